What follows belongs to an exercise in optimizing a design on an open flow for small area, a short achievable clock period and few clock cycles; a production flow would make more cautious choices. At most, simulation tests tie the RTL to the original design; equivalence was not proved. Runs are listed by start time; runs that overlapped did not see each other's results, and the first one shown may already differ from the original design. Some runs may be left out. An edit can pass the tests and still lose a function that they never use. Function not checked in runs 3 to 6: the RTL went through the layout flow alone.

===== design/flow/design.v =====
module mips_cpu_bus(
    input logic clk,
    input logic reset,
    output logic active,
    output logic[31:0] register_v0,
    output logic[31:0] address,
    output logic write,
    output logic read,
    input logic waitrequest,
    output logic[31:0] writedata,
    output logic[3:0] byteenable,
    input logic[31:0] readdata
);
    reg[31:0] instr;
    logic [31:0] addresstemp;
    logic [1:0] addressend;
    logic [3:0] bytetranslate;
    wire [5:0]  instr_opcode    = instr[31:26];  
    wire [4:0]  R_instr_rd          = instr[15:11];
    wire [5:0]  R_instr_func        = instr[5:0];
    wire [4:0]  I_instr_rt          = instr[20:16];
    wire [15:0] I_instr_immediate   = instr[15:0];
    reg [31:0] exImmediate, zeroImmediate;
	reg [4:0] shiftamount;
    wire [25:0]  J_instr_addr        = instr[25:0];
    typedef enum logic[5:0] {
        OPCODE_ADDIU = 6'b001001,
        OPCODE_ANDI  = 6'b001100,
        OPCODE_ORI    = 6'b001101,
        OPCODE_XORI   = 6'b001110,
        OPCODE_REGIMM = 6'b000001,
        OPCODE_BEQ    = 6'b000100,
        OPCODE_BLEZ   = 6'b000110,
        OPCODE_BGTZ   = 6'b000111,
        OPCODE_BNE    = 6'b000101,
        OPCODE_SLTI   = 6'b001010,
        OPCODE_SLTIU = 6'b001011,
        OPCODE_LB     = 6'b100000,
        OPCODE_LBU    = 6'b100100,
        OPCODE_LHU    = 6'b100101,
        OPCODE_LH     = 6'b100001,
        OPCODE_LUI    = 6'b001111,
        OPCODE_LW     = 6'b100011,
        OPCODE_LWL    = 6'b100010,
        OPCODE_LWR    = 6'b100110,
        OPCODE_SB     = 6'b101000,
        OPCODE_SH     = 6'b101001,
        OPCODE_SW     = 6'b101011,
        OPCODE_J      = 6'b000010,
        OPCODE_JAL    = 6'b000011,
        OPCODE_R    = 6'b000000
    } opcode_t;
    typedef enum logic[5:0] {
        FUNC_JR = 6'b001000,
        FUNC_JALR = 6'b001001,
        FUNC_ADDU = 6'b100001,
        FUNC_SUBU = 6'b100011,
        FUNC_XOR  = 6'b100110,
        FUNC_AND  = 6'b100100,
        FUNC_OR   = 6'b100101,
        FUNC_DIV  = 6'b011010,
        FUNC_DIVU = 6'b011011,
        FUNC_MULT = 6'b011000,
        FUNC_MULTU= 6'b011001,
        FUNC_MFHI = 6'b010000,
        FUNC_MFLO = 6'b010010,
        FUNC_MTHI = 6'b010001,
        FUNC_MTLO = 6'b010011,
        FUNC_SLT  = 6'b101010,
        FUNC_SLTU = 6'b101011,
        FUNC_SLL  = 6'b000000,
        FUNC_SLLV = 6'b000100,
        FUNC_SRA  = 6'b000011,
        FUNC_SRAV = 6'b000111,
        FUNC_SRL  = 6'b000010,
        FUNC_SRLV = 6'b000110
    } func_t;
    typedef enum logic[2:0] {
        INSTR_FETCH = 3'b000,
        INSTR_DECODE = 3'b001,
        EXEC         = 3'b010,
        MEM          = 3'b011,
        WRITE_BACK   = 3'b100,
        HALTED       = 3'b111
    } state_t;
    typedef enum logic[3:0]{
        ALU_AND = 4'd0,
        ALU_OR =  4'd1,
        ALU_ADD = 4'd2,
        ALU_SUB = 4'd3,
        ALU_SLT = 4'd4,
        ALU_XOR = 4'd5,
        ALU_SLL = 4'd6,
        ALU_SRL = 4'd7,
        ALU_SRA = 4'd8,
        ALU_SLLV = 4'd9,
        ALU_SRLV = 4'd10,
        ALU_SRAV = 4'd11,
        ALU_LUI  = 4'd12,
        ALU_SLTU = 4'd13,
        ALU_A    = 4'd14
    }aluop_t;
    typedef enum logic[4:0]{
        BGEZ  = 5'b00001,
        BGEZAL =5'b10001,  
        BLTZ   =5'b00000,
        BLTZAL =5'b10000  
    }branchop_t;
    logic [2:0] state;
    logic [31:0] PC, PC_increment, PC_temp;
    assign PC_increment = PC+4;
    reg [31:0] HI, LO;
    logic moduleReset;
    assign moduleReset = (reset) ? 1'b1:1'b0;
    logic regWriteEn;
    logic [4:0]  regDest, regRdA,     regRdB;
    reg [31:0] regDestData, regRdDataA, regRdDataB;
    logic[31:0] regBLSB,regBLSH;
    assign regBLSB = {4{regRdDataB[7:0]}};
    assign regBLSH = {2{regRdDataB[15:0]}};
    wire [4:0] regRdATemp, regRdBTemp;
    assign regRdATemp = (state == INSTR_DECODE) ? readdata[25:21] : regRdA;
    assign regRdBTemp = (state == INSTR_DECODE) ? readdata[20:16] : regRdB;
    logic regWriteEnable;
    assign regWriteEnable = !(instr_opcode == OPCODE_R && (R_instr_func == FUNC_MTLO ||R_instr_func == FUNC_MTHI
                                                        ||R_instr_func == FUNC_JR ||R_instr_func == FUNC_MULT
                                                        ||R_instr_func == FUNC_MULTU ||R_instr_func == FUNC_DIV
                                                        ||R_instr_func == FUNC_DIVU )
                            ||(instr_opcode == OPCODE_REGIMM && (I_instr_rt == BGEZ || I_instr_rt == BLTZ)) || instr_opcode == OPCODE_J
                            || instr_opcode == OPCODE_BEQ || instr_opcode == OPCODE_BNE|| instr_opcode == OPCODE_BLEZ ||  instr_opcode == OPCODE_BGTZ
                            || instr_opcode == OPCODE_SB || instr_opcode == OPCODE_SH|| instr_opcode == OPCODE_SW
                            || ((instr_opcode == OPCODE_LH||instr_opcode == OPCODE_LHU) &&  ALUOut[0] != 0)
                            || (instr_opcode == OPCODE_LW && !(ALUOut[0] == 0 && ALUOut[1] == 0)));
    logic [3:0] ALUop;
    logic [31:0] ALUInA, ALUInB;
    reg [31:0] ALUOut;
    reg ALUZero;
    assign ALUInB = (instr_opcode == OPCODE_ORI ||  instr_opcode == OPCODE_XORI || instr_opcode == OPCODE_ANDI) ? zeroImmediate
                    :(instr_opcode == OPCODE_R || instr_opcode == OPCODE_J || instr_opcode == OPCODE_JAL || instr_opcode == OPCODE_BEQ || instr_opcode == OPCODE_BNE || instr_opcode == OPCODE_REGIMM)? regRdDataB
                    : exImmediate;
    assign ALUInA = regRdDataA;
    reg [63:0] MultOut;
    logic MultSign;
    assign MultSign = (instr_opcode == OPCODE_R && R_instr_func == FUNC_MULT) ? 1'b1:1'b0;
    logic [31:0] DivQuotient, DivRemainder;
    logic DivStart, DivDone, DivDbz, DivSign;
    assign DivStart = (state == EXEC && instr_opcode == OPCODE_R && (R_instr_func == FUNC_DIV || R_instr_func == FUNC_DIVU)) ? 1:0;
    assign DivSign = (instr_opcode == OPCODE_R && R_instr_func == FUNC_DIV) ? 1'b1 :1'b0;
    assign bytetranslate = (addresstemp[1:0] == 2'b00) ? 4'b0001 : (addresstemp[1:0] == 2'b01) ? 4'b0010 : (addresstemp[1:0] == 2'b10) ? 4'b0100 : (addresstemp[1:0] == 2'b11) ? 4'b1000 : 4'b0000 ;
    assign addresstemp = (state == INSTR_FETCH) ? PC : ALUOut;
    assign address = {addresstemp[31:2],2'd0};
    assign read =   (state==INSTR_FETCH || (state == MEM &&
                                        (((instr_opcode == OPCODE_LH||instr_opcode == OPCODE_LHU) &&  ALUOut[0] == 0)
                                        ||(instr_opcode == OPCODE_LW && ALUOut[0] == 0 && ALUOut[1] == 0)
                                        ||instr_opcode == OPCODE_LWL||instr_opcode == OPCODE_LWR
                                        ||instr_opcode == OPCODE_LB||instr_opcode == OPCODE_LBU))
                    ) ? 1'b1 : 1'b0;
    assign byteenable = (state==INSTR_FETCH || (state == MEM && (instr_opcode == OPCODE_LW ||instr_opcode == OPCODE_SW) && addresstemp[1:0] == 2'b00)) ? 4'b1111
                        : (state == MEM & instr_opcode == OPCODE_LWL & addresstemp[1:0] == 2'b00) ? 4'b0001
                        : (state == MEM & instr_opcode == OPCODE_LWL & addresstemp[1:0] == 2'b01) ? 4'b0011
                        : (state == MEM & instr_opcode == OPCODE_LWL & addresstemp[1:0] == 2'b10) ? 4'b0111
                        : (state == MEM & instr_opcode == OPCODE_LWL & addresstemp[1:0] == 2'b11) ? 4'b1111
                        : (state == MEM & instr_opcode == OPCODE_LWR & addresstemp[1:0] == 2'b00) ? 4'b1111
                        : (state == MEM & instr_opcode == OPCODE_LWR & addresstemp[1:0] == 2'b01) ? 4'b1110
                        : (state == MEM & instr_opcode == OPCODE_LWR & addresstemp[1:0] == 2'b10) ? 4'b1100
                        : (state == MEM & instr_opcode == OPCODE_LWR & addresstemp[1:0] == 2'b11) ? 4'b1000
                        : (state == MEM && (instr_opcode == OPCODE_LB || instr_opcode == OPCODE_LBU || instr_opcode == OPCODE_SB)) ? bytetranslate
                        : (state == MEM && (instr_opcode == OPCODE_LH || instr_opcode == OPCODE_LHU || instr_opcode == OPCODE_SH) & addresstemp[1:0] == 2'b00) ? 4'b0011 
                        : (state == MEM && (instr_opcode == OPCODE_LH || instr_opcode == OPCODE_LHU || instr_opcode == OPCODE_SH) & addresstemp[1:0] == 2'b10) ? 4'b1100
                        : 4'b0000;
    assign write =  (state == MEM &&    (instr_opcode == OPCODE_SW || instr_opcode == OPCODE_SB
                                        ||instr_opcode == OPCODE_SH)
                    ) ? 1'b1 :1'b0;
    assign writedata =  (instr_opcode == OPCODE_SW  && addresstemp[1:0] == 2'b00) ? regRdDataB 
                        :(instr_opcode == OPCODE_SH && addresstemp[1:0] == 2'b00) ? 32'h0000FFFF & regBLSH
                        :(instr_opcode == OPCODE_SH && addresstemp[1:0] == 2'b10) ? 32'hFFFF0000 & regBLSH
                        :(instr_opcode == OPCODE_SB && addresstemp[1:0] == 2'b00) ? 32'h000000FF & regBLSB
                        :(instr_opcode == OPCODE_SB && addresstemp[1:0] == 2'b01) ? 32'h0000FF00 & regBLSB
                        :(instr_opcode == OPCODE_SB && addresstemp[1:0] == 2'b10) ? 32'h00FF0000 & regBLSB
                        :(instr_opcode == OPCODE_SB && addresstemp[1:0] == 2'b11) ? 32'hFF000000 & regBLSB
                        :32'b0;
    reg [2:0] branch;
    always @(posedge clk) begin
        if (reset) begin
            state <= INSTR_FETCH;
            PC <= 32'hBFC00000;
            PC_temp <= 32'd0;
            active<=1;
            branch <=0;
            HI <= 0;
            LO <= 0;
            regDestData <=0;
            regWriteEn <= 0;
        end
        else begin
        if (state==INSTR_FETCH) begin
            if(address == 32'h00000000) begin
                active <= 0; state<=HALTED;
            end else if(waitrequest) begin
            end else begin state<=INSTR_DECODE; end
            regWriteEn<=0;
        end
        if (state==INSTR_DECODE) begin
            state <= EXEC;
            instr <= readdata;
            regRdA <= readdata[25:21];
            regRdB <= readdata[20:16];
            exImmediate <= {{16{readdata[15]}}, readdata[15:0]};
            zeroImmediate<={16'b0, readdata[15:0]};
            shiftamount <= readdata[10:6];
            ALUop <=  (readdata[31:26] == OPCODE_ANDI    || (readdata[31:26] == OPCODE_R && readdata[5:0] == FUNC_AND)) ? ALU_AND
                    : (readdata[31:26] == OPCODE_ORI   || (readdata[31:26] == OPCODE_R && readdata[5:0] == FUNC_OR)) ? ALU_OR
                    : (readdata[31:26] == OPCODE_XORI  || (readdata[31:26] == OPCODE_R && readdata[5:0] == FUNC_XOR)) ? ALU_XOR
                    : (readdata[31:26] == OPCODE_SLTI  || (readdata[31:26] == OPCODE_R && readdata[5:0] == FUNC_SLT)) ? ALU_SLT
                    : (readdata[31:26] == OPCODE_SLTIU || (readdata[31:26] == OPCODE_R && readdata[5:0] == FUNC_SLTU)) ? ALU_SLTU
                    : (readdata[31:26] == OPCODE_BLEZ  || readdata[31:26] == OPCODE_BGTZ || (readdata[31:26] == OPCODE_REGIMM && (readdata[20:16] == BGEZ || readdata[20:16] == BGEZAL || readdata[20:16] == BLTZ || readdata[20:16] == BLTZAL))) ? ALU_A
                    : (readdata[31:26] == OPCODE_BEQ   || (readdata[31:26] == OPCODE_R && readdata[5:0] == FUNC_SUBU) || readdata[31:26] == OPCODE_BNE ) ? ALU_SUB
                    : (readdata[31:26] == OPCODE_LUI) ? ALU_LUI
                    : (readdata[31:26] == OPCODE_R && readdata[5:0] == FUNC_SRAV) ? ALU_SRAV
                    : (readdata[31:26] == OPCODE_R && readdata[5:0] == FUNC_SRLV) ? ALU_SRLV
                    : (readdata[31:26] == OPCODE_R && readdata[5:0] == FUNC_SLLV) ? ALU_SLLV
                    : (readdata[31:26] == OPCODE_R && readdata[5:0] == FUNC_SRA) ? ALU_SRA
                    : (readdata[31:26] == OPCODE_R && readdata[5:0] == FUNC_SLL) ? ALU_SLL
                    : (readdata[31:26] == OPCODE_R && readdata[5:0] == FUNC_SRL) ? ALU_SRL
                    : (
                        readdata[31:26] == OPCODE_ADDIU || readdata[31:26] == OPCODE_LW  || readdata[31:26] == OPCODE_LB  || readdata[31:26] == OPCODE_LBU 
                        || readdata[31:26] == OPCODE_LH || readdata[31:26] == OPCODE_LHU || readdata[31:26] == OPCODE_LWL || readdata[31:26] == OPCODE_LWR
                        || readdata[31:26] == OPCODE_SW || readdata[31:26] == OPCODE_SH  || readdata[31:26] == OPCODE_SB  || 
                        (
                            readdata[31:26] == OPCODE_R && (readdata[5:0] == FUNC_ADDU || readdata[5:0] == FUNC_MTHI || readdata[5:0] == FUNC_MTLO)
                        )
                    ) ? ALU_ADD 
                    : 4'b1111;
        end
        if (state==EXEC) begin
            state <= MEM;
            if (instr_opcode == OPCODE_J)begin
                    branch <= 1;
                    PC_temp <= {PC_increment[31:28],J_instr_addr, 2'd0};
            end else if(instr_opcode == OPCODE_JAL) begin
                    branch <=1;
                    PC_temp <= {PC_increment[31:28],J_instr_addr, 2'd0};
            end else if(instr_opcode == OPCODE_R)begin
                    if(R_instr_func == FUNC_JR)begin
                            branch <= 1;
                            PC_temp<=regRdDataA;
                    end else if(R_instr_func ==  FUNC_JALR) begin
                            branch <=1;
                            PC_temp<=regRdDataA;
                    end else begin end
            end else begin end
        end
        if (state==MEM) begin
            if (waitrequest || (!DivDone && instr_opcode == OPCODE_R && (R_instr_func == FUNC_DIVU||R_instr_func == FUNC_DIV)) ) begin 
            end
            else begin state <= WRITE_BACK; end
            if(instr_opcode == OPCODE_BEQ && ALUZero) begin
                branch <= 1;
                PC_temp <= PC_increment + {{14{I_instr_immediate[15]}},I_instr_immediate, 2'd0};
            end else if(instr_opcode == OPCODE_BNE && !ALUZero) begin
                branch <= 1;
                PC_temp <= PC_increment + {{14{I_instr_immediate[15]}},I_instr_immediate, 2'd0};
            end else if(instr_opcode == OPCODE_BGTZ && ALUOut[31] == 0 && !ALUZero) begin
                branch <= 1;
                PC_temp <= PC_increment + {{14{I_instr_immediate[15]}},I_instr_immediate, 2'd0};
            end else if(instr_opcode == OPCODE_BLEZ && (ALUOut[31] == 1 || ALUZero)) begin
                branch <= 1;
                PC_temp <= PC_increment + {{14{I_instr_immediate[15]}},I_instr_immediate, 2'd0};
            end else if(instr_opcode == OPCODE_REGIMM) begin
                if((I_instr_rt == BGEZ || I_instr_rt == BGEZAL) && ALUOut[31] == 0)begin
                    branch <= 1;
                    PC_temp <= PC_increment + {{14{I_instr_immediate[15]}},I_instr_immediate, 2'd0};
                end else if((I_instr_rt == BLTZ || I_instr_rt == BLTZAL) && ALUOut[31] == 1)begin
                    branch <= 1;
                    PC_temp <= PC_increment + {{14{I_instr_immediate[15]}},I_instr_immediate, 2'd0};
                end
            end
        end
        if (state==WRITE_BACK) begin
            state <= INSTR_FETCH;
            regDest <= (instr_opcode == OPCODE_JAL ||(instr_opcode == OPCODE_REGIMM && (I_instr_rt == BLTZAL || I_instr_rt == BGEZAL) )) ? 5'd31
                        :(instr_opcode == OPCODE_R) ? R_instr_rd
                        :I_instr_rt;
             regDestData <=  (instr_opcode == OPCODE_LB & addresstemp[1:0] == 2'b00) ? {{24{readdata[7]}},readdata[7:0]} : (instr_opcode == OPCODE_LB & addresstemp[1:0] == 2'b01) ? {{24{readdata[15]}},readdata[15:8]} : (instr_opcode == OPCODE_LB & addresstemp[1:0] == 2'b10) ? {{24{readdata[23]}},readdata[23:16]} : (instr_opcode == OPCODE_LB & addresstemp[1:0] == 2'b11) ? {{24{readdata[31]}},readdata[31:24]}
                            :(instr_opcode == OPCODE_LBU & addresstemp[1:0] == 2'b00) ? {24'b0,readdata[7:0]} : (instr_opcode == OPCODE_LBU & addresstemp[1:0] == 2'b01) ? {24'b0,readdata[15:8]} : (instr_opcode == OPCODE_LBU & addresstemp[1:0] == 2'b10) ? {24'b0,readdata[23:16]} : (instr_opcode == OPCODE_LBU & addresstemp[1:0] == 2'b11) ? {24'b0,readdata[31:24]}
                            :(instr_opcode == OPCODE_LH & addresstemp[1:0] == 2'b00)  ? {{16{readdata[15]}},readdata[15:0]} : (instr_opcode == OPCODE_LH & addresstemp[1:0] == 2'b10) ? {{16{readdata[31]}},readdata[31:16]}
                            :(instr_opcode == OPCODE_LHU & addresstemp[1:0] == 2'b00)  ? {16'b0,readdata[15:0]} : (instr_opcode == OPCODE_LHU & addresstemp[1:0] == 2'b10) ? {16'b0,readdata[31:16]}
                            :(instr_opcode == OPCODE_LW)  ? readdata
                            :(instr_opcode == OPCODE_LWL & addresstemp[1:0] == 0) ? {readdata[7:0],regRdDataB[23:0]}
                            :(instr_opcode == OPCODE_LWL & addresstemp[1:0] == 1) ? {readdata[15:0],regRdDataB[15:0]}
                            :(instr_opcode == OPCODE_LWL & addresstemp[1:0] == 2) ? {readdata[23:0],regRdDataB[7:0]}
                            :(instr_opcode == OPCODE_LWL & addresstemp[1:0] == 3) ? readdata
                            :(instr_opcode == OPCODE_LWR & addresstemp[1:0] == 0) ? readdata
                            :(instr_opcode == OPCODE_LWR & addresstemp[1:0] == 1) ? {regRdDataB[31:24],readdata[31:8]}
                            :(instr_opcode == OPCODE_LWR & addresstemp[1:0] == 2) ? {regRdDataB[31:16],readdata[31:16]}
                            :(instr_opcode == OPCODE_LWR & addresstemp[1:0] == 3) ? {regRdDataB[31:8],readdata[31:24]}
                            :(instr_opcode == OPCODE_JAL||(instr_opcode == OPCODE_R && R_instr_func == FUNC_JALR ||(instr_opcode == OPCODE_REGIMM && (I_instr_rt == BLTZAL || I_instr_rt == BGEZAL)))) ? PC+8
                            :(instr_opcode == OPCODE_R && R_instr_func == FUNC_MFHI) ? HI
                            :(instr_opcode == OPCODE_R && R_instr_func == FUNC_MFLO) ? LO
                            :ALUOut;
            regWriteEn<= (regWriteEnable) ? 1'b1 : 1'b0;
            if(instr_opcode == OPCODE_R && (R_instr_func == FUNC_MULT || R_instr_func == FUNC_MULTU)) begin
                HI <= MultOut[63:32];
                LO <= MultOut[31:0];
            end else if(instr_opcode == OPCODE_R && R_instr_func == FUNC_MTHI)  begin
                HI <= ALUOut;
            end else if(instr_opcode == OPCODE_R && R_instr_func == FUNC_MTLO)  begin
                LO <= ALUOut;
            end else if(instr_opcode == OPCODE_R && (R_instr_func == FUNC_DIV || R_instr_func == FUNC_DIVU)) begin
                HI <= DivRemainder;
                LO <= DivQuotient;
            end
            if (branch == 1) begin
                branch <=2;
                PC <= PC_increment;
            end else if (branch == 2)begin
                branch <= 0;
                PC<= PC_temp;
            end else begin
                branch <= 0;
                PC <= PC_increment;
            end
        end
        end
    end
    mips_cpu_registers registerInst(
        .clk(clk), .write(regWriteEn), .reset(moduleReset),
        .wrAddr(regDest), .wrData(regDestData),
        .rdAddrA(regRdATemp), .rdDataA(regRdDataA),
        .rdAddrB(regRdBTemp), .rdDataB(regRdDataB),
        .register_v0(register_v0)
    );
    mips_cpu_ALU ALUInst(
        .op(ALUop), .a(ALUInA), .b(ALUInB),
        .result(ALUOut), .zero(ALUZero), .sa(shiftamount), .clk(clk), .reset(moduleReset)
    );
    mips_cpu_multiplier MultInst(
        .a(regRdDataA), .b(regRdDataB), .out(MultOut), .sign(MultSign), .clk(clk), .reset(moduleReset)
    );
    mips_cpu_divider DivInst(
        .clk(clk), .start(DivStart), .sign(DivSign),
        .Dividend(regRdDataA), .Divisor(regRdDataB), 
        .Quotient(DivQuotient), .Remainder(DivRemainder), 
        .done(DivDone), .dbz(DivDbz), .reset(moduleReset)
    );
endmodule
module mips_cpu_registers
    (
        input logic clk,
        input logic write,
        input logic reset,
        input logic [4:0] wrAddr,
        input logic [31:0] wrData,
        input logic [4:0] rdAddrA,
        output logic [31:0] rdDataA,
        input logic [4:0] rdAddrB,
        output logic [31:0] rdDataB,
        output logic [31:0] register_v0
    );
    reg [31:0] Register[0:31];  
    assign register_v0 = (write && wrAddr == 2) ? wrData: Register[2];   
    integer i;
    always@(posedge clk) begin
        if(reset) begin
            for( i = 0; i<32; i= i+1)begin
                Register[i] <= 0;  
            end
        end else if (write && wrAddr == 0) begin  
        end else if(write) begin
            Register[wrAddr] <= wrData;  
        end
        rdDataA <= (reset == 1) ? 0 : Register[rdAddrA];
        rdDataB <= (reset == 1) ? 0 : Register[rdAddrB];
    end
endmodule
module mips_cpu_ALU (
  input logic [3:0] op,
  input logic [31:0] a,
  input logic [31:0] b,
  input logic [4:0] sa,
  output logic [31:0] result,
  output logic zero,
  input logic clk,
  input logic reset
);
  logic [4:0] sav;
  logic [15:0] lower;
  assign zero = (result == 0);
  assign sav = (op==9 || op==10 || op==11) ? a[4:0] : 5'b0;
  assign lower = b[15:0];
  always_ff @(posedge clk) begin
    if(reset) begin
      result <= 0;
    end else begin
    case (op)
      0: begin result <= a & b; end  
      1: begin result <= a | b; end  
      2: begin result <= a + b; end  
      3: begin result <= a - b; end  
      4: begin result <= $signed(a) < $signed(b) ? 1 : 0; end  
      5: begin result <= a ^ b; end  
      6: begin result <= b << sa; end 
      7: begin result <= b >> sa; end  
      8: begin result <= $signed(b) >>> sa; end  
      9: begin result <= b << sav; end  
      10: begin result <= b >> sav; end  
      11: begin result <= $signed(b) >>> sav; end  
      12: begin result <= {lower,16'd0}; end
      13: begin result <= $unsigned(a) < $unsigned(b) ? 1'b1 : 1'b0; end 
      14: begin result <= a; end 
      default: begin end
    endcase
  end
  end
endmodule
module mips_cpu_multiplier
    (
    input logic [31:0] a, 
    input logic [31:0] b,
    input logic  clk, sign, reset,
    output logic [63:0] out
    );
	  always_ff @(posedge clk) begin
        if (reset) begin
            out <=0;
        end else begin
            if(sign)begin 
                out <= $signed(a)*$signed(b); 
            end
            else begin 
                out =$unsigned(a)*$unsigned(b); 
            end
        end
    end
endmodule
module mips_cpu_divider 
    (
    input  logic clk,
    input  logic start,           
    input  logic [31:0] Dividend,   
    input  logic [31:0] Divisor,   
    input  logic reset,
    input  logic sign,
    output     logic [31:0] Quotient,   
    output     logic [31:0] Remainder,   
    output     logic done,            
    output     logic dbz              
    );
    wire [31:0] Dividend_in,Divisor_in,Quotient_out, Remainder_out;
    assign Dividend_in = (sign) ? (Dividend[31]) ? -Dividend :Dividend :Dividend;
    assign Divisor_in = (sign) ? (Divisor[31]) ? -Divisor :Divisor :Divisor;
    assign Quotient = (sign) ? (Divisor[31]==Dividend[31]) ? Quotient_out : -Quotient_out : Quotient_out;
    assign Remainder = (sign) ? (Dividend[31]) ? -Remainder_out : Remainder_out : Remainder_out;
    mips_cpu_divideru inst(
        .clk(clk), .start(start), .Dividend(Dividend_in), .Divisor(Divisor_in), .reset(reset), .done(done), .dbz(dbz),
        .Quotient(Quotient_out), .Remainder(Remainder_out)
    );
endmodule
module mips_cpu_divideru
    (
    input  logic clk,
    input  logic start,           
    input  logic [31:0] Dividend,   
    input  logic [31:0] Divisor,   
    input  logic reset,
    output     logic [31:0] Quotient,   
    output     logic [31:0] Remainder,   
    output     logic done,            
    output     logic dbz              
    );
    logic [31:0] y1;             
    logic [31:0] q1, q1_next;    
    logic [31:0] ac, ac_next;    
    logic [5:0] i;    
    always@(*) begin
        if (ac >= y1) begin
            ac_next = ac - y1;
            {ac_next, q1_next} = {ac_next[30:0], q1, 1'b1};
        end else begin
            {ac_next, q1_next} = {ac, q1} << 1;
        end
    end
    always_ff @(posedge clk) begin
        if (reset) begin
            Quotient <= 0;
            Remainder <= 0;
            done <= 0;
            dbz <= 0;
        end else if (start) begin
            if (Divisor == 0) begin   
                dbz <= 1;
                done <= 1;
                Quotient <= 0;
                Remainder <= 0;
            end else if(Dividend == 0) begin
                done <= 1;
                Quotient <= 0;
                Remainder <= 0;
            end else if (Divisor > Dividend) begin
                done <= 1;
                Quotient <= 0;
                Remainder <= Dividend;
            end else begin   
                dbz <= 0;
                done <= 0;
                i <= 0;
                y1 <= Divisor;
                {ac, q1} <= {{31{1'b0}}, Dividend, 1'b0};
            end
        end else if (!done) begin
            if (i == 31) begin   
                done <= 1;
                Quotient <= q1_next;
                Remainder <= ac_next >> 1;   
            end else begin   
                i <= i + 6'd1;
                ac <= ac_next;
                q1 <= q1_next;
            end
        end
    end
endmodule

===== design/flow/config.mk =====
export PLATFORM = sky130hd
export DESIGN_NAME = mips_cpu_bus
export DESIGN_NICKNAME = mips_cpu_bus
export VERILOG_FILES = /design/flow/design.v
export SDC_FILE = /design/flow/constraint.sdc
export NUM_CORES = 8
export LEC_CHECK = 0
export CAP_MARGIN = 20
export CORE_MARGIN = 2
export CORE_UTILIZATION = 40
export SLEW_MARGIN = 20

===== design/flow/constraint.sdc =====
create_clock -name core_clock -period 12.5 [get_ports {clk}]
set_input_delay 2.5000 -clock core_clock [delete_from_list [all_inputs] [get_ports {clk}]]
set_output_delay 2.5000 -clock core_clock [all_outputs]
set_load 0.01 [all_outputs]

===== design/flow/run.sh =====
#!/bin/bash
# synth_recipe.tcl (not shown) runs the flow's synth.tcl, then flattens the netlist and writes it again
# the make line also repeats each setting of config.mk as NAME=value (left out here)
make -C /OpenROAD-flow-scripts/flow DESIGN_CONFIG=/design/flow/config.mk WORK_HOME=/design/flow/orfs CLKGATE_MAP_FILE= SYNTH_SCRIPT=/design/flow/synth_recipe.tcl finish

==> impl_metrics.tcl, run 1 <==
set metrics [dict create \
    worst_ep_required_time_ps 13260 \
    postCtsHoldBufs 0 \
    core_area_um2 383000 \
    tightest_slew_ps 1380 \
    cts_setup_buffers 0 \
    synth_top_family_by_area "adder cells" \
    numClockSinks 1570 \
    drc 0 \
    die_width_um 624 \
    first_pass_iters 11 \
    gp_congestion 1.13 \
    maxCapViolCount 0 \
    netlist_area_um2 154000 \
    clockBufferDepth 4 \
    overflow 0 \
    max_slew_margin_pct 8.05 \
    synth_edf_count 1177 \
    port_buffers 135 \
    crit_path_max_fanout 20 \
    cp_common_cell "fa_1" \
    reg.largest.list "registerInst.Register x1024, MultInst.out x64" \
    clock-root-buffer "clkbuf_16" \
    fmax_mhz 93.3 \
    synth-warning-count 5 \
    status "timing/DRC/antenna clean" \
    setup_violations 0 \
    cp_slowest_cell "fa_1" \
    final_nets 19600 \
    rsz0062_at_grt "false" \
    drive_gt1_share_pct 6.47 \
    startpoint_type "register" \
    synth_area_leaders "edfxtp_1 23%, fa_1 19%, nand2_1 8.1%" \
    synth_common_cells "3,330 x nand2_1, 1,748 x inv_1, 1,476 x fa_1" \
    synth_mux_area_share_pct 2.23 \
    grt_start_max_net_pins 128 \
    async_flop_share_pct 0 \
    grt_pass1_wl_mm 990 \
    ys_seq_elements 1570 \
    die_area_um2 389000 \
    synth-compound-area-share_pct 12.3 \
    crit_chain "clkinv_1, nor2_1, fa_1, fa_1, fa_1, fa_1, inv_1, fa_1, inv_1, fa_1, fa_1, fa_1, ha_1, a21oi_1, o21ai_0, a31oi_1, nand4_1, and3_1, a31oi_1, xnor2_1, a2111oi_0" \
    ios 138 \
    timing.hold.ws_ps 462 \
    grt_antenna_before_repair 71 \
    hold_class "reg -> reg" \
    finClkSkew_ps 127 \
    synth_cell_type_count 97 \
    syn_inst 18100 \
    critPathKind "reg -> reg" \
    cts_resized 0 \
    timing.final.ws_setup_ps 1790 \
    n_fill_cell 37300 \
    grt_use_total_pct 35.0 \
    wl_per_cell_um 30.7 \
    synth_simple_gate_area_share_pct 23.5 \
    synth.largest_area_cell "edfxtp_1" \
    syn_avg_cell_area_um2 8.51 \
    clock_latency_ps 970 \
    synth_fa_ha_area_share_pct 24.0 \
    min_period_over_period_pct 85.7 \
    die_h_um 624 \
    start_util_pct 40.2 \
    finalCriticalPeriod_ps 10710 \
    via_per_inst 6.16 \
    first_iter_violations 20800 \
    largest_reg_flops 1024 \
    synth.top_cell.area_share_pct 23.0 \
    regMostFlops "registerInst.Register" \
    synth.most_common_cell "nand2_1" \
    worstPathArrival_ps 11470 \
    dp_slack_ps 2100 \
    cts_tree "built" \
    setup-tns-final_ps 0 \
    end_kind "register" \
    vias 140000 \
    finalHoldViolCount 0 \
    synth-xor-area-share_pct 2.04 \
    hpwl_mm 485 \
    regToRegSetupSlack_ps 1790 \
    clk_pin_slew_ps 70 \
    htree_levels 4 \
    finalMaxSlewViolations 0 \
    cpPeakStageDelay_ps 1020 \
    grt_pass1_vias 135000 \
    seq_area_frac_synth_pct 28.1 \
    postLayoutCoreUtil_pct 43.8 \
    wl_mm 698 \
    synthToLayoutAreaGrowth_pct 8.88 \
    synth_ff_type "edfxtp_1" \
    rows 227 \
    cts-buffers-inserted 189 \
    postRouteAntennaNets 0 \
]
cell type report:
class                      count  area, um2  area share [%]
sequential                  1570      43300            25.9
antenna                       52        130          0.0777
clock buffer                 258       5210            3.11
clock inverter                85        732           0.437
tap                         5038       6300            3.77
inverter                    1767       6670            3.99
multi-input combinational  13400      99800            59.6
timing repair buffer         629       5280            3.15
worst max-delay path: cells and delay by family (launching register included):
| family | cells | cell delay [ps] |
|---|---|---|
| fa+ha+maj | 9 | 5280 |
| compound gates | 5 | 1720 |
| simple gates | 3 | 1470 |
| buf+inv | 3 | 1230 |
| flops | 1 | 720 |
| xor+xnor | 1 | 110 |
stage by stage:
step / instances / instance area [um2]
3_3_place_gp: 22400 / 161000
5_1_grt: 22700 / 167000
6_report: 22800 / 167000
4_1_cts: 22700 / 167000
2_1_floorplan: 18100 / 154000
3_5_place_dp: 22400 / 161000
logic make-up (layout without fill, tap and decap cells):
logic type / count (synthesis) / count (layout)
AO/OA/AOI/OAI: 2839 / 2839
XOR/XNOR: 359 / 359
adder cells (fa/ha/maj): 2062 / 2062
buffers and inverters: 3166 / 2739
flip-flops: 1570 / 1570
multiplexers: 328 / 328
other: 1 / 86
AND/OR/NAND/NOR: 7748 / 7748
layout by cell type, fill, tap and decap left out, types with 192 or more instances in the layout:
cell type / count
nand2_1: 3327
inv_1: 1745
fa_1: 1476
and2_1: 1372
edfxtp_1: 1177
nand3_1: 1171
nor2_1: 979
a21oi_1: 736
ha_1: 586
buf_4: 475
o21ai_0: 426
a311oi_1: 352
dfxtp_1: 331
a211oi_1: 225
xnor2_1: 219
mux2i_1: 209
and3_1: 200
nor3_1: 197
clkbuf_16: 192
path summary, 6_finish.rpt:
path / startpoint / to / depth (start not counted)
worst max-delay path: registerInst.rdDataA[31] / MultInst.out[63] / 21
worst max register to register: registerInst.rdDataA[31] / MultInst.out[63] / 21
worst min register to register: LO[23] / LO[23] / 2
worst min-delay path: LO[23] / LO[23] / 2
routing by layer:
layer	global-route usage (%)	routed length, um	vias to the layer above
met5	0	263	-
met4	25.7	63200	40
met3	9.19	81000	2448
met2	52.5	299000	9606
met1	43.5	255000	68800
li1	-	-	59500
Testbench counts, summed over its fixed seeds: cycles 399,225.
Power of run 1 is not shown: the default activity estimate is doubtful for this run.
==> inputs of run 2 (changes only) <==
==> design/flow/design.v (replaced) <==
module mips_cpu_bus(
    input logic clk,
    input logic reset,
    output logic active,
    output logic[31:0] register_v0,
    output logic[31:0] address,
    output logic write,
    output logic read,
    input logic waitrequest,
    output logic[31:0] writedata,
    output logic[3:0] byteenable,
    input logic[31:0] readdata
);
    logic [29:0] fpc;           
    logic        inflight;      
    logic        f0;            
    logic        dbuf;          
    logic [31:0] ird;
    logic        ev;
    logic [31:0] ea, eb;
    logic [25:0] ei;            
    logic [29:0] epc4;          
    logic [4:0]  edst;          
    logic [3:0]  ealu;
    logic        eload, estore;
    logic [2:0]  emt;           
    logic        ebr, ejmp, ejr, elink;
    logic [2:0]  ebt;           
    logic        emfhi, emflo, emthi, emtlo, emul, ediv, emsign;
    logic        wv;
    logic [4:0]  wdst;
    logic [31:0] wd;
    logic        wload;
    logic [2:0]  wmt;
    logic [1:0]  woff;
    logic        dv;
    logic [31:0] di;
    assign dv = dbuf | inflight;
    assign di = dbuf ? ird : readdata;
    wire [5:0] d_op = di[31:26];
    wire [4:0] d_rs = di[25:21];
    wire [4:0] d_rt = di[20:16];
    wire [4:0] d_rd = di[15:11];
    wire [5:0] d_fn = di[5:0];
    wire d_r      = d_op == 6'b000000;
    wire d_regimm = d_op == 6'b000001;
    wire d_j      = d_op == 6'b000010;
    wire d_jal    = d_op == 6'b000011;
    wire d_br4    = d_op[5:2] == 4'b0001;            
    wire d_immalu = d_op[5:3] == 3'b001;              
    wire d_load   = d_op[5:3] == 3'b100;
    wire d_store  = d_op[5:3] == 3'b101;
    wire d_jr     = d_r & (d_fn == 6'b001000);
    wire d_jalr   = d_r & (d_fn == 6'b001001);
    wire d_mfhi   = d_r & (d_fn == 6'b010000);
    wire d_mflo   = d_r & (d_fn == 6'b010010);
    wire d_mthi   = d_r & (d_fn == 6'b010001);
    wire d_mtlo   = d_r & (d_fn == 6'b010011);
    wire d_mul    = d_r & (d_fn[5:1] == 5'b01100);
    wire d_div    = d_r & (d_fn[5:1] == 5'b01101);
    wire d_ralu   = d_r & (d_fn[5] | (d_fn[5:3] == 3'b000));
    wire d_rlink  = d_regimm & d_rt[4];
    localparam ALU_ADD = 4'd0, ALU_SUB = 4'd1, ALU_AND = 4'd2, ALU_OR = 4'd3,
               ALU_XOR = 4'd4, ALU_SLT = 4'd5, ALU_SLTU = 4'd6,
               ALU_SLL = 4'd8, ALU_SRL = 4'd10, ALU_SRA = 4'd11,
               ALU_SLLV = 4'd12, ALU_SRLV = 4'd14, ALU_SRAV = 4'd15;
    logic [3:0] d_alu;
    always_comb begin
        d_alu = ALU_ADD;
        if (d_r) begin
            case (d_fn)
                6'b100011: d_alu = ALU_SUB;
                6'b100100: d_alu = ALU_AND;
                6'b100101: d_alu = ALU_OR;
                6'b100110: d_alu = ALU_XOR;
                6'b101010: d_alu = ALU_SLT;
                6'b101011: d_alu = ALU_SLTU;
                6'b000000: d_alu = ALU_SLL;
                6'b000010: d_alu = ALU_SRL;
                6'b000011: d_alu = ALU_SRA;
                6'b000100: d_alu = ALU_SLLV;
                6'b000110: d_alu = ALU_SRLV;
                6'b000111: d_alu = ALU_SRAV;
                default:   d_alu = ALU_ADD;
            endcase
        end else begin
            case (d_op[2:0])
                3'b010: d_alu = ALU_SLT;
                3'b011: d_alu = ALU_SLTU;
                3'b100: d_alu = ALU_AND;
                3'b101: d_alu = ALU_OR;
                3'b110: d_alu = ALU_XOR;
                default: d_alu = ALU_ADD;    
            endcase
        end
    end
    logic [4:0] d_dst;
    always_comb begin
        if (d_jal | d_rlink)                 d_dst = 5'd31;
        else if (d_ralu | d_mfhi | d_mflo | d_jalr) d_dst = d_rd;
        else if (d_immalu | d_load)          d_dst = d_rt;
        else                                 d_dst = 5'd0;
    end
    logic [31:0] d_imm;
    always_comb begin
        if (d_op[2:0] == 3'b111)      d_imm = {di[15:0], 16'd0};               
        else if (d_op[2])             d_imm = {16'd0, di[15:0]};               
        else                          d_imm = {{16{di[15]}}, di[15:0]};        
    end
    logic        rf_we;
    logic [4:0]  rf_wa;
    logic [31:0] rf_wd;
    logic [31:0] rf_a, rf_b;
    mips_cpu_registers regs(
        .clk(clk), .reset(reset),
        .we(rf_we), .wa(rf_wa), .wd(rf_wd),
        .ra(d_rs), .rda(rf_a),
        .rb(d_rt), .rdb(rf_b),
        .v0(register_v0)
    );
    logic [31:0] alu_y;
    logic [4:0]  alu_sa;
    assign alu_sa = ealu[2] ? ea[4:0] : ei[10:6];
    mips_cpu_ALU alu(.op(ealu), .a(ea), .b(eb), .sa(alu_sa), .y(alu_y));
    logic        md_busy;
    logic [31:0] md_hi, md_lo;
    logic        md_start;
    wire [31:0] agu = ea + {{16{ei[15]}}, ei[15:0]};
    wire [29:0] link = epc4 + 30'd1;
    logic [31:0] eres;
    always_comb begin
        if (elink)      eres = {link, 2'b00};
        else if (emfhi) eres = md_hi;
        else if (emflo) eres = md_lo;
        else if (eload) eres = eb;
        else            eres = alu_y;
    end
    wire a_zero = (ea == 32'd0);
    wire a_neg  = ea[31];
    logic br_cond;
    always_comb begin
        case (ebt)
            3'b100:  br_cond = (ea == eb);           
            3'b101:  br_cond = (ea != eb);           
            3'b110:  br_cond = a_neg | a_zero;       
            3'b111:  br_cond = !a_neg & !a_zero;     
            3'b000:  br_cond = a_neg;                
            default: br_cond = !a_neg;               
        endcase
    end
    wire e_taken = ev & (ejmp | ejr | (ebr & br_cond));
    wire [29:0] bta = epc4 + {{14{ei[15]}}, ei[15:0]};
    wire [29:0] target = ejr ? ea[31:2] : ejmp ? {epc4[29:26], ei[25:0]} : bta;
    wire e_bus   = ev & (eload | estore);
    wire e_mdop  = emfhi | emflo | emthi | emtlo | emul | ediv;
    wire e_md_stall = ev & e_mdop & md_busy;
    wire e_br_wait  = e_taken & !dv;            
    logic halted;
    wire fetch_req = !halted && !e_bus && !(dv && f0) &&
                     (!dv || !ev || !(e_md_stall || e_br_wait));
    wire [29:0] faddr = (e_taken & dv) ? target : fpc;
    wire accepted = !waitrequest;
    wire e_done = ev & !e_md_stall & !e_br_wait &
                  !((e_bus | (e_taken & dv)) & waitrequest);
    wire e_free = !ev | e_done;
    wire d_hazard = ev & eload & (edst != 5'd0) & ((edst == d_rs) | (edst == d_rt));
    wire d_adv = dv & !f0 & e_free & !d_hazard;
    assign md_start = e_done & (emul | ediv);
    wire [1:0] boff = agu[1:0];
    logic [3:0] be_mem;
    always_comb begin
        case (emt[1:0])
            2'b00: be_mem = 4'b0001 << boff;                                    
            2'b01: be_mem = boff[0] ? 4'b0000 : (boff[1] ? 4'b1100 : 4'b0011);  
            2'b11: be_mem = (boff == 2'b00) ? 4'b1111 : 4'b0000;                
            default: be_mem = eload ? ((emt[2] ? (4'b1111 << boff)               
                                               : (4'b1111 >> (2'd3 - boff))))    
                                    : 4'b0000;
        endcase
    end
    assign address    = e_bus ? {agu[31:2], 2'b00} : {faddr, 2'b00};
    assign read       = (ev & eload) | (!e_bus & fetch_req);
    assign write      = ev & estore;
    assign byteenable = e_bus ? be_mem : 4'b1111;
    assign writedata  = (emt[1:0] == 2'b00) ? {4{eb[7:0]}} :
                        (emt[1:0] == 2'b01) ? {2{eb[15:0]}} : eb;
    logic [31:0] ld;
    always_comb begin
        case (wmt)
            3'b000: case (woff)                                    
                2'd0: ld = {{24{readdata[7]}},  readdata[7:0]};
                2'd1: ld = {{24{readdata[15]}}, readdata[15:8]};
                2'd2: ld = {{24{readdata[23]}}, readdata[23:16]};
                default: ld = {{24{readdata[31]}}, readdata[31:24]};
            endcase
            3'b100: case (woff)                                    
                2'd0: ld = {24'd0, readdata[7:0]};
                2'd1: ld = {24'd0, readdata[15:8]};
                2'd2: ld = {24'd0, readdata[23:16]};
                default: ld = {24'd0, readdata[31:24]};
            endcase
            3'b001: ld = woff[1] ? {{16{readdata[31]}}, readdata[31:16]}
                                 : {{16{readdata[15]}}, readdata[15:0]};    
            3'b101: ld = woff[1] ? {16'd0, readdata[31:16]}
                                 : {16'd0, readdata[15:0]};                 
            3'b010: case (woff)                                    
                2'd0: ld = {readdata[7:0],  wd[23:0]};
                2'd1: ld = {readdata[15:0], wd[15:0]};
                2'd2: ld = {readdata[23:0], wd[7:0]};
                default: ld = readdata;
            endcase
            3'b110: case (woff)                                    
                2'd0: ld = readdata;
                2'd1: ld = {wd[31:24], readdata[31:8]};
                2'd2: ld = {wd[31:16], readdata[31:16]};
                default: ld = {wd[31:8], readdata[31:24]};
            endcase
            default: ld = readdata;                                
        endcase
    end
    wire w_misal = wload & ((wmt[1:0] == 2'b11 & woff != 2'b00) |
                            (wmt[1:0] == 2'b01 & woff[0]));
    wire [31:0] wval = wload ? ld : wd;
    assign rf_we = wv & (wdst != 5'd0) & !w_misal;
    assign rf_wa = wdst;
    assign rf_wd = wval;
    wire e_fwd = e_done & !eload & (edst != 5'd0);
    wire [31:0] d_a = (e_fwd && edst == d_rs) ? eres :
                      (rf_we && wdst == d_rs) ? wval : rf_a;
    wire [31:0] d_b0 = (e_fwd && edst == d_rt) ? eres :
                       (rf_we && wdst == d_rt) ? wval : rf_b;
    wire [31:0] d_b = d_immalu ? d_imm : d_b0;
    always_ff @(posedge clk) begin
        if (reset) begin
            fpc      <= 30'h2FF00000;      
            inflight <= 1'b0;
            f0       <= 1'b0;
            dbuf     <= 1'b0;
            ev       <= 1'b0;
            wv       <= 1'b0;
            halted   <= 1'b0;
            active   <= 1'b1;
        end else begin
            inflight <= fetch_req & accepted;
            if (fetch_req & accepted) begin
                fpc <= faddr + 30'd1;
                f0  <= (faddr == 30'd0);
            end
            if (inflight & !d_adv) begin
                ird  <= readdata;
                dbuf <= 1'b1;
            end else if (d_adv) begin
                dbuf <= 1'b0;
            end
            if (e_free) ev <= d_adv;
            wv <= e_done & (edst != 5'd0);
            if (dv & f0 & !ev & !wv) begin
                halted <= 1'b1;
                active <= 1'b0;
            end
        end
        if (d_adv & e_free) begin
            ea    <= d_a;
            eb    <= d_b;
            ei    <= di[25:0];
            epc4  <= fpc;
            edst  <= d_dst;
            ealu  <= d_alu;
            eload <= d_load;
            estore<= d_store;
            emt   <= d_op[2:0];
            ebr   <= d_br4 | d_regimm;
            ebt   <= d_regimm ? {2'b00, d_rt[0]} : d_op[2:0];
            ejmp  <= d_j | d_jal;
            ejr   <= d_jr | d_jalr;
            elink <= d_jal | d_jalr | d_rlink;
            emfhi <= d_mfhi;
            emflo <= d_mflo;
            emthi <= d_mthi;
            emtlo <= d_mtlo;
            emul  <= d_mul;
            ediv  <= d_div;
            emsign<= !d_fn[0];
        end
        if (e_done) begin
            wdst  <= edst;
            wd    <= eres;
            wload <= eload;
            wmt   <= emt;
            woff  <= agu[1:0];
        end
    end
    mips_cpu_multiplier md(
        .clk(clk), .reset(reset),
        .start(md_start), .is_div(ediv), .sign(emsign),
        .a(ea), .b(eb),
        .wr_hi(e_done & emthi), .wr_lo(e_done & emtlo),
        .busy(md_busy), .hi(md_hi), .lo(md_lo)
    );
endmodule
module mips_cpu_registers(
    input  logic        clk,
    input  logic        reset,
    input  logic        we,
    input  logic [4:0]  wa,
    input  logic [31:0] wd,
    input  logic [4:0]  ra,
    output logic [31:0] rda,
    input  logic [4:0]  rb,
    output logic [31:0] rdb,
    output logic [31:0] v0
);
    logic [31:0] r [1:31];
    wire  [31:0] wdm = reset ? 32'd0 : wd;
    genvar i;
    generate
        for (i = 1; i < 32; i = i + 1) begin : g_reg
            always_ff @(posedge clk)
                if (reset | (we & (wa == i))) r[i] <= wdm;
        end
    endgenerate
    always_comb begin
        rda = 32'd0;
        rdb = 32'd0;
        for (int k = 1; k < 32; k++) begin
            if (ra == k) rda = r[k];
            if (rb == k) rdb = r[k];
        end
    end
    assign v0 = r[2];
endmodule
module mips_cpu_ALU(
    input  logic [3:0]  op,
    input  logic [31:0] a,
    input  logic [31:0] b,
    input  logic [4:0]  sa,
    output logic [31:0] y
);
    wire sub = (op == 4'd1) | (op == 4'd5) | (op == 4'd6);
    wire [32:0] s = {1'b0, a} + {1'b0, b ^ {32{sub}}} + {32'd0, sub};
    wire slt  = (a[31] ^ b[31]) ? a[31] : s[31];
    wire sltu = ~s[32];
    wire left  = op[3] & ~op[1];           
    wire arith = op[3] & op[1] & op[0];    
    logic [31:0] x, r, sh;
    always_comb begin
        for (int k = 0; k < 32; k++) x[k] = left ? b[31-k] : b[k];
        r = $signed({arith & b[31], x}) >>> sa;
        for (int k = 0; k < 32; k++) sh[k] = left ? r[31-k] : r[k];
    end
    always_comb begin
        case (op)
            4'd0, 4'd1: y = s[31:0];
            4'd2:       y = a & b;
            4'd3:       y = a | b;
            4'd4:       y = a ^ b;
            4'd5:       y = {31'd0, slt};
            4'd6:       y = {31'd0, sltu};
            default:    y = sh;
        endcase
    end
endmodule
module mips_cpu_multiplier(
    input  logic        clk,
    input  logic        reset,
    input  logic        start,
    input  logic        is_div,
    input  logic        sign,
    input  logic [31:0] a,
    input  logic [31:0] b,
    input  logic        wr_hi,
    input  logic        wr_lo,
    output logic        busy,
    output logic [31:0] hi,
    output logic [31:0] lo
);
    localparam S_IDLE = 3'd0, S_ABS1 = 3'd1, S_ABS2 = 3'd2, S_MUL = 3'd3,
               S_NORM = 3'd4, S_DIV = 3'd5, S_NEGH = 3'd6, S_NEGL = 3'd7;
    logic [2:0]  st;
    logic        div, negq, negr, nega, negb;
    logic [31:0] m, c;
    logic        cin;
    logic [5:0]  cnt;
    assign busy = (st != S_IDLE);
    logic [31:0] ax, ay;
    logic        aci;
    logic [32:0] asum;
    always_comb begin
        ax = 32'd0; ay = ~m; aci = 1'b1;
        case (st)
            S_ABS1: begin ax = 32'd0; ay = div ? ~hi : ~lo; aci = 1'b1; end
            S_ABS2: begin ax = 32'd0; ay = ~m;              aci = 1'b1; end
            S_MUL:  begin ax = hi;    ay = c;               aci = cin;  end
            S_NORM: begin ax = hi;    ay = ~{m[30:0], 1'b0}; aci = 1'b1; end
            S_DIV:  begin ax = hi;    ay = ~m;              aci = 1'b1; end
            S_NEGH: begin ax = 32'd0; ay = ~hi; aci = div ? 1'b1 : (lo == 32'd0); end
            S_NEGL: begin ax = 32'd0; ay = ~lo;             aci = 1'b1; end
            default: ;
        endcase
    end
    assign asum = {1'b0, ax} + {1'b0, ay} + {32'd0, aci};
    logic [35:0] p0, p1, p2, p3, s1, c1, s2, c2, s3, c3, s4, c4;
    logic [4:0]  low;
    always_comb begin
        p0 = lo[0] ? {4'd0, m}        : 36'd0;
        p1 = lo[1] ? {3'd0, m, 1'b0}  : 36'd0;
        p2 = lo[2] ? {2'd0, m, 2'b0}  : 36'd0;
        p3 = lo[3] ? {1'd0, m, 3'b0}  : 36'd0;
        s1 = {4'd0, hi} ^ {4'd0, c} ^ p0;
        c1 = (({4'd0, hi} & {4'd0, c}) | ({4'd0, hi} & p0) | ({4'd0, c} & p0)) << 1;
        s2 = p1 ^ p2 ^ p3;
        c2 = ((p1 & p2) | (p1 & p3) | (p2 & p3)) << 1;
        s3 = s1 ^ c1 ^ s2;
        c3 = ((s1 & c1) | (s1 & s2) | (c1 & s2)) << 1;
        s4 = s3 ^ c3 ^ c2;
        c4 = ((s3 & c3) | (s3 & c2) | (c3 & c2)) << 1;
        low = {1'b0, s4[3:0]} + {1'b0, c4[3:0]} + {4'd0, cin};
    end
    always_ff @(posedge clk) begin
        if (reset) begin
            st <= S_IDLE;
            hi <= 32'd0;
            lo <= 32'd0;
        end else begin
            case (st)
                S_IDLE: begin
                    if (wr_hi) hi <= a;
                    if (wr_lo) lo <= a;
                    if (start) begin
                        div  <= is_div;
                        nega <= sign & a[31];
                        negb <= sign & b[31];
                        negq <= sign & (a[31] ^ b[31]);
                        negr <= sign & a[31];
                        m    <= b;
                        c    <= 32'd0;
                        cin  <= 1'b0;
                        cnt  <= 6'd0;
                        if (is_div) begin hi <= a;     lo <= 32'd0; end
                        else        begin hi <= 32'd0; lo <= a;     end
                        st <= (sign & a[31]) ? S_ABS1 :
                              (sign & b[31]) ? S_ABS2 :
                              is_div ? S_NORM : S_MUL;
                    end
                end
                S_ABS1: begin
                    if (div) hi <= asum[31:0]; else lo <= asum[31:0];
                    st <= negb ? S_ABS2 : (div ? S_NORM : S_MUL);
                end
                S_ABS2: begin
                    m  <= asum[31:0];
                    st <= div ? S_NORM : S_MUL;
                end
                S_MUL: begin
                    if (cnt[3]) begin
                        hi <= asum[31:0];
                        st <= negq ? S_NEGH : S_IDLE;
                    end else begin
                        hi  <= s4[35:4];
                        c   <= c4[35:4];
                        cin <= low[4];
                        lo  <= {low[3:0], lo[31:4]};
                        cnt <= cnt + 6'd1;
                    end
                end
                S_NORM: begin
                    if (m == 32'd0) begin
                        hi <= 32'd0;
                        lo <= 32'd0;
                        st <= S_IDLE;
                    end else if (!m[31] && asum[32]) begin
                        m   <= {m[30:0], 1'b0};
                        cnt <= cnt + 6'd1;
                    end else begin
                        st <= S_DIV;
                    end
                end
                S_DIV: begin
                    if (asum[32]) hi <= asum[31:0];
                    lo  <= {lo[30:0], asum[32]};
                    m   <= {1'b0, m[31:1]};
                    cnt <= cnt - 6'd1;
                    if (cnt == 6'd0)
                        st <= negq ? S_NEGL : (negr ? S_NEGH : S_IDLE);
                end
                S_NEGL: begin
                    lo <= asum[31:0];
                    st <= (div & negr) ? S_NEGH : S_IDLE;
                end
                S_NEGH: begin
                    hi <= asum[31:0];
                    st <= div ? S_IDLE : S_NEGL;
                end
                default: st <= S_IDLE;
            endcase
        end
    end
endmodule
==> impl_metrics.tcl, run 2 <==
set metrics [dict create \
    status "timing/DRC/antenna clean" \
    cpPeakStageDelay_ps 940 \
    gp_congestion 1.02 \
    finalMaxSlewViolations 0 \
    syn_avg_cell_area_um2 10.4 \
    synth_area_leaders "edfxtp_1 46%, a21oi_1 3.4%, nand2_1 3.1%" \
    netlist_area_um2 84400 \
    crit_chain "buf_4, inv_1, ha_1, nor4_1, nand4_1, nor4_2, a2111o_2, o211a_1, o21ai_0, a31oi_1, nor2_1, a31oi_1, clkdlybuf4s50_1" \
    via_per_inst 7.02 \
    postCtsHoldBufs 0 \
    final_common_cell "edfxtp_1" \
    drc 0 \
    ios 138 \
    setup_violations 0 \
    rows 168 \
    grt_pass1_vias 72700 \
    postLayoutCoreUtil_pct 45.6 \
    first_iter_violations 13900 \
    first_pass_iters 10 \
    regMostFlops "regs.r" \
    ys_seq_elements 1394 \
    min_period_over_period_pct 71.4 \
    grt_start_max_net_pins 94 \
    synth.top_cell.area_share_pct 45.9 \
    postRouteAntennaNets 0 \
    core_area_um2 210000 \
    synth.largest_area_cell "edfxtp_1" \
    multi_input_area_um2 41200 \
    synth_cell_type_count 122 \
    vias 77800 \
    tightest_slew_ps 1400 \
    rsz0062_at_grt "false" \
    numClockSinks 1394 \
    die_area_um2 215000 \
    overflow 0 \
    clock-root-buffer "clkbuf_16" \
    synth_common_cells "1,290 x edfxtp_1, 698 x nand2_1, 583 x nor2_1" \
    final_nets 8491 \
    cts_tree "built" \
    wl_per_cell_um 36.9 \
    cts-buffers-inserted 159 \
    critPathKind "reg -> out" \
    finalCriticalPeriod_ps 8930 \
    grt_use_total_pct 36.7 \
    crit_path_max_fanout 26 \
    drive_gt1_share_pct 10.9 \
    die_h_um 463 \
    synth.most_common_cell "edfxtp_1" \
    clock_latency_ps 870 \
    htree_levels 4 \
    hold_class "reg -> reg" \
    clockBufferDepth 3 \
    hpwl_mm 281 \
    synth-warning-count 5 \
    synth_edf_count 1290 \
    cts_resized 0 \
    syn_inst 8096 \
    cp_common_cell "a31oi_1" \
    end_kind "primary output" \
    start_util_pct 40.2 \
    async_flop_share_pct 0 \
    finClkSkew_ps 73.7 \
    fmax_mhz 112 \
    setup-tns-final_ps 0 \
    max_slew_margin_pct 6.03 \
    worst_ep_required_time_ps 10000 \
    wl_mm 409 \
    register_area_um2 40800 \
    grt_pass1_wl_mm 567 \
    largest_reg_flops 992 \
    synth_ff_type "edfxtp_1" \
    grt_antenna_before_repair 25 \
    finalHoldViolCount 0 \
    seq_area_frac_synth_pct 48.3 \
    worstPathArrival_ps 6430 \
    n_fill_cell 19400 \
    synthToLayoutAreaGrowth_pct 13.3 \
    die_width_um 463 \
    port_buffers 135 \
    cp_slowest_cell "nor4_1" \
    final_cell_mix "1,290 x edfxtp_1, 683 x nand2_1, 559 x a21oi_1, 543 x nor2_1, 470 x o21ai_0" \
    clk_pin_slew_ps 60 \
    startpoint_type "register" \
    cts_setup_buffers 0 \
    maxCapViolCount 0 \
]
## run 2: cell types whose count changed in the layout (fill, tap and decap cells not counted), moves of 236 or more
cell      before  now
a311oi_1     352    6
nand3_1     1171  143
and2_1      1372  200
nand2_1     3327  683
nor2_1       979  543
inv_1       1745  192
fa_1        1476  129
ha_1         586  201
a22oi_1       28  264
## run 2: logic make-up (layout without fill, tap and decap cells)
group	Yosys count	after routing	share of synthesized area (%)
compound gates	2841	2841	23.1
xor+xnor	186	186	1.93
fa+ha+maj	330	330	6.04
buf+inv	814	979	3.86
flops	1394	1394	48.3
mux	283	283	4.11
other cells	1	21	0.00444
simple gates	2247	2247	12.6
## run 2: final cells by class
class	instances	area share, %
antenna	19	0.0497
clock buffer	201	4.40
clock inverter	96	1.14
inverter	205	0.814
multi-input combinational	5889	43.1
sequential	1394	42.7
tap	2805	3.67
timing repair buffer	477	4.15
## run 2: per-stage QoR
step	cell area [um2]	worst slack, ps	cells	hold WS, ps
after floorplan	84400	4980	8097	408
after global placement	90100	3770	10800	413
after detailed placement	90200	3960	10800	413
after CTS	95500	3630	11100	431
after global routing	95600	3330	11100	441
final	95600	3570	11100	437
## run 2: metal layers
| layer | track usage, % | wire length (um) |
|---|---|---|
| met3 | 9.24 | 48600 |
| met5 | 0.423 | 121 |
| met4 | 27.5 | 36800 |
| met1 | 45.7 | 147000 |
| met2 | 54.8 | 177000 |
## run 2: worst max-delay path, delay by kind of cell (launching register included)
kind,cells,cell delay [ps]
AO/OA/AOI/OAI,5,1930
adder cells (fa/ha/maj),1,360
buffers and inverters,3,1130
flip-flops,1,320
AND/OR/NAND/NOR,4,1840
## run 2: worst paths after layout
check	from	endpoint	slack, ps	cells after the start
setup reg to reg	md.st[1]	md.m[9]	5310	19
hold / removal	fpc[23]	epc4[23]	440	0
setup / recovery	eb[6]	address[30]	3570	13
hold reg to reg	fpc[23]	epc4[23]	440	0
Testbench counts for the RTL of run 2, summed over its fixed seeds: cycles 118,745.
Power of run 2 is not shown: the default activity estimate is doubtful for this run.
==> inputs of run 3 (changes only) <==
--- a/design/flow/design.v
+++ b/design/flow/design.v
@@ -26,7 +26,7 @@
     logic [2:0]  emt;           
     logic        ebr, ejmp, ejr, elink;
     logic [2:0]  ebt;           
-    logic        emfhi, emflo, emthi, emtlo, emul, ediv, emsign;
+    logic        emthi, emtlo, emul, ediv, emsign, emf, emfhi;
     logic        wv;
     logic [4:0]  wdst;
     logic [31:0] wd;
@@ -124,14 +124,13 @@
     mips_cpu_ALU alu(.op(ealu), .a(ea), .b(eb), .sa(alu_sa), .y(alu_y));
     logic        md_busy;
     logic [31:0] md_hi, md_lo;
+    logic        md_nhi, md_nlo, md_chi;
     logic        md_start;
     wire [31:0] agu = ea + {{16{ei[15]}}, ei[15:0]};
     wire [29:0] link = epc4 + 30'd1;
     logic [31:0] eres;
     always_comb begin
         if (elink)      eres = {link, 2'b00};
-        else if (emfhi) eres = md_hi;
-        else if (emflo) eres = md_lo;
         else if (eload) eres = eb;
         else            eres = alu_y;
     end
@@ -152,8 +151,8 @@
     wire [29:0] bta = epc4 + {{14{ei[15]}}, ei[15:0]};
     wire [29:0] target = ejr ? ea[31:2] : ejmp ? {epc4[29:26], ei[25:0]} : bta;
     wire e_bus   = ev & (eload | estore);
-    wire e_mdop  = emfhi | emflo | emthi | emtlo | emul | ediv;
-    wire e_md_stall = ev & e_mdop & md_busy;
+    wire e_mdop  = emthi | emtlo | emul | ediv;
+    wire e_md_stall = ev & (e_mdop | emf) & md_busy;
     wire e_br_wait  = e_taken & !dv;            
     logic halted;
     wire fetch_req = !halted && !e_bus && !(dv && f0) &&
@@ -163,7 +162,10 @@
     wire e_done = ev & !e_md_stall & !e_br_wait &
                   !((e_bus | (e_taken & dv)) & waitrequest);
     wire e_free = !ev | e_done;
-    wire d_hazard = ev & eload & (edst != 5'd0) & ((edst == d_rs) | (edst == d_rt));
+    wire d_uses_rs = !(d_j | d_jal);
+    wire d_uses_rt = d_r | d_store | (d_op[5:1] == 5'b00010) | (d_op[5:3] == 3'b100 & d_op[1:0] == 2'b10);
+    wire d_hazard = ev & eload & (edst != 5'd0) &
+                    (((edst == d_rs) & d_uses_rs) | ((edst == d_rt) & d_uses_rt));
     wire d_adv = dv & !f0 & e_free & !d_hazard;
     assign md_start = e_done & (emul | ediv);
     wire [1:0] boff = agu[1:0];
@@ -229,7 +231,12 @@
                       (rf_we && wdst == d_rs) ? wval : rf_a;
     wire [31:0] d_b0 = (e_fwd && edst == d_rt) ? eres :
                        (rf_we && wdst == d_rt) ? wval : rf_b;
-    wire [31:0] d_b = d_immalu ? d_imm : d_b0;
+    wire d_mf    = d_mfhi | d_mflo;
+    wire d_mfneg = d_fn[1] ? md_nlo : md_nhi;
+    wire d_mfc   = d_fn[1] | md_chi;
+    wire e_mfneg = emfhi ? md_nhi : md_nlo;
+    wire e_mfc   = !emfhi | md_chi;
+    wire [31:0] d_b = d_immalu ? d_imm : d_mf ? (d_fn[1] ? md_lo : md_hi) : d_b0;
     always_ff @(posedge clk) begin
         if (reset) begin
             fpc      <= 30'h2FF00000;      
@@ -260,12 +267,12 @@
             end
         end
         if (d_adv & e_free) begin
-            ea    <= d_a;
+            ea    <= d_a | {32{d_mf & d_mfneg & !d_mfc}};
             eb    <= d_b;
             ei    <= di[25:0];
             epc4  <= fpc;
             edst  <= d_dst;
-            ealu  <= d_alu;
+            ealu  <= (d_mf & d_mfneg) ? ALU_SUB : d_alu;
             eload <= d_load;
             estore<= d_store;
             emt   <= d_op[2:0];
@@ -274,14 +281,19 @@
             ejmp  <= d_j | d_jal;
             ejr   <= d_jr | d_jalr;
             elink <= d_jal | d_jalr | d_rlink;
-            emfhi <= d_mfhi;
-            emflo <= d_mflo;
             emthi <= d_mthi;
+            emf   <= d_mf;
+            emfhi <= d_mfhi;
             emtlo <= d_mtlo;
             emul  <= d_mul;
             ediv  <= d_div;
             emsign<= !d_fn[0];
         end
+        if (ev & emf & !e_done) begin
+            ea   <= {32{e_mfneg & !e_mfc}};
+            eb   <= emfhi ? md_hi : md_lo;
+            ealu <= e_mfneg ? ALU_SUB : ALU_ADD;
+        end
         if (e_done) begin
             wdst  <= edst;
             wd    <= eres;
@@ -295,7 +307,8 @@
         .start(md_start), .is_div(ediv), .sign(emsign),
         .a(ea), .b(eb),
         .wr_hi(e_done & emthi), .wr_lo(e_done & emtlo),
-        .busy(md_busy), .hi(md_hi), .lo(md_lo)
+        .busy(md_busy), .hi_n(md_hi), .lo_n(md_lo),
+        .nhi_n(md_nhi), .nlo_n(md_nlo), .chi_n(md_chi)
     );
 endmodule
 module mips_cpu_registers(
@@ -371,128 +384,172 @@
     input  logic        wr_hi,
     input  logic        wr_lo,
     output logic        busy,
-    output logic [31:0] hi,
-    output logic [31:0] lo
+    output logic [31:0] hi_n,       
+    output logic [31:0] lo_n,
+    output logic        nhi_n,
+    output logic        nlo_n,
+    output logic        chi_n       
 );
-    localparam S_IDLE = 3'd0, S_ABS1 = 3'd1, S_ABS2 = 3'd2, S_MUL = 3'd3,
-               S_NORM = 3'd4, S_DIV = 3'd5, S_NEGH = 3'd6, S_NEGL = 3'd7;
+    logic [31:0] hi, lo;
+    logic        neg_hi, neg_lo, c_hi;
+    localparam S_IDLE = 3'd0, S_ABSB = 3'd1, S_MUL = 3'd2, S_DCHK = 3'd3,
+               S_NORM = 3'd4, S_DIV = 3'd5;
     logic [2:0]  st;
-    logic        div, negq, negr, nega, negb;
-    logic [31:0] m, c;
+    logic        hix;               
+    logic [32:0] c;
     logic        cin;
     logic [5:0]  cnt;
+    logic [31:0] m;
     assign busy = (st != S_IDLE);
-    logic [31:0] ax, ay;
+    logic [32:0] ax, ay;
     logic        aci;
-    logic [32:0] asum;
+    logic [33:0] asum;
     always_comb begin
-        ax = 32'd0; ay = ~m; aci = 1'b1;
+        ax = {1'b0, hi}; ay = {1'b1, ~m}; aci = 1'b1;
         case (st)
-            S_ABS1: begin ax = 32'd0; ay = div ? ~hi : ~lo; aci = 1'b1; end
-            S_ABS2: begin ax = 32'd0; ay = ~m;              aci = 1'b1; end
-            S_MUL:  begin ax = hi;    ay = c;               aci = cin;  end
-            S_NORM: begin ax = hi;    ay = ~{m[30:0], 1'b0}; aci = 1'b1; end
-            S_DIV:  begin ax = hi;    ay = ~m;              aci = 1'b1; end
-            S_NEGH: begin ax = 32'd0; ay = ~hi; aci = div ? 1'b1 : (lo == 32'd0); end
-            S_NEGL: begin ax = 32'd0; ay = ~lo;             aci = 1'b1; end
-            default: ;
+            S_IDLE: begin ax = 33'd0; ay = {1'b1, ~a}; aci = 1'b1; end
+            S_ABSB: begin ax = 33'd0; ay = {1'b1, ~m}; aci = 1'b1; end
+            S_MUL:  begin ax = {hix, hi}; ay = c;       aci = cin;  end
+            S_NORM: begin ax = {1'b0, hi}; ay = ~{1'b0, m[30:0], 1'b0}; aci = 1'b1; end
+            default: ;    
         endcase
     end
-    assign asum = {1'b0, ax} + {1'b0, ay} + {32'd0, aci};
-    logic [35:0] p0, p1, p2, p3, s1, c1, s2, c2, s3, c3, s4, c4;
+    assign asum = {1'b0, ax} + {1'b0, ay} + {33'd0, aci};
+    wire ge = asum[33] | (st == S_MUL);    
+    logic [36:0] p0, p1, p2, p3, sv, cv, s1, c1, s2, c2, s3, c3, s4, c4;
     logic [4:0]  low;
     always_comb begin
-        p0 = lo[0] ? {4'd0, m}        : 36'd0;
-        p1 = lo[1] ? {3'd0, m, 1'b0}  : 36'd0;
-        p2 = lo[2] ? {2'd0, m, 2'b0}  : 36'd0;
-        p3 = lo[3] ? {1'd0, m, 3'b0}  : 36'd0;
-        s1 = {4'd0, hi} ^ {4'd0, c} ^ p0;
-        c1 = (({4'd0, hi} & {4'd0, c}) | ({4'd0, hi} & p0) | ({4'd0, c} & p0)) << 1;
+        sv = {4'd0, hix, hi};
+        cv = {4'd0, c};
+        p0 = lo[0] ? {5'd0, m}        : 37'd0;
+        p1 = lo[1] ? {4'd0, m, 1'b0}  : 37'd0;
+        p2 = lo[2] ? {3'd0, m, 2'b0}  : 37'd0;
+        p3 = lo[3] ? {2'd0, m, 3'b0}  : 37'd0;
+        s1 = sv ^ cv ^ p0;
+        c1 = {((sv & cv) | (sv & p0) | (cv & p0)), cin};    
         s2 = p1 ^ p2 ^ p3;
         c2 = ((p1 & p2) | (p1 & p3) | (p2 & p3)) << 1;
-        s3 = s1 ^ c1 ^ s2;
-        c3 = ((s1 & c1) | (s1 & s2) | (c1 & s2)) << 1;
+        s3 = s1 ^ c1[36:0] ^ s2;
+        c3 = ((s1 & c1[36:0]) | (s1 & s2) | (c1[36:0] & s2)) << 1;
         s4 = s3 ^ c3 ^ c2;
         c4 = ((s3 & c3) | (s3 & c2) | (c3 & c2)) << 1;
-        low = {1'b0, s4[3:0]} + {1'b0, c4[3:0]} + {4'd0, cin};
+        low = {1'b0, s4[3:0]} + {1'b0, c4[3:0]};
     end
-    always_ff @(posedge clk) begin
-        if (reset) begin
-            st <= S_IDLE;
-            hi <= 32'd0;
-            lo <= 32'd0;
-        end else begin
-            case (st)
-                S_IDLE: begin
-                    if (wr_hi) hi <= a;
-                    if (wr_lo) lo <= a;
-                    if (start) begin
-                        div  <= is_div;
-                        nega <= sign & a[31];
-                        negb <= sign & b[31];
-                        negq <= sign & (a[31] ^ b[31]);
-                        negr <= sign & a[31];
-                        m    <= b;
-                        c    <= 32'd0;
-                        cin  <= 1'b0;
-                        cnt  <= 6'd0;
-                        if (is_div) begin hi <= a;     lo <= 32'd0; end
-                        else        begin hi <= 32'd0; lo <= a;     end
-                        st <= (sign & a[31]) ? S_ABS1 :
-                              (sign & b[31]) ? S_ABS2 :
-                              is_div ? S_NORM : S_MUL;
-                    end
-                end
-                S_ABS1: begin
-                    if (div) hi <= asum[31:0]; else lo <= asum[31:0];
-                    st <= negb ? S_ABS2 : (div ? S_NORM : S_MUL);
-                end
-                S_ABS2: begin
-                    m  <= asum[31:0];
-                    st <= div ? S_NORM : S_MUL;
-                end
-                S_MUL: begin
-                    if (cnt[3]) begin
-                        hi <= asum[31:0];
-                        st <= negq ? S_NEGH : S_IDLE;
-                    end else begin
-                        hi  <= s4[35:4];
-                        c   <= c4[35:4];
-                        cin <= low[4];
-                        lo  <= {low[3:0], lo[31:4]};
-                        cnt <= cnt + 6'd1;
-                    end
-                end
-                S_NORM: begin
-                    if (m == 32'd0) begin
-                        hi <= 32'd0;
-                        lo <= 32'd0;
-                        st <= S_IDLE;
-                    end else if (!m[31] && asum[32]) begin
-                        m   <= {m[30:0], 1'b0};
-                        cnt <= cnt + 6'd1;
+    function automatic [4:0] clz32(input [31:0] x);
+        clz32 = 5'd0;
+        for (int k = 0; k < 32; k++) if (x[k]) clz32 = 5'd31 - k[4:0];
+    endfunction
+    wire [4:0] nsh = clz32(m) - clz32(hi);
+    wire [31:0] r1 = ge ? asum[31:0] : hi;
+    wire [32:0] sum2 = {1'b0, r1} + {1'b0, ~{1'b0, m[31:1]}} + 33'd1;
+    wire ge2 = sum2[32];
+    wire na = sign & a[31];
+    wire nb = sign & b[31];
+    wire [31:0] am = a ^ {32{na}};
+    wire [31:0] bm = b ^ {32{nb}};
+    logic [2:0]  st_n;
+    logic        hix_n, cin_n;
+    logic [32:0] c_n;
+    logic [5:0]  cnt_n;
+    logic [31:0] m_n;
+    always_comb begin
+        st_n = st; hix_n = hix; cin_n = cin; c_n = c; cnt_n = cnt; m_n = m;
+        hi_n = hi; lo_n = lo; nhi_n = neg_hi; nlo_n = neg_lo; chi_n = c_hi;
+        case (st)
+            S_IDLE: begin
+                if (wr_hi) begin hi_n = a; nhi_n = 1'b0; chi_n = 1'b1; end
+                if (wr_lo) begin lo_n = a; nlo_n = 1'b0; end
+                if (start) begin
+                    cnt_n = 6'd0;
+                    if (is_div) begin
+                        hi_n  = na ? asum[31:0] : a;
+                        m_n   = b;
+                        lo_n  = 32'd0;
+                        nlo_n = na ^ nb;
+                        nhi_n = na;
+                        chi_n = 1'b1;
+                        st_n  = nb ? S_ABSB : S_DCHK;
                     end else begin
-                        st <= S_DIV;
+                        m_n   = am;
+                        lo_n  = bm;
+                        hi_n  = na ? bm : 32'd0;
+                        hix_n = 1'b0;
+                        c_n   = nb ? {1'b0, am} : 33'd0;
+                        cin_n = na & nb;
+                        nlo_n = na ^ nb;
+                        nhi_n = na ^ nb;
+                        st_n  = S_MUL;
                     end
                 end
-                S_DIV: begin
-                    if (asum[32]) hi <= asum[31:0];
-                    lo  <= {lo[30:0], asum[32]};
-                    m   <= {1'b0, m[31:1]};
-                    cnt <= cnt - 6'd1;
-                    if (cnt == 6'd0)
-                        st <= negq ? S_NEGL : (negr ? S_NEGH : S_IDLE);
+            end
+            S_ABSB: begin
+                m_n  = asum[31:0];
+                st_n = S_DCHK;
+            end
+            S_MUL: begin
+                if (cnt[3]) begin
+                    hi_n  = asum[31:0];
+                    chi_n = (lo == 32'd0);
+                    st_n  = S_IDLE;
+                end else begin
+                    {hix_n, hi_n} = s4[36:4];
+                    c_n   = c4[36:4];
+                    cin_n = low[4];
+                    lo_n  = {low[3:0], lo[31:4]};
+                    cnt_n = cnt + 6'd1;
                 end
-                S_NEGL: begin
-                    lo <= asum[31:0];
-                    st <= (div & negr) ? S_NEGH : S_IDLE;
+            end
+            S_DCHK: begin
+                if (m == 32'd0) begin
+                    hi_n = 32'd0;
+                    st_n = S_IDLE;
+                end else if (!ge) begin
+                    st_n = S_IDLE;
+                end else begin
+                    st_n = S_NORM;
                 end
-                S_NEGH: begin
-                    hi <= asum[31:0];
-                    st <= div ? S_IDLE : S_NEGL;
+            end
+            S_NORM: begin
+                m_n   = m << nsh;
+                cnt_n = {1'b0, nsh};
+                st_n  = S_DIV;
+            end
+            S_DIV: begin
+                if (cnt == 6'd0) begin
+                    if (ge) hi_n = asum[31:0];
+                    lo_n = {lo[30:0], ge};
+                    st_n = S_IDLE;
+                end else begin
+                    hi_n = ge2 ? sum2[31:0] : r1;
+                    lo_n = {lo[29:0], ge, ge2};
+                    m_n  = {2'b0, m[31:2]};
+                    cnt_n = cnt - 6'd2;
+                    if (cnt == 6'd1) st_n = S_IDLE;
                 end
-                default: st <= S_IDLE;
-            endcase
+            end
+            default: st_n = S_IDLE;
+        endcase
+    end
+    always_ff @(posedge clk) begin
+        if (reset) begin
+            st     <= S_IDLE;
+            hi     <= 32'd0;
+            lo     <= 32'd0;
+            neg_hi <= 1'b0;
+            neg_lo <= 1'b0;
+            c_hi   <= 1'b1;
+        end else begin
+            st     <= st_n;
+            hi     <= hi_n;
+            lo     <= lo_n;
+            neg_hi <= nhi_n;
+            neg_lo <= nlo_n;
+            c_hi   <= chi_n;
         end
+        hix <= hix_n;
+        cin <= cin_n;
+        c   <= c_n;
+        cnt <= cnt_n;
+        m   <= m_n;
     end
 endmodule
--- a/design/flow/config.mk
+++ b/design/flow/config.mk
@@ -8,4 +8,5 @@
 export CAP_MARGIN = 20
 export CORE_MARGIN = 2
 export CORE_UTILIZATION = 40
+export SETUP_SLACK_MARGIN = 5
 export SLEW_MARGIN = 20
==> impl_metrics.tcl, run 3 <==
set metrics [dict create \
    grt_pass1_wl_mm 693 \
    syn_avg_cell_area_um2 9.83 \
    worstPathArrival_ps 8290 \
    finalNonFillerCells 12800 \
    finalHoldViolCount 0 \
    synth.top_cell.area_share_pct 41.4 \
    final_cell_mix "1,286 x edfxtp_1, 769 x nand2_1, 694 x nor2_1, 650 x a21oi_1, 614 x o21ai_0" \
    status "timing/DRC/antenna clean" \
    startpoint_type "input port" \
    holdCritStartpoint "active" \
    synth_ff_type "edfxtp_1" \
    worst_ep_required_time_ps 13030 \
    end_kind "register" \
    setup-tns-final_ps 0 \
    crit_path_max_fanout 21 \
    rsz0062_at_grt "true" \
    fmax_mhz 129 \
    grt_use_total_pct 41.1 \
    drc 0 \
    finalCriticalPeriod_ps 7750 \
    clockBufferDepth 3 \
    first_pass_iters 13 \
    min_period_over_period_pct 62.0 \
    clock_latency_ps 870 \
    final_common_cell "edfxtp_1" \
    die_width_um 487 \
    drive_gt1_share_pct 13.9 \
    syn_inst 9482 \
    synth_cell_type_count 119 \
    htree_levels 4 \
    register_area_um2 40800 \
    die_area_um2 237000 \
    core_area_um2 232000 \
    holdPathEnd "active" \
    cts_tree "built" \
    synth-warning-count 5 \
    ios 138 \
    reg2reg_to "eb[11]" \
    async_flop_share_pct 0 \
    via_per_inst 7.27 \
    start_util_pct 40.2 \
    finalMaxSlewViolations 0 \
    wl_mm 505 \
    port_buffers 135 \
    rows 177 \
    n_fill_cell 21900 \
    dpl.cell_count 12400 \
    largest_reg_flops 992 \
    cts-buffers-inserted 159 \
    clock-root-buffer "clkbuf_16" \
    max_slew_margin_pct 6.41 \
    regToRegSetupSlack_ps 5170 \
    postRouteAntennaNets 0 \
    regMostFlops "regs.r" \
    maxCapViolCount 0 \
    numClockSinks 1393 \
    ff2ff_path_depth 33 \
    synthToLayoutAreaGrowth_pct 14.8 \
    overflow 0 \
    final_nets 9989 \
    synth_area_leaders "edfxtp_1 41%, a21oi_1 3.6%, o21ai_0 3.5%" \
    holdPathStages 1 \
    grt_antenna_before_repair 34 \
    vias 92900 \
    multi_input_area_um2 50200 \
    netlist_area_um2 93200 \
    clk_pin_slew_ps 60 \
    gp_congestion 1.07 \
    die_h_um 487 \
    postCtsHoldBufs 0 \
    synth_edf_count 1286 \
    hpwl_mm 353 \
    setup_violations 0 \
    grt_pass1_vias 86500 \
    finClkSkew_ps 84.9 \
    ys_seq_elements 1393 \
    first_iter_violations 18100 \
    synth.most_common_cell "edfxtp_1" \
    wl_per_cell_um 39.5 \
    grt_start_max_net_pins 69 \
    synth.largest_area_cell "edfxtp_1" \
    r2r-start "ea[0]" \
    hold_class "reg -> reg" \
    synth_common_cells "1,286 x edfxtp_1, 788 x nand2_1, 748 x nor2_1" \
    tightest_slew_ps 1400 \
    seq_area_frac_synth_pct 43.7 \
    critPathKind "in -> reg" \
]
[run 3: cell type report]
type | instances | share of cell area (%)
Clock buffer | 185 | 3.87
Timing Repair Buffer | 681 | 5.36
Multi-Input combinational cell | 7122 | 46.9
Antenna cell | 25 | 0.0584
Inverter | 227 | 0.839
Clock inverter | 111 | 1.33
Tap cell | 3043 | 3.56
Sequential cell | 1393 | 38.1
[run 3: per-stage QoR]
stage | hold slack, ps | area (um2) | setup WS [ps] | util [%]
4_1_cts | 461 | 106000 | 4870 | 45.8
2_1_floorplan | 422 | 93300 | 5060 | -
6_report | 458 | 107000 | 4750 | 46.1
3_5_place_dp | 441 | 99500 | 3190 | 42.9
5_1_grt | 474 | 107000 | 4880 | 46.1
3_3_place_gp | 443 | 99500 | 3310 | 42.9
[run 3: cell families after synthesis]
| family | count (synthesis) | share of synthesized area [%] |
|---|---|---|
| other | 1 | 0.00402 |
| adders and majority gates | 370 | 6.03 |
| muxes | 413 | 5.53 |
| AOI/OAI and AO/OA | 3359 | 24.3 |
| and+or+nand+nor | 2707 | 13.7 |
| buffers and inverters | 968 | 4.15 |
| DFF | 1393 | 43.7 |
| xor gates and xnor gates | 271 | 2.55 |
[run 3: routing by layer]
metal / wire length, um / share of wire, % / global-route usage (%) / vias up
li1: - / - / - / 37100
met5: 278 / 0.055 / 0 / -
met1: 178000 / 35 / 50.8 / 45400
met3: 68200 / 13 / 13.0 / 2057
met4: 48800 / 9.7 / 31.1 / 30
met2: 210000 / 42 / 59.9 / 8315
[run 3: what timing repair did]
action,CTS,global route
endpoints found under the setup margin,95,81
resized for setup,177,118
pin swaps,20,34
setup buffers,50,34
cloned,3,1
[run 3: how the worst max path moves through the flow]
stage,start,endpoint,slack (ps),depth (start not counted)
3_5_place_dp,md.st[1],eb[1],3190,25
6_report,readdata[20],eb[18],4750,17
5_1_grt,ei[0],address[22],4880,13
4_1_cts,ea[2],address[31],4870,16
2_1_floorplan,md.st[2],eb[29],5060,29
3_3_place_gp,md.st[1],eb[11],3310,29
[run 3: critical path, cell delays in order]
cell,delay [ps]
clkdlybuf4s50_1,400
buf_4,230
mux2i_1,160
buf_4,240
inv_1,350
o21ai_0,450
nor2_2,340
buf_4,370
a22oi_1,180
nand3_1,100
a221oi_1,470
a21oi_1,190
o21ai_0,660
a31oi_1,210
a22o_1,260
a2111oi_0,990
a21oi_1,130
Power of run 3 is not shown: the default activity estimate is doubtful for this run.
==> inputs of run 4 (changes only) <==
==> design/flow/design.v (replaced) <==
module mips_cpu_bus(
    input logic clk,
    input logic reset,
    output logic active,
    output logic[31:0] register_v0,
    output logic[31:0] address,
    output logic write,
    output logic read,
    input logic waitrequest,
    output logic[31:0] writedata,
    output logic[3:0] byteenable,
    input logic[31:0] readdata
);
    localparam [29:0] RESET_PC = 30'h2FF00000;    
    logic        qv, qd, qw;
    logic [29:0] qa;
    logic [3:0]  qbe;
    logic [31:0] qwd;
    assign address    = {qa, 2'b00};
    assign read       = qv & !qw;
    assign write      = qv & qw;
    assign byteenable = qbe;
    assign writedata  = qwd;
    wire acc = qv & !waitrequest;
    logic [29:0] fpc;           
    logic        arr;           
    logic [1:0]  nq;            
    logic [31:0] iq0, iq1;
    logic [29:0] dpc;           
    logic        dsk;           
    logic        halting;
    logic        ev;
    logic [31:0] ea, eb;
    logic [25:0] ei;
    logic [29:0] epc1;          
    logic [4:0]  edst;
    logic [3:0]  ealu;
    logic        eload, estore, elink;
    logic [2:0]  emt;
    logic        ebr, ejmp, ejr;
    logic [2:0]  ebt;
    logic        emfhi, emflo, emthi, emtlo, emul, ediv, emsign;
    logic        mv, mmem, mload;
    logic [4:0]  mdst;
    logic [31:0] mres;
    logic [2:0]  mmt;
    logic [1:0]  moff;
    logic        wv, wload;
    logic [4:0]  wdst;
    logic [31:0] wres;
    logic [2:0]  wmt;
    logic [1:0]  woff;
    wire        dv = (nq != 2'd0) | arr;
    wire [31:0] di = (nq != 2'd0) ? iq0 : readdata;
    wire [5:0] d_op = di[31:26];
    wire [4:0] d_rs = di[25:21];
    wire [4:0] d_rt = di[20:16];
    wire [4:0] d_rd = di[15:11];
    wire [5:0] d_fn = di[5:0];
    wire d_r      = d_op == 6'b000000;
    wire d_regimm = d_op == 6'b000001;
    wire d_j      = d_op == 6'b000010;
    wire d_jal    = d_op == 6'b000011;
    wire d_br4    = d_op[5:2] == 4'b0001;            
    wire d_immalu = d_op[5:3] == 3'b001;              
    wire d_load   = d_op[5:3] == 3'b100;
    wire d_store  = d_op[5:3] == 3'b101;
    wire d_jr     = d_r & (d_fn == 6'b001000);
    wire d_jalr   = d_r & (d_fn == 6'b001001);
    wire d_mfhi   = d_r & (d_fn == 6'b010000);
    wire d_mflo   = d_r & (d_fn == 6'b010010);
    wire d_mthi   = d_r & (d_fn == 6'b010001);
    wire d_mtlo   = d_r & (d_fn == 6'b010011);
    wire d_mul    = d_r & (d_fn[5:1] == 5'b01100);
    wire d_div    = d_r & (d_fn[5:1] == 5'b01101);
    wire d_ralu   = d_r & (d_fn[5] | (d_fn[5:3] == 3'b000));
    wire d_rlink  = d_regimm & d_rt[4];
    wire d_link   = d_jal | d_jalr | d_rlink;
    localparam ALU_ADD = 4'd0, ALU_SUB = 4'd1, ALU_AND = 4'd2, ALU_OR = 4'd3,
               ALU_XOR = 4'd4, ALU_SLT = 4'd5, ALU_SLTU = 4'd6,
               ALU_SLL = 4'd8, ALU_SRL = 4'd10, ALU_SRA = 4'd11,
               ALU_SLLV = 4'd12, ALU_SRLV = 4'd14, ALU_SRAV = 4'd15;
    logic [3:0] d_alu;
    always_comb begin
        d_alu = ALU_ADD;
        if (d_r) begin
            case (d_fn)
                6'b100011: d_alu = ALU_SUB;
                6'b100100: d_alu = ALU_AND;
                6'b100101: d_alu = ALU_OR;
                6'b100110: d_alu = ALU_XOR;
                6'b101010: d_alu = ALU_SLT;
                6'b101011: d_alu = ALU_SLTU;
                6'b000000: d_alu = ALU_SLL;
                6'b000010: d_alu = ALU_SRL;
                6'b000011: d_alu = ALU_SRA;
                6'b000100: d_alu = ALU_SLLV;
                6'b000110: d_alu = ALU_SRLV;
                6'b000111: d_alu = ALU_SRAV;
                default:   d_alu = ALU_ADD;
            endcase
        end else begin
            case (d_op[2:0])
                3'b010: d_alu = ALU_SLT;
                3'b011: d_alu = ALU_SLTU;
                3'b100: d_alu = ALU_AND;
                3'b101: d_alu = ALU_OR;
                3'b110: d_alu = ALU_XOR;
                default: d_alu = ALU_ADD;    
            endcase
        end
    end
    logic [4:0] d_dst;
    always_comb begin
        if (d_jal | d_rlink)                        d_dst = 5'd31;
        else if (d_ralu | d_mfhi | d_mflo | d_jalr) d_dst = d_rd;
        else if (d_immalu | d_load)                 d_dst = d_rt;
        else                                        d_dst = 5'd0;
    end
    logic [31:0] d_imm;
    always_comb begin
        if (d_op[2:0] == 3'b111) d_imm = {di[15:0], 16'd0};               
        else if (d_op[2])        d_imm = {16'd0, di[15:0]};               
        else                     d_imm = {{16{di[15]}}, di[15:0]};        
    end
    wire [29:0] dpc1 = dpc + 30'd1;
    wire [29:0] dpc2 = dpc1 + 30'd1;
    logic        rf_we;
    logic [4:0]  rf_wa;
    logic [31:0] rf_wd;
    logic [31:0] rf_a, rf_b;
    mips_cpu_registers regs(
        .clk(clk), .reset(reset),
        .we(rf_we), .wa(rf_wa), .wd(rf_wd),
        .ra(d_rs), .rda(rf_a),
        .rb(d_rt), .rdb(rf_b),
        .v0(register_v0)
    );
    logic [31:0] alu_y;
    wire  [4:0]  alu_sa = ealu[2] ? ea[4:0] : ei[10:6];
    mips_cpu_ALU alu(.op(ealu), .a(ea), .b(eb), .sa(alu_sa), .y(alu_y));
    logic        md_busy;
    logic [31:0] md_hi, md_lo;
    logic [31:0] eres;
    always_comb begin
        if (eload | elink) eres = eb;
        else if (emfhi)    eres = md_hi;
        else if (emflo)    eres = md_lo;
        else               eres = alu_y;
    end
    wire [31:0] agu = ea + {{16{ei[15]}}, ei[15:0]};
    wire a_zero = (ea == 32'd0);
    wire a_neg  = ea[31];
    logic br_cond;
    always_comb begin
        case (ebt)
            3'b100:  br_cond = (ea == eb);           
            3'b101:  br_cond = (ea != eb);           
            3'b110:  br_cond = a_neg | a_zero;       
            3'b111:  br_cond = !a_neg & !a_zero;     
            3'b000:  br_cond = a_neg;                
            default: br_cond = !a_neg;               
        endcase
    end
    wire        e_taken = ev & (ejmp | ejr | (ebr & br_cond));
    wire [29:0] bta     = epc1 + {{14{ei[15]}}, ei[15:0]};
    wire [29:0] target  = ejr ? ea[31:2] : ejmp ? {epc1[29:26], ei[25:0]} : bta;
    wire q_free   = !qv | acc | !qd;
    wire m_done   = mv & (!mmem | (acc & qd));
    wire m_free   = !mv | m_done;
    wire e_mdop     = emthi | emtlo | emul | ediv | emfhi | emflo;
    wire e_md_stall = e_mdop & md_busy;
    wire e_mem      = eload | estore;
    wire e_br_wait  = e_taken & !dv;              
    wire e_done = ev & m_free & !e_md_stall & !e_br_wait &
                  !((e_mem | e_taken) & !q_free);
    wire e_free = !ev | e_done;
    wire d_uses_rs = !(d_j | d_jal);
    wire d_uses_rt = d_r | d_store | (d_op[5:1] == 5'b00010) |
                     (d_op[5:3] == 3'b100 & d_op[1:0] == 2'b10);
    wire d_dep_e = (edst != 5'd0) & (((edst == d_rs) & d_uses_rs) | ((edst == d_rt) & d_uses_rt));
    wire d_dep_m = (mdst != 5'd0) & (((mdst == d_rs) & d_uses_rs) | ((mdst == d_rt) & d_uses_rt));
    wire d_hazard = (ev & eload & d_dep_e) | (mv & mload & d_dep_m);
    wire d_adv = dv & e_free & !d_hazard;
    wire redirect = e_done & e_taken;
    wire [1:0] nq_next_raw = nq + {1'b0, arr} - {1'b0, d_adv};
    wire s0 = (nq == 2'd0) & !arr;                  
    wire s1 = ((nq == 2'd0) & arr) | ((nq == 2'd1) & !arr);
    wire af = acc & !qd;                            
    wire fetch_ok = !halting && !redirect &&
                    (d_adv ? !(!s0 & !s1 & af) : (s0 | (s1 & !af)));
    wire [29:0] nfa = (acc & !qd) ? qa + 30'd1 : fpc;
    wire [1:0] boff = agu[1:0];
    logic [3:0] be_mem;
    always_comb begin
        case (emt[1:0])
            2'b00: be_mem = 4'b0001 << boff;                                    
            2'b01: be_mem = boff[0] ? 4'b0000 : (boff[1] ? 4'b1100 : 4'b0011);  
            2'b11: be_mem = (boff == 2'b00) ? 4'b1111 : 4'b0000;                
            default: be_mem = eload ? (emt[2] ? (4'b1111 << boff)               
                                              : (4'b1111 >> (2'd3 - boff)))     
                                    : 4'b0000;
        endcase
    end
    wire [31:0] st_data = (emt[1:0] == 2'b00) ? {4{eb[7:0]}} :
                          (emt[1:0] == 2'b01) ? {2{eb[15:0]}} : eb;
    logic [31:0] ld;
    always_comb begin
        case (wmt)
            3'b000: case (woff)                                    
                2'd0: ld = {{24{readdata[7]}},  readdata[7:0]};
                2'd1: ld = {{24{readdata[15]}}, readdata[15:8]};
                2'd2: ld = {{24{readdata[23]}}, readdata[23:16]};
                default: ld = {{24{readdata[31]}}, readdata[31:24]};
            endcase
            3'b100: case (woff)                                    
                2'd0: ld = {24'd0, readdata[7:0]};
                2'd1: ld = {24'd0, readdata[15:8]};
                2'd2: ld = {24'd0, readdata[23:16]};
                default: ld = {24'd0, readdata[31:24]};
            endcase
            3'b001: ld = woff[1] ? {{16{readdata[31]}}, readdata[31:16]}
                                 : {{16{readdata[15]}}, readdata[15:0]};    
            3'b101: ld = woff[1] ? {16'd0, readdata[31:16]}
                                 : {16'd0, readdata[15:0]};                 
            3'b010: case (woff)                                    
                2'd0: ld = {readdata[7:0],  wres[23:0]};
                2'd1: ld = {readdata[15:0], wres[15:0]};
                2'd2: ld = {readdata[23:0], wres[7:0]};
                default: ld = readdata;
            endcase
            3'b110: case (woff)                                    
                2'd0: ld = readdata;
                2'd1: ld = {wres[31:24], readdata[31:8]};
                2'd2: ld = {wres[31:16], readdata[31:16]};
                default: ld = {wres[31:8], readdata[31:24]};
            endcase
            default: ld = readdata;                                
        endcase
    end
    wire w_misal = wload & ((wmt[1:0] == 2'b11 & woff != 2'b00) |
                            (wmt[1:0] == 2'b01 & woff[0]));
    wire [31:0] wval = wload ? ld : wres;
    assign rf_we = wv & (wdst != 5'd0) & !w_misal;
    assign rf_wa = wdst;
    assign rf_wd = wval;
    wire fe = ev & !eload & (edst != 5'd0);
    wire fm = mv & !mload & (mdst != 5'd0);
    wire [31:0] d_a  = (fe && edst == d_rs) ? eres :
                       (fm && mdst == d_rs) ? mres :
                       (rf_we && wdst == d_rs) ? wval : rf_a;
    wire [31:0] d_b0 = (fe && edst == d_rt) ? eres :
                       (fm && mdst == d_rt) ? mres :
                       (rf_we && wdst == d_rt) ? wval : rf_b;
    wire [31:0] d_b  = d_immalu ? d_imm : d_link ? {dpc2, 2'b00} : d_b0;
    always_ff @(posedge clk) begin
        if (reset) begin
            qv      <= 1'b1;
            qd      <= 1'b0;
            qw      <= 1'b0;
            qa      <= RESET_PC;
            qbe     <= 4'b1111;
            fpc     <= RESET_PC;
            arr     <= 1'b0;
            nq      <= 2'd0;
            dpc     <= RESET_PC;
            dsk     <= 1'b0;
            halting <= 1'b0;
            ev      <= 1'b0;
            mv      <= 1'b0;
            wv      <= 1'b0;
            active  <= 1'b1;
        end else begin
            if (e_done & e_mem) begin
                qv  <= 1'b1;
                qd  <= 1'b1;
                qw  <= estore;
                qa  <= agu[31:2];
                qbe <= be_mem;
                qwd <= st_data;
            end else if (redirect) begin
                qv  <= (target != 30'd0);
                qd  <= 1'b0;
                qw  <= 1'b0;
                qa  <= target;
                qbe <= 4'b1111;
            end else if (q_free) begin
                qv  <= fetch_ok;
                qd  <= 1'b0;
                qw  <= 1'b0;
                qa  <= nfa;
                qbe <= 4'b1111;
            end
            if (acc & !qd) fpc <= qa + 30'd1;
            if (redirect)  fpc <= target;
            if (redirect & (target == 30'd0)) halting <= 1'b1;
            arr <= acc & !qd & !redirect;
            if (redirect) begin
                if (d_adv) nq <= 2'd0;
                else begin
                    nq  <= 2'd1;
                    iq0 <= di;
                end
            end else begin
                nq <= nq_next_raw;
                case (nq)
                    2'd0: if (arr & !d_adv) iq0 <= readdata;
                    2'd1: if (d_adv) begin if (arr) iq0 <= readdata; end
                          else if (arr) iq1 <= readdata;
                    default: if (d_adv) begin iq0 <= iq1; if (arr) iq1 <= readdata; end
                endcase
            end
            if (redirect) begin
                dpc <= target;
                dsk <= !d_adv;
            end else if (d_adv) begin
                if (dsk) dsk <= 1'b0;
                else     dpc <= dpc1;
            end
            if (e_free) ev <= d_adv;
            if (m_free) mv <= e_done;
            wv <= m_done;
            if (halting & !dv & !ev & !mv & !wv) active <= 1'b0;
        end
        if (d_adv) begin
            ea    <= d_a;
            eb    <= d_b;
            ei    <= di[25:0];
            epc1  <= dpc1;
            edst  <= d_dst;
            ealu  <= d_alu;
            eload <= d_load;
            estore<= d_store;
            elink <= d_link;
            emt   <= d_op[2:0];
            ebr   <= d_br4 | d_regimm;
            ebt   <= d_regimm ? {2'b00, d_rt[0]} : d_op[2:0];
            ejmp  <= d_j | d_jal;
            ejr   <= d_jr | d_jalr;
            emfhi <= d_mfhi;
            emflo <= d_mflo;
            emthi <= d_mthi;
            emtlo <= d_mtlo;
            emul  <= d_mul;
            ediv  <= d_div;
            emsign<= !d_fn[0];
        end
        if (e_done) begin
            mmem  <= e_mem;
            mload <= eload;
            mdst  <= edst;
            mres  <= eres;
            mmt   <= emt;
            moff  <= agu[1:0];
        end
        if (m_done) begin
            wload <= mload;
            wdst  <= mdst;
            wres  <= mres;
            wmt   <= mmt;
            woff  <= moff;
        end
    end
    mips_cpu_multiplier md(
        .clk(clk), .reset(reset),
        .start(e_done & (emul | ediv)), .is_div(ediv), .sign(emsign),
        .a(ea), .b(eb),
        .wr_hi(e_done & emthi), .wr_lo(e_done & emtlo),
        .busy(md_busy), .hi(md_hi), .lo(md_lo)
    );
endmodule
module mips_cpu_registers(
    input  logic        clk,
    input  logic        reset,
    input  logic        we,
    input  logic [4:0]  wa,
    input  logic [31:0] wd,
    input  logic [4:0]  ra,
    output logic [31:0] rda,
    input  logic [4:0]  rb,
    output logic [31:0] rdb,
    output logic [31:0] v0
);
    logic [31:0] r [1:31];
    wire  [31:0] wdm = reset ? 32'd0 : wd;
    genvar i;
    generate
        for (i = 1; i < 32; i = i + 1) begin : g_reg
            always_ff @(posedge clk)
                if (reset | (we & (wa == i))) r[i] <= wdm;
        end
    endgenerate
    always_comb begin
        rda = 32'd0;
        rdb = 32'd0;
        for (int k = 1; k < 32; k++) begin
            if (ra == k) rda = r[k];
            if (rb == k) rdb = r[k];
        end
    end
    assign v0 = r[2];
endmodule
module mips_cpu_ALU(
    input  logic [3:0]  op,
    input  logic [31:0] a,
    input  logic [31:0] b,
    input  logic [4:0]  sa,
    output logic [31:0] y
);
    wire sub = (op == 4'd1) | (op == 4'd5) | (op == 4'd6);
    wire [32:0] s = {1'b0, a} + {1'b0, b ^ {32{sub}}} + {32'd0, sub};
    wire slt  = (a[31] ^ b[31]) ? a[31] : s[31];
    wire sltu = ~s[32];
    wire left  = op[3] & ~op[1];           
    wire arith = op[3] & op[1] & op[0];    
    logic [31:0] x, r, sh;
    always_comb begin
        for (int k = 0; k < 32; k++) x[k] = left ? b[31-k] : b[k];
        r = $signed({arith & b[31], x}) >>> sa;
        for (int k = 0; k < 32; k++) sh[k] = left ? r[31-k] : r[k];
    end
    always_comb begin
        case (op)
            4'd0, 4'd1: y = s[31:0];
            4'd2:       y = a & b;
            4'd3:       y = a | b;
            4'd4:       y = a ^ b;
            4'd5:       y = {31'd0, slt};
            4'd6:       y = {31'd0, sltu};
            default:    y = sh;
        endcase
    end
endmodule
module mips_cpu_multiplier(
    input  logic        clk,
    input  logic        reset,
    input  logic        start,
    input  logic        is_div,
    input  logic        sign,
    input  logic [31:0] a,
    input  logic [31:0] b,
    input  logic        wr_hi,
    input  logic        wr_lo,
    output logic        busy,
    output logic [31:0] hi,
    output logic [31:0] lo
);
    localparam S_IDLE = 4'd0, S_ABS1 = 4'd1, S_ABS2 = 4'd2, S_MUL = 4'd3,
               S_NORM = 4'd4, S_DIV = 4'd5, S_NEGH = 4'd6, S_NEGL = 4'd7,
               S_NRM4 = 4'd8;
    logic [3:0]  st;
    logic        div, negq, negr, nega, negb;
    logic [31:0] m, c;
    logic        cin;
    logic [5:0]  cnt;
    assign busy = (st != S_IDLE);
    logic [31:0] ax, ay;
    logic        aci;
    logic [32:0] asum;
    always_comb begin
        ax = 32'd0; ay = ~m; aci = 1'b1;
        case (st)
            S_ABS1: begin ax = 32'd0; ay = div ? ~hi : ~lo; aci = 1'b1; end
            S_ABS2: begin ax = 32'd0; ay = ~m;              aci = 1'b1; end
            S_MUL:  begin ax = hi;    ay = c;               aci = cin;  end
            S_NORM: begin ax = hi;    ay = ~{m[30:0], 1'b0}; aci = 1'b1; end
            S_NRM4: begin ax = hi;    ay = ~{m[27:0], 4'b0}; aci = 1'b1; end
            S_DIV:  begin ax = hi;    ay = ~m;              aci = 1'b1; end
            S_NEGH: begin ax = 32'd0; ay = ~hi; aci = div ? 1'b1 : (lo == 32'd0); end
            S_NEGL: begin ax = 32'd0; ay = ~lo;             aci = 1'b1; end
            default: ;
        endcase
    end
    assign asum = {1'b0, ax} + {1'b0, ay} + {32'd0, aci};
    logic [35:0] p0, p1, p2, p3, s1, c1, s2, c2, s3, c3, s4, c4;
    logic [4:0]  low;
    always_comb begin
        p0 = lo[0] ? {4'd0, m}        : 36'd0;
        p1 = lo[1] ? {3'd0, m, 1'b0}  : 36'd0;
        p2 = lo[2] ? {2'd0, m, 2'b0}  : 36'd0;
        p3 = lo[3] ? {1'd0, m, 3'b0}  : 36'd0;
        s1 = {4'd0, hi} ^ {4'd0, c} ^ p0;
        c1 = (({4'd0, hi} & {4'd0, c}) | ({4'd0, hi} & p0) | ({4'd0, c} & p0)) << 1;
        s2 = p1 ^ p2 ^ p3;
        c2 = ((p1 & p2) | (p1 & p3) | (p2 & p3)) << 1;
        s3 = s1 ^ c1 ^ s2;
        c3 = ((s1 & c1) | (s1 & s2) | (c1 & s2)) << 1;
        s4 = s3 ^ c3 ^ c2;
        c4 = ((s3 & c3) | (s3 & c2) | (c3 & c2)) << 1;
        low = {1'b0, s4[3:0]} + {1'b0, c4[3:0]} + {4'd0, cin};
    end
    always_ff @(posedge clk) begin
        if (reset) begin
            st <= S_IDLE;
            hi <= 32'd0;
            lo <= 32'd0;
        end else begin
            case (st)
                S_IDLE: begin
                    if (wr_hi) hi <= a;
                    if (wr_lo) lo <= a;
                    if (start) begin
                        div  <= is_div;
                        nega <= sign & a[31];
                        negb <= sign & b[31];
                        negq <= sign & (a[31] ^ b[31]);
                        negr <= sign & a[31];
                        m    <= b;
                        c    <= 32'd0;
                        cin  <= 1'b0;
                        cnt  <= 6'd0;
                        if (is_div) begin hi <= a;     lo <= 32'd0; end
                        else        begin hi <= 32'd0; lo <= a;     end
                        st <= (sign & a[31]) ? S_ABS1 :
                              (sign & b[31]) ? S_ABS2 :
                              is_div ? S_NRM4 : S_MUL;
                    end
                end
                S_ABS1: begin
                    if (div) hi <= asum[31:0]; else lo <= asum[31:0];
                    st <= negb ? S_ABS2 : (div ? S_NRM4 : S_MUL);
                end
                S_ABS2: begin
                    m  <= asum[31:0];
                    st <= div ? S_NRM4 : S_MUL;
                end
                S_MUL: begin
                    if (cnt[3]) begin
                        hi <= asum[31:0];
                        st <= negq ? S_NEGH : S_IDLE;
                    end else begin
                        hi  <= s4[35:4];
                        c   <= c4[35:4];
                        cin <= low[4];
                        lo  <= {low[3:0], lo[31:4]};
                        cnt <= cnt + 6'd1;
                    end
                end
                S_NRM4: begin
                    if (m == 32'd0) begin
                        hi <= 32'd0;
                        lo <= 32'd0;
                        st <= S_IDLE;
                    end else if (m[31:28] == 4'd0 && asum[32]) begin
                        m   <= {m[27:0], 4'b0};
                        cnt <= cnt + 6'd4;
                    end else begin
                        st <= S_NORM;
                    end
                end
                S_NORM: begin
                    if (m == 32'd0) begin
                        hi <= 32'd0;
                        lo <= 32'd0;
                        st <= S_IDLE;
                    end else if (!m[31] && asum[32]) begin
                        m   <= {m[30:0], 1'b0};
                        cnt <= cnt + 6'd1;
                    end else begin
                        st <= S_DIV;
                    end
                end
                S_DIV: begin
                    if (asum[32]) hi <= asum[31:0];
                    lo  <= {lo[30:0], asum[32]};
                    m   <= {1'b0, m[31:1]};
                    cnt <= cnt - 6'd1;
                    if (cnt == 6'd0)
                        st <= negq ? S_NEGL : (negr ? S_NEGH : S_IDLE);
                end
                S_NEGL: begin
                    lo <= asum[31:0];
                    st <= (div & negr) ? S_NEGH : S_IDLE;
                end
                S_NEGH: begin
                    hi <= asum[31:0];
                    st <= div ? S_IDLE : S_NEGL;
                end
                default: st <= S_IDLE;
            endcase
        end
    end
endmodule
==> impl_metrics.tcl, run 4 <==
set metrics [dict create \
    syn_avg_cell_area_um2 10.4 \
    grt_use_total_pct 38.6 \
    via_per_inst 7.18 \
    clk_pin_slew_ps 60 \
    synth.largest_area_cell "edfxtp_1" \
    clockBufferDepth 3 \
    synth_common_cells "1,398 x edfxtp_1, 708 x nor2_1, 634 x nand2_1" \
    synth.most_common_cell "edfxtp_1" \
    rows 176 \
    crit_path_max_fanout 29 \
    grt_start_max_net_pins 160 \
    maxCapViolCount 0 \
    cts_resized 0 \
    hold_class "reg -> reg" \
    synth_cell_type_count 115 \
    core_area_um2 230000 \
    synth_ff_type "edfxtp_1" \
    first_iter_violations 16600 \
    drive_gt1_share_pct 10.5 \
    holdPathStages 0 \
    r2r-start "md.st[3]" \
    first_pass_iters 13 \
    max_slew_margin_pct 7.02 \
    startpoint_type "input port" \
    setup-tns-final_ps 0 \
    ff2ff_path_depth 21 \
    final_nets 9278 \
    cpPeakStageDelay_ps 670 \
    ys_seq_elements 1572 \
    worstPathArrival_ps 8380 \
    synth_simple_gate_area_share_pct 12.9 \
    cts_setup_buffers 0 \
    gp_congestion 1.06 \
    cp_common_cell "o21ai_0" \
    synth-compound-area-share_pct 22.5 \
    die_area_um2 236000 \
    synth_top_family_by_area "compound AO/OA/AOI/OAI gates" \
    final_common_cell "edfxtp_1" \
    syn_inst 8881 \
    postRouteAntennaNets 0 \
    postCtsHoldBufs 0 \
    reg2reg_to "md.m[13]" \
    netlist_area_um2 92700 \
    clock_latency_ps 900 \
    synth_area_leaders "edfxtp_1 45%, dfxtp_1 3.8%, a21oi_1 3.2%" \
    seq_area_frac_synth_pct 49.0 \
    wl_per_cell_um 39.0 \
    async_flop_share_pct 0 \
    cp_slowest_cell "a31oi_1" \
    htree_levels 4 \
    worst_ep_required_time_ps 13170 \
    grt_pass1_vias 80600 \
    tightest_slew_ps 1380 \
    final_cell_mix "1,398 x edfxtp_1, 671 x nor2_1, 629 x nand2_1, 590 x a21oi_1, 532 x o21ai_0" \
    crit_start "readdata[20]" \
    clock-root-buffer "clkbuf_16" \
    wl_mm 473 \
    synth_mux_area_share_pct 3.68 \
    rsz0062_at_grt "false" \
    finalHoldViolCount 0 \
    cts_tree "built" \
    ios 138 \
    overflow 0 \
    start_util_pct 40.3 \
    synth-warning-count 5 \
    synthToLayoutAreaGrowth_pct 13.2 \
    synth_edf_count 1398 \
    endpoint "eb[7]" \
    die_h_um 486 \
    status "timing/DRC/antenna clean" \
    fmax_mhz 130 \
    numClockSinks 1572 \
    crit_chain "clkdlybuf4s50_1, nor3b_1, nor2_4, buf_4, nor3_2, buf_4, nor2_1, o21ai_0, nor3_1, o21ai_0, a21o_1, a31oi_1, o21ai_0, o211ai_1" \
    min_period_over_period_pct 61.7 \
    hpwl_mm 322 \
    finalMaxSlewViolations 0 \
    end_kind "register" \
    port_buffers 135 \
    synth-xor-area-share_pct 2.41 \
    grt_pass1_wl_mm 647 \
    largest_reg_flops 992 \
    regToRegSetupSlack_ps 5490 \
    critPathKind "in -> reg" \
    postLayoutCoreUtil_pct 45.6 \
    drc 0 \
    setup_violations 0 \
    die_width_um 486 \
    synth.top_cell.area_share_pct 45.3 \
    finalCriticalPeriod_ps 7710 \
    synth_fa_ha_area_share_pct 5.55 \
    vias 86900 \
    regMostFlops "regs.r" \
    finClkSkew_ps 79.4 \
    cts-buffers-inserted 178 \
    grt_antenna_before_repair 26 \
]
[run 4: changes by cell type in the layout (fill, tap and decap cells not counted), sizes merged, moves of 67 or more]
cell / before / now
a21oi: 676 / 595
buf: 544 / 381
dfxtp: 107 / 174
edfxtp: 1286 / 1398
mux2i: 261 / 192
nand2: 790 / 635
o21ai: 687 / 583
[run 4: cells by family after synthesis]
family | Yosys count
AO/OA/AOI/OAI | 3073
XOR/XNOR | 255
adder cells (fa/ha/maj) | 334
multiplexers | 280
other | 1
AND/OR/NAND/NOR | 2480
buffers and inverters | 886
flip-flops | 1572
[run 4: layout make-up]
| class | count | area [um2] |
|---|---|---|
| antenna | 24 | 60.1 |
| clock buffer | 217 | 4650 |
| clock inverter | 110 | 1390 |
| fill | 21400 | 125000 |
| inverter | 217 | 817 |
| multi-input combinational | 6424 | 44500 |
| sequential | 1572 | 45500 |
| tap | 3026 | 3790 |
| timing repair buffer | 516 | 4250 |
[run 4: critical path, delay by kind of cell]
kind	cells	cell delay [ps]
simple gates	5	2190
compound gates	6	2140
buf+inv	3	1450
[run 4: worst min-delay path by stage]
stage	startpoint	end	slack, ps
6_report	mmt[0]	wmt[0]	440
5_1_grt	mmt[1]	wmt[1]	440
4_1_cts	mmt[0]	wmt[0]	420
3_5_place_dp	mmt[0]	wmt[0]	410
3_3_place_gp	mmt[0]	wmt[0]	410
2_1_floorplan	mmt[0]	wmt[0]	400
[run 4: per-layer routing]
| layer | track usage, % | wire length, um | part of all wire [%] |
|---|---|---|---|
| met5 | 0.408 | 173 | 0.037 |
| met4 | 29.0 | 44700 | 9.5 |
| met3 | 12.9 | 65400 | 14 |
| met2 | 56.6 | 198000 | 42 |
| met1 | 46.9 | 165000 | 35 |
[run 4: per-stage QoR]
| step | cells | area, um2 | setup WS, ps | hold slack [ps] |
|---|---|---|---|---|
| floorplan | 8882 | 92800 | 5010 | 400 |
| global placement | 11800 | 98700 | 4350 | 412 |
| detailed placement | 11800 | 98800 | 4440 | 406 |
| CTS | 12100 | 105000 | 5270 | 425 |
| global route | 12100 | 105000 | 5040 | 439 |
| finish | 12100 | 105000 | 4790 | 437 |
Power of run 4 is not shown: the default activity estimate is doubtful for this run.
==> inputs of run 5 (changes only) <==
--- a/design/flow/design.v
+++ b/design/flow/design.v
@@ -15,12 +15,11 @@
     logic        qv, qd, qw;
     logic [29:0] qa;
     logic [3:0]  qbe;
-    logic [31:0] qwd;
     assign address    = {qa, 2'b00};
     assign read       = qv & !qw;
     assign write      = qv & qw;
     assign byteenable = qbe;
-    assign writedata  = qwd;
+    assign writedata  = mres;        
     wire acc = qv & !waitrequest;
     logic [29:0] fpc;           
     logic        arr;           
@@ -32,7 +31,6 @@
     logic        ev;
     logic [31:0] ea, eb;
     logic [25:0] ei;
-    logic [29:0] epc1;          
     logic [4:0]  edst;
     logic [3:0]  ealu;
     logic        eload, estore, elink;
@@ -124,7 +122,6 @@
         else                     d_imm = {{16{di[15]}}, di[15:0]};        
     end
     wire [29:0] dpc1 = dpc + 30'd1;
-    wire [29:0] dpc2 = dpc1 + 30'd1;
     logic        rf_we;
     logic [4:0]  rf_wa;
     logic [31:0] rf_wd;
@@ -143,7 +140,8 @@
     logic [31:0] md_hi, md_lo;
     logic [31:0] eres;
     always_comb begin
-        if (eload | elink) eres = eb;
+        if (eload)         eres = eb;
+        else if (elink)    eres = {dpc1, 2'b00};    
         else if (emfhi)    eres = md_hi;
         else if (emflo)    eres = md_lo;
         else               eres = alu_y;
@@ -163,15 +161,15 @@
         endcase
     end
     wire        e_taken = ev & (ejmp | ejr | (ebr & br_cond));
-    wire [29:0] bta     = epc1 + {{14{ei[15]}}, ei[15:0]};
-    wire [29:0] target  = ejr ? ea[31:2] : ejmp ? {epc1[29:26], ei[25:0]} : bta;
+    wire [29:0] bta     = dpc + {{14{ei[15]}}, ei[15:0]};
+    wire [29:0] target  = ejr ? ea[31:2] : ejmp ? {dpc[29:26], ei[25:0]} : bta;
     wire q_free   = !qv | acc | !qd;
     wire m_done   = mv & (!mmem | (acc & qd));
     wire m_free   = !mv | m_done;
     wire e_mdop     = emthi | emtlo | emul | ediv | emfhi | emflo;
     wire e_md_stall = e_mdop & md_busy;
     wire e_mem      = eload | estore;
-    wire e_br_wait  = e_taken & !dv;              
+    wire e_br_wait  = (e_taken | elink) & !dv;    
     wire e_done = ev & m_free & !e_md_stall & !e_br_wait &
                   !((e_mem | e_taken) & !q_free);
     wire e_free = !ev | e_done;
@@ -252,7 +250,7 @@
     wire [31:0] d_b0 = (fe && edst == d_rt) ? eres :
                        (fm && mdst == d_rt) ? mres :
                        (rf_we && wdst == d_rt) ? wval : rf_b;
-    wire [31:0] d_b  = d_immalu ? d_imm : d_link ? {dpc2, 2'b00} : d_b0;
+    wire [31:0] d_b  = d_immalu ? d_imm : d_b0;
     always_ff @(posedge clk) begin
         if (reset) begin
             qv      <= 1'b1;
@@ -277,7 +275,6 @@
                 qw  <= estore;
                 qa  <= agu[31:2];
                 qbe <= be_mem;
-                qwd <= st_data;
             end else if (redirect) begin
                 qv  <= (target != 30'd0);
                 qd  <= 1'b0;
@@ -326,7 +323,6 @@
             ea    <= d_a;
             eb    <= d_b;
             ei    <= di[25:0];
-            epc1  <= dpc1;
             edst  <= d_dst;
             ealu  <= d_alu;
             eload <= d_load;
@@ -349,7 +345,7 @@
             mmem  <= e_mem;
             mload <= eload;
             mdst  <= edst;
-            mres  <= eres;
+            mres  <= estore ? st_data : eres;
             mmt   <= emt;
             moff  <= agu[1:0];
         end
==> design/flow/flow/run.sh (new file) <==
#!/bin/bash
# Layout flow: the standard ORFS flow (standard synthesis unchanged), with
# repair_timing aiming below the design's clock period, and real buffers
# (not delay cells) on the ports. Each tool's output goes to flow.log.
set -euo pipefail
MARGIN=$(cat flow/margin.txt 2>/dev/null || echo 7)
sed -e "s#\"\${@:-finish}\"#SETUP_SLACK_MARGIN=${MARGIN} BUFFER_PORTS_ARGS=\"-buffer_cell sky130_fd_sc_hd__buf_4\" \"\${@:-finish}\"#" \
    standard.sh > my_standard.sh
cat my_standard.sh > my_standard_sh.log
bash my_standard.sh > flow.log 2>&1
==> design/flow/flow/margin.txt (new file) <==
7
==> design/flow/standard.sh (new file) <==
#!/bin/bash
# synth_recipe.tcl (not shown) runs the flow's synth.tcl, then flattens the netlist and writes it again
# the make line also repeats each setting of config.mk as NAME=value (left out here)
make -C /OpenROAD-flow-scripts/flow DESIGN_CONFIG=/design/flow/config.mk WORK_HOME=/design/flow/orfs CLKGATE_MAP_FILE= SYNTH_SCRIPT=/design/flow/synth_recipe.tcl "${@:-finish}"
--- a/design/flow/config.mk
+++ b/design/flow/config.mk
@@ -8,5 +8,4 @@
 export CAP_MARGIN = 20
 export CORE_MARGIN = 2
 export CORE_UTILIZATION = 40
-export SETUP_SLACK_MARGIN = 5
 export SLEW_MARGIN = 20
removed: design/flow/run.sh
==> impl_metrics.tcl, run 5 <==
set metrics [dict create \
    status "timing/DRC/antenna clean" \
    synthToLayoutAreaGrowth_pct 16.2 \
    drc 0 \
    crit_family "compound AO/OA/AOI/OAI gates" \
    start_util_pct 40.2 \
    synth_fa_ha_area_share_pct 5.62 \
    hpwl_mm 343 \
    maxCapViolCount 0 \
    synth_mux_area_share_pct 4.02 \
    rows 175 \
    clock-root-buffer "clkbuf_16" \
    port_buffers 135 \
    setup_violations 0 \
    cp_slowest_cell "a211oi_4" \
    clock_latency_ps 900 \
    finalCriticalPeriod_ps 5740 \
    final_common_cell "edfxtp_1" \
    clk_pin_slew_ps 60 \
    vias 88000 \
    hold_class "reg -> reg" \
    first_pass_iters 10 \
    worstPathArrival_ps 6390 \
    setup-tns-final_ps 0 \
    grt_pass1_wl_mm 676 \
    max_slew_margin_pct 15.6 \
    final_nets 9366 \
    numClockSinks 1510 \
    critPathKind "in -> reg" \
    syn_inst 8877 \
    wl_mm 499 \
    wl_per_cell_um 40.9 \
    gp_congestion 1.07 \
    crit_path_max_fanout 26 \
    cpPeakStageDelay_ps 600 \
    seq_area_frac_synth_pct 47.7 \
    tightest_slew_ps 1240 \
    async_flop_share_pct 0 \
    end_kind "register" \
    die_area_um2 232000 \
    core_area_um2 227000 \
    synth_common_cells "1,336 x edfxtp_1, 755 x nor2_1, 624 x a21oi_1" \
    ys_seq_elements 1510 \
    postRouteAntennaNets 0 \
    die_width_um 482 \
    grt_start_max_net_pins 100 \
    synth_cell_type_count 115 \
    synth_edf_count 1336 \
    worst_ep_required_time_ps 13160 \
    netlist_area_um2 91400 \
    synth-warning-count 5 \
    crit_chain "buf_4, or4_1, o31ai_1, buf_4, nand2_1, buf_4, a2bb2oi_1, o22ai_1, o221ai_1, a211oi_4, o21ai_0, a211oi_2, o22ai_1, a21oi_1" \
    synth-compound-area-share_pct 23.3 \
    startpoint_type "input port" \
    syn_avg_cell_area_um2 10.3 \
    clockBufferDepth 3 \
    synth_top_family_by_area "compound AO/OA/AOI/OAI gates" \
    cts_tree "built" \
    synth.top_cell.area_share_pct 43.9 \
    cts-buffers-inserted 172 \
    final_cell_mix "1,336 x edfxtp_1, 710 x nor2_1, 600 x nand2_1, 588 x a21oi_1, 541 x buf_4" \
    fmax_mhz 174 \
    largest_reg_flops 992 \
    synth.most_common_cell "edfxtp_1" \
    via_per_inst 7.22 \
    postCtsHoldBufs 0 \
    cp_common_cell "buf_4" \
    finClkSkew_ps 105 \
    finalHoldViolCount 0 \
    grt_pass1_vias 80400 \
    ios 138 \
    crit_buf_inv 3 \
    n_fill_cell 20900 \
    postLayoutCoreUtil_pct 46.7 \
    die_h_um 482 \
    synth_ff_type "edfxtp_1" \
    min_period_over_period_pct 45.9 \
    synth_area_leaders "edfxtp_1 44%, dfxtp_1 3.8%, a21oi_1 3.4%" \
    overflow 0 \
    regMostFlops "regs.r" \
    synth.largest_area_cell "edfxtp_1" \
    synth-xor-area-share_pct 2.10 \
    drive_gt1_share_pct 15.8 \
    synth_simple_gate_area_share_pct 13.5 \
    grt_use_total_pct 41.6 \
    htree_levels 4 \
    grt_antenna_before_repair 34 \
    finalMaxSlewViolations 0 \
    first_iter_violations 16000 \
    rsz0062_at_grt "true" \
]
## run 5: routing by layer
| layer | track usage (%) | up-vias | routed length, um |
|---|---|---|---|
| li1 | - | 35000 | - |
| met1 | 50.9 | 43200 | 174000 |
| met2 | 59.7 | 7739 | 207000 |
| met3 | 12.2 | 2046 | 62900 |
| met4 | 36.3 | 10 | 54900 |
| met5 | 0 | - | 94 |
## run 5: per-stage QoR
| stage | worst slack [ps] | std cells | hold WS [ps] | cell area, um2 |
|---|---|---|---|---|
| after detailed placement | 4760 | 11800 | 407 | 97300 |
| after CTS | 6810 | 12100 | 418 | 105000 |
| after global routing | 6860 | 12200 | 419 | 106000 |
| final | 6760 | 12200 | 426 | 106000 |
| after global placement | 4790 | 11800 | 408 | 97300 |
| after floorplan | 5310 | 8878 | 400 | 91500 |
## run 5: what timing repair did
action                                 CTS  global route
setup buffers                           37            23
gates cloned                             6             6
pin swaps                               23            42
endpoints found under the hold margin    0             0
gates resized for setup                296           204
setup endpoints to repair              428           360
## run 5: path summary, 6_finish.rpt
| path | from | endpoint | slack (ps) | cells past startpoint |
|---|---|---|---|---|
| max | readdata[19] | eb[21] | 6760 | 14 |
| max reg2reg | ea[20] | qv | 6940 | 15 |
| min reg2reg | mmt[2] | wmt[2] | 430 | 0 |
| min | mmt[2] | wmt[2] | 430 | 0 |
## run 5: cell families after synthesis
family          after synthesis
xor+xnor                    219
simple gates               2548
buf+inv                     853
other cells                   1
compound gates             3116
fa+ha+maj                   333
flops                      1510
mux                         297
## run 5: layout make-up
type / instances / area (um2) / share of cell area [%]
multi-input combinational: 6517 / 46900 / 44.1
clock buffer: 217 / 4560 / 4.30
tap: 3009 / 3760 / 3.55
inverter: 184 / 762 / 0.718
sequential: 1510 / 43600 / 41.1
clock inverter: 100 / 1170 / 1.10
antenna: 36 / 90.1 / 0.0849
timing repair buffer: 613 / 5320 / 5.01
## run 5: worst register-to-register path, delay by kind of cell, from the launching register on
family / cells / cell delay (ps)
compound gates: 3 / 1160
fa+ha+maj: 1 / 420
buf+inv: 3 / 990
flops: 1 / 310
simple gates: 8 / 2480
Power of run 5 is not shown: the default activity estimate is doubtful for this run.
==> inputs of run 6 (changes only) <==
==> design/flow/flow/margin.txt (replaced) <==
8
==> impl_metrics.tcl, run 6 <==
set metrics [dict create \
    rows 175 \
    critPathKind "in -> reg" \
    wl_per_cell_um 42.8 \
    first_iter_violations 18100 \
    cts_tree "built" \
    end_kind "register" \
    hold_class "reg -> reg" \
    synth_common_cells "1,336 x edfxtp_1, 755 x nor2_1, 624 x a21oi_1" \
    ios 138 \
    seq_area_frac_synth_pct 47.7 \
    port_buffers 135 \
    async_flop_share_pct 0 \
    htree_levels 4 \
    finalCriticalPeriod_ps 5610 \
    syn_inst 8877 \
    setup_violations 0 \
    ys_seq_elements 1510 \
    numClockSinks 1510 \
    met3_usage_pct 16.9 \
    synth_simple_gate_area_share_pct 13.5 \
    core_area_um2 227000 \
    netlist_area_um2 91400 \
    clock-root-buffer "clkbuf_16" \
    failed_checks "capacitance limit, slew limit" \
    crit_chain "buf_12, or4_4, o31a_1, buf_12, nor3_4, buf_6, buf_12, buf_12, a2bb2oi_2, o22ai_2, o221ai_2, a211oi_4, o21ai_2, a211oi_4, o22ai_1, a21oi_1" \
    first_pass_iters 9 \
    synth_cell_type_count 115 \
    clockBufferDepth 3 \
    synth_mux_area_share_pct 4.02 \
    clock_latency_ps 880 \
    hpwl_mm 347 \
    synth.top_cell.area_share_pct 43.9 \
    finClkSkew_ps 78.7 \
    final_common_cell "edfxtp_1" \
    synth_area_leaders "edfxtp_1 44%, dfxtp_1 3.8%, a21oi_1 3.4%" \
    synth-warning-count 5 \
    final_nets 10100 \
    via_per_inst 7.38 \
    finalHoldViolCount 0 \
    synth.most_common_cell "edfxtp_1" \
    vias 95200 \
    use_met1_pct 53.7 \
    grt_pass1_wl_mm 733 \
    die_area_um2 232000 \
    finalMaxSlewViolations 2 \
    largest_reg_flops 992 \
    grt_use_total_pct 45.4 \
    worst_ep_required_time_ps 13190 \
    postRouteAntennaNets 0 \
    synth_ff_type "edfxtp_1" \
    die_width_um 482 \
    synth_edf_count 1336 \
    regMostFlops "regs.r" \
    maxCapViolCount 2 \
    crit_family "compound AO/OA/AOI/OAI gates" \
    crit_buf_inv 5 \
    tightest_slew_ps 1500 \
    synth-xor-area-share_pct 2.10 \
    postCtsHoldBufs 0 \
    startpoint_type "input port" \
    cpPeakStageDelay_ps 850 \
    cp_common_cell "buf_12" \
    start_util_pct 40.2 \
    n_fill_cell 19500 \
    grt_antenna_before_repair 47 \
    overflow 0 \
    min_period_over_period_pct 44.9 \
    synth_top_family_by_area "compound AO/OA/AOI/OAI gates" \
    crit_path_max_fanout 6 \
    drc 0 \
    gp_congestion 1.04 \
    worstPathArrival_ps 6290 \
    drive_gt1_share_pct 29.0 \
    cp_slowest_cell "a211oi_4" \
    synthToLayoutAreaGrowth_pct 32.9 \
    grt_pass1_vias 86600 \
    cts-buffers-inserted 172 \
    wl_mm 552 \
    grt_start_max_net_pins 72 \
    synth-compound-area-share_pct 23.3 \
    final_cell_mix "1,336 x edfxtp_1, 838 x buf_4, 632 x nor2_1, 557 x nand2_1, 525 x a21oi_1" \
    gr-usage-met2_pct 63.6 \
    status "failed layout checks" \
    clk_pin_slew_ps 60 \
    max_slew_margin_pct -0.379 \
    synth.largest_area_cell "edfxtp_1" \
    setup-tns-final_ps 0 \
    synth_fa_ha_area_share_pct 5.62 \
    syn_avg_cell_area_um2 10.3 \
    rsz0062_at_grt "true" \
    grt.busiest_layer "met2" \
    fmax_mhz 178 \
    die_h_um 482 \
]
[run 6: what timing repair did]
item	in CTS	in global routing
pin swaps	440	404
setup endpoints to repair	1202	818
buffers inserted	474	219
gates resized for setup	1419	444
gates cloned	86	30
[run 6: metal layers]
| metal | wire (um) | vias up |
|---|---|---|
| li1 | - | 36600 |
| met1 | 183000 | 46300 |
| met2 | 220000 | 9411 |
| met3 | 80300 | 2867 |
| met4 | 68100 | 42 |
| met5 | 593 | - |
[run 6: cells by family (layout without fill, tap and decap cells)]
kind of cell / Yosys count / after routing
AO/OA/AOI/OAI: 3116 / 3116
XOR/XNOR: 219 / 219
adder cells (fa/ha/maj): 333 / 333
buffers and inverters: 853 / 1798
flip-flops: 1510 / 1510
multiplexers: 297 / 297
other: 1 / 37
AND/OR/NAND/NOR: 2548 / 2569
[run 6: final timing paths]
check                from     end  slack (ps)  depth (start not counted)
max reg2reg         nq[0]  eb[12]        7240                         16
max          readdata[19]  eb[21]        6890                         16
min                mmt[0]  wmt[0]         440                          0
min reg2reg        mmt[0]  wmt[0]         440                          0
[run 6: cell type report]
| type | count | area, um2 | share of cell area, % |
|---|---|---|---|
| inverter | 184 | 779 | 0.642 |
| clock buffer | 204 | 4540 | 3.74 |
| sequential | 1510 | 43600 | 35.9 |
| tap | 3009 | 3760 | 3.10 |
| multi-input combinational | 6536 | 52700 | 43.4 |
| timing repair inverter | 6 | 66.3 | 0.0546 |
| timing repair buffer | 1297 | 14600 | 12.0 |
| antenna | 35 | 87.6 | 0.0721 |
| clock inverter | 107 | 1290 | 1.07 |
[run 6: metrics by stage]
step / worst slack (ps) / utilization [%] / hold WS [ps] / std cells / instance area (um2)
after floorplan: 5320 / - / 400 / 8878 / 93300
after global placement: 4430 / 43.1 / 417 / 11700 / 98000
after detailed placement: 4830 / 43.1 / 429 / 11700 / 98100
after CTS: 7330 / 51.3 / 434 / 12600 / 117000
after global routing: 7020 / 53.4 / 447 / 12900 / 121000
final: 6890 / 53.4 / 439 / 12900 / 121000
Power of run 6 is not shown: the default activity estimate is doubtful for this run.
==> inputs of run 7 (changes only) <==
--- a/design/flow/design.v
+++ b/design/flow/design.v
@@ -32,6 +32,10 @@
     logic [31:0] ea, eb;
     logic [25:0] ei;
     logic [4:0]  edst;
+    logic [1:0]  sela, selb;    
+    logic        lda, ldb;      
+    logic        eimm;          
+    logic [2:0]  eimmt;
     logic [3:0]  ealu;
     logic        eload, estore, elink;
     logic [2:0]  emt;
@@ -48,6 +52,8 @@
     logic [31:0] wres;
     logic [2:0]  wmt;
     logic [1:0]  woff;
+    logic [4:0]  w2dst;
+    logic [31:0] w2val;
     wire        dv = (nq != 2'd0) | arr;
     wire [31:0] di = (nq != 2'd0) ? iq0 : readdata;
     wire [5:0] d_op = di[31:26];
@@ -115,12 +121,6 @@
         else if (d_immalu | d_load)                 d_dst = d_rt;
         else                                        d_dst = 5'd0;
     end
-    logic [31:0] d_imm;
-    always_comb begin
-        if (d_op[2:0] == 3'b111) d_imm = {di[15:0], 16'd0};               
-        else if (d_op[2])        d_imm = {16'd0, di[15:0]};               
-        else                     d_imm = {{16{di[15]}}, di[15:0]};        
-    end
     wire [29:0] dpc1 = dpc + 30'd1;
     logic        rf_we;
     logic [4:0]  rf_wa;
@@ -134,26 +134,49 @@
         .v0(register_v0)
     );
     logic [31:0] alu_y;
-    wire  [4:0]  alu_sa = ealu[2] ? ea[4:0] : ei[10:6];
-    mips_cpu_ALU alu(.op(ealu), .a(ea), .b(eb), .sa(alu_sa), .y(alu_y));
+    logic [31:0] opa, opb, opb_r, immx;
+    always_comb begin
+        if (eimmt == 3'b111) immx = {ei[15:0], 16'd0};               
+        else if (eimmt[2])   immx = {16'd0, ei[15:0]};               
+        else                 immx = {{16{ei[15]}}, ei[15:0]};        
+    end
+    always_comb begin
+        case (sela)
+            2'd3:    opa = mres;
+            2'd2:    opa = wres;
+            2'd1:    opa = w2val;
+            default: opa = ea;
+        endcase
+        case (selb)
+            2'd3:    opb_r = mres;
+            2'd2:    opb_r = wres;
+            2'd1:    opb_r = w2val;
+            default: opb_r = eb;
+        endcase
+        opb = eimm ? immx : opb_r;
+    end
+    wire haza = lda & sela[1];
+    wire hazb = ldb & selb[1];
+    wire  [4:0]  alu_sa = ealu[2] ? opa[4:0] : ei[10:6];
+    mips_cpu_ALU alu(.op(ealu), .a(opa), .b(opb), .sa(alu_sa), .y(alu_y));
     logic        md_busy;
     logic [31:0] md_hi, md_lo;
     logic [31:0] eres;
     always_comb begin
-        if (eload)         eres = eb;
+        if (eload)         eres = opb;
         else if (elink)    eres = {dpc1, 2'b00};    
         else if (emfhi)    eres = md_hi;
         else if (emflo)    eres = md_lo;
         else               eres = alu_y;
     end
-    wire [31:0] agu = ea + {{16{ei[15]}}, ei[15:0]};
-    wire a_zero = (ea == 32'd0);
-    wire a_neg  = ea[31];
+    wire [31:0] agu = opa + {{16{ei[15]}}, ei[15:0]};
+    wire a_zero = (opa == 32'd0);
+    wire a_neg  = opa[31];
     logic br_cond;
     always_comb begin
         case (ebt)
-            3'b100:  br_cond = (ea == eb);           
-            3'b101:  br_cond = (ea != eb);           
+            3'b100:  br_cond = (opa == opb);         
+            3'b101:  br_cond = (opa != opb);         
             3'b110:  br_cond = a_neg | a_zero;       
             3'b111:  br_cond = !a_neg & !a_zero;     
             3'b000:  br_cond = a_neg;                
@@ -162,24 +185,35 @@
     end
     wire        e_taken = ev & (ejmp | ejr | (ebr & br_cond));
     wire [29:0] bta     = dpc + {{14{ei[15]}}, ei[15:0]};
-    wire [29:0] target  = ejr ? ea[31:2] : ejmp ? {dpc[29:26], ei[25:0]} : bta;
+    wire [29:0] target  = ejr ? opa[31:2] : ejmp ? {dpc[29:26], ei[25:0]} : bta;
     wire q_free   = !qv | acc | !qd;
     wire m_done   = mv & (!mmem | (acc & qd));
     wire m_free   = !mv | m_done;
-    wire e_mdop     = emthi | emtlo | emul | ediv | emfhi | emflo;
-    wire e_md_stall = e_mdop & md_busy;
+    wire e_md_stall = (emthi | emtlo | emfhi | emflo) & md_busy;
     wire e_mem      = eload | estore;
-    wire e_br_wait  = (e_taken | elink) & !dv;    
-    wire e_done = ev & m_free & !e_md_stall & !e_br_wait &
-                  !((e_mem | e_taken) & !q_free);
+    wire e_cti      = ebr | ejmp | ejr;
+    wire e_br_wait  = e_cti & !dv;
+    wire e_haz      = haza | hazb;
+    wire e_done = ev & m_free & !e_md_stall & !e_br_wait & !e_haz &
+                  !((e_mem | e_cti) & !q_free);
     wire e_free = !ev | e_done;
     wire d_uses_rs = !(d_j | d_jal);
-    wire d_uses_rt = d_r | d_store | (d_op[5:1] == 5'b00010) |
-                     (d_op[5:3] == 3'b100 & d_op[1:0] == 2'b10);
-    wire d_dep_e = (edst != 5'd0) & (((edst == d_rs) & d_uses_rs) | ((edst == d_rt) & d_uses_rt));
-    wire d_dep_m = (mdst != 5'd0) & (((mdst == d_rs) & d_uses_rs) | ((mdst == d_rt) & d_uses_rt));
-    wire d_hazard = (ev & eload & d_dep_e) | (mv & mload & d_dep_m);
-    wire d_adv = dv & e_free & !d_hazard;
+    wire d_uses_rt = d_r | d_store | d_load | (d_op[5:1] == 5'b00010);
+    wire d_adv = dv & e_free;
+    wire fa_e = ev & (edst != 5'd0) & (edst == d_rs) & d_uses_rs;
+    wire fa_m = mv & (mdst != 5'd0) & (mdst == d_rs) & d_uses_rs;
+    wire fa_w = wv & (wdst != 5'd0) & (wdst == d_rs) & d_uses_rs;
+    wire d_usb = d_uses_rt & !d_immalu;
+    wire fb_e = ev & (edst != 5'd0) & (edst == d_rt) & d_usb;
+    wire fb_m = mv & (mdst != 5'd0) & (mdst == d_rt) & d_usb;
+    wire fb_w = wv & (wdst != 5'd0) & (wdst == d_rt) & d_usb;
+    wire [1:0] m_next = m_done ? 2'd2 : 2'd3;    
+    wire [1:0] sela_d = fa_e ? 2'd3 : fa_m ? m_next : fa_w ? 2'd1 : 2'd0;
+    wire [1:0] selb_d = fb_e ? 2'd3 : fb_m ? m_next : fb_w ? 2'd1 : 2'd0;
+    wire lda_d = fa_e ? eload : mload;
+    wire ldb_d = fb_e ? eload : mload;
+    wire [1:0] sela_s = (sela == 2'd3) ? m_next : {1'b0, sela[1]};
+    wire [1:0] selb_s = (selb == 2'd3) ? m_next : {1'b0, selb[1]};
     wire redirect = e_done & e_taken;
     wire [1:0] nq_next_raw = nq + {1'b0, arr} - {1'b0, d_adv};
     wire s0 = (nq == 2'd0) & !arr;                  
@@ -200,8 +234,8 @@
                                     : 4'b0000;
         endcase
     end
-    wire [31:0] st_data = (emt[1:0] == 2'b00) ? {4{eb[7:0]}} :
-                          (emt[1:0] == 2'b01) ? {2{eb[15:0]}} : eb;
+    wire [31:0] st_data = (emt[1:0] == 2'b00) ? {4{opb[7:0]}} :
+                          (emt[1:0] == 2'b01) ? {2{opb[15:0]}} : opb;
     logic [31:0] ld;
     always_comb begin
         case (wmt)
@@ -238,19 +272,10 @@
     end
     wire w_misal = wload & ((wmt[1:0] == 2'b11 & woff != 2'b00) |
                             (wmt[1:0] == 2'b01 & woff[0]));
-    wire [31:0] wval = wload ? ld : wres;
-    assign rf_we = wv & (wdst != 5'd0) & !w_misal;
+    wire [31:0] wval = (wload & !w_misal) ? ld : wres;
+    assign rf_we = wv & (wdst != 5'd0);
     assign rf_wa = wdst;
     assign rf_wd = wval;
-    wire fe = ev & !eload & (edst != 5'd0);
-    wire fm = mv & !mload & (mdst != 5'd0);
-    wire [31:0] d_a  = (fe && edst == d_rs) ? eres :
-                       (fm && mdst == d_rs) ? mres :
-                       (rf_we && wdst == d_rs) ? wval : rf_a;
-    wire [31:0] d_b0 = (fe && edst == d_rt) ? eres :
-                       (fm && mdst == d_rt) ? mres :
-                       (rf_we && wdst == d_rt) ? wval : rf_b;
-    wire [31:0] d_b  = d_immalu ? d_imm : d_b0;
     always_ff @(posedge clk) begin
         if (reset) begin
             qv      <= 1'b1;
@@ -320,8 +345,10 @@
             if (halting & !dv & !ev & !mv & !wv) active <= 1'b0;
         end
         if (d_adv) begin
-            ea    <= d_a;
-            eb    <= d_b;
+            eimm  <= d_immalu;
+            eimmt <= d_op[2:0];
+            lda   <= lda_d;
+            ldb   <= ldb_d;
             ei    <= di[25:0];
             edst  <= d_dst;
             ealu  <= d_alu;
@@ -341,6 +368,12 @@
             ediv  <= d_div;
             emsign<= !d_fn[0];
         end
+        ea <= d_adv ? rf_a : opa;
+        eb <= d_adv ? rf_b : opb_r;
+        sela <= d_adv ? sela_d : sela_s;
+        selb <= d_adv ? selb_d : selb_s;
+        w2dst <= rf_we ? rf_wa : 5'd0;
+        w2val <= rf_wd;
         if (e_done) begin
             mmem  <= e_mem;
             mload <= eload;
@@ -360,7 +393,7 @@
     mips_cpu_multiplier md(
         .clk(clk), .reset(reset),
         .start(e_done & (emul | ediv)), .is_div(ediv), .sign(emsign),
-        .a(ea), .b(eb),
+        .a(opa), .b(opb),
         .wr_hi(e_done & emthi), .wr_lo(e_done & emtlo),
         .busy(md_busy), .hi(md_hi), .lo(md_lo)
     );
@@ -443,12 +476,12 @@
 );
     localparam S_IDLE = 4'd0, S_ABS1 = 4'd1, S_ABS2 = 4'd2, S_MUL = 4'd3,
                S_NORM = 4'd4, S_DIV = 4'd5, S_NEGH = 4'd6, S_NEGL = 4'd7,
-               S_NRM4 = 4'd8;
+               S_NRM4 = 4'd8, S_DCHK = 4'd9;
     logic [3:0]  st;
     logic        div, negq, negr, nega, negb;
-    logic [31:0] m, c;
-    logic        cin;
+    logic [31:0] m;
     logic [5:0]  cnt;
+    logic        lcy;
     assign busy = (st != S_IDLE);
     logic [31:0] ax, ay;
     logic        aci;
@@ -458,86 +491,66 @@
         case (st)
             S_ABS1: begin ax = 32'd0; ay = div ? ~hi : ~lo; aci = 1'b1; end
             S_ABS2: begin ax = 32'd0; ay = ~m;              aci = 1'b1; end
-            S_MUL:  begin ax = hi;    ay = c;               aci = cin;  end
+            S_MUL:  begin ax = hi;    ay = lo[0] ? m : 32'd0; aci = 1'b0; end
             S_NORM: begin ax = hi;    ay = ~{m[30:0], 1'b0}; aci = 1'b1; end
             S_NRM4: begin ax = hi;    ay = ~{m[27:0], 4'b0}; aci = 1'b1; end
-            S_DIV:  begin ax = hi;    ay = ~m;              aci = 1'b1; end
-            S_NEGH: begin ax = 32'd0; ay = ~hi; aci = div ? 1'b1 : (lo == 32'd0); end
+            S_DIV,
+            S_DCHK: begin ax = hi;    ay = ~m;              aci = 1'b1; end
+            S_NEGH: begin ax = 32'd0; ay = ~hi; aci = div | lcy; end
             S_NEGL: begin ax = 32'd0; ay = ~lo;             aci = 1'b1; end
             default: ;
         endcase
     end
     assign asum = {1'b0, ax} + {1'b0, ay} + {32'd0, aci};
-    logic [35:0] p0, p1, p2, p3, s1, c1, s2, c2, s3, c3, s4, c4;
-    logic [4:0]  low;
-    always_comb begin
-        p0 = lo[0] ? {4'd0, m}        : 36'd0;
-        p1 = lo[1] ? {3'd0, m, 1'b0}  : 36'd0;
-        p2 = lo[2] ? {2'd0, m, 2'b0}  : 36'd0;
-        p3 = lo[3] ? {1'd0, m, 3'b0}  : 36'd0;
-        s1 = {4'd0, hi} ^ {4'd0, c} ^ p0;
-        c1 = (({4'd0, hi} & {4'd0, c}) | ({4'd0, hi} & p0) | ({4'd0, c} & p0)) << 1;
-        s2 = p1 ^ p2 ^ p3;
-        c2 = ((p1 & p2) | (p1 & p3) | (p2 & p3)) << 1;
-        s3 = s1 ^ c1 ^ s2;
-        c3 = ((s1 & c1) | (s1 & s2) | (c1 & s2)) << 1;
-        s4 = s3 ^ c3 ^ c2;
-        c4 = ((s3 & c3) | (s3 & c2) | (c3 & c2)) << 1;
-        low = {1'b0, s4[3:0]} + {1'b0, c4[3:0]} + {4'd0, cin};
-    end
     always_ff @(posedge clk) begin
         if (reset) begin
             st <= S_IDLE;
             hi <= 32'd0;
             lo <= 32'd0;
+        end else if (start) begin
+            if ((a == 32'd0) | (b == 32'd0)) begin
+                hi <= 32'd0;
+                lo <= 32'd0;
+                st <= S_IDLE;
+            end else begin
+                div  <= is_div;
+                nega <= sign & a[31];
+                negb <= sign & b[31];
+                negq <= sign & (a[31] ^ b[31]);
+                negr <= sign & a[31];
+                m    <= b;
+                cnt  <= 6'd0;
+                if (is_div) begin hi <= a;     lo <= 32'd0; end
+                else        begin hi <= 32'd0; lo <= a;     end
+                st <= (sign & a[31]) ? S_ABS1 :
+                      (sign & b[31]) ? S_ABS2 :
+                      is_div ? S_DCHK : S_MUL;
+            end
         end else begin
             case (st)
                 S_IDLE: begin
                     if (wr_hi) hi <= a;
                     if (wr_lo) lo <= a;
-                    if (start) begin
-                        div  <= is_div;
-                        nega <= sign & a[31];
-                        negb <= sign & b[31];
-                        negq <= sign & (a[31] ^ b[31]);
-                        negr <= sign & a[31];
-                        m    <= b;
-                        c    <= 32'd0;
-                        cin  <= 1'b0;
-                        cnt  <= 6'd0;
-                        if (is_div) begin hi <= a;     lo <= 32'd0; end
-                        else        begin hi <= 32'd0; lo <= a;     end
-                        st <= (sign & a[31]) ? S_ABS1 :
-                              (sign & b[31]) ? S_ABS2 :
-                              is_div ? S_NRM4 : S_MUL;
-                    end
                 end
                 S_ABS1: begin
                     if (div) hi <= asum[31:0]; else lo <= asum[31:0];
-                    st <= negb ? S_ABS2 : (div ? S_NRM4 : S_MUL);
+                    st <= negb ? S_ABS2 : (div ? S_DCHK : S_MUL);
                 end
                 S_ABS2: begin
                     m  <= asum[31:0];
-                    st <= div ? S_NRM4 : S_MUL;
+                    st <= div ? S_DCHK : S_MUL;
                 end
                 S_MUL: begin
-                    if (cnt[3]) begin
-                        hi <= asum[31:0];
-                        st <= negq ? S_NEGH : S_IDLE;
-                    end else begin
-                        hi  <= s4[35:4];
-                        c   <= c4[35:4];
-                        cin <= low[4];
-                        lo  <= {low[3:0], lo[31:4]};
-                        cnt <= cnt + 6'd1;
-                    end
+                    {hi, lo} <= {asum[32:0], lo[31:1]};
+                    cnt <= cnt + 6'd1;
+                    if (cnt == 6'd31) st <= negq ? S_NEGL : S_IDLE;
+                end
+                S_DCHK: begin
+                    if (!asum[32]) st <= negr ? S_NEGH : S_IDLE;
+                    else           st <= S_NRM4;
                 end
                 S_NRM4: begin
-                    if (m == 32'd0) begin
-                        hi <= 32'd0;
-                        lo <= 32'd0;
-                        st <= S_IDLE;
-                    end else if (m[31:28] == 4'd0 && asum[32]) begin
+                    if (m[31:28] == 4'd0 && asum[32]) begin
                         m   <= {m[27:0], 4'b0};
                         cnt <= cnt + 6'd4;
                     end else begin
@@ -545,11 +558,7 @@
                     end
                 end
                 S_NORM: begin
-                    if (m == 32'd0) begin
-                        hi <= 32'd0;
-                        lo <= 32'd0;
-                        st <= S_IDLE;
-                    end else if (!m[31] && asum[32]) begin
+                    if (!m[31] && asum[32]) begin
                         m   <= {m[30:0], 1'b0};
                         cnt <= cnt + 6'd1;
                     end else begin
@@ -565,12 +574,13 @@
                         st <= negq ? S_NEGL : (negr ? S_NEGH : S_IDLE);
                 end
                 S_NEGL: begin
-                    lo <= asum[31:0];
-                    st <= (div & negr) ? S_NEGH : S_IDLE;
+                    lo  <= asum[31:0];
+                    lcy <= asum[32];
+                    st  <= (!div | negr) ? S_NEGH : S_IDLE;
                 end
                 S_NEGH: begin
                     hi <= asum[31:0];
-                    st <= div ? S_IDLE : S_NEGL;
+                    st <= S_IDLE;
                 end
                 default: st <= S_IDLE;
             endcase
==> design/flow/flow/margin.txt (replaced) <==
7.5
==> impl_metrics.tcl, run 7 <==
set metrics [dict create \
    status "timing/DRC/antenna clean" \
    startpoint_type "input port" \
    hpwl_mm 334 \
    place_area_um2 93400 \
    r2r-start "wres[4]" \
    htree_levels 4 \
    crit_buf_inv 5 \
    finClkSkew_ps 67.5 \
    finalCriticalPeriod_ps 5480 \
    clockBufferDepth 3 \
    final_common_cell "edfxtp_1" \
    hold_class "reg -> reg" \
    final_nets 9410 \
    synth_ff_type "edfxtp_1" \
    synth.largest_area_cell "edfxtp_1" \
    syn_inst 8693 \
    drc 0 \
    via_per_inst 7.44 \
    finalHoldViolCount 0 \
    crit_cells 14 \
    async_flop_share_pct 0 \
    die_h_um 472 \
    seq_area_frac_synth_pct 48.9 \
    holdPathStages 0 \
    ys_seq_elements 1517 \
    syn_avg_cell_area_um2 10.1 \
    worstPathArrival_ps 6210 \
    gp_congestion 1.07 \
    largest_reg_flops 992 \
    first_iter_violations 19300 \
    first_pass_iters 13 \
    numClockSinks 1517 \
    ios 138 \
    core_area_um2 217000 \
    synth.top_cell.area_share_pct 42.6 \
    fmax_mhz 182 \
    clock_latency_ps 910 \
    synth_cell_type_count 103 \
    synth_common_cells "1,243 x edfxtp_1, 856 x nor2_1, 705 x a21oi_1" \
    crit_chain "buf_8, or4b_4, o21ai_4, buf_12, buf_6, buf_16, a222oi_1, inv_1, a222oi_1, a31oi_2, a2111oi_4, nor3_2, nor3_4, o221ai_2" \
    grt_pass1_vias 80800 \
    wl_mm 519 \
    ff2ff_path_depth 19 \
    setup-tns-final_ps 0 \
    cp_slowest_cell "a222oi_1" \
    overflow 0 \
    worst_ep_required_time_ps 13230 \
    rows 171 \
    die_area_um2 223000 \
    finalMaxSlewViolations 0 \
    grt_antenna_before_repair 47 \
    finalNonFillerCells 12200 \
    final_cell_mix "1,243 x edfxtp_1, 778 x nor2_1, 660 x buf_4, 615 x a21oi_1, 608 x nand2_1" \
    regMostFlops "regs.r" \
    clk_pin_slew_ps 60 \
    max_slew_margin_pct 12.2 \
    finalInstanceArea_um2 110000 \
    cts-buffers-inserted 168 \
    cts_tree "built" \
    crit_path_max_fanout 11 \
    synth_area_leaders "edfxtp_1 43%, dfxtp_1 6.3%, a21oi_1 4.0%" \
    setup_violations 0 \
    rsz0062_at_grt "true" \
    cp_common_cell "a222oi_1" \
    wl_per_cell_um 42.6 \
    crit_start "readdata[21]" \
    start_util_pct 40.3 \
    end_kind "register" \
    synth_edf_count 1243 \
    tightest_slew_ps 1310 \
    synth.most_common_cell "edfxtp_1" \
    min_period_over_period_pct 43.9 \
    postRouteAntennaNets 0 \
    vias 90700 \
    grt_pass1_wl_mm 688 \
    synth-warning-count 5 \
    die_width_um 472 \
    endpoint "ea[28]" \
    synthToLayoutAreaGrowth_pct 25.9 \
    grt_use_total_pct 44.2 \
    netlist_area_um2 87600 \
    grt_start_max_net_pins 101 \
    maxCapViolCount 0 \
    crit_family "compound AO/OA/AOI/OAI gates" \
    port_buffers 135 \
    cpPeakStageDelay_ps 1000 \
    dpl.cell_count 11400 \
    drive_gt1_share_pct 23.7 \
    reg2reg_to "mres[16]" \
    clock-root-buffer "clkbuf_16" \
    critPathKind "in -> reg" \
    regToRegSetupSlack_ps 7160 \
]
run 7: cell types whose count changed after synthesis, sizes merged, moves of 57 or more:
cell,before,now
edfxtp,1336,1243
and2,188,44
fa,129,6
a211oi,198,141
nor2,757,857
a21oi,625,710
dfxtp,174,274
run 7: worst min-delay path by stage:
stage / start / endpoint / slack, ps
detailed placement: moff[1] / woff[1] / 410
floorplan: mmt[0] / wmt[0] / 400
global placement: moff[0] / woff[0] / 410
global route: moff[1] / woff[1] / 440
finish: moff[0] / woff[0] / 420
CTS: moff[0] / woff[0] / 420
run 7: per-stage QoR:
step / hold slack (ps) / util (%) / worst slack, ps
finish: 423 / 50.8 / 7020
global route: 436 / 50.7 / 7110
CTS: 424 / 48.7 / 7310
detailed placement: 411 / 43.0 / 4450
global placement: 408 / 43.0 / 4520
floorplan: 400 / - / 7150
run 7: timing repair:
action / 4_1_cts / 5_1_grt
endpoints found under the setup margin: 747 / 718
gates resized for setup: 796 / 552
hold buffers: 0 / 0
hold endpoints to repair: 0 / 0
pin swaps: 155 / 238
gates cloned: 55 / 16
setup buffers: 222 / 174
run 7: cell type report:
cell class | count | area, um2
fill | 19300 | 107000
antenna | 22 | 55.1
clock buffer | 214 | 4500
timing repair inverter | 5 | 46.3
inverter | 175 | 806
tap | 2854 | 3570
clock inverter | 98 | 1110
timing repair buffer | 943 | 10200
multi-input combinational | 6363 | 47200
sequential | 1517 | 42800
run 7: worst reg2reg max path: stages, from the launching register on:
cell and delay, ps:
edfxtp_1 550, mux4_2 570, a21boi_4 210, buf_6 160, clkinvlp_4 210, xnor2_2 200
ha_1 340, a21o_1 220, a21oi_4 310, buf_4 210, nand3_1 110, nand2b_1 210
nand2_1 100, nand2b_1 80, nand2_1 70, xor2_1 290, a221oi_1 160, a31oi_1 320
a211oi_2 140, a221oi_4 600
run 7: layer usage:
| layer | part of all wire (%) | global-route usage (%) | up-vias |
|---|---|---|---|
| met1 | 34 | 53.6 | 44100 |
| li1 | - | - | 35100 |
| met3 | 16 | 19.2 | 2233 |
| met5 | 0.045 | 0 | - |
| met4 | 10 | 32.5 | 34 |
| met2 | 40 | 61.8 | 9251 |
run 7: cells by family after synthesis:
kind of cell / count (synthesis) / synth area share [%]
fa+ha+maj: 202 / 2.94
flops: 1517 / 48.9
buf+inv: 829 / 3.73
simple gates: 2414 / 12.5
xor+xnor: 256 / 2.56
other cells: 1 / 0.00428
mux: 347 / 5.22
compound gates: 3127 / 24.1
Testbench counts for the RTL of run 7, summed over its fixed seeds: cycles 118,396.
Power of run 7 is not shown: the default activity estimate is doubtful for this run.
==> inputs of run 8 (changes only) <==
--- a/design/flow/design.v
+++ b/design/flow/design.v
@@ -161,14 +161,18 @@
     mips_cpu_ALU alu(.op(ealu), .a(opa), .b(opb), .sa(alu_sa), .y(alu_y));
     logic        md_busy;
     logic [31:0] md_hi, md_lo;
-    logic [31:0] eres;
+    wire [31:0] st_data = (emt[1:0] == 2'b00) ? {4{opb[7:0]}} :
+                          (emt[1:0] == 2'b01) ? {2{opb[15:0]}} : opb;
+    logic [31:0] eoth;
     always_comb begin
-        if (eload)         eres = opb;
-        else if (elink)    eres = {dpc1, 2'b00};    
-        else if (emfhi)    eres = md_hi;
-        else if (emflo)    eres = md_lo;
-        else               eres = alu_y;
+        if (estore)        eoth = st_data;
+        else if (eload)    eoth = opb;
+        else if (elink)    eoth = {dpc1, 2'b00};    
+        else if (emfhi)    eoth = md_hi;
+        else               eoth = md_lo;
     end
+    wire ealu_res = !(estore | eload | elink | emfhi | emflo);
+    wire [31:0] eres = ealu_res ? alu_y : eoth;
     wire [31:0] agu = opa + {{16{ei[15]}}, ei[15:0]};
     wire a_zero = (opa == 32'd0);
     wire a_neg  = opa[31];
@@ -219,7 +223,8 @@
     wire s0 = (nq == 2'd0) & !arr;                  
     wire s1 = ((nq == 2'd0) & arr) | ((nq == 2'd1) & !arr);
     wire af = acc & !qd;                            
-    wire fetch_ok = !halting && !redirect &&
+    wire q0 = qv & !qd & (qa == 30'd0);
+    wire fetch_ok = !halting && !q0 && !redirect &&
                     (d_adv ? !(!s0 & !s1 & af) : (s0 | (s1 & !af)));
     wire [29:0] nfa = (acc & !qd) ? qa + 30'd1 : fpc;
     wire [1:0] boff = agu[1:0];
@@ -234,8 +239,6 @@
                                     : 4'b0000;
         endcase
     end
-    wire [31:0] st_data = (emt[1:0] == 2'b00) ? {4{opb[7:0]}} :
-                          (emt[1:0] == 2'b01) ? {2{opb[15:0]}} : opb;
     logic [31:0] ld;
     always_comb begin
         case (wmt)
@@ -301,7 +304,7 @@
                 qa  <= agu[31:2];
                 qbe <= be_mem;
             end else if (redirect) begin
-                qv  <= (target != 30'd0);
+                qv  <= 1'b1;
                 qd  <= 1'b0;
                 qw  <= 1'b0;
                 qa  <= target;
@@ -315,8 +318,8 @@
             end
             if (acc & !qd) fpc <= qa + 30'd1;
             if (redirect)  fpc <= target;
-            if (redirect & (target == 30'd0)) halting <= 1'b1;
-            arr <= acc & !qd & !redirect;
+            if (q0) halting <= 1'b1;
+            arr <= acc & !qd & !redirect & !q0;
             if (redirect) begin
                 if (d_adv) nq <= 2'd0;
                 else begin
@@ -378,17 +381,15 @@
             mmem  <= e_mem;
             mload <= eload;
             mdst  <= edst;
-            mres  <= estore ? st_data : eres;
+            mres  <= eres;
             mmt   <= emt;
             moff  <= agu[1:0];
         end
-        if (m_done) begin
-            wload <= mload;
-            wdst  <= mdst;
-            wres  <= mres;
-            wmt   <= mmt;
-            woff  <= moff;
-        end
+        wload <= mload;
+        wdst  <= mdst;
+        wres  <= mres;
+        wmt   <= mmt;
+        woff  <= moff;
     end
     mips_cpu_multiplier md(
         .clk(clk), .reset(reset),
==> design/flow/flow/margin.txt (replaced) <==
7
--- a/design/flow/config.mk
+++ b/design/flow/config.mk
@@ -7,5 +7,7 @@
 export LEC_CHECK = 0
 export CAP_MARGIN = 20
 export CORE_MARGIN = 2
-export CORE_UTILIZATION = 40
+export CORE_UTILIZATION = 50
+export CTS_CLUSTER_DIAMETER = 120
+export CTS_CLUSTER_SIZE = 20
 export SLEW_MARGIN = 20
==> impl_metrics.tcl, run 8 <==
set metrics [dict create \
    status "timing/DRC/antenna clean" \
    regToRegSetupSlack_ps 6700 \
    clockBufferDepth 3 \
    clk_pin_slew_ps 100 \
    wl_mm 439 \
    cpPeakStageDelay_ps 1170 \
    setup-tns-final_ps 0 \
    top_layer_used "met5" \
    final_nets 8721 \
    holdCritStartpoint "mmt[2]" \
    synth_cell_type_count 106 \
    holdPathStages 0 \
    ios 138 \
    synthToLayoutAreaGrowth_pct 9.86 \
    m1WireLength_mm 148 \
    reg2reg_to "mres[23]" \
    syn_inst 8587 \
    finalCriticalPeriod_ps 5800 \
    cts-buffers-inserted 88 \
    drc 0 \
    regMostFlops "regs.r" \
    start_util_pct 50.2 \
    setup_violations 0 \
    drive_gt1_share_pct 12.2 \
    vias 83000 \
    min_period_over_period_pct 46.4 \
    worst_ep_required_time_ps 13000 \
    tightest_slew_ps 1300 \
    finalInstanceArea_um2 95700 \
    synth.most_common_cell "edfxtp_1" \
    r2r-start "selb[1]" \
    grt_start_max_net_pins 120 \
    rows 153 \
    synth-warning-count 5 \
    fmax_mhz 173 \
    ys_seq_elements 1517 \
    end_kind "register" \
    timing.final.ws_setup_ps 6700 \
    rsz0062_at_grt "true" \
    synth_edf_count 1200 \
    critPathKind "reg -> reg" \
    grt_use_total_pct 47.4 \
    cp_slowest_cell "a2111oi_1" \
    grt_pass1_wl_mm 601 \
    async_flop_share_pct 0 \
    clock-root-buffer "clkbuf_16" \
    core_area_um2 173000 \
    holdPathEnd "wmt[2]" \
    final_cell_mix "1,200 x edfxtp_1, 635 x nor2_1, 628 x a21oi_1, 609 x nand2_1, 457 x buf_4" \
    die_width_um 421 \
    hpwl_mm 295 \
    clock_latency_ps 830 \
    wl_per_cell_um 40.3 \
    gp_congestion 1.09 \
    crit_family "compound AO/OA/AOI/OAI gates" \
    numClockSinks 1517 \
    first_iter_violations 15400 \
    final_common_cell "edfxtp_1" \
    place_area_um2 91300 \
    seq_area_frac_synth_pct 48.6 \
    synth.largest_area_cell "edfxtp_1" \
    finClkSkew_ps 61.2 \
    cts_tree "built" \
    die_area_um2 178000 \
    max_slew_margin_pct 13.2 \
    syn_avg_cell_area_um2 10.1 \
    netlist_area_um2 87100 \
    crit_cells 12 \
    finalNonFillerCells 10900 \
    grt_antenna_before_repair 37 \
    worstPathArrival_ps 6290 \
    crit_start "selb[1]" \
    port_buffers 135 \
    crit_path_max_fanout 15 \
    first_pass_iters 10 \
    synth_area_leaders "edfxtp_1 41%, dfxtp_1 7.3%, a21oi_1 3.7%" \
    dp_slack_ps 5400 \
    crit_buf_inv 2 \
    hold_class "reg -> reg" \
    wl_met2_mm 187 \
    crit_chain "bufbuf_16, mux4_2, nor2_1, a31o_2, inv_1, mux4_2, nor2_1, a211o_1, or2_2, a31oi_1, a2111oi_1, a31oi_1" \
    finalMaxSlewViolations 0 \
    htree_levels 3 \
    postRouteAntennaNets 0 \
    synth.top_cell.area_share_pct 41.4 \
    maxCapViolCount 0 \
    ff2ff_path_depth 12 \
    dpl.cell_count 10600 \
    met3_length_mm 56.4 \
    largest_reg_flops 992 \
    postCtsHoldBufs 0 \
    startpoint_type "register" \
    synth_ff_type "edfxtp_1" \
    synth_common_cells "1,200 x edfxtp_1, 668 x nor2_1, 640 x a21oi_1" \
    overflow 0 \
    via_per_inst 7.61 \
    die_h_um 421 \
    grt_pass1_vias 75100 \
    finalHoldViolCount 0 \
]
run 8: worst max-delay path by stage:
stage	end	slack, ps
finish	mres[23]	6700
global route	mres[0]	6810
CTS	eb[20]	7000
detailed placement	ea[18]	5400
global placement	ea[23]	5040
floorplan	md.m[0]	7030
run 8: per-stage QoR:
stage                     hold slack (ps)  utilization (%)
after floorplan                       323                -
after global placement                326             52.6
after detailed placement              330             52.6
after CTS                             312             54.7
after global routing                  356             55.2
final                                 343             55.2
run 8: cells by family after synthesis:
logic type,Yosys count,synth area share [%]
adders and majority gates,203,2.97
and+or+nand+nor,2239,12.0
xor gates and xnor gates,238,2.39
buffers and inverters,938,4.27
DFF,1517,48.6
AOI/OAI and AO/OA,3139,24.7
muxes,312,5.00
other,1,0.00430
run 8: layout make-up:
class	count	area, um2
fillers	15300	77700
flip-flops and latches	1517	42400
multi-input cells	6136	42400
inverters	231	908
repair buffers	509	4310
clock inverters	15	246
clock buffers	149	2470
diodes	24	60.1
well taps	2325	2910
run 8: per-layer routing:
metal,global-route usage [%],vias up
li1,-,33500
met1,56.6,40500
met2,71.3,7081
met3,14.1,1858
met4,38.0,32
met5,1.18,-
run 8: what timing repair did:
action | in CTS | in global routing
resized for setup | 128 | 89
buffers inserted | 21 | 45
cloned | 8 | 3
pin swaps | 11 | 9
setup endpoints to repair | 492 | 307
Testbench counts for the RTL of run 8, summed over its fixed seeds: cycles 118,396.
Power of run 8 is not shown: the default activity estimate is doubtful for this run.
==> inputs of run 9 (changes only) <==
--- a/design/flow/design.v
+++ b/design/flow/design.v
@@ -81,7 +81,7 @@
     wire d_rlink  = d_regimm & d_rt[4];
     wire d_link   = d_jal | d_jalr | d_rlink;
     localparam ALU_ADD = 4'd0, ALU_SUB = 4'd1, ALU_AND = 4'd2, ALU_OR = 4'd3,
-               ALU_XOR = 4'd4, ALU_SLT = 4'd5, ALU_SLTU = 4'd6,
+               ALU_XOR = 4'd4, ALU_SLT = 4'd5, ALU_SLTU = 4'd6, ALU_PASSB = 4'd7,
                ALU_SLL = 4'd8, ALU_SRL = 4'd10, ALU_SRA = 4'd11,
                ALU_SLLV = 4'd12, ALU_SRLV = 4'd14, ALU_SRAV = 4'd15;
     logic [3:0] d_alu;
@@ -153,34 +153,32 @@
             2'd1:    opb_r = w2val;
             default: opb_r = eb;
         endcase
-        opb = eimm ? immx : opb_r;
+    end
+    always_comb begin
+        if (eimm)          opb = immx;
+        else if (estore)   opb = st_data;
+        else if (elink)    opb = {dpc1, 2'b00};    
+        else if (emfhi)    opb = md_hi;
+        else if (emflo)    opb = md_lo;
+        else               opb = opb_r;            
     end
     wire haza = lda & sela[1];
     wire hazb = ldb & selb[1];
-    wire  [4:0]  alu_sa = ealu[2] ? opa[4:0] : ei[10:6];
-    mips_cpu_ALU alu(.op(ealu), .a(opa), .b(opb), .sa(alu_sa), .y(alu_y));
     logic        md_busy;
     logic [31:0] md_hi, md_lo;
-    wire [31:0] st_data = (emt[1:0] == 2'b00) ? {4{opb[7:0]}} :
-                          (emt[1:0] == 2'b01) ? {2{opb[15:0]}} : opb;
-    logic [31:0] eoth;
-    always_comb begin
-        if (estore)        eoth = st_data;
-        else if (eload)    eoth = opb;
-        else if (elink)    eoth = {dpc1, 2'b00};    
-        else if (emfhi)    eoth = md_hi;
-        else               eoth = md_lo;
-    end
-    wire ealu_res = !(estore | eload | elink | emfhi | emflo);
-    wire [31:0] eres = ealu_res ? alu_y : eoth;
+    wire [31:0] st_data = (emt[1:0] == 2'b00) ? {4{opb_r[7:0]}} :
+                          (emt[1:0] == 2'b01) ? {2{opb_r[15:0]}} : opb_r;
+    wire  [4:0]  alu_sa = ealu[2] ? opa[4:0] : ei[10:6];
+    mips_cpu_ALU alu(.op(ealu), .a(opa), .b(opb), .sa(alu_sa), .y(alu_y));
+    wire [31:0] eres = alu_y;
     wire [31:0] agu = opa + {{16{ei[15]}}, ei[15:0]};
     wire a_zero = (opa == 32'd0);
     wire a_neg  = opa[31];
     logic br_cond;
     always_comb begin
         case (ebt)
-            3'b100:  br_cond = (opa == opb);         
-            3'b101:  br_cond = (opa != opb);         
+            3'b100:  br_cond = (opa == opb_r);       
+            3'b101:  br_cond = (opa != opb_r);       
             3'b110:  br_cond = a_neg | a_zero;       
             3'b111:  br_cond = !a_neg & !a_zero;     
             3'b000:  br_cond = a_neg;                
@@ -354,7 +352,7 @@
             ldb   <= ldb_d;
             ei    <= di[25:0];
             edst  <= d_dst;
-            ealu  <= d_alu;
+            ealu  <= (d_load | d_store | d_link | d_mfhi | d_mflo) ? ALU_PASSB : d_alu;
             eload <= d_load;
             estore<= d_store;
             elink <= d_link;
@@ -394,7 +392,7 @@
     mips_cpu_multiplier md(
         .clk(clk), .reset(reset),
         .start(e_done & (emul | ediv)), .is_div(ediv), .sign(emsign),
-        .a(opa), .b(opb),
+        .a(opa), .b(opb_r),
         .wr_hi(e_done & emthi), .wr_lo(e_done & emtlo),
         .busy(md_busy), .hi(md_hi), .lo(md_lo)
     );
@@ -457,6 +455,7 @@
             4'd4:       y = a ^ b;
             4'd5:       y = {31'd0, slt};
             4'd6:       y = {31'd0, sltu};
+            4'd7:       y = b;
             default:    y = sh;
         endcase
     end
--- a/design/flow/config.mk
+++ b/design/flow/config.mk
@@ -7,7 +7,7 @@
 export LEC_CHECK = 0
 export CAP_MARGIN = 20
 export CORE_MARGIN = 2
-export CORE_UTILIZATION = 50
+export CORE_UTILIZATION = 56
 export CTS_CLUSTER_DIAMETER = 120
 export CTS_CLUSTER_SIZE = 20
 export SLEW_MARGIN = 20
==> impl_metrics.tcl, run 9 <==
set metrics [dict create \
    status "timing/DRC/antenna clean" \
    cts_tree "built" \
    synth_cell_type_count 103 \
    synth.top_cell.area_share_pct 40.8 \
    worst_ep_required_time_ps 13210 \
    multi_input_area_um2 44600 \
    setup-tns-final_ps 0 \
    die_width_um 401 \
    grt_pass1_wl_mm 605 \
    final_common_cell "edfxtp_1" \
    postRouteAntennaNets 0 \
    via_per_inst 7.96 \
    rsz0062_at_grt "true" \
    hold_class "reg -> reg" \
    drc 0 \
    finalCriticalPeriod_ps 5770 \
    m1WireLength_mm 140 \
    first_pass_iters 17 \
    max_slew_margin_pct 11.7 \
    overflow 0 \
    crit_path_max_fanout 51 \
    cpPeakStageDelay_ps 750 \
    die_area_um2 161000 \
    rows 145 \
    clock_latency_ps 830 \
    grt_antenna_before_repair 47 \
    synth_common_cells "1,200 x edfxtp_1, 864 x nor2_1, 725 x a21oi_1" \
    maxCapViolCount 0 \
    drive_gt1_share_pct 13.8 \
    crit_family "compound AO/OA/AOI/OAI gates" \
    synth_edf_count 1200 \
    port_buffers 135 \
    end_kind "register" \
    syn_inst 8941 \
    clockBufferDepth 3 \
    wl_per_cell_um 39.8 \
    worstPathArrival_ps 6480 \
    crit_chain "buf_4, or4b_2, o21ai_1, nand2_1, nor2_4, buf_12, a21oi_1, a21oi_1, o21ai_4, a31oi_1, o21ai_1, o211ai_1" \
    register_area_um2 42400 \
    finClkSkew_ps 91.9 \
    largest_reg_flops 992 \
    finalHoldViolCount 0 \
    clk_pin_slew_ps 100 \
    startpoint_type "input port" \
    core_area_um2 156000 \
    r2r-start "eb[2]" \
    synth-warning-count 5 \
    ios 138 \
    start_util_pct 56.4 \
    final_cell_mix "1,200 x edfxtp_1, 820 x nor2_1, 702 x a21oi_1, 640 x nand2_1, 532 x buf_4" \
    netlist_area_um2 88200 \
    final_nets 9162 \
    cts-buffers-inserted 87 \
    met3_length_mm 68.5 \
    synthToLayoutAreaGrowth_pct 11.0 \
    synth.most_common_cell "edfxtp_1" \
    gp_congestion 1.13 \
    clock-root-buffer "clkbuf_16" \
    die_h_um 401 \
    numClockSinks 1517 \
    ys_seq_elements 1517 \
    n_fill_cell 12800 \
    wl_met2_mm 179 \
    postCtsHoldBufs 0 \
    synth_area_leaders "edfxtp_1 41%, dfxtp_1 7.2%, a21oi_1 4.1%" \
    regMostFlops "regs.r" \
    tightest_slew_ps 1320 \
    seq_area_frac_synth_pct 48.0 \
    top_layer_used "met5" \
    first_iter_violations 20000 \
    critPathKind "in -> reg" \
    synth.largest_area_cell "edfxtp_1" \
    holdCritStartpoint "mmt[2]" \
    syn_avg_cell_area_um2 9.87 \
    wl_mm 440 \
    finalMaxSlewViolations 0 \
    crit_start "readdata[19]" \
    grt_start_max_net_pins 107 \
    async_flop_share_pct 0 \
    grt_pass1_vias 78800 \
    hpwl_mm 294 \
    vias 88100 \
    cp_slowest_cell "a21oi_1" \
    setup_violations 0 \
    synth_ff_type "edfxtp_1" \
    min_period_over_period_pct 46.2 \
    fmax_mhz 173 \
    htree_levels 3 \
    crit_buf_inv 2 \
    grt_use_total_pct 52.5 \
]
run 9: area by class of cell:
cell class | count | share of cell area, %
multi-input combinational | 6551 | 45.6
clock buffer | 132 | 2.40
tap | 2058 | 2.63
inverter | 176 | 0.718
timing repair inverter | 2 | 0.0102
clock inverter | 12 | 0.234
sequential | 1517 | 43.3
timing repair buffer | 589 | 5.08
antenna | 20 | 0.0511
run 9: repair_timing:
item	CTS	global route
buffers inserted	72	58
setup endpoints to repair	491	368
gates cloned	7	9
pin swaps	16	30
gates resized for setup	183	210
run 9: worst register-to-register path, stage by stage (launching register included):
cell,delay [ps]
dfxtp_1,750
mux4_2,600
buf_4,220
buf_4,200
o22ai_1,110
a211oi_1,900
o311ai_1,440
a21oi_1,310
a211oi_1,110
a31oi_1,300
mux2_2,290
mux2i_1,170
o221a_1,390
o221ai_1,600
run 9: cells by family after synthesis:
group                    count (synthesis)  share of synthesized area (%)
multiplexers                           269                           4.19
other                                    1                        0.00425
XOR/XNOR                               243                           2.41
AND/OR/NAND/NOR                       2526                           13.2
AO/OA/AOI/OAI                         3301                           25.4
flip-flops                            1517                           48.0
buffers and inverters                  881                           3.86
adder cells (fa/ha/maj)                203                           2.93
run 9: worst paths after layout:
check | slack (ps) | to | cells past startpoint
min reg2reg | 330 | wmt[2] | 0
min | 330 | wmt[2] | 0
max reg2reg | 6840 | mres[1] | 13
max | 6730 | eb[27] | 12
run 9: metrics by stage:
step / hold slack [ps] / cells / worst slack (ps) / instance area [um2] / utilization (%)
after global placement: 329 / 10700 / 4710 / 92300 / 59.0
after CTS: 347 / 11000 / 6950 / 96300 / 61.6
after detailed placement: 329 / 10700 / 4460 / 92300 / 59.0
after global routing: 361 / 11000 / 6740 / 97900 / 62.6
final: 335 / 11100 / 6730 / 97900 / 62.6
after floorplan: 323 / 8942 / 6930 / 88300 / -
run 9: routing by layer:
metal  track usage [%]  vias up
met1              61.6    41700
met3              20.7     2499
met5              1.04        -
met2              74.7     8908
met4              45.7       58
li1                  -    34900
Testbench counts for the RTL of run 9, summed over its fixed seeds: cycles 118,396.
Power of run 9 is not shown: the default activity estimate is doubtful for this run.
==> inputs of run 10 (changes only) <==
--- a/design/flow/config.mk
+++ b/design/flow/config.mk
@@ -7,7 +7,7 @@
 export LEC_CHECK = 0
 export CAP_MARGIN = 20
 export CORE_MARGIN = 2
-export CORE_UTILIZATION = 56
+export CORE_UTILIZATION = 50
 export CTS_CLUSTER_DIAMETER = 120
 export CTS_CLUSTER_SIZE = 20
 export SLEW_MARGIN = 20
==> impl_metrics.tcl, run 10 <==
set metrics [dict create \
    synth_mux_area_share_pct 4.19 \
    finalInstanceArea_um2 98000 \
    synth-xor-area-share_pct 2.41 \
    finalCriticalPeriod_ps 5650 \
    grt_antenna_before_repair 41 \
    gr-usage-met2_pct 70.8 \
    die_area_um2 180000 \
    grt_use_total_pct 48.9 \
    grt_pass1_vias 77800 \
    overflow 0 \
    synthToLayoutAreaGrowth_pct 11.1 \
    gp_congestion 1.09 \
    synth_fa_ha_area_share_pct 2.93 \
    setup-tns-final_ps 0 \
    clk_pin_slew_ps 90 \
    synth_cell_type_count 103 \
    grt_start_max_net_pins 87 \
    finClkSkew_ps 84.8 \
    postRouteAntennaNets 0 \
    clockBufferDepth 3 \
    seq_area_frac_synth_pct 48.0 \
    syn_avg_cell_area_um2 9.87 \
    die_width_um 424 \
    hold_class "reg -> reg" \
    rsz0062_at_grt "true" \
    htree_levels 3 \
    tightest_slew_ps 1330 \
    crit_chain "buf_4, or4b_2, o21a_2, nor2_1, buf_4, a21oi_1, o2bb2ai_1, o21ai_0, a21oi_1, o21ai_2, a21oi_1, o21ai_0, a31oi_1" \
    finalHoldViolCount 0 \
    max_slew_margin_pct 10.9 \
    end_kind "register" \
    crit_cells 13 \
    crit_family "compound AO/OA/AOI/OAI gates" \
    synth.top_cell.area_share_pct 40.8 \
    drive_gt1_share_pct 13.5 \
    netlist_area_um2 88200 \
    regMostFlops "regs.r" \
    ys_seq_elements 1517 \
    holdPathStages 0 \
    crit_buf_inv 2 \
    cts-buffers-inserted 86 \
    largest_reg_flops 992 \
    status "timing/DRC/antenna clean" \
    port_buffers 135 \
    synth_simple_gate_area_share_pct 13.2 \
    synth_ff_type "edfxtp_1" \
    cp_common_cell "a21oi_1" \
    final_common_cell "edfxtp_1" \
    async_flop_share_pct 0 \
    met3_usage_pct 15.7 \
    fmax_mhz 177 \
    final_nets 9145 \
    multi_input_area_um2 44500 \
    wl_per_cell_um 40.2 \
    synth-compound-area-share_pct 25.4 \
    maxCapViolCount 0 \
    place_area_um2 92900 \
    finalMaxSlewViolations 0 \
    synth.largest_area_cell "edfxtp_1" \
    hpwl_mm 316 \
    final_cell_mix "1,200 x edfxtp_1, 822 x nor2_1, 698 x a21oi_1, 643 x nand2_1, 523 x buf_4" \
    first_pass_iters 13 \
    synth_area_leaders "edfxtp_1 41%, dfxtp_1 7.2%, a21oi_1 4.1%" \
    numClockSinks 1517 \
    cp_slowest_cell "or4b_2" \
    use_met1_pct 58.6 \
    synth_top_family_by_area "compound AO/OA/AOI/OAI gates" \
    grt_pass1_wl_mm 623 \
    vias 86300 \
    ff2ff_path_depth 13 \
    synth_edf_count 1200 \
    synth-warning-count 5 \
    wl_mm 456 \
    synth_common_cells "1,200 x edfxtp_1, 864 x nor2_1, 725 x a21oi_1" \
    first_iter_violations 16000 \
    critPathKind "in -> reg" \
    clock_latency_ps 830 \
    grt.busiest_layer "met2" \
    ios 138 \
    worst_ep_required_time_ps 13160 \
    n_fill_cell 15400 \
    crit_path_max_fanout 12 \
    syn_inst 8941 \
    die_h_um 424 \
    synth.most_common_cell "edfxtp_1" \
    core_area_um2 176000 \
    cpPeakStageDelay_ps 680 \
    cts_tree "built" \
    via_per_inst 7.61 \
    worstPathArrival_ps 6310 \
    register_area_um2 42400 \
    rows 154 \
    setup_violations 0 \
    clock-root-buffer "clkbuf_16" \
    start_util_pct 50.2 \
    min_period_over_period_pct 45.2 \
    drc 0 \
    startpoint_type "input port" \
]
-- run 10: cell counts after synthesis --
Identical to the previous run, type by type.
-- run 10: through the flow --
| step | setup slack [ps] | instances | hold WS, ps | utilization [%] |
|---|---|---|---|---|
| after global routing | 6950 | 11300 | 357 | 55.7 |
| after global placement | 4710 | 11000 | 327 | 52.8 |
| after CTS | 6850 | 11300 | 351 | 55.0 |
| after floorplan | 6930 | 8942 | 323 | - |
| after detailed placement | 4510 | 11100 | 329 | 52.9 |
| final | 6850 | 11300 | 350 | 55.8 |
-- run 10: cell families after synthesis --
kind of cell	count (synthesis)
compound gates	3301
simple gates	2526
flops	1517
buf+inv	881
mux	269
xor+xnor	243
fa+ha+maj	203
other cells	1
-- run 10: layer usage --
layer  routed length [um]  share of wire, %
met3                61800                14
met2               189000                41
met5                  345             0.076
met1               152000                33
met4                52300                11
-- run 10: worst paths after layout --
path	start	endpoint	slack, ps
max	readdata[24]	ea[20]	6850
min	moff[1]	woff[1]	350
max reg2reg	selb[1]	mres[1]	6970
min reg2reg	moff[1]	woff[1]	350
-- run 10: layout make-up --
| cell class | count | share of cell area, % |
|---|---|---|
| inverters | 176 | 0.715 |
| clock inverters | 10 | 0.197 |
| repair buffers | 576 | 4.94 |
| well taps | 2340 | 2.99 |
| clock buffers | 139 | 2.41 |
| multi-input cells | 6549 | 45.4 |
| flip-flops and latches | 1517 | 43.3 |
| diodes | 29 | 0.0741 |
| repair inverters | 1 | 0.00511 |
-- run 10: what timing repair did --
action	in CTS	in global routing
resized for setup	191	156
cloned	7	1
buffers inserted	47	49
setup endpoints to repair	477	403
hold endpoints to repair	0	0
hold buffers	0	0
pin swaps	13	24
Power of run 10 is not shown: the default activity estimate is doubtful for this run.
==> inputs of run 11 (changes only) <==
--- a/design/flow/design.v
+++ b/design/flow/design.v
@@ -474,32 +474,35 @@
     output logic [31:0] hi,
     output logic [31:0] lo
 );
-    localparam S_IDLE = 4'd0, S_ABS1 = 4'd1, S_ABS2 = 4'd2, S_MUL = 4'd3,
-               S_NORM = 4'd4, S_DIV = 4'd5, S_NEGH = 4'd6, S_NEGL = 4'd7,
-               S_NRM4 = 4'd8, S_DCHK = 4'd9;
-    logic [3:0]  st;
+    localparam I_IDLE = 0, I_ABS1 = 1, I_ABS2 = 2, I_MUL = 3, I_NORM = 4,
+               I_DIV = 5, I_NEGH = 6, I_NEGL = 7, I_NRM4 = 8, I_DCHK = 9;
+    localparam [9:0] S_IDLE = 10'b1 << I_IDLE, S_ABS1 = 10'b1 << I_ABS1,
+                     S_ABS2 = 10'b1 << I_ABS2, S_MUL  = 10'b1 << I_MUL,
+                     S_NORM = 10'b1 << I_NORM, S_DIV  = 10'b1 << I_DIV,
+                     S_NEGH = 10'b1 << I_NEGH, S_NEGL = 10'b1 << I_NEGL,
+                     S_NRM4 = 10'b1 << I_NRM4, S_DCHK = 10'b1 << I_DCHK;
+    logic [9:0]  st;
     logic        div, negq, negr, nega, negb;
     logic [31:0] m;
     logic [5:0]  cnt;
     logic        lcy;
-    assign busy = (st != S_IDLE);
+    assign busy = !st[I_IDLE];
     logic [31:0] ax, ay;
     logic        aci;
     logic [32:0] asum;
+    wire x_hi = st[I_MUL] | st[I_NORM] | st[I_NRM4] | st[I_DIV] | st[I_DCHK];
+    wire y_hi = (st[I_ABS1] & div) | st[I_NEGH];
+    wire y_lo = (st[I_ABS1] & !div) | st[I_NEGL];
+    wire y_m  = st[I_ABS2] | st[I_DIV] | st[I_DCHK];
     always_comb begin
-        ax = 32'd0; ay = ~m; aci = 1'b1;
-        case (st)
-            S_ABS1: begin ax = 32'd0; ay = div ? ~hi : ~lo; aci = 1'b1; end
-            S_ABS2: begin ax = 32'd0; ay = ~m;              aci = 1'b1; end
-            S_MUL:  begin ax = hi;    ay = lo[0] ? m : 32'd0; aci = 1'b0; end
-            S_NORM: begin ax = hi;    ay = ~{m[30:0], 1'b0}; aci = 1'b1; end
-            S_NRM4: begin ax = hi;    ay = ~{m[27:0], 4'b0}; aci = 1'b1; end
-            S_DIV,
-            S_DCHK: begin ax = hi;    ay = ~m;              aci = 1'b1; end
-            S_NEGH: begin ax = 32'd0; ay = ~hi; aci = div | lcy; end
-            S_NEGL: begin ax = 32'd0; ay = ~lo;             aci = 1'b1; end
-            default: ;
-        endcase
+        ax  = x_hi ? hi : 32'd0;
+        ay  = ({32{y_hi}} & ~hi) |
+              ({32{y_lo}} & ~lo) |
+              ({32{y_m}} & ~m) |
+              ({32{st[I_NORM]}} & ~{m[30:0], 1'b0}) |
+              ({32{st[I_NRM4]}} & ~{m[27:0], 4'b0}) |
+              ({32{st[I_MUL] & lo[0]}} & m);
+        aci = !st[I_MUL] & (!st[I_NEGH] | div | lcy);
     end
     assign asum = {1'b0, ax} + {1'b0, ay} + {32'd0, aci};
     always_ff @(posedge clk) begin
@@ -527,29 +530,29 @@
                       is_div ? S_DCHK : S_MUL;
             end
         end else begin
-            case (st)
-                S_IDLE: begin
+            case (1'b1)
+                st[I_IDLE]: begin
                     if (wr_hi) hi <= a;
                     if (wr_lo) lo <= a;
                 end
-                S_ABS1: begin
+                st[I_ABS1]: begin
                     if (div) hi <= asum[31:0]; else lo <= asum[31:0];
                     st <= negb ? S_ABS2 : (div ? S_DCHK : S_MUL);
                 end
-                S_ABS2: begin
+                st[I_ABS2]: begin
                     m  <= asum[31:0];
                     st <= div ? S_DCHK : S_MUL;
                 end
-                S_MUL: begin
+                st[I_MUL]: begin
                     {hi, lo} <= {asum[32:0], lo[31:1]};
                     cnt <= cnt + 6'd1;
                     if (cnt == 6'd31) st <= negq ? S_NEGL : S_IDLE;
                 end
-                S_DCHK: begin
+                st[I_DCHK]: begin
                     if (!asum[32]) st <= negr ? S_NEGH : S_IDLE;
                     else           st <= S_NRM4;
                 end
-                S_NRM4: begin
+                st[I_NRM4]: begin
                     if (m[31:28] == 4'd0 && asum[32]) begin
                         m   <= {m[27:0], 4'b0};
                         cnt <= cnt + 6'd4;
@@ -557,7 +560,7 @@
                         st <= S_NORM;
                     end
                 end
-                S_NORM: begin
+                st[I_NORM]: begin
                     if (!m[31] && asum[32]) begin
                         m   <= {m[30:0], 1'b0};
                         cnt <= cnt + 6'd1;
@@ -565,7 +568,7 @@
                         st <= S_DIV;
                     end
                 end
-                S_DIV: begin
+                st[I_DIV]: begin
                     if (asum[32]) hi <= asum[31:0];
                     lo  <= {lo[30:0], asum[32]};
                     m   <= {1'b0, m[31:1]};
@@ -573,12 +576,12 @@
                     if (cnt == 6'd0)
                         st <= negq ? S_NEGL : (negr ? S_NEGH : S_IDLE);
                 end
-                S_NEGL: begin
+                st[I_NEGL]: begin
                     lo  <= asum[31:0];
                     lcy <= asum[32];
                     st  <= (!div | negr) ? S_NEGH : S_IDLE;
                 end
-                S_NEGH: begin
+                st[I_NEGH]: begin
                     hi <= asum[31:0];
                     st <= S_IDLE;
                 end
==> impl_metrics.tcl, run 11 <==
set metrics [dict create \
    setup_violations 0 \
    rows 153 \
    min_period_over_period_pct 46.1 \
    finClkSkew_ps 45.2 \
    worst_ep_required_time_ps 12920 \
    core_area_um2 174000 \
    first_iter_violations 14800 \
    synth_ff_type "edfxtp_1" \
    clockBufferDepth 3 \
    hold_class "reg -> reg" \
    start_util_pct 50.4 \
    vias 82000 \
    die_area_um2 179000 \
    netlist_area_um2 87800 \
    status "timing/DRC/antenna clean" \
    grt_use_total_pct 44.1 \
    grt_antenna_before_repair 18 \
    numClockSinks 1523 \
    gr-usage-met2_pct 68.9 \
    clock_latency_ps 800 \
    timing.hold.ws_ps 341 \
    synthToLayoutAreaGrowth_pct 9.53 \
    synth_edf_count 1200 \
    synth.most_common_cell "edfxtp_1" \
    wl_mm 416 \
    clk_pin_slew_ps 100 \
    port_buffers 135 \
    grt_start_max_net_pins 78 \
    die_h_um 423 \
    drive_gt1_share_pct 12.5 \
    syn_avg_cell_area_um2 10.2 \
    end_kind "register" \
    regMostFlops "regs.r" \
    max_slew_margin_pct 13.5 \
    postLayoutCoreUtil_pct 55.2 \
    ys_seq_elements 1523 \
    finalCriticalPeriod_ps 5770 \
    grt_pass1_vias 74100 \
    use_met1_pct 55.9 \
    startpoint_type "register" \
    rsz0062_at_grt "true" \
    tightest_slew_ps 1290 \
    met3_usage_pct 8.99 \
    final_cell_mix "1,200 x edfxtp_1, 645 x nor2_1, 615 x a21oi_1, 612 x nand2_1, 566 x o21ai_0" \
    finalNonFillerCells 10900 \
    die_width_um 423 \
    first_pass_iters 14 \
    synth_common_cells "1,200 x edfxtp_1, 669 x nor2_1, 632 x a21oi_1" \
    grt_pass1_wl_mm 572 \
    dpl.cell_count 10700 \
    finalHoldViolCount 0 \
    overflow 0 \
    via_per_inst 7.51 \
    drc 0 \
    async_flop_share_pct 0 \
    synth.top_cell.area_share_pct 41.0 \
    postRouteAntennaNets 0 \
    setup-tns-final_ps 0 \
    cts-buffers-inserted 89 \
    grt.busiest_layer "met2" \
    gp_congestion 1.07 \
    final_common_cell "edfxtp_1" \
    syn_inst 8652 \
    regToRegSetupSlack_ps 6730 \
    multi_input_area_um2 43300 \
    synth_cell_type_count 115 \
    finalMaxSlewViolations 0 \
    critPathKind "reg -> reg" \
    n_fill_cell 15300 \
    cts_tree "built" \
    clock-root-buffer "clkbuf_16" \
    wl_per_cell_um 38.1 \
    final_nets 8732 \
    hpwl_mm 284 \
    crit_path_max_fanout 19 \
    fmax_mhz 173 \
    worstPathArrival_ps 6180 \
    synth.largest_area_cell "edfxtp_1" \
    seq_area_frac_synth_pct 48.4 \
    largest_reg_flops 992 \
    htree_levels 3 \
    ios 138 \
    synth-warning-count 5 \
    register_area_um2 42500 \
    maxCapViolCount 0 \
    synth_area_leaders "edfxtp_1 41%, dfxtp_1 7.4%, a21oi_1 3.6%" \
]
## run 11: cell types whose count changed after synthesis, sizes merged, moves of 42 or more
cell,change
a31o,+55
nand3,-65
a21oi,-92
o211ai,-62
o21ai,+83
mux2i,+101
nor2b,-63
nor2,-194
o2bb2ai,+78
a2bb2oi,-42
nor3,-73
a222oi,+42
and2,+70
## run 11: final cells by class
type,instances,share of cell area (%)
Antenna cell,24,0.0624
Clock buffer,151,2.60
Clock inverter,12,0.166
Inverter,169,0.691
Multi-Input combinational cell,6242,45.0
Sequential cell,1523,44.2
Tap cell,2325,3.02
Timing Repair Buffer,470,4.30
Timing Repair inverter,1,0.00520
## run 11: metal layers
| layer | share of wire, % | up-vias |
|---|---|---|
| met1 | 36 | 40400 |
| met3 | 11 | 1355 |
| li1 | - | 33700 |
| met2 | 45 | 6543 |
| met5 | 0.010 | - |
| met4 | 8.1 | 6 |
## run 11: worst max-delay path, cell delays in order (launching register included)
cell and delay, ps:
dfxtp_4 460, buf_4 230, bufbuf_16 380, mux4_2 710
o21ai_1 300, nor3_1 160, a21o_1 440, mux4_2 640
o21ai_0 500, mux2i_1 440, a221oi_1 710, o221ai_1 370
## run 11: stage by stage
step | cell area, um2 | setup WS, ps
after global placement | 91600 | 5120
final | 96200 | 6730
after CTS | 95200 | 6720
after floorplan | 87900 | 7030
after global routing | 96200 | 6850
after detailed placement | 91600 | 5070
## run 11: final timing paths
kind         startpoint  depth (start not counted)       end
max reg2reg     selb[0]                         11  mres[16]
min             moff[1]                          0   woff[1]
max             selb[0]                         11  mres[16]
min reg2reg     moff[1]                          0   woff[1]
## run 11: timing repair
action | in CTS | in global routing
endpoints found under the setup margin | 352 | 286
hold buffers | 0 | 0
pin swaps | 8 | 14
buffers inserted | 28 | 32
gates cloned | 6 | 10
resized for setup | 137 | 124
## run 11: cell families (layout without fill, tap and decap cells)
kind of cell,after synthesis,after routing,share of synthesized area (%)
compound gates,3278,3279,25.4
xor+xnor,256,256,2.55
fa+ha+maj,201,201,2.91
mux,378,378,5.49
buf+inv,892,803,4.02
flops,1523,1523,48.4
other cells,1,26,0.00427
simple gates,2123,2126,11.2
Testbench counts for the RTL of run 11, summed over its fixed seeds: cycles 118,396.
Power of run 11 is not shown: the default activity estimate is doubtful for this run.
==> inputs of run 12 (changes only) <==
--- a/design/flow/design.v
+++ b/design/flow/design.v
@@ -32,7 +32,8 @@
     logic [31:0] ea, eb;
     logic [25:0] ei;
     logic [4:0]  edst;
-    logic [1:0]  sela, selb;    
+    logic        am, aw, aw2, an;
+    logic        bm, bw, bw2, bn, bi;
     logic        lda, ldb;      
     logic        eimm;          
     logic [2:0]  eimmt;
@@ -81,7 +82,7 @@
     wire d_rlink  = d_regimm & d_rt[4];
     wire d_link   = d_jal | d_jalr | d_rlink;
     localparam ALU_ADD = 4'd0, ALU_SUB = 4'd1, ALU_AND = 4'd2, ALU_OR = 4'd3,
-               ALU_XOR = 4'd4, ALU_SLT = 4'd5, ALU_SLTU = 4'd6, ALU_PASSB = 4'd7,
+               ALU_XOR = 4'd4, ALU_SLT = 4'd5, ALU_SLTU = 4'd6,
                ALU_SLL = 4'd8, ALU_SRL = 4'd10, ALU_SRA = 4'd11,
                ALU_SLLV = 4'd12, ALU_SRLV = 4'd14, ALU_SRAV = 4'd15;
     logic [3:0] d_alu;
@@ -134,51 +135,43 @@
         .v0(register_v0)
     );
     logic [31:0] alu_y;
-    logic [31:0] opa, opb, opb_r, immx;
+    logic [31:0] opa, opb, immx;
     always_comb begin
         if (eimmt == 3'b111) immx = {ei[15:0], 16'd0};               
         else if (eimmt[2])   immx = {16'd0, ei[15:0]};               
         else                 immx = {{16{ei[15]}}, ei[15:0]};        
     end
     always_comb begin
-        case (sela)
-            2'd3:    opa = mres;
-            2'd2:    opa = wres;
-            2'd1:    opa = w2val;
-            default: opa = ea;
-        endcase
-        case (selb)
-            2'd3:    opb_r = mres;
-            2'd2:    opb_r = wres;
-            2'd1:    opb_r = w2val;
-            default: opb_r = eb;
-        endcase
-    end
-    always_comb begin
-        if (eimm)          opb = immx;
-        else if (estore)   opb = st_data;
-        else if (elink)    opb = {dpc1, 2'b00};    
-        else if (emfhi)    opb = md_hi;
-        else if (emflo)    opb = md_lo;
-        else               opb = opb_r;            
+        opa = ({32{am}} & mres) | ({32{aw}} & wres) | ({32{aw2}} & w2val) | ({32{an}} & ea);
+        opb = ({32{bm}} & mres) | ({32{bw}} & wres) | ({32{bw2}} & w2val) | ({32{bn}} & eb) |
+              ({32{bi}} & immx);
     end
-    wire haza = lda & sela[1];
-    wire hazb = ldb & selb[1];
-    logic        md_busy;
-    logic [31:0] md_hi, md_lo;
-    wire [31:0] st_data = (emt[1:0] == 2'b00) ? {4{opb_r[7:0]}} :
-                          (emt[1:0] == 2'b01) ? {2{opb_r[15:0]}} : opb_r;
+    wire haza = lda & (am | aw);
+    wire hazb = ldb & (bm | bw);
     wire  [4:0]  alu_sa = ealu[2] ? opa[4:0] : ei[10:6];
     mips_cpu_ALU alu(.op(ealu), .a(opa), .b(opb), .sa(alu_sa), .y(alu_y));
-    wire [31:0] eres = alu_y;
+    logic        md_busy;
+    logic [31:0] md_hi, md_lo;
+    wire [31:0] st_data = (emt[1:0] == 2'b00) ? {4{opb[7:0]}} :
+                          (emt[1:0] == 2'b01) ? {2{opb[15:0]}} : opb;
+    logic [31:0] eoth;
+    always_comb begin
+        if (estore)        eoth = st_data;
+        else if (eload)    eoth = opb;
+        else if (elink)    eoth = {dpc1, 2'b00};    
+        else if (emfhi)    eoth = md_hi;
+        else               eoth = md_lo;
+    end
+    wire ealu_res = !(estore | eload | elink | emfhi | emflo);
+    wire [31:0] eres = ealu_res ? alu_y : eoth;
     wire [31:0] agu = opa + {{16{ei[15]}}, ei[15:0]};
     wire a_zero = (opa == 32'd0);
     wire a_neg  = opa[31];
     logic br_cond;
     always_comb begin
         case (ebt)
-            3'b100:  br_cond = (opa == opb_r);       
-            3'b101:  br_cond = (opa != opb_r);       
+            3'b100:  br_cond = (opa == opb);         
+            3'b101:  br_cond = (opa != opb);         
             3'b110:  br_cond = a_neg | a_zero;       
             3'b111:  br_cond = !a_neg & !a_zero;     
             3'b000:  br_cond = a_neg;                
@@ -209,13 +202,14 @@
     wire fb_e = ev & (edst != 5'd0) & (edst == d_rt) & d_usb;
     wire fb_m = mv & (mdst != 5'd0) & (mdst == d_rt) & d_usb;
     wire fb_w = wv & (wdst != 5'd0) & (wdst == d_rt) & d_usb;
-    wire [1:0] m_next = m_done ? 2'd2 : 2'd3;    
-    wire [1:0] sela_d = fa_e ? 2'd3 : fa_m ? m_next : fa_w ? 2'd1 : 2'd0;
-    wire [1:0] selb_d = fb_e ? 2'd3 : fb_m ? m_next : fb_w ? 2'd1 : 2'd0;
+    wire am_d  = fa_e | (fa_m & !m_done);
+    wire aw_d  = !fa_e & fa_m & m_done;
+    wire aw2_d = !fa_e & !fa_m & fa_w;
+    wire bm_d  = fb_e | (fb_m & !m_done);
+    wire bw_d  = !fb_e & fb_m & m_done;
+    wire bw2_d = !fb_e & !fb_m & fb_w;
     wire lda_d = fa_e ? eload : mload;
     wire ldb_d = fb_e ? eload : mload;
-    wire [1:0] sela_s = (sela == 2'd3) ? m_next : {1'b0, sela[1]};
-    wire [1:0] selb_s = (selb == 2'd3) ? m_next : {1'b0, selb[1]};
     wire redirect = e_done & e_taken;
     wire [1:0] nq_next_raw = nq + {1'b0, arr} - {1'b0, d_adv};
     wire s0 = (nq == 2'd0) & !arr;                  
@@ -352,7 +346,7 @@
             ldb   <= ldb_d;
             ei    <= di[25:0];
             edst  <= d_dst;
-            ealu  <= (d_load | d_store | d_link | d_mfhi | d_mflo) ? ALU_PASSB : d_alu;
+            ealu  <= d_alu;
             eload <= d_load;
             estore<= d_store;
             elink <= d_link;
@@ -370,9 +364,15 @@
             emsign<= !d_fn[0];
         end
         ea <= d_adv ? rf_a : opa;
-        eb <= d_adv ? rf_b : opb_r;
-        sela <= d_adv ? sela_d : sela_s;
-        selb <= d_adv ? selb_d : selb_s;
+        eb <= d_adv ? rf_b : opb;
+        if (d_adv) begin
+            am <= am_d; aw <= aw_d; aw2 <= aw2_d; an <= !(am_d | aw_d | aw2_d);
+            bm <= bm_d; bw <= bw_d; bw2 <= bw2_d; bn <= !(bm_d | bw_d | bw2_d) & !d_immalu;
+            bi <= d_immalu;
+        end else begin
+            am <= am & !m_done; aw <= am & m_done; aw2 <= aw; an <= an | aw2;
+            bm <= bm & !m_done; bw <= bm & m_done; bw2 <= bw; bn <= bn | bw2;
+        end
         w2dst <= rf_we ? rf_wa : 5'd0;
         w2val <= rf_wd;
         if (e_done) begin
@@ -392,7 +392,7 @@
     mips_cpu_multiplier md(
         .clk(clk), .reset(reset),
         .start(e_done & (emul | ediv)), .is_div(ediv), .sign(emsign),
-        .a(opa), .b(opb_r),
+        .a(opa), .b(opb),
         .wr_hi(e_done & emthi), .wr_lo(e_done & emtlo),
         .busy(md_busy), .hi(md_hi), .lo(md_lo)
     );
@@ -455,7 +455,6 @@
             4'd4:       y = a ^ b;
             4'd5:       y = {31'd0, slt};
             4'd6:       y = {31'd0, sltu};
-            4'd7:       y = b;
             default:    y = sh;
         endcase
     end
@@ -474,35 +473,32 @@
     output logic [31:0] hi,
     output logic [31:0] lo
 );
-    localparam I_IDLE = 0, I_ABS1 = 1, I_ABS2 = 2, I_MUL = 3, I_NORM = 4,
-               I_DIV = 5, I_NEGH = 6, I_NEGL = 7, I_NRM4 = 8, I_DCHK = 9;
-    localparam [9:0] S_IDLE = 10'b1 << I_IDLE, S_ABS1 = 10'b1 << I_ABS1,
-                     S_ABS2 = 10'b1 << I_ABS2, S_MUL  = 10'b1 << I_MUL,
-                     S_NORM = 10'b1 << I_NORM, S_DIV  = 10'b1 << I_DIV,
-                     S_NEGH = 10'b1 << I_NEGH, S_NEGL = 10'b1 << I_NEGL,
-                     S_NRM4 = 10'b1 << I_NRM4, S_DCHK = 10'b1 << I_DCHK;
-    logic [9:0]  st;
+    localparam S_IDLE = 4'd0, S_ABS1 = 4'd1, S_ABS2 = 4'd2, S_MUL = 4'd3,
+               S_NORM = 4'd4, S_DIV = 4'd5, S_NEGH = 4'd6, S_NEGL = 4'd7,
+               S_NRM4 = 4'd8, S_DCHK = 4'd9;
+    logic [3:0]  st;
     logic        div, negq, negr, nega, negb;
     logic [31:0] m;
     logic [5:0]  cnt;
     logic        lcy;
-    assign busy = !st[I_IDLE];
+    assign busy = (st != S_IDLE);
     logic [31:0] ax, ay;
     logic        aci;
     logic [32:0] asum;
-    wire x_hi = st[I_MUL] | st[I_NORM] | st[I_NRM4] | st[I_DIV] | st[I_DCHK];
-    wire y_hi = (st[I_ABS1] & div) | st[I_NEGH];
-    wire y_lo = (st[I_ABS1] & !div) | st[I_NEGL];
-    wire y_m  = st[I_ABS2] | st[I_DIV] | st[I_DCHK];
-    always_comb begin
-        ax  = x_hi ? hi : 32'd0;
-        ay  = ({32{y_hi}} & ~hi) |
-              ({32{y_lo}} & ~lo) |
-              ({32{y_m}} & ~m) |
-              ({32{st[I_NORM]}} & ~{m[30:0], 1'b0}) |
-              ({32{st[I_NRM4]}} & ~{m[27:0], 4'b0}) |
-              ({32{st[I_MUL] & lo[0]}} & m);
-        aci = !st[I_MUL] & (!st[I_NEGH] | div | lcy);
+    always_comb begin
+        ax = 32'd0; ay = ~m; aci = 1'b1;
+        case (st)
+            S_ABS1: begin ax = 32'd0; ay = div ? ~hi : ~lo; aci = 1'b1; end
+            S_ABS2: begin ax = 32'd0; ay = ~m;              aci = 1'b1; end
+            S_MUL:  begin ax = hi;    ay = lo[0] ? m : 32'd0; aci = 1'b0; end
+            S_NORM: begin ax = hi;    ay = ~{m[30:0], 1'b0}; aci = 1'b1; end
+            S_NRM4: begin ax = hi;    ay = ~{m[27:0], 4'b0}; aci = 1'b1; end
+            S_DIV,
+            S_DCHK: begin ax = hi;    ay = ~m;              aci = 1'b1; end
+            S_NEGH: begin ax = 32'd0; ay = ~hi; aci = div | lcy; end
+            S_NEGL: begin ax = 32'd0; ay = ~lo;             aci = 1'b1; end
+            default: ;
+        endcase
     end
     assign asum = {1'b0, ax} + {1'b0, ay} + {32'd0, aci};
     always_ff @(posedge clk) begin
@@ -530,29 +526,29 @@
                       is_div ? S_DCHK : S_MUL;
             end
         end else begin
-            case (1'b1)
-                st[I_IDLE]: begin
+            case (st)
+                S_IDLE: begin
                     if (wr_hi) hi <= a;
                     if (wr_lo) lo <= a;
                 end
-                st[I_ABS1]: begin
+                S_ABS1: begin
                     if (div) hi <= asum[31:0]; else lo <= asum[31:0];
                     st <= negb ? S_ABS2 : (div ? S_DCHK : S_MUL);
                 end
-                st[I_ABS2]: begin
+                S_ABS2: begin
                     m  <= asum[31:0];
                     st <= div ? S_DCHK : S_MUL;
                 end
-                st[I_MUL]: begin
+                S_MUL: begin
                     {hi, lo} <= {asum[32:0], lo[31:1]};
                     cnt <= cnt + 6'd1;
                     if (cnt == 6'd31) st <= negq ? S_NEGL : S_IDLE;
                 end
-                st[I_DCHK]: begin
+                S_DCHK: begin
                     if (!asum[32]) st <= negr ? S_NEGH : S_IDLE;
                     else           st <= S_NRM4;
                 end
-                st[I_NRM4]: begin
+                S_NRM4: begin
                     if (m[31:28] == 4'd0 && asum[32]) begin
                         m   <= {m[27:0], 4'b0};
                         cnt <= cnt + 6'd4;
@@ -560,7 +556,7 @@
                         st <= S_NORM;
                     end
                 end
-                st[I_NORM]: begin
+                S_NORM: begin
                     if (!m[31] && asum[32]) begin
                         m   <= {m[30:0], 1'b0};
                         cnt <= cnt + 6'd1;
@@ -568,7 +564,7 @@
                         st <= S_DIV;
                     end
                 end
-                st[I_DIV]: begin
+                S_DIV: begin
                     if (asum[32]) hi <= asum[31:0];
                     lo  <= {lo[30:0], asum[32]};
                     m   <= {1'b0, m[31:1]};
@@ -576,12 +572,12 @@
                     if (cnt == 6'd0)
                         st <= negq ? S_NEGL : (negr ? S_NEGH : S_IDLE);
                 end
-                st[I_NEGL]: begin
+                S_NEGL: begin
                     lo  <= asum[31:0];
                     lcy <= asum[32];
                     st  <= (!div | negr) ? S_NEGH : S_IDLE;
                 end
-                st[I_NEGH]: begin
+                S_NEGH: begin
                     hi <= asum[31:0];
                     st <= S_IDLE;
                 end
==> impl_metrics.tcl, run 12 <==
set metrics [dict create \
    grt_use_total_pct 46.4 \
    cts_tree "built" \
    gp_congestion 1.08 \
    synth.top_cell.area_share_pct 41.4 \
    postRouteAntennaNets 0 \
    drc 0 \
    postCtsHoldBufs 0 \
    worstPathArrival_ps 6370 \
    rows 153 \
    finClkSkew_ps 51.3 \
    wl_mm 431 \
    finalCriticalPeriod_ps 5640 \
    holdPathStages 0 \
    finalHoldViolCount 0 \
    met3_usage_pct 11.7 \
    synth_area_leaders "edfxtp_1 41%, dfxtp_1 7.4%, a21oi_1 4.1%" \
    grt_start_max_net_pins 92 \
    netlist_area_um2 87000 \
    end_kind "register" \
    min_period_over_period_pct 45.1 \
    grt_pass1_vias 75300 \
    crit_chain "buf_4, or4b_2, o21a_2, nor2_4, buf_6, o2bb2ai_1, nand2_1, a22oi_2, o22ai_1, nor3_1, o21ai_0, a41o_1, a31oi_1" \
    holdCritStartpoint "mmt[2]" \
    htree_levels 3 \
    syn_inst 8791 \
    multi_input_area_um2 42500 \
    setup_violations 0 \
    clock_latency_ps 810 \
    synth_mux_area_share_pct 3.80 \
    worst_ep_required_time_ps 13220 \
    syn_avg_cell_area_um2 9.90 \
    gr-usage-met2_pct 70.3 \
    ys_seq_elements 1521 \
    die_width_um 421 \
    vias 82900 \
    port_buffers 135 \
    first_pass_iters 11 \
    final_nets 8976 \
    first_iter_violations 15000 \
    tightest_slew_ps 1280 \
    synth_ff_type "edfxtp_1" \
    hpwl_mm 293 \
    drive_gt1_share_pct 12.2 \
    synth_fa_ha_area_share_pct 2.97 \
    synth.largest_area_cell "edfxtp_1" \
    die_area_um2 177000 \
    clk_pin_slew_ps 90 \
    synth_top_family_by_area "compound AO/OA/AOI/OAI gates" \
    register_area_um2 42500 \
    synth_common_cells "1,200 x edfxtp_1, 834 x nand2_1, 774 x nor2_1" \
    fmax_mhz 177 \
    synth-compound-area-share_pct 25.9 \
    max_slew_margin_pct 13.6 \
    cp_slowest_cell "or4b_2" \
    final_cell_mix "1,200 x edfxtp_1, 813 x nand2_1, 756 x nor2_1, 687 x a21oi_1, 485 x buf_4" \
    finalNonFillerCells 11100 \
    use_met1_pct 57.7 \
    finalMaxSlewViolations 0 \
    wl_per_cell_um 38.8 \
    grt_pass1_wl_mm 593 \
    final_common_cell "edfxtp_1" \
    synth_simple_gate_area_share_pct 12.1 \
    synth-warning-count 5 \
    core_area_um2 173000 \
    holdPathEnd "wmt[2]" \
    n_fill_cell 15400 \
    dpl.cell_count 10900 \
    setup-tns-final_ps 0 \
    overflow 0 \
    seq_area_frac_synth_pct 48.8 \
    ios 138 \
    status "timing/DRC/antenna clean" \
    start_util_pct 50.2 \
    synth.most_common_cell "edfxtp_1" \
    numClockSinks 1521 \
    grt.busiest_layer "met2" \
    async_flop_share_pct 0 \
    grt_antenna_before_repair 23 \
    crit_family "compound AO/OA/AOI/OAI gates" \
    reg2reg_to "qa[5]" \
    clockBufferDepth 3 \
    via_per_inst 7.45 \
    startpoint_type "input port" \
    die_h_um 421 \
    cpPeakStageDelay_ps 670 \
    hold_class "reg -> reg" \
    ff2ff_path_depth 17 \
    synth_cell_type_count 105 \
    maxCapViolCount 0 \
    crit_path_max_fanout 31 \
    r2r-start "aw" \
    synth-xor-area-share_pct 2.53 \
    synth_edf_count 1200 \
    crit_buf_inv 2 \
    synthToLayoutAreaGrowth_pct 10.5 \
    rsz0062_at_grt "true" \
    critPathKind "in -> reg" \
    largest_reg_flops 992 \
    cts-buffers-inserted 88 \
    regMostFlops "regs.r" \
    regToRegSetupSlack_ps 7020 \
    clock-root-buffer "clkbuf_16" \
]
run 12: cell types whose count changed after synthesis, sizes merged, moves of 71 or more:
cell / change
nor2b: +97
nor2: +106
nand2: +208
o22ai: +107
o21ai: -132
and2: -82
a21oi: +71
a22oi: +92
run 12: cell type report:
| cell class | instances | area share, % |
|---|---|---|
| antenna | 14 | 0.0365 |
| multi-input combinational | 6415 | 44.2 |
| clock buffer | 129 | 2.51 |
| sequential | 1521 | 44.2 |
| timing repair buffer | 552 | 4.99 |
| inverter | 160 | 0.753 |
| clock inverter | 13 | 0.253 |
| tap | 2325 | 3.03 |
run 12: through the flow:
stage	cell area, um2	hold WS (ps)	setup WS, ps	utilization (%)
after floorplan	87100	323	7040	-
after global placement	91300	328	4770	52.7
after detailed placement	91400	333	5080	52.7
after CTS	94900	345	7010	54.7
after global routing	96100	352	6930	55.4
final	96100	338	6860	55.4
run 12: metal layers:
metal | part of all wire [%] | vias to the layer above
li1 | - | 34000
met1 | 35 | 40200
met2 | 43 | 6971
met3 | 12 | 1614
met4 | 9.4 | 20
met5 | 0.031 | -
run 12: logic make-up after synthesis:
kind of cell	count (synthesis)
compound gates	3305
xor+xnor	251
other cells	1
flops	1521
mux	286
fa+ha+maj	203
buf+inv	861
simple gates	2363
run 12: worst max path at each step:
stage | cells after the start | start | to | slack [ps]
floorplan | 12 | waitrequest | iq0[0] | 7040
detailed placement | 13 | readdata[20] | eb[6] | 5080
CTS | 23 | md.st[1] | md.hi[30] | 7010
finish | 13 | readdata[22] | ea[10] | 6860
global route | 25 | md.st[2] | md.hi[3] | 6930
global placement | 13 | readdata[21] | ea[1] | 4770
run 12: repair_timing:
action                     4_1_cts  5_1_grt
setup buffers                   35       51
cloned                           4       13
setup endpoints to repair      389      173
pin swaps                       12       21
resized for setup              134      124
Testbench counts for the RTL of run 12, summed over its fixed seeds: cycles 118,396.
Power of run 12 is not shown: the default activity estimate is doubtful for this run.
==> inputs of run 13 (changes only) <==
--- a/design/flow/design.v
+++ b/design/flow/design.v
@@ -475,32 +475,37 @@
 );
     localparam S_IDLE = 4'd0, S_ABS1 = 4'd1, S_ABS2 = 4'd2, S_MUL = 4'd3,
                S_NORM = 4'd4, S_DIV = 4'd5, S_NEGH = 4'd6, S_NEGL = 4'd7,
-               S_NRM4 = 4'd8, S_DCHK = 4'd9;
+               S_NRM4 = 4'd8, S_DCHK = 4'd9, S_MFIX = 4'd10;
     logic [3:0]  st;
-    logic        div, negq, negr, nega, negb;
-    logic [31:0] m;
+    logic        div, negq, negr, negb, mfix;
+    logic [32:0] m;          
+    logic [3:0]  hx;         
+    logic        bp;         
     logic [5:0]  cnt;
-    logic        lcy;
     assign busy = (st != S_IDLE);
-    logic [31:0] ax, ay;
+    wire bneg = lo[1] & !(lo[0] & bp);
+    wire bone = lo[0] ^ bp;
+    wire btwo = (lo[1] & !lo[0] & !bp) | (!lo[1] & lo[0] & bp);
+    wire [35:0] mx  = {{3{m[32]}}, m};
+    wire [35:0] bsel = ({36{bone}} & mx) | ({36{btwo}} & {mx[34:0], 1'b0});
+    logic [35:0] ax, ay;
     logic        aci;
-    logic [32:0] asum;
     always_comb begin
-        ax = 32'd0; ay = ~m; aci = 1'b1;
+        ax = {4'd0, hi}; ay = ~{3'd0, m}; aci = 1'b1;
         case (st)
-            S_ABS1: begin ax = 32'd0; ay = div ? ~hi : ~lo; aci = 1'b1; end
-            S_ABS2: begin ax = 32'd0; ay = ~m;              aci = 1'b1; end
-            S_MUL:  begin ax = hi;    ay = lo[0] ? m : 32'd0; aci = 1'b0; end
-            S_NORM: begin ax = hi;    ay = ~{m[30:0], 1'b0}; aci = 1'b1; end
-            S_NRM4: begin ax = hi;    ay = ~{m[27:0], 4'b0}; aci = 1'b1; end
-            S_DIV,
-            S_DCHK: begin ax = hi;    ay = ~m;              aci = 1'b1; end
-            S_NEGH: begin ax = 32'd0; ay = ~hi; aci = div | lcy; end
-            S_NEGL: begin ax = 32'd0; ay = ~lo;             aci = 1'b1; end
-            default: ;
+            S_ABS1: begin ax = 36'd0; ay = ~{4'd0, hi}; end
+            S_ABS2: begin ax = 36'd0; ay = ~{3'd0, m}; end
+            S_MUL:  begin ax = {hx, hi}; ay = bneg ? ~bsel : bsel; aci = bneg; end
+            S_MFIX: begin ax = {hx, hi}; ay = mx; aci = 1'b0; end
+            S_NORM: begin ay = ~{3'd0, m[31:0], 1'b0}; end
+            S_NRM4: begin ay = ~{m[31:0], 4'b0}; end
+            S_NEGH: begin ax = 36'd0; ay = ~{4'd0, hi}; end
+            S_NEGL: begin ax = 36'd0; ay = ~{4'd0, lo}; end
+            default: ;    
         endcase
     end
-    assign asum = {1'b0, ax} + {1'b0, ay} + {32'd0, aci};
+    wire [36:0] asum = {1'b0, ax} + {1'b0, ay} + {36'd0, aci};
+    wire ge = asum[36];      
     always_ff @(posedge clk) begin
         if (reset) begin
             st <= S_IDLE;
@@ -511,19 +516,26 @@
                 hi <= 32'd0;
                 lo <= 32'd0;
                 st <= S_IDLE;
-            end else begin
-                div  <= is_div;
-                nega <= sign & a[31];
+            end else if (is_div) begin
+                div  <= 1'b1;
                 negb <= sign & b[31];
                 negq <= sign & (a[31] ^ b[31]);
                 negr <= sign & a[31];
-                m    <= b;
+                m    <= {1'b0, b};
+                cnt  <= 6'd0;
+                hi   <= a;
+                lo   <= 32'd0;
+                st   <= (sign & a[31]) ? S_ABS1 : (sign & b[31]) ? S_ABS2 : S_DCHK;
+            end else begin
+                div  <= 1'b0;
+                m    <= {sign & a[31], a};
+                mfix <= !sign & b[31];
+                hi   <= 32'd0;
+                hx   <= 4'd0;
+                lo   <= b;
+                bp   <= 1'b0;
                 cnt  <= 6'd0;
-                if (is_div) begin hi <= a;     lo <= 32'd0; end
-                else        begin hi <= 32'd0; lo <= a;     end
-                st <= (sign & a[31]) ? S_ABS1 :
-                      (sign & b[31]) ? S_ABS2 :
-                      is_div ? S_DCHK : S_MUL;
+                st   <= S_MUL;
             end
         end else begin
             case (st)
@@ -532,50 +544,55 @@
                     if (wr_lo) lo <= a;
                 end
                 S_ABS1: begin
-                    if (div) hi <= asum[31:0]; else lo <= asum[31:0];
-                    st <= negb ? S_ABS2 : (div ? S_DCHK : S_MUL);
+                    hi <= asum[31:0];
+                    st <= negb ? S_ABS2 : S_DCHK;
                 end
                 S_ABS2: begin
-                    m  <= asum[31:0];
-                    st <= div ? S_DCHK : S_MUL;
+                    m  <= {1'b0, asum[31:0]};
+                    st <= S_DCHK;
                 end
                 S_MUL: begin
-                    {hi, lo} <= {asum[32:0], lo[31:1]};
+                    {hx, hi} <= {{2{asum[35]}}, asum[35:2]};
+                    lo  <= {asum[1:0], lo[31:2]};
+                    bp  <= lo[1];
                     cnt <= cnt + 6'd1;
-                    if (cnt == 6'd31) st <= negq ? S_NEGL : S_IDLE;
+                    if (cnt == 6'd15) st <= mfix ? S_MFIX : S_IDLE;
+                end
+                S_MFIX: begin
+                    hi <= asum[31:0];
+                    st <= S_IDLE;
                 end
                 S_DCHK: begin
-                    if (!asum[32]) st <= negr ? S_NEGH : S_IDLE;
-                    else           st <= S_NRM4;
+                    if (!ge) st <= negr ? S_NEGH : S_IDLE;
+                    else     st <= S_NRM4;
                 end
                 S_NRM4: begin
-                    if (m[31:28] == 4'd0 && asum[32]) begin
-                        m   <= {m[27:0], 4'b0};
+                    if (m[31:28] == 4'd0 && ge) begin
+                        m   <= {1'b0, m[27:0], 4'b0};
                         cnt <= cnt + 6'd4;
                     end else begin
                         st <= S_NORM;
                     end
                 end
                 S_NORM: begin
-                    if (!m[31] && asum[32]) begin
-                        m   <= {m[30:0], 1'b0};
+                    if (!m[31] && ge) begin
+                        m   <= {1'b0, m[30:0], 1'b0};
                         cnt <= cnt + 6'd1;
                     end else begin
                         st <= S_DIV;
                     end
                 end
                 S_DIV: begin
-                    if (asum[32]) hi <= asum[31:0];
-                    lo  <= {lo[30:0], asum[32]};
-                    m   <= {1'b0, m[31:1]};
+                    if (ge) hi <= asum[31:0];
+                    lo  <= {lo[30:0], ge};
+                    m   <= {2'b0, m[31:1]};
                     cnt <= cnt - 6'd1;
                     if (cnt == 6'd0)
                         st <= negq ? S_NEGL : (negr ? S_NEGH : S_IDLE);
                 end
                 S_NEGL: begin
-                    lo  <= asum[31:0];
-                    lcy <= asum[32];
-                    st  <= (!div | negr) ? S_NEGH : S_IDLE;
+                    lo <= asum[31:0];
+                    st <= negr ? S_NEGH : S_IDLE;
                 end
                 S_NEGH: begin
                     hi <= asum[31:0];
==> impl_metrics.tcl, run 13 <==
set metrics [dict create \
    cts-buffers-inserted 90 \
    numClockSinks 1524 \
    n_fill_cell 15300 \
    r2r-start "mres[1]" \
    synthToLayoutAreaGrowth_pct 9.70 \
    wl_mm 461 \
    startpoint_type "input port" \
    finalNonFillerCells 11300 \
    min_period_over_period_pct 46.1 \
    finalMaxSlewViolations 0 \
    seq_area_frac_synth_pct 48.5 \
    hold_class "reg -> reg" \
    finalHoldViolCount 0 \
    crit_path_max_fanout 32 \
    hpwl_mm 315 \
    postLayoutCoreUtil_pct 55.3 \
    synth.most_common_cell "edfxtp_1" \
    synth_ff_type "edfxtp_1" \
    grt_start_max_net_pins 79 \
    multi_input_area_um2 42600 \
    wl_per_cell_um 40.7 \
    ys_seq_elements 1524 \
    finalCriticalPeriod_ps 5760 \
    syn_inst 9004 \
    syn_avg_cell_area_um2 9.74 \
    die_h_um 423 \
    postRouteAntennaNets 0 \
    drc 0 \
    port_buffers 135 \
    synth_common_cells "1,203 x edfxtp_1, 777 x nor2_1, 771 x nand2_1" \
    rsz0062_at_grt "true" \
    drive_gt1_share_pct 11.2 \
    reg.largest.list "regs.r x992, md.m x33" \
    setup-tns-final_ps 0 \
    regToRegSetupSlack_ps 6870 \
    grt_pass1_vias 77600 \
    clockBufferDepth 3 \
    crit_start "readdata[23]" \
    synth.largest_area_cell "edfxtp_1" \
    gr-usage-met2_pct 73.2 \
    fmax_mhz 173 \
    register_area_um2 42600 \
    die_width_um 423 \
    dpl.cell_count 11000 \
    cp_slowest_cell "or4b_2" \
    cp_common_cell "a21oi_1" \
    worstPathArrival_ps 6500 \
    crit_family "compound AO/OA/AOI/OAI gates" \
    crit_chain "buf_4, or4b_2, o21a_1, nor2_2, buf_6, a22o_1, a221oi_1, and3_1, a21oi_1, o21ai_1, a21oi_1, o221ai_1, a31oi_1" \
    worst_ep_required_time_ps 13240 \
    setup_violations 0 \
    synth_area_leaders "edfxtp_1 41%, dfxtp_1 7.3%, a22oi_1 4.4%" \
    final_cell_mix "1,203 x edfxtp_1, 758 x a21oi_1, 750 x nand2_1, 742 x nor2_1, 513 x a22oi_1" \
    final_common_cell "edfxtp_1" \
    grt_antenna_before_repair 53 \
    core_area_um2 174000 \
    cts_tree "built" \
    via_per_inst 7.61 \
    holdPathStages 0 \
    first_pass_iters 13 \
    clk_pin_slew_ps 90 \
    overflow 0 \
    critPathKind "in -> reg" \
    ff2ff_path_depth 15 \
    start_util_pct 50.4 \
    use_met1_pct 57.5 \
    clock_latency_ps 830 \
    largest_reg_flops 992 \
    regMostFlops "regs.r" \
    max_slew_margin_pct 13.1 \
    die_area_um2 179000 \
    tightest_slew_ps 1290 \
    synth-warning-count 5 \
    holdPathEnd "woff[0]" \
    finClkSkew_ps 62.9 \
    htree_levels 3 \
    end_kind "register" \
    met3_usage_pct 16.3 \
    rows 153 \
    grt_use_total_pct 49.6 \
    maxCapViolCount 0 \
    synth_cell_type_count 110 \
    async_flop_share_pct 0 \
    grt_pass1_wl_mm 627 \
    cpPeakStageDelay_ps 640 \
    gp_congestion 1.12 \
    clock-root-buffer "clkbuf_16" \
    grt.busiest_layer "met2" \
    ios 138 \
    status "timing/DRC/antenna clean" \
    vias 86200 \
    reg2reg_to "iq1[15]" \
    netlist_area_um2 87700 \
    synth.top_cell.area_share_pct 41.2 \
    final_nets 9126 \
    crit_buf_inv 2 \
    synth_edf_count 1203 \
    holdCritStartpoint "moff[0]" \
    first_iter_violations 17000 \
]
-- run 13: cell types whose count changed after synthesis, moves of 55 or more --
cell | previous run | this run
nor3_1 | 210 | 155
o22ai_1 | 441 | 375
o21ai_0 | 473 | 540
mux2i_1 | 214 | 144
nand3_1 | 111 | 178
nand2_1 | 834 | 771
o2bb2ai_1 | 64 | 3
a21oi_1 | 704 | 767
a22oi_1 | 276 | 515
-- run 13: layer usage --
metal  part of all wire, %  wire length, um  vias to the layer above
met5                 0.061              283                        -
met4                    12            53600                       40
met2                    42           195000                     7831
met1                    33           152000                    41400
li1                      -                -                    34700
met3                    13            60700                     2256
-- run 13: how the worst max path moves through the flow --
stage	slack (ps)	end	depth (start not counted)
floorplan	7000	md.m[0]	22
global placement	5090	md.m[6]	22
detailed placement	5020	md.m[8]	22
CTS	6930	ea[24]	13
global route	6770	ea[29]	13
finish	6740	ea[29]	13
-- run 13: what timing repair did --
item                       CTS  global route
setup endpoints to repair  354           216
pin swaps                    9            22
hold buffers                 0             0
cloned                       4            10
gates resized for setup    100           111
setup buffers               18            42
-- run 13: logic make-up after synthesis --
kind of cell,after synthesis,share of synthesized area [%]
compound gates,3525,26.8
other cells,1,0.00428
simple gates,2337,11.9
flops,1524,48.5
buf+inv,923,4.18
mux,202,2.71
fa+ha+maj,208,3.02
xor+xnor,284,2.84
-- run 13: layout make-up --
class,instances,area share (%)
diodes,47,0.122
clock buffers,151,2.62
inverters,171,0.722
repair buffers,533,4.65
multi-input cells,6563,44.3
flip-flops and latches,1524,44.3
well taps,2325,3.02
clock inverters,16,0.290
-- run 13: per-stage QoR --
stage / hold slack (ps) / worst slack [ps] / cell area [um2]
after floorplan: 323 / 7000 / 87800
after global placement: 335 / 5090 / 91700
after detailed placement: 335 / 5020 / 91700
after CTS: 359 / 6930 / 95100
after global routing: 373 / 6770 / 96100
final: 354 / 6740 / 96200
Testbench counts for the RTL of run 13, summed over its fixed seeds: cycles 115,907.
Power of run 13 is not shown: the default activity estimate is doubtful for this run.
==> inputs of run 14 (changes only) <==
--- a/design/flow/design.v
+++ b/design/flow/design.v
@@ -43,6 +43,7 @@
     logic        ebr, ejmp, ejr;
     logic [2:0]  ebt;
     logic        emfhi, emflo, emthi, emtlo, emul, ediv, emsign;
+    logic        epred;         
     logic        mv, mmem, mload;
     logic [4:0]  mdst;
     logic [31:0] mres;
@@ -179,7 +180,10 @@
         endcase
     end
     wire        e_taken = ev & (ejmp | ejr | (ebr & br_cond));
-    wire [29:0] bta     = dpc + {{14{ei[15]}}, ei[15:0]};
+    wire        sel_e   = ev & (ebr | ejmp | ejr);
+    wire [15:0] t_imm   = sel_e ? ei[15:0] : di[15:0];
+    wire [30:0] t_sum   = {dpc, 1'b1} + {{14{t_imm[15]}}, t_imm, !sel_e};
+    wire [29:0] bta     = t_sum[30:1];
     wire [29:0] target  = ejr ? opa[31:2] : ejmp ? {dpc[29:26], ei[25:0]} : bta;
     wire q_free   = !qv | acc | !qd;
     wire m_done   = mv & (!mmem | (acc & qd));
@@ -210,12 +214,18 @@
     wire bw2_d = !fb_e & !fb_m & fb_w;
     wire lda_d = fa_e ? eload : mload;
     wire ldb_d = fb_e ? eload : mload;
-    wire redirect = e_done & e_taken;
+    wire redirect = e_done & (epred ? !e_taken : e_taken);
+    wire [29:0] rtarget = epred ? dpc1 : target;
     wire [1:0] nq_next_raw = nq + {1'b0, arr} - {1'b0, d_adv};
     wire s0 = (nq == 2'd0) & !arr;                  
     wire s1 = ((nq == 2'd0) & arr) | ((nq == 2'd1) & !arr);
     wire af = acc & !qd;                            
     wire q0 = qv & !qd & (qa == 30'd0);
+    wire d_pred = ((d_br4 | d_regimm) & di[15]) | d_j | d_jal;
+    wire [29:0] d_ptgt = (d_j | d_jal) ? {dpc1[29:26], di[25:0]} : bta;
+    wire n_after = !s0 & !s1;                       
+    wire pred_fire = d_adv & d_pred & (n_after | af) & q_free & !sel_e &
+                     !(e_done & e_mem) & !redirect;
     wire fetch_ok = !halting && !q0 && !redirect &&
                     (d_adv ? !(!s0 & !s1 & af) : (s0 | (s1 & !af)));
     wire [29:0] nfa = (acc & !qd) ? qa + 30'd1 : fpc;
@@ -299,7 +309,13 @@
                 qv  <= 1'b1;
                 qd  <= 1'b0;
                 qw  <= 1'b0;
-                qa  <= target;
+                qa  <= rtarget;
+                qbe <= 4'b1111;
+            end else if (pred_fire) begin
+                qv  <= 1'b1;
+                qd  <= 1'b0;
+                qw  <= 1'b0;
+                qa  <= d_ptgt;
                 qbe <= 4'b1111;
             end else if (q_free) begin
                 qv  <= fetch_ok;
@@ -309,9 +325,10 @@
                 qbe <= 4'b1111;
             end
             if (acc & !qd) fpc <= qa + 30'd1;
-            if (redirect)  fpc <= target;
+            if (redirect)  fpc <= rtarget;
+            else if (pred_fire) fpc <= d_ptgt;
             if (q0) halting <= 1'b1;
-            arr <= acc & !qd & !redirect & !q0;
+            arr <= acc & !qd & !redirect & !q0 & !(pred_fire & n_after);
             if (redirect) begin
                 if (d_adv) nq <= 2'd0;
                 else begin
@@ -327,7 +344,7 @@
                     default: if (d_adv) begin iq0 <= iq1; if (arr) iq1 <= readdata; end
                 endcase
             end
-            if (redirect) begin
+            if (e_done & e_taken) begin
                 dpc <= target;
                 dsk <= !d_adv;
             end else if (d_adv) begin
@@ -362,6 +379,7 @@
             emul  <= d_mul;
             ediv  <= d_div;
             emsign<= !d_fn[0];
+            epred <= pred_fire;
         end
         ea <= d_adv ? rf_a : opa;
         eb <= d_adv ? rf_b : opb;
@@ -475,37 +493,32 @@
 );
     localparam S_IDLE = 4'd0, S_ABS1 = 4'd1, S_ABS2 = 4'd2, S_MUL = 4'd3,
                S_NORM = 4'd4, S_DIV = 4'd5, S_NEGH = 4'd6, S_NEGL = 4'd7,
-               S_NRM4 = 4'd8, S_DCHK = 4'd9, S_MFIX = 4'd10;
+               S_NRM4 = 4'd8, S_DCHK = 4'd9;
     logic [3:0]  st;
-    logic        div, negq, negr, negb, mfix;
-    logic [32:0] m;          
-    logic [3:0]  hx;         
-    logic        bp;         
+    logic        div, negq, negr, nega, negb;
+    logic [31:0] m;
     logic [5:0]  cnt;
+    logic        lcy;
     assign busy = (st != S_IDLE);
-    wire bneg = lo[1] & !(lo[0] & bp);
-    wire bone = lo[0] ^ bp;
-    wire btwo = (lo[1] & !lo[0] & !bp) | (!lo[1] & lo[0] & bp);
-    wire [35:0] mx  = {{3{m[32]}}, m};
-    wire [35:0] bsel = ({36{bone}} & mx) | ({36{btwo}} & {mx[34:0], 1'b0});
-    logic [35:0] ax, ay;
+    logic [31:0] ax, ay;
     logic        aci;
+    logic [32:0] asum;
     always_comb begin
-        ax = {4'd0, hi}; ay = ~{3'd0, m}; aci = 1'b1;
+        ax = 32'd0; ay = ~m; aci = 1'b1;
         case (st)
-            S_ABS1: begin ax = 36'd0; ay = ~{4'd0, hi}; end
-            S_ABS2: begin ax = 36'd0; ay = ~{3'd0, m}; end
-            S_MUL:  begin ax = {hx, hi}; ay = bneg ? ~bsel : bsel; aci = bneg; end
-            S_MFIX: begin ax = {hx, hi}; ay = mx; aci = 1'b0; end
-            S_NORM: begin ay = ~{3'd0, m[31:0], 1'b0}; end
-            S_NRM4: begin ay = ~{m[31:0], 4'b0}; end
-            S_NEGH: begin ax = 36'd0; ay = ~{4'd0, hi}; end
-            S_NEGL: begin ax = 36'd0; ay = ~{4'd0, lo}; end
-            default: ;    
+            S_ABS1: begin ax = 32'd0; ay = div ? ~hi : ~lo; aci = 1'b1; end
+            S_ABS2: begin ax = 32'd0; ay = ~m;              aci = 1'b1; end
+            S_MUL:  begin ax = hi;    ay = lo[0] ? m : 32'd0; aci = 1'b0; end
+            S_NORM: begin ax = hi;    ay = ~{m[30:0], 1'b0}; aci = 1'b1; end
+            S_NRM4: begin ax = hi;    ay = ~{m[27:0], 4'b0}; aci = 1'b1; end
+            S_DIV,
+            S_DCHK: begin ax = hi;    ay = ~m;              aci = 1'b1; end
+            S_NEGH: begin ax = 32'd0; ay = ~hi; aci = div | lcy; end
+            S_NEGL: begin ax = 32'd0; ay = ~lo;             aci = 1'b1; end
+            default: ;
         endcase
     end
-    wire [36:0] asum = {1'b0, ax} + {1'b0, ay} + {36'd0, aci};
-    wire ge = asum[36];      
+    assign asum = {1'b0, ax} + {1'b0, ay} + {32'd0, aci};
     always_ff @(posedge clk) begin
         if (reset) begin
             st <= S_IDLE;
@@ -516,26 +529,19 @@
                 hi <= 32'd0;
                 lo <= 32'd0;
                 st <= S_IDLE;
-            end else if (is_div) begin
-                div  <= 1'b1;
+            end else begin
+                div  <= is_div;
+                nega <= sign & a[31];
                 negb <= sign & b[31];
                 negq <= sign & (a[31] ^ b[31]);
                 negr <= sign & a[31];
-                m    <= {1'b0, b};
+                m    <= b;
                 cnt  <= 6'd0;
-                hi   <= a;
-                lo   <= 32'd0;
-                st   <= (sign & a[31]) ? S_ABS1 : (sign & b[31]) ? S_ABS2 : S_DCHK;
-            end else begin
-                div  <= 1'b0;
-                m    <= {sign & a[31], a};
-                mfix <= !sign & b[31];
-                hi   <= 32'd0;
-                hx   <= 4'd0;
-                lo   <= b;
-                bp   <= 1'b0;
-                cnt  <= 6'd0;
-                st   <= S_MUL;
+                if (is_div) begin hi <= a;     lo <= 32'd0; end
+                else        begin hi <= 32'd0; lo <= a;     end
+                st <= (sign & a[31]) ? S_ABS1 :
+                      (sign & b[31]) ? S_ABS2 :
+                      is_div ? S_DCHK : S_MUL;
             end
         end else begin
             case (st)
@@ -544,55 +550,50 @@
                     if (wr_lo) lo <= a;
                 end
                 S_ABS1: begin
-                    hi <= asum[31:0];
-                    st <= negb ? S_ABS2 : S_DCHK;
+                    if (div) hi <= asum[31:0]; else lo <= asum[31:0];
+                    st <= negb ? S_ABS2 : (div ? S_DCHK : S_MUL);
                 end
                 S_ABS2: begin
-                    m  <= {1'b0, asum[31:0]};
-                    st <= S_DCHK;
+                    m  <= asum[31:0];
+                    st <= div ? S_DCHK : S_MUL;
                 end
                 S_MUL: begin
-                    {hx, hi} <= {{2{asum[35]}}, asum[35:2]};
-                    lo  <= {asum[1:0], lo[31:2]};
-                    bp  <= lo[1];
+                    {hi, lo} <= {asum[32:0], lo[31:1]};
                     cnt <= cnt + 6'd1;
-                    if (cnt == 6'd15) st <= mfix ? S_MFIX : S_IDLE;
-                end
-                S_MFIX: begin
-                    hi <= asum[31:0];
-                    st <= S_IDLE;
+                    if (cnt == 6'd31) st <= negq ? S_NEGL : S_IDLE;
                 end
                 S_DCHK: begin
-                    if (!ge) st <= negr ? S_NEGH : S_IDLE;
-                    else     st <= S_NRM4;
+                    if (!asum[32]) st <= negr ? S_NEGH : S_IDLE;
+                    else           st <= S_NRM4;
                 end
                 S_NRM4: begin
-                    if (m[31:28] == 4'd0 && ge) begin
-                        m   <= {1'b0, m[27:0], 4'b0};
+                    if (m[31:28] == 4'd0 && asum[32]) begin
+                        m   <= {m[27:0], 4'b0};
                         cnt <= cnt + 6'd4;
                     end else begin
                         st <= S_NORM;
                     end
                 end
                 S_NORM: begin
-                    if (!m[31] && ge) begin
-                        m   <= {1'b0, m[30:0], 1'b0};
+                    if (!m[31] && asum[32]) begin
+                        m   <= {m[30:0], 1'b0};
                         cnt <= cnt + 6'd1;
                     end else begin
                         st <= S_DIV;
                     end
                 end
                 S_DIV: begin
-                    if (ge) hi <= asum[31:0];
-                    lo  <= {lo[30:0], ge};
-                    m   <= {2'b0, m[31:1]};
+                    if (asum[32]) hi <= asum[31:0];
+                    lo  <= {lo[30:0], asum[32]};
+                    m   <= {1'b0, m[31:1]};
                     cnt <= cnt - 6'd1;
                     if (cnt == 6'd0)
                         st <= negq ? S_NEGL : (negr ? S_NEGH : S_IDLE);
                 end
                 S_NEGL: begin
-                    lo <= asum[31:0];
-                    st <= negr ? S_NEGH : S_IDLE;
+                    lo  <= asum[31:0];
+                    lcy <= asum[32];
+                    st  <= (!div | negr) ? S_NEGH : S_IDLE;
                 end
                 S_NEGH: begin
                     hi <= asum[31:0];
--- a/design/flow/config.mk
+++ b/design/flow/config.mk
@@ -5,9 +5,9 @@
 export SDC_FILE = /design/flow/constraint.sdc
 export NUM_CORES = 8
 export LEC_CHECK = 0
-export CAP_MARGIN = 20
+export CAP_MARGIN = 30
 export CORE_MARGIN = 2
 export CORE_UTILIZATION = 50
 export CTS_CLUSTER_DIAMETER = 120
 export CTS_CLUSTER_SIZE = 20
-export SLEW_MARGIN = 20
+export SLEW_MARGIN = 30
==> impl_metrics.tcl, run 14 <==
set metrics [dict create \
    finalHoldViolCount 0 \
    regToRegSetupSlack_ps 6570 \
    synth-warning-count 5 \
    timing.hold.ws_ps 354 \
    cts-buffers-inserted 89 \
    postLayoutCoreUtil_pct 56.1 \
    cts_tree "built" \
    finalCriticalPeriod_ps 5930 \
    clockBufferDepth 3 \
    async_flop_share_pct 0 \
    vias 90000 \
    crit_path_max_fanout 17 \
    via_per_inst 7.89 \
    ys_seq_elements 1522 \
    worstPathArrival_ps 6430 \
    max_slew_margin_pct 15.4 \
    synth.top_cell.area_share_pct 40.6 \
    drc 0 \
    critPathKind "reg -> reg" \
    synth_common_cells "1,201 x edfxtp_1, 812 x nor2_1, 759 x nand2_1" \
    rows 154 \
    synth.largest_area_cell "edfxtp_1" \
    ios 138 \
    cpPeakStageDelay_ps 1000 \
    crit_family "compound AO/OA/AOI/OAI gates" \
    reg2reg_to "mres[29]" \
    hpwl_mm 334 \
    wl_mm 491 \
    crit_buf_inv 3 \
    maxCapViolCount 0 \
    synth_ff_type "edfxtp_1" \
    cp_common_cell "buf_12" \
    cp_slowest_cell "a2bb2oi_1" \
    clock-root-buffer "clkbuf_16" \
    grt_pass1_vias 80900 \
    tightest_slew_ps 1260 \
    first_pass_iters 29 \
    synth_edf_count 1201 \
    grt_antenna_before_repair 36 \
    core_area_um2 176000 \
    finalInstanceArea_um2 98800 \
    gp_congestion 1.13 \
    syn_inst 9054 \
    end_kind "register" \
    final_common_cell "edfxtp_1" \
    grt_use_total_pct 52.4 \
    postRouteAntennaNets 0 \
    final_cell_mix "1,201 x edfxtp_1, 784 x nor2_1, 743 x nand2_1, 599 x a21oi_1, 490 x buf_4" \
    start_util_pct 50.4 \
    final_nets 9228 \
    die_area_um2 181000 \
    netlist_area_um2 88800 \
    overflow 0 \
    grt_start_max_net_pins 78 \
    holdPathStages 0 \
    largest_reg_flops 992 \
    holdPathEnd "woff[0]" \
    place_area_um2 93500 \
    clock_latency_ps 820 \
    drive_gt1_share_pct 13.2 \
    ff2ff_path_depth 11 \
    postCtsHoldBufs 0 \
    die_width_um 425 \
    status "timing/DRC/antenna clean" \
    worst_ep_required_time_ps 13000 \
    seq_area_frac_synth_pct 47.9 \
    holdCritStartpoint "moff[0]" \
    first_iter_violations 19000 \
    die_h_um 425 \
    n_fill_cell 15400 \
    synthToLayoutAreaGrowth_pct 11.3 \
    rsz0062_at_grt "true" \
    synth_cell_type_count 99 \
    synth_area_leaders "edfxtp_1 41%, dfxtp_1 7.2%, a21oi_1 3.5%" \
    r2r-start "emt[1]" \
    htree_levels 3 \
    setup_violations 0 \
    startpoint_type "register" \
    finClkSkew_ps 60.8 \
    setup-tns-final_ps 0 \
    finalMaxSlewViolations 0 \
    syn_avg_cell_area_um2 9.80 \
    clk_pin_slew_ps 100 \
    hold_class "reg -> reg" \
    grt_pass1_wl_mm 666 \
    min_period_over_period_pct 47.4 \
    numClockSinks 1522 \
    crit_chain "buf_12, and3_4, buf_12, o211a_1, clkinv_1, mux4_2, a22oi_1, a2bb2oi_1, a21oi_1, a2111oi_0, a31oi_1" \
    synth.most_common_cell "edfxtp_1" \
    regMostFlops "regs.r" \
    wl_per_cell_um 43.1 \
    fmax_mhz 169 \
    port_buffers 135 \
]
==> run 14: cell count changes after synthesis, moves of 35 or more <==
cell | previous run | this run
mux2_2 | 29 | 66
xor2_1 | 135 | 93
mux2i_1 | 144 | 201
inv_1 | 144 | 207
and3_1 | 42 | 88
and4_1 | 5 | 40
nand4_1 | 38 | 143
nor2_1 | 777 | 812
a2111oi_0 | 63 | 20
o21ai_1 | 70 | 13
a21oi_1 | 767 | 629
a221oi_1 | 122 | 236
o22ai_1 | 375 | 290
a22oi_1 | 515 | 361
==> run 14: timing repair <==
item | in CTS | in global routing
hold endpoints to repair | 0 | 0
gates cloned | 8 | 5
resized for setup | 197 | 185
buffers inserted | 25 | 49
pin swaps | 13 | 29
endpoints found under the setup margin | 412 | 312
==> run 14: kinds of logic after synthesis <==
group | Yosys count | synth area share, %
compound gates | 3253 | 25.2
simple gates | 2557 | 13.4
mux | 295 | 3.81
other cells | 1 | 0.00422
buf+inv | 972 | 4.26
fa+ha+maj | 203 | 2.91
flops | 1522 | 47.9
xor+xnor | 251 | 2.48
==> run 14: how the worst max path moves through the flow <==
stage,depth (start not counted),end,from
after CTS,18,qa[21],emt[1]
final,11,mres[29],emt[1]
after detailed placement,13,eb[24],readdata[16]
after global routing,19,qa[21],emt[1]
after global placement,13,eb[11],readdata[16]
after floorplan,10,md.cnt[0],waitrequest
==> run 14: per-layer routing <==
| metal | GRT usage, % | routed length (um) | vias to the layer above |
|---|---|---|---|
| met5 | 0.212 | 181 | - |
| met4 | 42.2 | 55100 | 28 |
| met3 | 20.6 | 77100 | 2508 |
| met2 | 74.7 | 198000 | 9313 |
| met1 | 62.5 | 161000 | 43000 |
| li1 | - | - | 35200 |
==> run 14: layout make-up <==
cell class	instances	area, um2	share of cell area, %
multi-input combinational	6567	44600	45.2
sequential	1522	42500	43.0
timing repair buffer	581	5090	5.15
tap	2340	2930	2.96
clock buffer	128	2410	2.44
inverter	229	918	0.929
clock inverter	16	258	0.261
antenna	29	72.6	0.0734
==> run 14: metrics by stage <==
step | worst slack (ps) | cells
6_report | 6570 | 11400
5_1_grt | 6920 | 11400
4_1_cts | 6840 | 11300
3_5_place_dp | 4860 | 11200
3_3_place_gp | 4310 | 11100
2_1_floorplan | 7010 | 9055
Testbench counts for the RTL of run 14, summed over its fixed seeds: cycles 116,417.
Power of run 14 is not shown: the default activity estimate is doubtful for this run.
==> inputs of run 15 (changes only) <==
--- a/design/flow/design.v
+++ b/design/flow/design.v
@@ -493,32 +493,37 @@
 );
     localparam S_IDLE = 4'd0, S_ABS1 = 4'd1, S_ABS2 = 4'd2, S_MUL = 4'd3,
                S_NORM = 4'd4, S_DIV = 4'd5, S_NEGH = 4'd6, S_NEGL = 4'd7,
-               S_NRM4 = 4'd8, S_DCHK = 4'd9;
+               S_NRM4 = 4'd8, S_DCHK = 4'd9, S_MFIX = 4'd10;
     logic [3:0]  st;
-    logic        div, negq, negr, nega, negb;
-    logic [31:0] m;
+    logic        div, negq, negr, negb, mfix;
+    logic [32:0] m;          
+    logic [3:0]  hx;         
+    logic        bp;         
     logic [5:0]  cnt;
-    logic        lcy;
     assign busy = (st != S_IDLE);
-    logic [31:0] ax, ay;
+    wire bneg = lo[1] & !(lo[0] & bp);
+    wire bone = lo[0] ^ bp;
+    wire btwo = (lo[1] & !lo[0] & !bp) | (!lo[1] & lo[0] & bp);
+    wire [35:0] mx  = {{3{m[32]}}, m};
+    wire [35:0] bsel = ({36{bone}} & mx) | ({36{btwo}} & {mx[34:0], 1'b0});
+    logic [35:0] ax, ay;
     logic        aci;
-    logic [32:0] asum;
     always_comb begin
-        ax = 32'd0; ay = ~m; aci = 1'b1;
+        ax = {4'd0, hi}; ay = ~{3'd0, m}; aci = 1'b1;
         case (st)
-            S_ABS1: begin ax = 32'd0; ay = div ? ~hi : ~lo; aci = 1'b1; end
-            S_ABS2: begin ax = 32'd0; ay = ~m;              aci = 1'b1; end
-            S_MUL:  begin ax = hi;    ay = lo[0] ? m : 32'd0; aci = 1'b0; end
-            S_NORM: begin ax = hi;    ay = ~{m[30:0], 1'b0}; aci = 1'b1; end
-            S_NRM4: begin ax = hi;    ay = ~{m[27:0], 4'b0}; aci = 1'b1; end
-            S_DIV,
-            S_DCHK: begin ax = hi;    ay = ~m;              aci = 1'b1; end
-            S_NEGH: begin ax = 32'd0; ay = ~hi; aci = div | lcy; end
-            S_NEGL: begin ax = 32'd0; ay = ~lo;             aci = 1'b1; end
-            default: ;
+            S_ABS1: begin ax = 36'd0; ay = ~{4'd0, hi}; end
+            S_ABS2: begin ax = 36'd0; ay = ~{3'd0, m}; end
+            S_MUL:  begin ax = {hx, hi}; ay = bneg ? ~bsel : bsel; aci = bneg; end
+            S_MFIX: begin ax = {hx, hi}; ay = mx; aci = 1'b0; end
+            S_NORM: begin ay = ~{3'd0, m[31:0], 1'b0}; end
+            S_NRM4: begin ay = ~{m[31:0], 4'b0}; end
+            S_NEGH: begin ax = 36'd0; ay = ~{4'd0, hi}; end
+            S_NEGL: begin ax = 36'd0; ay = ~{4'd0, lo}; end
+            default: ;    
         endcase
     end
-    assign asum = {1'b0, ax} + {1'b0, ay} + {32'd0, aci};
+    wire [36:0] asum = {1'b0, ax} + {1'b0, ay} + {36'd0, aci};
+    wire ge = asum[36];      
     always_ff @(posedge clk) begin
         if (reset) begin
             st <= S_IDLE;
@@ -529,19 +534,26 @@
                 hi <= 32'd0;
                 lo <= 32'd0;
                 st <= S_IDLE;
-            end else begin
-                div  <= is_div;
-                nega <= sign & a[31];
+            end else if (is_div) begin
+                div  <= 1'b1;
                 negb <= sign & b[31];
                 negq <= sign & (a[31] ^ b[31]);
                 negr <= sign & a[31];
-                m    <= b;
+                m    <= {1'b0, b};
+                cnt  <= 6'd0;
+                hi   <= a;
+                lo   <= 32'd0;
+                st   <= (sign & a[31]) ? S_ABS1 : (sign & b[31]) ? S_ABS2 : S_DCHK;
+            end else begin
+                div  <= 1'b0;
+                m    <= {sign & a[31], a};
+                mfix <= !sign & b[31];
+                hi   <= 32'd0;
+                hx   <= 4'd0;
+                lo   <= b;
+                bp   <= 1'b0;
                 cnt  <= 6'd0;
-                if (is_div) begin hi <= a;     lo <= 32'd0; end
-                else        begin hi <= 32'd0; lo <= a;     end
-                st <= (sign & a[31]) ? S_ABS1 :
-                      (sign & b[31]) ? S_ABS2 :
-                      is_div ? S_DCHK : S_MUL;
+                st   <= S_MUL;
             end
         end else begin
             case (st)
@@ -550,50 +562,55 @@
                     if (wr_lo) lo <= a;
                 end
                 S_ABS1: begin
-                    if (div) hi <= asum[31:0]; else lo <= asum[31:0];
-                    st <= negb ? S_ABS2 : (div ? S_DCHK : S_MUL);
+                    hi <= asum[31:0];
+                    st <= negb ? S_ABS2 : S_DCHK;
                 end
                 S_ABS2: begin
-                    m  <= asum[31:0];
-                    st <= div ? S_DCHK : S_MUL;
+                    m  <= {1'b0, asum[31:0]};
+                    st <= S_DCHK;
                 end
                 S_MUL: begin
-                    {hi, lo} <= {asum[32:0], lo[31:1]};
+                    {hx, hi} <= {{2{asum[35]}}, asum[35:2]};
+                    lo  <= {asum[1:0], lo[31:2]};
+                    bp  <= lo[1];
                     cnt <= cnt + 6'd1;
-                    if (cnt == 6'd31) st <= negq ? S_NEGL : S_IDLE;
+                    if (cnt == 6'd15) st <= mfix ? S_MFIX : S_IDLE;
+                end
+                S_MFIX: begin
+                    hi <= asum[31:0];
+                    st <= S_IDLE;
                 end
                 S_DCHK: begin
-                    if (!asum[32]) st <= negr ? S_NEGH : S_IDLE;
-                    else           st <= S_NRM4;
+                    if (!ge) st <= negr ? S_NEGH : S_IDLE;
+                    else     st <= S_NRM4;
                 end
                 S_NRM4: begin
-                    if (m[31:28] == 4'd0 && asum[32]) begin
-                        m   <= {m[27:0], 4'b0};
+                    if (m[31:28] == 4'd0 && ge) begin
+                        m   <= {1'b0, m[27:0], 4'b0};
                         cnt <= cnt + 6'd4;
                     end else begin
                         st <= S_NORM;
                     end
                 end
                 S_NORM: begin
-                    if (!m[31] && asum[32]) begin
-                        m   <= {m[30:0], 1'b0};
+                    if (!m[31] && ge) begin
+                        m   <= {1'b0, m[30:0], 1'b0};
                         cnt <= cnt + 6'd1;
                     end else begin
                         st <= S_DIV;
                     end
                 end
                 S_DIV: begin
-                    if (asum[32]) hi <= asum[31:0];
-                    lo  <= {lo[30:0], asum[32]};
-                    m   <= {1'b0, m[31:1]};
+                    if (ge) hi <= asum[31:0];
+                    lo  <= {lo[30:0], ge};
+                    m   <= {2'b0, m[31:1]};
                     cnt <= cnt - 6'd1;
                     if (cnt == 6'd0)
                         st <= negq ? S_NEGL : (negr ? S_NEGH : S_IDLE);
                 end
                 S_NEGL: begin
-                    lo  <= asum[31:0];
-                    lcy <= asum[32];
-                    st  <= (!div | negr) ? S_NEGH : S_IDLE;
+                    lo <= asum[31:0];
+                    st <= negr ? S_NEGH : S_IDLE;
                 end
                 S_NEGH: begin
                     hi <= asum[31:0];
==> impl_metrics.tcl, run 15 <==
set metrics [dict create \
    top_layer_used "met5" \
    start_util_pct 50.3 \
    overflow 0 \
    n_fill_cell 15400 \
    cp_common_cell "buf_4" \
    port_buffers 135 \
    wl_mm 493 \
    max_slew_margin_pct 20.1 \
    end_kind "register" \
    synthToLayoutAreaGrowth_pct 12.7 \
    syn_inst 9360 \
    seq_area_frac_synth_pct 47.4 \
    crit_family "compound AO/OA/AOI/OAI gates" \
    worst_ep_required_time_ps 12960 \
    die_h_um 428 \
    first_pass_iters 11 \
    reg.largest.list "regs.r x992, md.m x33" \
    critPathKind "reg -> reg" \
    setup_violations 0 \
    core_area_um2 178000 \
    synth_common_cells "1,204 x edfxtp_1, 951 x nand2_1, 857 x nor2_1" \
    postRouteAntennaNets 0 \
    die_area_um2 183000 \
    finClkSkew_ps 58.1 \
    timing.hold.ws_ps 358 \
    postLayoutCoreUtil_pct 56.7 \
    cts_tree "built" \
    syn_avg_cell_area_um2 9.59 \
    ys_seq_elements 1525 \
    met3_length_mm 68.0 \
    final_cell_mix "1,204 x edfxtp_1, 919 x nand2_1, 821 x nor2_1, 645 x a21oi_1, 551 x o21ai_0" \
    synth_area_leaders "edfxtp_1 40%, dfxtp_1 7.2%, nand2_1 4.0%" \
    grt_pass1_wl_mm 663 \
    synth_edf_count 1204 \
    vias 91900 \
    synth.most_common_cell "edfxtp_1" \
    tightest_slew_ps 1190 \
    first_iter_violations 18000 \
    synth_ff_type "edfxtp_1" \
    final_nets 9562 \
    wl_met2_mm 205 \
    clk_pin_slew_ps 100 \
    htree_levels 3 \
    drc 0 \
    rsz0062_at_grt "true" \
    numClockSinks 1525 \
    startpoint_type "register" \
    finalHoldViolCount 0 \
    maxCapViolCount 0 \
    grt_start_max_net_pins 79 \
    synth-warning-count 5 \
    async_flop_share_pct 0 \
    regMostFlops "regs.r" \
    via_per_inst 7.79 \
    m1WireLength_mm 159 \
    grt_pass1_vias 82300 \
    die_width_um 428 \
    min_period_over_period_pct 46.2 \
    grt_antenna_before_repair 58 \
    hpwl_mm 327 \
    finalMaxSlewViolations 0 \
    largest_reg_flops 992 \
    postCtsHoldBufs 0 \
    finalNonFillerCells 11800 \
    crit_buf_inv 4 \
    cts-buffers-inserted 89 \
    clock_latency_ps 830 \
    ios 138 \
    drive_gt1_share_pct 13.4 \
    clock-root-buffer "clkbuf_16" \
    crit_path_max_fanout 33 \
    dpl.cell_count 11400 \
    gp_congestion 1.12 \
    synth.largest_area_cell "edfxtp_1" \
    setup-tns-final_ps 0 \
    fmax_mhz 173 \
    worstPathArrival_ps 6230 \
    netlist_area_um2 89800 \
    synth_cell_type_count 99 \
    hold_class "reg -> reg" \
    synth.top_cell.area_share_pct 40.3 \
    grt_use_total_pct 51.7 \
    cp_slowest_cell "o31ai_1" \
    wl_per_cell_um 41.8 \
    rows 155 \
    status "timing/DRC/antenna clean" \
    cpPeakStageDelay_ps 970 \
    crit_chain "buf_4, a22oi_1, nand2_2, inv_1, buf_4, a21oi_2, buf_4, mux4_2, o31ai_1, nor2_1, a31oi_1, o22ai_1, o31ai_1" \
    finalCriticalPeriod_ps 5770 \
    clockBufferDepth 3 \
    final_common_cell "edfxtp_1" \
]
[run 15: cell types whose count changed after synthesis, sizes merged, moves of 48 or more]
cell,delta
nand4,-108
o21ai,+117
nand2,+192
o22ai,+149
clkbuf,+79
inv,-48
a2111oi,+51
a22oi,-52
[run 15: worst reg2reg max path, stage by stage, from the launching register on]
cell and delay [ps]:
dfxtp_1 330, buf_4 430, a22oi_1 300, nand2_2 300, inv_1 130, buf_4 230, a21oi_2 150, buf_4 320
mux4_2 680, o31ai_1 770, nor2_1 80, a31oi_1 500, o22ai_1 200, o31ai_1 970
[run 15: routing by layer]
| metal | vias to the layer above | GRT usage, % |
|---|---|---|
| met4 | 38 | 48.9 |
| met3 | 2553 | 17.5 |
| met1 | 44100 | 59.4 |
| li1 | 36300 | - |
| met5 | - | 0.625 |
| met2 | 8960 | 75.3 |
[run 15: layout make-up]
class / instances / area [um2] / share of cell area, %
multi-input cells: 6880 / 46000 / 45.5
repair buffers: 642 / 5920 / 5.85
clock buffers: 150 / 2490 / 2.46
diodes: 52 / 130 / 0.129
well taps: 2355 / 2950 / 2.91
inverters: 181 / 758 / 0.750
clock inverters: 15 / 267 / 0.264
flip-flops and latches: 1525 / 42600 / 42.1
[run 15: metrics by stage]
| step | worst slack (ps) | cell area, um2 |
|---|---|---|
| 2_1_floorplan | 7010 | 89900 |
| 3_3_place_gp | 4800 | 94000 |
| 3_5_place_dp | 4870 | 94400 |
| 4_1_cts | 6970 | 99000 |
| 5_1_grt | 6540 | 101000 |
| 6_report | 6730 | 101000 |
[run 15: final timing paths]
path / from / to / slack [ps] / depth (start not counted)
max: aw2 / mres[14] / 6730 / 13
min: moff[1] / woff[1] / 360 / 0
max reg2reg: aw2 / mres[14] / 6730 / 13
min reg2reg: moff[1] / woff[1] / 360 / 0
[run 15: cell families after synthesis]
kind of cell | after synthesis | synth area share, %
adders and majority gates | 208 | 2.95
muxes | 232 | 2.94
xor gates and xnor gates | 271 | 2.64
other | 1 | 0.00418
DFF | 1525 | 47.4
and+or+nand+nor | 2613 | 12.9
buffers and inverters | 964 | 4.16
AOI/OAI and AO/OA | 3546 | 27.0
[run 15: timing repair]
item / CTS / global route
cloned: 9 / 13
pin swaps: 34 / 61
setup buffers: 64 / 82
endpoints found under the setup margin: 419 / 311
resized for setup: 278 / 231
hold endpoints to repair: 0 / 0
Testbench counts for the RTL of run 15, summed over its fixed seeds: cycles 113,906.
Power of run 15 is not shown: the default activity estimate is doubtful for this run.

## what the ideal ports hide
The results above use ideal ports. As a check the final layouts listed here were re-extracted and re-timed, cells and wires unchanged. Step 1: set_driving_cell puts a clkbuf_16 on clk and a buf_2 on each other input, an assumption about the parent block. Step 2 also shifts input and output timing later by t, the mid clock arrival at the registers, as if the neighbouring blocks saw the same clock. a / b / c = ideal / step 1 / step 2; a / b = the first two.
run | shift t [ns] | slack for setup (ns) | latest minus earliest clock arrival (ns) | cell pins on the clock port's net
run 1 | 0.988 | 1.786 / 1.786 / 1.786 | 0.133 / 0.133 | 1
run 2 | 0.921 | 3.569 / 3.478 / 3.593 | 0.073 / 0.074 | 1
run 3 | 0.925 | 4.747 / 4.817 / 3.891 | 0.085 / 0.085 | 1
run 4 | 0.949 | 4.794 / 4.854 / 3.906 | 0.079 / 0.079 | 1
run 5 | 0.946 | 6.765 / 6.837 / 5.891 | 0.106 / 0.106 | 1
run 6 | 0.944 | 6.890 / 6.939 / 5.995 | 0.080 / 0.081 | 1
run 7 | 0.965 | 7.018 / 7.071 / 6.107 | 0.087 / 0.087 | 1
run 8 | 0.883 | 6.703 / 6.703 / 6.078 | 0.064 / 0.064 | 1
run 9 | 0.875 | 6.726 / 6.792 / 5.918 | 0.093 / 0.093 | 1
run 10 | 0.879 | 6.848 / 6.915 / 6.037 | 0.085 / 0.085 | 1
run 11 | 0.869 | 6.732 / 6.732 / 6.163 | 0.045 / 0.046 | 1
run 12 | 0.879 | 6.856 / 6.924 / 6.045 | 0.051 / 0.052 | 1
run 13 | 0.900 | 6.736 / 6.812 / 5.912 | 0.063 / 0.062 | 1
run 14 | 0.895 | 6.570 / 6.570 / 6.007 | 0.061 / 0.061 | 1
run 15 | 0.898 | 6.731 / 6.731 / 5.882 | 0.060 / 0.060 | 1
The setup slack of run 7, which loses most, moves by +0.053 ns with the drivers and by -0.911 ns with both steps.
